From an optimization exercise on the open Yosys and OpenROAD flow, aimed at small area, a short achievable clock period and few clock cycles per item; shortcuts taken in it are not production practice. At most, simulation tests tie the RTL to the original design; equivalence was not proved. Runs are listed by start time; runs that overlapped did not see each other's results, and the first one shown may already differ from the original design. Some runs may be left out. An edit can pass the tests and still lose a function that they never use. For runs 2, 3, 19 and 20, only the layout was checked, not whether the RTL still works. Power is estimated from default activity; no workload was simulated.

## flow/constraint.sdc

```tcl
create_clock -name core_clock -period 5.0 [get_ports {ACLK}]
set_input_delay 1.0000 -clock core_clock [delete_from_list [all_inputs] [get_ports {ACLK}]]
set_output_delay 1.0000 -clock core_clock [all_outputs]
set_load 0.01 [all_outputs]
```

## flow/config.mk

```make
export PLATFORM = sky130hd
export DESIGN_NAME = axi4_lite_slave
export DESIGN_NICKNAME = axi4_lite_slave
export VERILOG_FILES = /design/flow/design.v
export SDC_FILE = /design/flow/constraint.sdc
export NUM_CORES = 4
export LEC_CHECK = 0
export CAP_MARGIN = 40
export CORE_MARGIN = 2
export CORE_UTILIZATION = 40
export SLEW_MARGIN = 40
```

## flow/run.sh

```bash
#!/bin/bash
# synth_recipe.tcl (not shown) runs the flow's synth.tcl, then flattens the netlist and writes it again
# the make line also repeats each setting of config.mk as NAME=value (left out here)
make -C /OpenROAD-flow-scripts/flow DESIGN_CONFIG=/design/flow/config.mk WORK_HOME=/design/flow/orfs CLKGATE_MAP_FILE= SYNTH_SCRIPT=/design/flow/synth_recipe.tcl finish
```

## flow/design.v

```verilog
module axi4_lite_slave #(
    parameter ADDRESS     = 32,
    parameter DATA_WIDTH  = 32,
    parameter REG_COUNT   = 32
) (
    input  wire                        ACLK,
    input  wire                        ARESETN,
    input  wire [ADDRESS-1:0]          S_ARADDR,
    input  wire                        S_ARVALID,
    output wire                        S_ARREADY,
    output reg  [DATA_WIDTH-1:0]       S_RDATA,
    output reg  [1:0]                  S_RRESP,
    output reg                         S_RVALID,
    input  wire                        S_RREADY,
    input  wire [ADDRESS-1:0]          S_AWADDR,
    input  wire                        S_AWVALID,
    output wire                        S_AWREADY,
    input  wire [DATA_WIDTH-1:0]       S_WDATA,
    input  wire [(DATA_WIDTH/8)-1:0]   S_WSTRB,
    input  wire                        S_WVALID,
    output wire                        S_WREADY,
    output reg  [1:0]                  S_BRESP,
    output reg                         S_BVALID,
    input  wire                        S_BREADY
);
    localparam [1:0] RESP_OKAY   = 2'b00;
    localparam [1:0] RESP_SLVERR = 2'b10;
    reg [31:0] regs [0:31];
    reg [31:0] written;
    reg        aw_v;             
    reg [4:0]  aw_idx;
    reg        aw_al;            
    reg        w_v;              
    reg [31:0] w_data;
    reg [3:0]  w_strb;
    reg        b1_v;             
    reg        b1_err;
    reg        awready_r, wready_r;
    assign S_AWREADY = awready_r;
    assign S_WREADY  = wready_r;
    wire w_commit = aw_v && w_v && !b1_v;
    wire w_ok     = aw_al && (w_strb != 4'b0000);
    wire aw_hs    = S_AWVALID && awready_r;
    wire w_hs     = S_WVALID && wready_r;
    wire b_pop    = S_BVALID && S_BREADY;
    wire aw_v_n = aw_hs || (aw_v && !w_commit);
    wire w_v_n  = w_hs  || (w_v  && !w_commit);
    wire b1_v_n = S_BVALID && !b_pop && (b1_v || w_commit);
    wire w_commit_n = aw_v_n && w_v_n && !b1_v_n;
    always @(posedge ACLK or negedge ARESETN) begin
        if (!ARESETN) begin
            aw_v      <= 1'b0;
            w_v       <= 1'b0;
            awready_r <= 1'b0;
            wready_r  <= 1'b0;
        end else begin
            aw_v      <= aw_v_n;
            w_v       <= w_v_n;
            awready_r <= !aw_v_n || w_commit_n;
            wready_r  <= !w_v_n  || w_commit_n;
        end
    end
    always @(posedge ACLK) begin
        if (awready_r) begin
            aw_idx <= S_AWADDR[6:2];
            aw_al  <= (S_AWADDR[1:0] == 2'b00);
        end
        if (wready_r) begin
            w_data <= S_WDATA;
            w_strb <= S_WSTRB;
        end
    end
    always @(posedge ACLK or negedge ARESETN) begin
        if (!ARESETN) begin
            S_BVALID <= 1'b0;
            S_BRESP  <= RESP_OKAY;
            b1_v     <= 1'b0;
            b1_err   <= 1'b0;
        end else begin
            if (!S_BVALID || b_pop) begin
                if (b1_v) begin
                    S_BVALID <= 1'b1;
                    S_BRESP  <= b1_err ? RESP_SLVERR : RESP_OKAY;
                end else begin
                    S_BVALID <= w_commit;
                    S_BRESP  <= w_ok ? RESP_OKAY : RESP_SLVERR;
                end
            end
            b1_v <= b1_v_n;
            if (w_commit)
                b1_err <= !w_ok;
        end
    end
    integer r, b;
    always @(posedge ACLK or negedge ARESETN) begin
        if (!ARESETN) begin
            written <= 32'd0;
        end else if (w_commit && w_ok) begin
            written[aw_idx] <= 1'b1;
        end
    end
    always @(posedge ACLK) begin
        for (r = 0; r < 32; r = r + 1)
            for (b = 0; b < 4; b = b + 1)
                if (w_commit && w_ok && aw_idx == r && (w_strb[b] || !written[r]))
                    regs[r][b*8 +: 8] <= w_strb[b] ? w_data[b*8 +: 8] : 8'd0;
    end
    reg        ar_v, ars_v;
    reg [4:0]  ar_idx, ars_idx;
    reg        ar_al, ars_al;
    assign S_ARREADY = !ars_v;
    wire ar_hs    = S_ARVALID && !ars_v;
    wire r_commit = ar_v && (!S_RVALID || S_RREADY);
    always @(posedge ACLK or negedge ARESETN) begin
        if (!ARESETN) begin
            ar_v     <= 1'b0;
            ars_v    <= 1'b0;
            S_RVALID <= 1'b0;
        end else begin
            if (r_commit) begin
                ar_v  <= ars_v || ar_hs;
                ars_v <= 1'b0;
            end else if (ar_hs) begin
                ar_v  <= 1'b1;
                ars_v <= ar_v;
            end
            S_RVALID <= r_commit || (S_RVALID && !S_RREADY);
        end
    end
    always @(posedge ACLK) begin
        if (r_commit || !ar_v) begin
            ar_idx <= ars_v ? ars_idx : S_ARADDR[6:2];
            ar_al  <= ars_v ? ars_al  : (S_ARADDR[1:0] == 2'b00);
        end
        if (!ars_v) begin
            ars_idx <= S_ARADDR[6:2];
            ars_al  <= (S_ARADDR[1:0] == 2'b00);
        end
    end
    always @(posedge ACLK) begin
        if (r_commit) begin
            S_RDATA <= (ar_al && written[ar_idx]) ? regs[ar_idx] : 32'd0;
            S_RRESP <= ar_al ? RESP_OKAY : RESP_SLVERR;
        end
    end
endmodule
```

==> impl_metrics.toml, run 1 <==
[synthesis]
syn-cell-area_mm2 = 0.04424
syn_avg_cell_area_um2 = 17.42
synth_async_sr_flop_share_pct = 3.726
yosys_register_bits = 1154
synth_flop_cell = "edfxtp_1"
synth_top_area_cell = "edfxtp_1"
yosys.area.top_type_share_pct = 75.00
synth_cell_type_count = 71
synth.yosys.seq_area_share_pct = 77.71
synth_commonest_cells = "edfxtp_1 (1,105), a21oi_1 (185), mux2i_1 (127)"
synth-edff-count = 1105
synthMostInstantiatedCell = "edfxtp_1"
yosysWarnings = 2
synth_cells = 2540
synthTopCellsByArea = "edfxtp_1 (75%), mux2i_1 (2.9%), dfrtp_1 (2.4%), a22o_1 (2.2%), a21oi_1 (2.1%)"

[drt]
drtAntennaViolNets = 0
first_iter_violations = 2879
drt-total-wl_mm = 128.9
viasPerCell = 5.826
first_pass_iters = 5
num_vias = 25670
drcViolationCount = 0
wl_per_cell_um = 29.25

[critical_path]
timing.critical_path.from = "ar_idx[2]$_DFFE_PN_"
critPathMostFrequentCell = "buf_4"
cp_max_fo = 22
crit_buf_inv = 3
setup.worst_path.class = "flop to flop"
cp-end-kind = "flop"
path_cells = "buf_4, buf_4, and2_1, and3_1, buf_4, a221oi_1, o2111a_1, a311oi_1"
crit_slowest_cell = "edfxtp_1"
arrival_ps = 4250
cp.required_ps = 5420
critPathMaxStageDelay_ps = 760
r2r-start = "ar_idx[2]$_DFFE_PN_"
critPathLaunchType = "flop"
cpLargestDelayFamily = "buffers and inverters"

[floorplan]
initial_core_util_pct = 40.14
core_area_mm2 = 0.1102
pin_count = 148
row_count = 122
die_x_um = 336.6
die_h_um = 336.6
dieArea_mm2 = 0.1133

[pwr]
p_comb_share_pct = 22.2
power.switching_mw = 8.089
finalPower_mw = 26.71
power-per-cell-area_mw_per_mm2 = 514.4
p_seq_share_pct = 45.6
switching_share_pct = 30.28
max-vdd-ir-drop_uv = 434.2
p_leak_nw = 17.23
internal-power_mw = 18.62
pwr-share-clk_pct = 32.3

[timing]
setup_violations = 0
post-route-min-period_ps = 3830
slew_viol_final = 0
period_share_pct = 76.59
setup_tns_ps = 0
rsz0062_at_grt = "false"
timing.fmax_mhz = 261.1
fin_skew_ps = 18.55
worst_pin_slew_ps = 912.8
hold_viol = 0
max_slew_margin_pct = 39.02
timing.hold.ws_ps = 292.9

[grt]
grtUsageMet2_pct = 36.12
use_met1_pct = 30.31
grt_remaining_overflow = 0
grt_pass1_vias = 25740
grt-busiest-layer = "met2"
grt_max_degree = 73
antenna_found_initial = 1
grt_pass1_wl_mm = 181.7
grt_util_all_layers_pct = 22.49
grt_use_met3_pct = 4.774

[layout]
n_fill_cell = 9371
area_growth_pct = 17.38
final_nets = 2931
instances_no_fill = 4406
drive_gt1_share_pct = 18.38

[place]
place.gp.congestion = 0.9947
placed_cells = 4189
port_buffers = 95
hpwl_mm = 84.27

[cts]
cts_root_buffer = "clkbuf_16"
cts_buffers = 113
ctsHtreeMaxLevel = 3
holdBufCountCts = 0
clockBufferDepth = 3
cts.repair.resized = 0
cts.sinks = 1154
clk_latency_ps = 700
cts_tree = "built"
cts_setup_buffers = 0
clkTransAtPathRegs_ps = 60

[flow_run]
max-cap-violations = 0

[min_path]
hp-class = "input pin to asynchronous set/reset pin"

[status]
status = "timing/DRC/antenna clean"
[layout by cell type (no fill, tap or decap), types with 30 or more instances in the layout]
master           synthesis  layout
buf_4                   16     209
mux2_2                  37      37
and3_1                  44      44
a221oi_1                77      77
a21oi_1                185     171
dfrtp_1                 43      42
mux2i_1                127     127
o21ai_0                 31      31
nor3b_1                 30      30
clkdlybuf4s50_1          0      94
edfxtp_1              1105    1105
clkbuf_16                0     115
a22o_1                 111     111
nor2_1                  94      81
o21bai_1                32      32
a22oi_1                 93      93
[path summary, 6_finish.rpt]
check	cells after the start	slack [ps]	end
max in group asynchronous	1	4300	wready_r$_DFF_PN0_
hold reg to reg	2	470	S_BVALID$_DFFE_PN0P_
setup reg to reg	8	1170	S_RDATA[31]$_SDFFCE_PN0P_
setup / recovery	8	1170	S_RDATA[31]$_SDFFCE_PN0P_
min in group core_clock	2	470	S_BVALID$_DFFE_PN0P_
hold / removal	1	290	ar_v$_DFFE_PN0P_
[metal layers]
| metal | routed length, um | part of all wire [%] | vias up |
|---|---|---|---|
| li1 | - | - | 10970 |
| met1 | 53690 | 42 | 13270 |
| met2 | 60700 | 47 | 1176 |
| met3 | 10320 | 8.0 | 245 |
| met4 | 4152 | 3.2 | 2 |
| met5 | 13 | 0.010 | - |
[per-stage QoR]
step,utilization [%],area [um^2],worst slack (ps)
2_1_floorplan,-,44240,2663
3_3_place_gp,43.55,47990,1061
3_5_place_dp,43.66,48120,1410
4_1_cts,47.07,51880,1339
5_1_grt,47.12,51930,1195
6_report,47.12,51930,1170
[logic make-up after synthesis]
family,Yosys count,share of synthesized area [%]
AOI/OAI and AO/OA,681,11.53
DFF,1154,77.71
buffers and inverters,163,1.804
and+or+nand+nor,365,4.664
muxes,170,4.121
other,1,0.008476
adders and majority gates,6,0.1697
[sequential cells by signal, summed over array words and instances (netlist names), 4 cells and up]
name	flops
ar_idx	5
ars_idx	5
w_strb	4
written	32
regs	1024
aw_idx	5
S_RDATA	32
w_data	32
[power by group through the flow]
stage / logic, mW / registers [mW] / clock network (mW)
finish: 5.92 / 12.2 / 8.62
global placement: 5.68 / 12.4 / 0
global route: 6.25 / 12.2 / 9.10
CTS: 5.88 / 12.2 / 8.72
detailed placement: 5.85 / 12.4 / 0
floorplan: 3.34 / 12.1 / 0
[area by class of cell]
class / count / area [um^2] / area share (%)
well taps: 1488 / 1862 / 3.585
flip-flops and latches: 1154 / 34380 / 66.20
diodes: 1 / 2.502 / 0.004819
inverters: 13 / 48.80 / 0.09397
multi-input cells: 1224 / 9214 / 17.74
clock inverters: 72 / 743.2 / 1.431
clock buffers: 142 / 3019 / 5.814
repair buffers: 312 / 2660 / 5.123
Testbench counts, summed over its fixed seeds: cycles 2,416, items 4,800.
==> run 2, diff against run 1 <==
--- a/flow/design.v
+++ b/flow/design.v
@@ -107,30 +107,34 @@
     end
-    reg        ar_v, ars_v;
-    reg [4:0]  ar_idx, ars_idx;
-    reg        ar_al, ars_al;
-    assign S_ARREADY = !ars_v;
-    wire ar_hs    = S_ARVALID && !ars_v;
+    reg        ar_v, ars_v, arready_r;
+    reg [31:0] ar_sel;
+    reg        ar_al;
+    reg [4:0]  ars_idx;
+    reg        ars_al;
+    assign S_ARREADY = arready_r;
+    wire ar_hs    = S_ARVALID && arready_r;
     wire r_commit = ar_v && (!S_RVALID || S_RREADY);
+    wire ars_v_n  = !r_commit && (ars_v || (ar_hs && ar_v));
     always @(posedge ACLK or negedge ARESETN) begin
         if (!ARESETN) begin
-            ar_v     <= 1'b0;
-            ars_v    <= 1'b0;
-            S_RVALID <= 1'b0;
+            ar_v      <= 1'b0;
+            ars_v     <= 1'b0;
+            arready_r <= 1'b0;
+            S_RVALID  <= 1'b0;
         end else begin
-            if (r_commit) begin
-                ar_v  <= ars_v || ar_hs;
-                ars_v <= 1'b0;
-            end else if (ar_hs) begin
-                ar_v  <= 1'b1;
-                ars_v <= ar_v;
-            end
-            S_RVALID <= r_commit || (S_RVALID && !S_RREADY);
+            ar_v      <= ars_v || ar_hs || (ar_v && !r_commit);
+            ars_v     <= ars_v_n;
+            arready_r <= !ars_v_n;
+            S_RVALID  <= r_commit || (S_RVALID && !S_RREADY);
         end
     end
+    wire [4:0] src_idx = ars_v ? ars_idx : S_ARADDR[6:2];
+    wire       src_al  = ars_v ? ars_al  : (S_ARADDR[1:0] == 2'b00);
+    integer k;
     always @(posedge ACLK) begin
         if (r_commit || !ar_v) begin
-            ar_idx <= ars_v ? ars_idx : S_ARADDR[6:2];
-            ar_al  <= ars_v ? ars_al  : (S_ARADDR[1:0] == 2'b00);
+            for (k = 0; k < 32; k = k + 1)
+                ar_sel[k] <= src_al && written[k] && (src_idx == k);
+            ar_al <= src_al;
         end
-        if (!ars_v) begin
+        if (arready_r) begin
             ars_idx <= S_ARADDR[6:2];
@@ -139,5 +143,12 @@
     end
+    reg [31:0] rd_or;
+    integer q;
+    always @* begin
+        rd_or = 32'd0;
+        for (q = 0; q < 32; q = q + 1)
+            rd_or = rd_or | (regs[q] & {32{ar_sel[q]}});
+    end
     always @(posedge ACLK) begin
         if (r_commit) begin
-            S_RDATA <= (ar_al && written[ar_idx]) ? regs[ar_idx] : 32'd0;
+            S_RDATA <= rd_or;
             S_RRESP <= ar_al ? RESP_OKAY : RESP_SLVERR;
--- a/flow/config.mk
+++ b/flow/config.mk
@@ -10,2 +10,3 @@
 export CORE_UTILIZATION = 40
+export SETUP_SLACK_MARGIN = 2.8
 export SLEW_MARGIN = 40
==> impl_metrics.toml, run 2 <==
[synthesis]
synth-edff-count = 1138
synth_commonest_cells = "edfxtp_1 (1,138), a22oi_1 (513), nand4_1 (138)"
syn-cell-area_mm2 = 0.04319
yosysWarnings = 2
synth_cells = 2365
yosys.area.top_type_share_pct = 79.13
synth_top_area_cell = "edfxtp_1"
synth_async_sr_flop_share_pct = 3.723
synth_cell_type_count = 54
yosys_register_bits = 1182
synth_flop_cell = "edfxtp_1"
synthMostInstantiatedCell = "edfxtp_1"
syn_avg_cell_area_um2 = 18.26
synth.yosys.seq_area_share_pct = 81.68
synthTopCellsByArea = "edfxtp_1 (79%), a22oi_1 (8.9%), dfrtp_1 (2.5%), nand4_1 (2.0%), clkbuf_1 (1.1%)"

[critical_path]
cp-end-kind = "flop"
rr_worst_depth = 7
arrival_ps = 2670
r2r-start = "b1_v$_DFF_PN0_"
critPathLaunchType = "flop"
cp.required_ps = 5370
timing.critical_path.from = "b1_v$_DFF_PN0_"
cp_max_fo = 24
r2r_end = "regs[3][31]$_DFFE_PP_"
setup.worst_path.class = "flop to flop"
rrSetupSlack_ps = 2710
endpoint = "regs[3][31]$_DFFE_PP_"

[grt]
grt_pass1_vias = 26110
grt_max_degree = 45
antenna_found_initial = 7
grt_remaining_overflow = 0
grt_util_all_layers_pct = 25.67
grt_pass1_wl_mm = 199.5

[drt]
first_iter_violations = 4099
drt-total-wl_mm = 146.5
drtAntennaViolNets = 0
first_pass_iters = 5
num_vias = 27220
drcViolationCount = 0
viasPerCell = 6.398
wl_per_cell_um = 34.43

[pwr]
max-vdd-ir-drop_uv = 349.0
p_leak_nw = 17.34
power-per-cell-area_mw_per_mm2 = 494.6
finalPower_mw = 26.67

[timing]
timing.hold.ws_ps = 284.8
setup_violations = 0
rsz0062_at_grt = "true"
post-route-min-period_ps = 2292
period_share_pct = 45.84
worst_pin_slew_ps = 887.1
hold_viol = 0
max_slew_margin_pct = 40.86
setup_tns_ps = 0
timing.fmax_mhz = 436.3
fin_skew_ps = 28.70
slew_viol_final = 0

[place]
port_buffers = 95
hpwl_mm = 83.62
place_area_mm2 = 0.04753
place.gp.congestion = 0.9426

[layout]
finalInstanceArea_mm2 = 0.05391
antenna_cells = 0
final_nets = 2866
largest_register_ffs = 1024
regMostFlops = "regs"
final_common_cell = "edfxtp_1"
post-route-util_pct = 50.36
n_fill_cell = 8500
drive_gt1_share_pct = 24.83
area_growth_pct = 24.83
layout_common_cells = "edfxtp_1 (1,138), a22oi_1 (508), buf_4 (173), nand4_1 (138), clkbuf_16 (121)"

[cts]
cts_buffers = 113
clkTransAtPathRegs_ps = 60
holdBufCountCts = 0
cts_tree = "built"
clockBufferDepth = 3
clk_latency_ps = 710
ctsHtreeMaxLevel = 3
cts_root_buffer = "clkbuf_16"
cts.sinks = 1182

[min_path]
hp-class = "input pin to asynchronous set/reset pin"

[flow_run]
max-cap-violations = 0

[floorplan]
initial_core_util_pct = 40.34
die_x_um = 332.6
dieArea_mm2 = 0.1106
core_area_mm2 = 0.1071
die_h_um = 332.6
row_count = 120
pin_count = 148

[status]
status = "timing/DRC/antenna clean"
[run 2: changes by cell type after synthesis, sizes merged, moves of 34 or more]
cell    change
o21ai      -34
a221oi     -77
a22oi     +420
mux2       -37
nor2       -84
buf        -72
mux2i     -127
nand4     +123
a22o      -108
clkbuf     +55
a21oi     -103
[run 2: where the power goes]
group / total (mW) / internal (mW) / switching, mW
clock: 8.61 / 4.95 / 3.66
combinational: 5.59 / 1.55 / 4.04
sequential: 12.5 / 11.9 / 0.578
total: 26.7 / 18.4 / 8.28
[run 2: area by class of cell]
class                   count  area (um^2)  area share (%)
well taps                1403         1755           3.256
inverters                  16        71.32          0.1323
multi-input cells        1039         8936           16.58
flip-flops and latches   1182        35280           65.45
clock buffers             140         3097           5.744
clock inverters            73        650.6           1.207
repair buffers            401         4118           7.638
[run 2: cells by family (layout without fill, tap and decap cells)]
kind of cell | after synthesis | after routing | share of synthesized area [%]
AOI/OAI and AO/OA | 703 | 703 | 12.03
and+or+nand+nor | 324 | 328 | 4.737
buffers and inverters | 149 | 630 | 1.373
other | 1 | 2 | 0.008683
DFF | 1182 | 1182 | 81.68
adders and majority gates | 6 | 6 | 0.1738
[run 2: worst min-delay path by stage]
stage                                   from                      to  cells past startpoint
final                                ARESETN           w_v$_DFF_PN0_                      1
after global routing                 ARESETN           w_v$_DFF_PN0_                      1
after CTS                            ARESETN  S_BRESP[1]$_DFFE_PN0P_                      1
after detailed placement  b1_err$_DFFE_PN0P_      b1_err$_DFFE_PN0P_                      2
after global placement        ar_v$_DFF_PN0_      S_RVALID$_DFF_PN0_                      1
after floorplan           b1_err$_DFFE_PN0P_      b1_err$_DFFE_PN0P_                      2
[run 2: worst max-delay path, stage by stage (launching register included)]
cell	delay, ps
dfrtp_1	380
nand4b_4	250
nor2_4	180
buf_6	260
nand4_1	240
buf_4	230
a21oi_1	160
buf_4	260
[run 2: repair_timing]
| item | CTS | global route |
|---|---|---|
| hold endpoints to repair | 0 | 0 |
| buffers inserted | 122 | 36 |
| gates cloned | 3 | 4 |
| setup endpoints to repair | 1123 | 813 |
| pin swaps | 48 | 24 |
| gates resized for setup | 257 | 93 |
[run 2: stage by stage]
step / instances / worst slack (ps)
2_1_floorplan: 2366 / 2442
3_3_place_gp: 3834 / 1659
3_5_place_dp: 3876 / 1767
4_1_cts: 4214 / 2690
5_1_grt: 4254 / 2703
6_report: 4254 / 2708
[run 2: routing by layer]
metal	global-route usage, %	share of wire [%]	vias up
met2	39.75	45	2032
met4	9.188	4.0	4
met3	5.649	13	371
met5	0	0.016	-
met1	35.81	38	14010
li1	-	-	10800
==> run 3, diff against run 2 <==
--- a/flow/config.mk
+++ b/flow/config.mk
@@ -10,3 +10,3 @@
 export CORE_UTILIZATION = 40
-export SETUP_SLACK_MARGIN = 2.8
+export SETUP_SLACK_MARGIN = 2.4
 export SLEW_MARGIN = 40
==> impl_metrics.toml, run 3 <==
[cts]
clkTransAtPathRegs_ps = 60
cts_tree = "built"
ctsHtreeMaxLevel = 3
cts_buffers = 110
clockBufferDepth = 3
cts.sinks = 1182
cts_root_buffer = "clkbuf_16"
holdBufCountCts = 0
clk_latency_ps = 710

[critical_path]
critPathMostFrequentCell = "buf_4"
path_cells = "inv_1, buf_4, or4_4, or2_4, a21oi_1, buf_4"
rrSetupSlack_ps = 2410
crit_buf_inv = 3
setup.worst_path.class = "flop to flop"
crit_slowest_cell = "or4_4"
cp.required_ps = 5380
critPathMaxStageDelay_ps = 650
critPathLaunchType = "flop"
cp-end-kind = "flop"
rr_worst_depth = 6
r2r_end = "regs[20][11]$_DFFE_PP_"
cp.depth = 6
r2r-start = "aw_idx[2]$_DFFE_PP_"
cp_max_fo = 22
cpLargestDelayFamily = "simple AND/OR/NAND/NOR gates"
arrival_ps = 2970

[layout]
area_growth_pct = 18.79
largest_register_ffs = 1024
layout_common_cells = "edfxtp_1 (1,138), a22oi_1 (513), buf_4 (169), nand4_1 (138), clkbuf_16 (114)"
final_nets = 2760
regMostFlops = "regs"
final_common_cell = "edfxtp_1"
drive_gt1_share_pct = 18.23
finalInstanceArea_mm2 = 0.05130

[drt]
drcViolationCount = 0
first_pass_iters = 6
viasPerCell = 6.418
num_vias = 26610
drtAntennaViolNets = 0
first_iter_violations = 3938
drt-total-wl_mm = 144.4
wl_per_cell_um = 34.83

[synthesis]
synthTopCellsByArea = "edfxtp_1 (79%), a22oi_1 (8.9%), dfrtp_1 (2.5%), nand4_1 (2.0%), clkbuf_1 (1.1%)"
synth_async_sr_flop_share_pct = 3.723
synthMuxAreaShare_pct = 0
yosys.area.top_type_share_pct = 79.13
syn-cell-area_mm2 = 0.04319
syn_avg_cell_area_um2 = 18.26
synth_top_area_cell = "edfxtp_1"
yosys_register_bits = 1182
synth_flop_cell = "edfxtp_1"
synth_adder_area_share_pct = 0.1738
synth_cell_type_count = 54
synthMostInstantiatedCell = "edfxtp_1"
synth_cells = 2365
synth-edff-count = 1138
synth_commonest_cells = "edfxtp_1 (1,138), a22oi_1 (513), nand4_1 (138)"
synthXorXnorAreaFrac_pct = 0
yosysWarnings = 2
synth.yosys.seq_area_share_pct = 81.68
synth_top_family_by_area = "compound AO/OA/AOI/OAI gates"
synth_compound_area_share_pct = 12.03
synth-simple-area-share_pct = 4.737

[timing]
worst_pin_slew_ps = 895.7
fin_skew_ps = 30.37
hold_viol = 0
setup_violations = 0
setup_tns_ps = 0
post-route-min-period_ps = 2594
timing.hold.ws_ps = 282.7
timing.fmax_mhz = 385.5
max_slew_margin_pct = 40.29
period_share_pct = 51.88
slew_viol_final = 0
setup_ws_ps = 2406
rsz0062_at_grt = "true"

[place]
place.gp.congestion = 0.9568
hpwl_mm = 83.86
pre_cts_slack_ps = 1518
port_buffers = 95
place_area_mm2 = 0.04723

[grt]
antenna_found_initial = 7
grt_pass1_vias = 25570
grt_max_degree = 45
grt_remaining_overflow = 0
grt_pass1_wl_mm = 198.8
grt_util_all_layers_pct = 25.62

[floorplan]
die_h_um = 332.6
die_x_um = 332.6
pin_count = 148
row_count = 120
core_area_mm2 = 0.1071
dieArea_mm2 = 0.1106
initial_core_util_pct = 40.34

[pwr]
power-per-cell-area_mw_per_mm2 = 501.2
max-vdd-ir-drop_uv = 440.2
p_leak_nw = 16.51

[status]
status = "timing/DRC/antenna clean"

[flow_run]
max-cap-violations = 0

[min_path]
hp-class = "input pin to asynchronous set/reset pin"
run 3: cell counts after synthesis:
No cell type changed its count.
run 3: cell families after synthesis:
logic type                 after synthesis
DFF                                   1182
other                                    1
adders and majority gates                6
AOI/OAI and AO/OA                      703
buffers and inverters                  149
and+or+nand+nor                        324
run 3: cell type report:
class | count | area, um^2
Clock buffer | 128 | 2905
Tap cell | 1403 | 1755
Clock inverter | 79 | 625.6
Timing Repair Buffer | 301 | 2786
Antenna cell | 1 | 2.502
Inverter | 16 | 60.06
Fill cell | 8839 | 55750
Multi-Input combinational cell | 1036 | 7888
Sequential cell | 1182 | 35280
run 3: metal layers:
| metal | vias to the layer above | track usage (%) | wire length, um |
|---|---|---|---|
| met1 | 13740 | 36.29 | 56320 |
| met3 | 295 | 5.568 | 17460 |
| met5 | - | 0 | 0 |
| met2 | 1986 | 39.33 | 65410 |
| li1 | 10590 | - | - |
| met4 | 0 | 8.723 | 5195 |
run 3: worst register-to-register path, stage by stage, from the launching register on:
cell and delay [ps]:
edfxtp_1 450, inv_1 80, buf_4 260, or4_4 670, or2_4 320, a21oi_1 190, buf_4 280
run 3: worst max path at each step:
stage	endpoint	slack [ps]	startpoint
floorplan	regs[15][0]$_DFFE_PP_	2040	aw_idx[0]$_DFFE_PP_
global placement	regs[23][0]$_DFFE_PP_	1400	aw_idx[0]$_DFFE_PP_
detailed placement	regs[27][26]$_DFFE_PP_	1520	w_strb[1]$_DFFE_PP_
CTS	regs[4][8]$_DFFE_PP_	2400	aw_idx[2]$_DFFE_PP_
global route	regs[9][20]$_DFFE_PP_	2400	aw_idx[1]$_DFFE_PP_
finish	regs[20][11]$_DFFE_PP_	2410	aw_idx[2]$_DFFE_PP_
run 3: repair_timing:
action,4_1_cts,5_1_grt
gates resized for setup,44,13
pin swaps,1,1
buffers inserted,22,4
setup endpoints to repair,1059,220
cloned,2,0
run 3: stage by stage:
| step | instances | power (mW) | util [%] |
|---|---|---|---|
| detailed placement | 3910 | 17.39 | 44.12 |
| global placement | 3890 | 17.17 | 43.78 |
| floorplan | 2366 | 14.69 | - |
| global route | 4145 | 26.36 | 47.92 |
| finish | 4146 | 25.71 | 47.92 |
| CTS | 4141 | 25.61 | 47.80 |
run 3: where the power goes:
part | switching, mW | internal (mW)
sequential | 0.612 | 11.9
combinational | 3.66 | 1.30
clock | 3.64 | 4.61
total | 7.90 | 17.8
==> run 4, diff against run 3 <==
--- a/flow/design.v
+++ b/flow/design.v
@@ -29,10 +29,6 @@
     reg [31:0] written;
-    reg        aw_v;             
-    reg [4:0]  aw_idx;
-    reg        aw_al;            
-    reg        w_v;              
-    reg [31:0] w_data;
-    reg [3:0]  w_strb;
-    reg        b1_v;             
-    reg        b1_err;
+    reg        aw_v, aws_v;
+    reg [4:0]  aw_idx, aws_idx;
+    reg        aw_al, aws_al;
+    reg        b1_v, b1_err;
     reg        awready_r, wready_r;
@@ -40,11 +36,9 @@
     assign S_WREADY  = wready_r;
-    wire w_commit = aw_v && w_v && !b1_v;
-    wire w_ok     = aw_al && (w_strb != 4'b0000);
-    wire aw_hs    = S_AWVALID && awready_r;
-    wire w_hs     = S_WVALID && wready_r;
-    wire b_pop    = S_BVALID && S_BREADY;
-    wire aw_v_n = aw_hs || (aw_v && !w_commit);
-    wire w_v_n  = w_hs  || (w_v  && !w_commit);
-    wire b1_v_n = S_BVALID && !b_pop && (b1_v || w_commit);
-    wire w_commit_n = aw_v_n && w_v_n && !b1_v_n;
+    wire aw_hs = S_AWVALID && awready_r;
+    wire w_hs  = S_WVALID && wready_r;
+    wire b_pop = S_BVALID && S_BREADY;
+    wire w_ok  = aw_al && (S_WSTRB != 4'b0000);
+    wire aw_v_n  = aws_v || aw_hs || (aw_v && !w_hs);
+    wire aws_v_n = !w_hs && (aws_v || (aw_hs && aw_v));
+    wire b1_v_n  = S_BVALID && !b_pop && (b1_v || w_hs);
     always @(posedge ACLK or negedge ARESETN) begin
@@ -52,29 +46,17 @@
             aw_v      <= 1'b0;
-            w_v       <= 1'b0;
+            aws_v     <= 1'b0;
             awready_r <= 1'b0;
             wready_r  <= 1'b0;
+            b1_v      <= 1'b0;
+            b1_err    <= 1'b0;
+            S_BVALID  <= 1'b0;
+            S_BRESP   <= RESP_OKAY;
         end else begin
             aw_v      <= aw_v_n;
-            w_v       <= w_v_n;
-            awready_r <= !aw_v_n || w_commit_n;
-            wready_r  <= !w_v_n  || w_commit_n;
-        end
-    end
-    always @(posedge ACLK) begin
-        if (awready_r) begin
-            aw_idx <= S_AWADDR[6:2];
-            aw_al  <= (S_AWADDR[1:0] == 2'b00);
-        end
-        if (wready_r) begin
-            w_data <= S_WDATA;
-            w_strb <= S_WSTRB;
-        end
-    end
-    always @(posedge ACLK or negedge ARESETN) begin
-        if (!ARESETN) begin
-            S_BVALID <= 1'b0;
-            S_BRESP  <= RESP_OKAY;
-            b1_v     <= 1'b0;
-            b1_err   <= 1'b0;
-        end else begin
+            aws_v     <= aws_v_n;
+            awready_r <= !aws_v_n;
+            wready_r  <= aw_v_n && !b1_v_n;
+            b1_v      <= b1_v_n;
+            if (w_hs)
+                b1_err <= !w_ok;
             if (!S_BVALID || b_pop) begin
@@ -84,3 +66,3 @@
                 end else begin
-                    S_BVALID <= w_commit;
+                    S_BVALID <= w_hs;
                     S_BRESP  <= w_ok ? RESP_OKAY : RESP_SLVERR;
@@ -88,5 +70,12 @@
             end
-            b1_v <= b1_v_n;
-            if (w_commit)
-                b1_err <= !w_ok;
+        end
+    end
+    always @(posedge ACLK) begin
+        if (w_hs || !aw_v) begin
+            aw_idx <= aws_v ? aws_idx : S_AWADDR[6:2];
+            aw_al  <= aws_v ? aws_al  : (S_AWADDR[1:0] == 2'b00);
+        end
+        if (awready_r) begin
+            aws_idx <= S_AWADDR[6:2];
+            aws_al  <= (S_AWADDR[1:0] == 2'b00);
         end
@@ -97,3 +86,3 @@
             written <= 32'd0;
-        end else if (w_commit && w_ok) begin
+        end else if (w_hs && aw_al) begin
             written[aw_idx] <= 1'b1;
@@ -104,4 +93,4 @@
             for (b = 0; b < 4; b = b + 1)
-                if (w_commit && w_ok && aw_idx == r && (w_strb[b] || !written[r]))
-                    regs[r][b*8 +: 8] <= w_strb[b] ? w_data[b*8 +: 8] : 8'd0;
+                if (w_hs && aw_al && aw_idx == r && (S_WSTRB[b] || !written[r]))
+                    regs[r][b*8 +: 8] <= S_WSTRB[b] ? S_WDATA[b*8 +: 8] : 8'd0;
     end
--- a/flow/config.mk
+++ b/flow/config.mk
@@ -10,3 +10,3 @@
 export CORE_UTILIZATION = 40
-export SETUP_SLACK_MARGIN = 2.4
+export SETUP_SLACK_MARGIN = 2.8
 export SLEW_MARGIN = 40
==> impl_metrics.toml, run 4 <==
[min_path]
hp-class = "input pin to asynchronous set/reset pin"

[synthesis]
synth-edff-count = 1108
synth_top_area_cell = "edfxtp_1"
synthTopCellsByArea = "edfxtp_1 (79%), a22oi_1 (9.2%), dfrtp_1 (2.6%), nand4_1 (1.9%), a21oi_1 (1.6%)"
synthMostInstantiatedCell = "edfxtp_1"
syn-cell-area_mm2 = 0.04207
yosys.area.top_type_share_pct = 79.08
yosysWarnings = 2
synth.yosys.seq_area_share_pct = 81.70
syn_avg_cell_area_um2 = 18.05
yosys_register_bits = 1152
synth_async_sr_flop_share_pct = 3.819
synth_cells = 2331
synth_commonest_cells = "edfxtp_1 (1,108), a22oi_1 (518), a21oi_1 (131)"
synth_cell_type_count = 52
synth_flop_cell = "edfxtp_1"

[critical_path]
cp.required_ps = 4000
cp_max_fo = 2
crit_buf_inv = 1
cpLargestDelayFamily = "flip-flops"
path_cells = "buf_6"
crit_slowest_cell = "dfrtp_2"
cp-end-kind = "primary output"
critPathMaxStageDelay_ps = 430
setup.worst_path.class = "flop to primary output"
critPathLaunchType = "flop"
arrival_ps = 1250

[place]
port_buffers = 95
pre_cts_slack_ps = 1099
hpwl_mm = 84.40
place.gp.congestion = 0.9639

[layout]
final_nets = 2760
largest_register_ffs = 1024
n_fill_cell = 8326
post-route-util_pct = 50.73
multi_input_area_mm2 = 0.008931
layout_common_cells = "edfxtp_1 (1,108), a22oi_1 (507), nand4_1 (129), clkbuf_16 (111), a21oi_4 (110)"
area_growth_pct = 25.32
drive_gt1_share_pct = 25.36
final_common_cell = "edfxtp_1"
regMostFlops = "regs"
ff_latch_area_mm2 = 0.03438

[grt]
grt_max_degree = 45
grt_remaining_overflow = 0
grt_util_all_layers_pct = 26.60
grt_pass1_vias = 25700
grt_pass1_wl_mm = 199.4
antenna_found_initial = 5

[timing]
hold_viol = 0
max_slew_margin_pct = 39.16
worst_pin_slew_ps = 912.6
rsz0062_at_grt = "true"
fin_skew_ps = 21.23
setup_ws_ps = 2753
post-route-min-period_ps = 2247
setup_tns_ps = 0
slew_viol_final = 0
setup_violations = 0
period_share_pct = 44.95
timing.fmax_mhz = 445.0

[cts]
clockBufferDepth = 3
cts_tree = "built"
holdBufCountCts = 0
clk_latency_ps = 700
clkTransAtPathRegs_ps = 60
ctsHtreeMaxLevel = 3
cts_buffers = 109
cts_root_buffer = "clkbuf_16"
cts.sinks = 1152

[drt]
first_pass_iters = 7
viasPerCell = 6.414
dr_wl_met2_mm = 66.82
wl_met3_mm = 17.19
drt-met1-wl_mm = 55.19
num_vias = 26440
drcViolationCount = 0
drtAntennaViolNets = 0
wl_per_cell_um = 35.11
drt-total-wl_mm = 144.7
first_iter_violations = 3961
highest_layer = "met4"

[status]
status = "timing/DRC/antenna clean"

[floorplan]
dieArea_mm2 = 0.1078
die_h_um = 328.3
die_x_um = 328.3
initial_core_util_pct = 40.48
row_count = 118
core_area_mm2 = 0.1039
pin_count = 148

[pwr]
finalPower_mw = 25.34
power-per-cell-area_mw_per_mm2 = 480.6
max-vdd-ir-drop_uv = 356.3
p_leak_nw = 16.90

[flow_run]
max-cap-violations = 0
[run 4: cell types whose count changed in the layout (fill, tap and decap cells not counted), moves of 19 or more]
cell           change
a2111oi_2         -47
buf_4             -72
a21oi_1           -48
buf_12            +91
buf_2             +34
buf_6             +19
a21oi_4           +95
edfxtp_1          -30
dlygate4sd2_1     -21
[run 4: through the flow]
stage | instance area (um^2) | hold slack [ps] | std cells
finish | 52730 | 303.1 | 4122
global route | 52730 | 337.7 | 4122
CTS | 52440 | 305.1 | 4109
detailed placement | 46070 | 497.8 | 3765
global placement | 45740 | 492.4 | 3747
floorplan | 43110 | 468.2 | 2332
[run 4: final timing paths]
kind / startpoint / end / slack, ps / cells after the start
worst max register to register: aw_idx[2]$_DFFE_PN_ / regs[8][30]$_DFFE_PP_ / 2770 / 4
worst max-delay path: arready_r$_DFF_PN0_ / S_ARREADY / 2750 / 1
min in group core_clock: b1_err$_DFFE_PN0P_ / b1_err$_DFFE_PN0P_ / 520 / 1
worst min-delay path: ARESETN / S_RVALID$_DFF_PN0_ / 300 / 1
worst min register to register: b1_err$_DFFE_PN0P_ / b1_err$_DFFE_PN0P_ / 520 / 1
max in group asynchronous: ARESETN / wready_r$_DFF_PN0_ / 4260 / 1
[run 4: report_power, final]
part	switching, mW	total [mW]	internal (mW)
logic	3.43	4.99	1.57
clock network	3.58	8.43	4.85
registers	0.813	11.9	11.1
[run 4: kinds of logic (layout without fill, tap and decap cells)]
kind of cell	Yosys count	after routing	share of synthesized area [%]
adders and majority gates	6	6	0.1784
xor gates and xnor gates	3	3	0.06246
AOI/OAI and AO/OA	691	691	11.58
and+or+nand+nor	331	332	4.895
buffers and inverters	137	545	1.309
other	1	3	0.008913
muxes	10	10	0.2617
DFF	1152	1152	81.70
[run 4: timing repair]
item                        CTS  global route
setup endpoints to repair  1462           747
gates cloned                  1             0
setup buffers               138            12
pin swaps                    33             8
resized for setup           276            43
[run 4: layer usage]
layer / track usage, % / vias up
met4: 9.619 / 0
met3: 6.350 / 326
li1: - / 10450
met2: 41.56 / 1909
met5: 0 / -
met1: 36.46 / 13750
[run 4: layout make-up]
cell class,count,area share (%)
diodes,1,0.004746
clock buffers,125,5.387
clock inverters,80,1.521
inverters,11,0.1210
multi-input cells,1044,16.94
flip-flops and latches,1152,65.20
well taps,1380,3.275
repair buffers,329,7.553
Testbench counts for the RTL of run 4, summed over its fixed seeds: cycles 2,416, items 4,800.
==> run 5, diff against run 4 <==
--- a/flow/config.mk
+++ b/flow/config.mk
@@ -7,6 +7,8 @@
 export LEC_CHECK = 0
-export CAP_MARGIN = 40
+export CAP_MARGIN = 20
 export CORE_MARGIN = 2
 export CORE_UTILIZATION = 40
+export CTS_CLUSTER_DIAMETER = 100
+export CTS_CLUSTER_SIZE = 30
 export SETUP_SLACK_MARGIN = 2.8
-export SLEW_MARGIN = 40
+export SLEW_MARGIN = 20
==> impl_metrics.toml, run 5 <==
[status]
status = "timing/DRC/antenna clean"

[timing]
timing.hold.ws_ps = 218.8
hold_viol = 0
worst_pin_slew_ps = 1053
max_slew_margin_pct = 29.80
setup_ws_ps = 2762
period_share_pct = 44.77
setup_tns_ps = 0
rsz0062_at_grt = "true"
fin_skew_ps = 21.66
setup_violations = 0
timing.fmax_mhz = 446.7
slew_viol_final = 0
post-route-min-period_ps = 2238

[grt]
grt_remaining_overflow = 0
grt_util_all_layers_pct = 26.19
grt_pass1_vias = 24970
grt_pass1_wl_mm = 196.2
grt_max_degree = 45
antenna_found_initial = 2

[pwr]
p_seq_share_pct = 55.7
power.switching_mw = 7.019
p_leak_nw = 15.67
pwr-share-clk_pct = 20.9
max-vdd-ir-drop_uv = 325.4
power-per-cell-area_mw_per_mm2 = 424.4
p_comb_share_pct = 23.4
internal-power_mw = 14.34
switching_share_pct = 32.86

[synthesis]
synth.yosys.seq_area_share_pct = 81.70
synth-edff-count = 1108
yosys.area.top_type_share_pct = 79.08
synth_top_area_cell = "edfxtp_1"
syn_avg_cell_area_um2 = 18.05
yosysWarnings = 2
syn-cell-area_mm2 = 0.04207
synth_flop_cell = "edfxtp_1"
synth_async_sr_flop_share_pct = 3.819
synth_cell_type_count = 52
synthTopCellsByArea = "edfxtp_1 (79%), a22oi_1 (9.2%), dfrtp_1 (2.6%), nand4_1 (1.9%), a21oi_1 (1.6%)"
yosys_register_bits = 1152
synthMostInstantiatedCell = "edfxtp_1"
synth_commonest_cells = "edfxtp_1 (1,108), a22oi_1 (518), a21oi_1 (131)"
synth_cells = 2331

[layout]
largest_register_ffs = 1024
final_common_cell = "edfxtp_1"
final_nets = 2691
n_fill_cell = 8564
layout_common_cells = "edfxtp_1 (1,108), a22oi_1 (506), nand4_1 (129), a21oi_4 (110), buf_12 (110)"
instances_no_fill = 3974
finalInstanceArea_mm2 = 0.05033
antenna_cells = 0
area_growth_pct = 19.64
regMostFlops = "regs"
drive_gt1_share_pct = 21.82

[cts]
cts_root_buffer = "clkbuf_16"
clockBufferDepth = 3
cts.sinks = 1152
ctsHtreeMaxLevel = 2
clk_latency_ps = 650
cts_tree = "built"
cts_buffers = 44
clkTransAtPathRegs_ps = 110

[drt]
num_vias = 25890
drcViolationCount = 0
wl_per_cell_um = 35.92
viasPerCell = 6.514
drt-total-wl_mm = 142.8
first_pass_iters = 6
first_iter_violations = 4317
drtAntennaViolNets = 0

[floorplan]
die_x_um = 328.3
row_count = 118
dieArea_mm2 = 0.1078
die_h_um = 328.3
initial_core_util_pct = 40.48
pin_count = 148
core_area_mm2 = 0.1039

[critical_path]
crit_slowest_cell = "or4_1"
r2r_end = "S_RDATA[4]$_DFFE_PP_"
critPathMaxStageDelay_ps = 630
arrival_ps = 2630
r2r-start = "ar_sel[31]$_DFFE_PN_"
rrSetupSlack_ps = 2760
rr_worst_depth = 4
cp_max_fo = 21
crit_buf_inv = 1
cp-end-kind = "flop"
setup.worst_path.class = "flop to flop"
path_cells = "buf_4, a22oi_1, nand4_1, or4_1"
cpLargestDelayFamily = "simple AND/OR/NAND/NOR gates"
cp.required_ps = 5390
critPathLaunchType = "flop"

[place]
pre_cts_slack_ps = 1104
place_area_mm2 = 0.04580
place.gp.congestion = 0.9639
port_buffers = 95
hpwl_mm = 83.61
placed_cells = 3750

[flow_run]
max-cap-violations = 0

[min_path]
hp-class = "input pin to asynchronous set/reset pin"
==> run 5: layer usage <==
layer  vias to the layer above  track usage (%)  part of all wire (%)
li1                      10200                -                     -
met1                     13540            37.03                    38
met2                      1865            40.99                    46
met3                       274            5.337                    12
met4                         0            8.060                   3.5
met5                         -                0                     0
==> run 5: worst max path at each step <==
stage / cells past startpoint / slack, ps / end / startpoint
floorplan: 1 / 2580 / ar_al$_DFFE_PN_ / S_RREADY
global placement: 4 / 1110 / regs[28][12]$_DFFE_PP_ / S_WVALID
detailed placement: 4 / 1100 / regs[28][12]$_DFFE_PP_ / S_WVALID
CTS: 4 / 2540 / b1_err$_DFFE_PN0P_ / S_WSTRB[1]
global route: 1 / 2740 / S_ARREADY / arready_r$_DFF_PN0_
finish: 4 / 2760 / S_RDATA[4]$_DFFE_PP_ / ar_sel[31]$_DFFE_PN_
==> run 5: logic make-up (layout without fill, tap and decap cells) <==
kind of cell / Yosys count / count (layout) / synth area share, %
AO/OA/AOI/OAI: 691 / 691 / 11.58
XOR/XNOR: 3 / 3 / 0.06246
other: 1 / 2 / 0.008913
multiplexers: 10 / 10 / 0.2617
AND/OR/NAND/NOR: 331 / 332 / 4.895
flip-flops: 1152 / 1152 / 81.70
buffers and inverters: 137 / 398 / 1.309
adder cells (fa/ha/maj): 6 / 6 / 0.1784
==> run 5: final cells by class <==
class	count	area, um^2	share of cell area [%]
clock inverter	2	21.27	0.04226
multi-input combinational	1044	8952	17.79
timing repair buffer	325	4009	7.964
sequential	1152	34380	68.30
clock buffer	60	1182	2.349
inverter	11	66.31	0.1317
tap	1380	1727	3.430
==> run 5: power groups by stage <==
stage	logic [mW]	registers (mW)	clock network, mW
after floorplan	2.20	11.7	0
after global placement	3.89	12.3	0
after detailed placement	4.00	12.3	0
after CTS	4.69	11.8	4.50
after global routing	5.19	11.9	4.80
final	5.00	11.9	4.47
==> run 5: stage by stage <==
stage	utilization [%]	power, mW
3_3_place_gp	44.01	16.21
4_1_cts	48.03	21.03
3_5_place_dp	44.06	16.30
2_1_floorplan	-	13.94
5_1_grt	48.43	21.88
6_report	48.43	21.36
==> run 5: timing repair <==
action / CTS / global route
hold buffers: 0 / 0
buffers inserted: 144 / 15
gates cloned: 0 / 2
endpoints found under the setup margin: 1980 / 1004
gates resized for setup: 304 / 64
pin swaps: 32 / 11
==> run 6, diff against run 5 <==
--- a/flow/config.mk
+++ b/flow/config.mk
@@ -10,5 +10,5 @@
 export CORE_UTILIZATION = 40
-export CTS_CLUSTER_DIAMETER = 100
-export CTS_CLUSTER_SIZE = 30
-export SETUP_SLACK_MARGIN = 2.8
+export CTS_CLUSTER_DIAMETER = 80
+export CTS_CLUSTER_SIZE = 25
+export SETUP_SLACK_MARGIN = 2.7
 export SLEW_MARGIN = 20
==> impl_metrics.toml, run 6 <==
[layout]
layout_common_cells = "edfxtp_1 (1,108), a22oi_1 (514), buf_4 (169), nand4_1 (129), a21oi_1 (63)"
regMostFlops = "regs"
final_common_cell = "edfxtp_1"
area_growth_pct = 17.41
largest_register_ffs = 1024
finalInstanceArea_mm2 = 0.04940
final_nets = 2714
drive_gt1_share_pct = 20.03

[pwr]
pwr-share-clk_pct = 24.0
p_seq_share_pct = 54.1
p_comb_share_pct = 21.9
power-per-cell-area_mw_per_mm2 = 439.6
p_leak_nw = 15.71
power.switching_mw = 7.013
internal-power_mw = 14.70
max-vdd-ir-drop_uv = 261.4
switching_share_pct = 32.29

[critical_path]
cp-end-kind = "flop"
arrival_ps = 2690
setup.worst_path.class = "flop to flop"
cp_max_fo = 8
crit_slowest_cell = "edfxtp_1"
path_cells = "nor2b_4, nand3_1, a21oi_1, buf_4"
crit_buf_inv = 1
critPathMaxStageDelay_ps = 640
cpLargestDelayFamily = "simple AND/OR/NAND/NOR gates"
cp.required_ps = 5360
critPathLaunchType = "flop"

[place]
place.gp.congestion = 1.025
hpwl_mm = 85.31
place_area_mm2 = 0.04543
port_buffers = 95

[timing]
fin_skew_ps = 32.16
post-route-min-period_ps = 2327
rsz0062_at_grt = "false"
slew_viol_final = 0
timing.fmax_mhz = 429.7
setup_tns_ps = 0
max_slew_margin_pct = 34.50
timing.hold.ws_ps = 427.4
setup_violations = 0
period_share_pct = 46.54
worst_pin_slew_ps = 982.5
hold_viol = 0

[synthesis]
synth_cells = 2331
synth_flop_cell = "edfxtp_1"
syn_avg_cell_area_um2 = 18.05
synth-edff-count = 1108
synth_top_family_by_area = "compound AO/OA/AOI/OAI gates"
synth_adder_area_share_pct = 0.1784
yosys.area.top_type_share_pct = 79.08
synth_async_sr_flop_share_pct = 3.819
synthMostInstantiatedCell = "edfxtp_1"
synth.yosys.seq_area_share_pct = 81.70
synth_top_area_cell = "edfxtp_1"
synth_cell_type_count = 52
synthMuxAreaShare_pct = 0.2617
synthXorXnorAreaFrac_pct = 0.06245
synth_commonest_cells = "edfxtp_1 (1,108), a22oi_1 (518), a21oi_1 (131)"
synth-simple-area-share_pct = 4.895
yosys_register_bits = 1152
synthTopCellsByArea = "edfxtp_1 (79%), a22oi_1 (9.2%), dfrtp_1 (2.6%), nand4_1 (1.9%), a21oi_1 (1.6%)"
syn-cell-area_mm2 = 0.04207
synth_compound_area_share_pct = 11.58
yosysWarnings = 2

[floorplan]
initial_core_util_pct = 40.48
dieArea_mm2 = 0.1078
row_count = 118
pin_count = 148
die_x_um = 328.3
die_h_um = 328.3
core_area_mm2 = 0.1039

[drt]
num_vias = 26020
viasPerCell = 6.485
first_pass_iters = 6
first_iter_violations = 3960
drtAntennaViolNets = 0
wl_per_cell_um = 36.20
drcViolationCount = 0
drt-total-wl_mm = 145.3

[grt]
antenna_found_initial = 1
grt_pass1_vias = 24880
grt_remaining_overflow = 0
grt_max_degree = 45
grt_util_all_layers_pct = 26.46
grt_pass1_wl_mm = 198.1

[cts]
cts_root_buffer = "clkbuf_16"
cts_tree = "built"
holdBufCountCts = 0
clockBufferDepth = 3
cts_buffers = 55
ctsHtreeMaxLevel = 2
cts.sinks = 1152
clkTransAtPathRegs_ps = 100
clk_latency_ps = 670

[flow_run]
max-cap-violations = 0

[status]
status = "timing/DRC/antenna clean"

[min_path]
hp-class = "input pin to asynchronous set/reset pin"
[run 6: changes by cell type in the layout (fill, tap and decap cells not counted), sizes merged]
cell / delta
clkinv: +2
clkbuf: +16
diode: +1
and4b: -1
clkdlybuf4s15: +3
buf: +7
clkinvlp: +3
bufinv: +1
and4: +1
inv: +5
[run 6: logic make-up (layout without fill, tap and decap cells)]
family	Yosys count	count (layout)
AND/OR/NAND/NOR	331	332
buffers and inverters	137	435
adder cells (fa/ha/maj)	6	6
flip-flops	1152	1152
AO/OA/AOI/OAI	691	691
multiplexers	10	10
XOR/XNOR	3	3
other	1	3
[run 6: cell type report]
type	count	area, um^2
Antenna cell	1	2.502
Clock buffer	75	1493
Clock inverter	12	160.2
Fill cell	8670	54540
Inverter	11	51.30
Multi-Input combinational cell	1044	8159
Sequential cell	1152	34380
Tap cell	1380	1727
Timing Repair Buffer	336	3421
Timing Repair inverter	1	7.507
[run 6: layer usage]
| layer | vias up | track usage [%] | routed length, um |
|---|---|---|---|
| met5 | - | 0 | 0 |
| met4 | 0 | 9.917 | 6481 |
| met3 | 315 | 5.258 | 16810 |
| met2 | 1845 | 41.45 | 66800 |
| met1 | 13590 | 36.73 | 55160 |
| li1 | 10270 | - | - |
[run 6: worst paths after layout]
kind / startpoint / end / slack (ps) / depth (start not counted)
max in group asynchronous: ARESETN / arready_r$_DFF_PN0_ / 4040 / 2
min in group core_clock: b1_err$_DFFE_PN0P_ / b1_err$_DFFE_PN0P_ / 520 / 1
max reg2reg: aw_idx[4]$_DFFE_PN_ / regs[20][2]$_DFFE_PP_ / 2670 / 4
min: ARESETN / S_BVALID$_DFFE_PN0P_ / 430 / 2
min reg2reg: b1_err$_DFFE_PN0P_ / b1_err$_DFFE_PN0P_ / 520 / 1
max: aw_idx[4]$_DFFE_PN_ / regs[20][2]$_DFFE_PP_ / 2670 / 4
[run 6: worst reg2reg max path, delay by kind of cell, from the launching register on]
family                 cells  cell delay (ps)
and+or+nand+nor            2              810
DFF                        1              640
buffers and inverters      1              280
AOI/OAI and AO/OA          1              300
[run 6: per-stage QoR]
| step | cells | total power, mW | utilization [%] | setup slack, ps |
|---|---|---|---|---|
| after floorplan | 2332 | 13.76 | - | 2519 |
| after global placement | 3790 | 15.99 | 43.58 | 1204 |
| after global routing | 4011 | 22.22 | 47.52 | 2701 |
| after CTS | 4008 | 21.55 | 47.47 | 2560 |
| after detailed placement | 3796 | 16.11 | 43.71 | 1155 |
| final | 4012 | 21.72 | 47.53 | 2673 |
[run 6: power groups by stage]
stage               clock network (mW)  registers [mW]  logic [mW]
CTS                               5.22            11.7        4.63
global placement                     0            12.3        3.69
floorplan                            0            11.6        2.11
global route                      5.55            11.8        4.91
finish                            5.21            11.8        4.76
detailed placement                   0            12.3        3.84
[run 6: repair_timing]
| action | in CTS | in global routing |
|---|---|---|
| resized for setup | 279 | 39 |
| setup buffers | 123 | 3 |
| pin swaps | 5 | 0 |
| setup endpoints to repair | 1943 | 564 |
| cloned | 2 | 0 |
==> run 7, diff against run 6 <==
--- a/flow/config.mk
+++ b/flow/config.mk
@@ -9,6 +9,6 @@
 export CORE_MARGIN = 2
-export CORE_UTILIZATION = 40
+export CORE_UTILIZATION = 55
 export CTS_CLUSTER_DIAMETER = 80
 export CTS_CLUSTER_SIZE = 25
-export SETUP_SLACK_MARGIN = 2.7
+export SETUP_SLACK_MARGIN = 2.8
 export SLEW_MARGIN = 20
==> impl_metrics.toml, run 7 <==
[critical_path]
cp.required_ps = 5360
cp_max_fo = 11
critPathLaunchType = "flop"
cp-end-kind = "flop"
setup.worst_path.class = "flop to flop"
arrival_ps = 2640

[layout]
final_nets = 2727
area_growth_pct = 19.59
largest_register_ffs = 1024
drive_gt1_share_pct = 22.84
instances_no_fill = 3623
layout_common_cells = "edfxtp_1 (1,108), a22oi_1 (509), buf_4 (135), nand4_1 (129), a21oi_4 (105)"
final_common_cell = "edfxtp_1"
regMostFlops = "regs"

[place]
port_buffers = 95
place.gp.congestion = 1.042
placed_cells = 3358
hpwl_mm = 84.46

[timing]
fin_skew_ps = 40.37
period_share_pct = 45.52
setup_violations = 0
timing.fmax_mhz = 439.4
setup_tns_ps = 0
slew_viol_final = 0
max_slew_margin_pct = 38.51
hold_viol = 0
rsz0062_at_grt = "true"
post-route-min-period_ps = 2276
worst_pin_slew_ps = 922.4

[synthesis]
synthMostInstantiatedCell = "edfxtp_1"
synth_top_area_cell = "edfxtp_1"
synth_cell_type_count = 52
synth_flop_cell = "edfxtp_1"
syn_avg_cell_area_um2 = 18.05
synth-edff-count = 1108
yosys.area.top_type_share_pct = 79.08
synth_commonest_cells = "edfxtp_1 (1,108), a22oi_1 (518), a21oi_1 (131)"
synth_cells = 2331
yosysWarnings = 2
synth_async_sr_flop_share_pct = 3.819
yosys_register_bits = 1152
synth.yosys.seq_area_share_pct = 81.70
synthTopCellsByArea = "edfxtp_1 (79%), a22oi_1 (9.2%), dfrtp_1 (2.6%), nand4_1 (1.9%), a21oi_1 (1.6%)"
syn-cell-area_mm2 = 0.04207

[floorplan]
pin_count = 148
dieArea_mm2 = 0.07872
initial_core_util_pct = 55.49
core_area_mm2 = 0.07582
row_count = 101
die_x_um = 280.6
die_h_um = 280.6

[drt]
drtAntennaViolNets = 0
wl_per_cell_um = 40.32
first_pass_iters = 8
drcViolationCount = 0
viasPerCell = 7.299
drt-total-wl_mm = 146.1
num_vias = 26450
first_iter_violations = 4592

[status]
status = "timing/DRC/antenna clean"

[grt]
grt_pass1_wl_mm = 196.7
grt_util_all_layers_pct = 36.96
grt_max_degree = 45
grt_remaining_overflow = 0
grt_pass1_vias = 24680
antenna_found_initial = 3

[cts]
cts_tree = "built"
cts_buffers = 53
ctsHtreeMaxLevel = 2
clk_latency_ps = 670
clockBufferDepth = 3
cts.sinks = 1152
holdBufCountCts = 0
cts_root_buffer = "clkbuf_16"
clkTransAtPathRegs_ps = 100

[pwr]
p_leak_nw = 15.95
max-vdd-ir-drop_uv = 395.8
power-per-cell-area_mw_per_mm2 = 439.4

[min_path]
hp-class = "input pin to asynchronous set/reset pin"

[flow_run]
max-cap-violations = 0
## run 7: cell counts after synthesis
No cell type changed its count.
## run 7: cell families after synthesis
group / synth area share (%)
compound gates: 11.58
xor+xnor: 0.06246
fa+ha+maj: 0.1784
buf+inv: 1.309
flops: 81.70
mux: 0.2617
other cells: 0.008913
simple gates: 4.895
## run 7: worst max-delay path, cell delays in order, from the launching register on
cell and delay (ps):
edfxtp_1 420, buf_4 200, ha_4 280, and2b_2 280
nand3_2 350, a21oi_4 250, buf_4 200
## run 7: worst paths after layout
kind                            slack [ps]                     to  cells after the start                 from
min in group core_clock                540   S_BVALID$_DFFE_PN0P_                      2       b1_v$_DFF_PN0_
worst min-delay path                   350         ar_v$_DFF_PN0_                      1              ARESETN
worst max-delay path                  2720  regs[27][8]$_DFFE_PP_                      6  aw_idx[0]$_DFFE_PN_
worst max register to register        2720  regs[27][8]$_DFFE_PP_                      6  aw_idx[0]$_DFFE_PN_
worst min register to register         540   S_BVALID$_DFFE_PN0P_                      2       b1_v$_DFF_PN0_
max in group asynchronous             4190    awready_r$_DFF_PN0_                      1              ARESETN
## run 7: what timing repair did
item | CTS | global route
pin swaps | 25 | 11
cloned | 2 | 2
setup buffers | 155 | 20
gates resized for setup | 316 | 37
setup endpoints to repair | 2091 | 783
## run 7: metal layers
metal / vias up / wire (um) / track usage, %
met5: - / 13 / 0
li1: 10310 / - / -
met2: 2073 / 65800 / 55.81
met4: 2 / 5394 / 11.64
met3: 288 / 19230 / 8.036
met1: 13770 / 55660 / 54.37
## run 7: where the power goes
part | switching [mW] | leakage (nW) | internal, mW
logic | 3.57 | 4.50 | 1.60
registers | 0.785 | 10.7 | 11.1
clock network | 2.93 | 0.757 | 2.14
## run 7: through the flow
stage | instance area, um^2 | util, % | worst slack (ps) | hold slack (ps) | total power, mW
finish | 50310 | 66.35 | 2724 | 345.7 | 22.11
global route | 50310 | 66.35 | 2713 | 382.7 | 22.53
global placement | 45300 | 59.74 | 1177 | 498.5 | 16.23
detailed placement | 45400 | 59.87 | 1105 | 511.3 | 16.33
floorplan | 43110 | - | 2582 | 468.2 | 13.94
CTS | 49850 | 65.75 | 2737 | 531.6 | 21.70
## run 7: final cells by class
cell class | count | area [um^2]
multi-input cells | 1045 | 8962
repair buffers | 351 | 4109
flip-flops and latches | 1152 | 34380
inverters | 11 | 66.31
well taps | 978 | 1224
diodes | 1 | 2.502
clock inverters | 9 | 95.09
clock buffers | 76 | 1476
fillers | 5176 | 25510
==> run 8, diff against run 7 <==
--- a/flow/config.mk
+++ b/flow/config.mk
@@ -9,3 +9,3 @@
 export CORE_MARGIN = 2
-export CORE_UTILIZATION = 55
+export CORE_UTILIZATION = 40
 export CTS_CLUSTER_DIAMETER = 80
==> impl_metrics.toml, run 8 <==
[grt]
grt_remaining_overflow = 0
grt_max_degree = 45
grt_pass1_vias = 25030
use_met1_pct = 36.30
grt_util_all_layers_pct = 26.20
antenna_found_initial = 3
grt-busiest-layer = "met2"
grtUsageMet2_pct = 41.00
grt_use_met3_pct = 6.507
grt_pass1_wl_mm = 196.4

[synthesis]
synth_async_sr_flop_share_pct = 3.819
yosys.area.top_type_share_pct = 79.08
synth_cell_type_count = 52
synth-edff-count = 1108
synth_flop_cell = "edfxtp_1"
synth.yosys.seq_area_share_pct = 81.70
syn_avg_cell_area_um2 = 18.05
yosys_register_bits = 1152
syn-cell-area_mm2 = 0.04207
synth_commonest_cells = "edfxtp_1 (1,108), a22oi_1 (518), a21oi_1 (131)"
synth_top_area_cell = "edfxtp_1"
synthMostInstantiatedCell = "edfxtp_1"
synth_cells = 2331
synthTopCellsByArea = "edfxtp_1 (79%), a22oi_1 (9.2%), dfrtp_1 (2.6%), nand4_1 (1.9%), a21oi_1 (1.6%)"
yosysWarnings = 2

[floorplan]
pin_count = 148
core_area_mm2 = 0.1039
row_count = 118
die_h_um = 328.3
initial_core_util_pct = 40.48
die_x_um = 328.3
dieArea_mm2 = 0.1078

[critical_path]
crit_slowest_cell = "clkdlybuf4s50_1"
cp-end-kind = "flop"
path_cells = "clkdlybuf4s50_1, buf_4, and2_2"
cp_max_fo = 32
critPathLaunchType = "input pin"
crit_buf_inv = 2
critPathMaxStageDelay_ps = 730
cpLargestDelayFamily = "buffers and inverters"
arrival_ps = 2670
setup.worst_path.class = "input pin to flop"
cp.required_ps = 5380

[min_path]
hp-class = "input pin to asynchronous set/reset pin"

[cts]
cts_tree = "built"
cts.sinks = 1152
clkTransAtPathRegs_ps = 100
clk_latency_ps = 670
ctsHtreeMaxLevel = 2
cts_buffers = 53
cts_root_buffer = "clkbuf_16"
clockBufferDepth = 3

[drt]
first_pass_iters = 6
drt-total-wl_mm = 143.3
drtAntennaViolNets = 0
first_iter_violations = 4042
drcViolationCount = 0
wl_per_cell_um = 35.87
num_vias = 25890
viasPerCell = 6.482

[layout]
area_growth_pct = 20.38
final_common_cell = "edfxtp_1"
largest_register_ffs = 1024
final_nets = 2699
drive_gt1_share_pct = 22.31
layout_common_cells = "edfxtp_1 (1,108), a22oi_1 (504), nand4_1 (129), a21oi_4 (110), buf_12 (109)"
regMostFlops = "regs"
instances_no_fill = 3994
n_fill_cell = 8558

[place]
placed_cells = 3750
port_buffers = 95
place.gp.congestion = 0.9639
hpwl_mm = 83.61

[timing]
worst_pin_slew_ps = 1052
max_slew_margin_pct = 29.84
timing.fmax_mhz = 436.4
hold_viol = 0
setup_tns_ps = 0
setup_violations = 0
period_share_pct = 45.83
rsz0062_at_grt = "true"
fin_skew_ps = 40.73
post-route-min-period_ps = 2292
slew_viol_final = 0

[pwr]
power-per-cell-area_mw_per_mm2 = 432.7
max-vdd-ir-drop_uv = 373.0
p_leak_nw = 15.85
finalPower_mw = 21.91

[flow_run]
max-cap-violations = 0

[status]
status = "timing/DRC/antenna clean"
[run 8: cell counts after synthesis]
Identical to the previous run, type by type.
[run 8: path summary, 6_finish.rpt]
check | from | end | slack (ps) | cells past startpoint
worst max-delay path | S_WSTRB[1] | regs[24][8]$_DFFE_PP_ | 2710 | 3
worst min-delay path | ARESETN | S_BRESP[1]$_DFFE_PN0P_ | 200 | 1
worst max register to register | ar_sel[18]$_DFFE_PN_ | S_RDATA[4]$_DFFE_PP_ | 2730 | 7
worst min register to register | ar_al$_DFFE_PN_ | S_RRESP[1]$_DFFE_PP_ | 520 | 1
max in group asynchronous | ARESETN | wready_r$_DFF_PN0_ | 4320 | 2
min in group core_clock | ar_al$_DFFE_PN_ | S_RRESP[1]$_DFFE_PP_ | 520 | 1
[run 8: worst reg2reg max path: stages (launching register included)]
cell      delay, ps
edfxtp_1        540
buf_12          220
buf_16          160
buf_12          150
buf_4           170
a22oi_1         160
nand4_1         160
or4_4           460
[run 8: metrics by stage]
step / hold WS [ps] / util [%] / cell area [um^2] / setup slack (ps)
5_1_grt: 187.2 / 48.72 / 50640 / 2700
3_5_place_dp: 495.8 / 44.06 / 45800 / 1104
3_3_place_gp: 492.4 / 44.01 / 45740 / 1107
2_1_floorplan: 468.2 / - / 43110 / 2582
6_report: 199.3 / 48.73 / 50640 / 2708
4_1_cts: 505.7 / 48.29 / 50190 / 2567
[run 8: layout make-up]
type / count / area (um^2) / share of cell area [%]
Antenna cell: 1 / 2.502 / 0.004941
Clock buffer: 75 / 1471 / 2.905
Clock inverter: 7 / 67.56 / 0.1334
Inverter: 11 / 63.81 / 0.1260
Multi-Input combinational cell: 1043 / 8927 / 17.63
Sequential cell: 1152 / 34380 / 67.88
Tap cell: 1380 / 1727 / 3.409
Timing Repair Buffer: 325 / 4009 / 7.916
[run 8: report_power, final]
part           internal, mW  leakage [nW]  switching [mW]
clock                  2.08         0.748            2.92
sequential             11.1          10.7           0.803
combinational          1.59          4.41            3.43
total                  14.8          15.8            7.16
[run 8: kinds of logic (layout without fill, tap and decap cells)]
logic type,after synthesis,after routing,share of synthesized area (%)
other,1,3,0.008913
AOI/OAI and AO/OA,691,691,11.58
xor gates and xnor gates,3,3,0.06246
DFF,1152,1152,81.70
adders and majority gates,6,6,0.1784
and+or+nand+nor,331,331,4.895
buffers and inverters,137,418,1.309
muxes,10,10,0.2617
[run 8: routing by layer]
metal	up-vias	wire length (um)
met1	13560	54870
met4	0	4876
met2	1799	66330
li1	10240	-
met3	281	17210
met5	-	0
[run 8: what timing repair did]
action | CTS | global route
pin swaps | 25 | 19
hold buffers | 0 | 0
cloned | 0 | 1
gates resized for setup | 305 | 61
setup buffers | 141 | 18
setup endpoints to repair | 1950 | 1051
==> run 9, diff against run 8 <==
--- a/flow/config.mk
+++ b/flow/config.mk
@@ -12,3 +12,3 @@
 export CTS_CLUSTER_SIZE = 25
-export SETUP_SLACK_MARGIN = 2.8
+export SETUP_SLACK_MARGIN = 3.0
 export SLEW_MARGIN = 20
==> impl_metrics.toml, run 9 <==
[status]
status = "timing/DRC/antenna clean"

[synthesis]
synth_compound_area_share_pct = 11.58
synth_async_sr_flop_share_pct = 3.819
synth_cell_type_count = 52
yosys_register_bits = 1152
synthMostInstantiatedCell = "edfxtp_1"
yosys.area.top_type_share_pct = 79.08
syn-cell-area_mm2 = 0.04207
synthMuxAreaShare_pct = 0.2617
synth_cells = 2331
syn_avg_cell_area_um2 = 18.05
synth_top_area_cell = "edfxtp_1"
synth-simple-area-share_pct = 4.895
synthXorXnorAreaFrac_pct = 0.06245
synth-edff-count = 1108
synth.yosys.seq_area_share_pct = 81.70
synth_top_family_by_area = "compound AO/OA/AOI/OAI gates"
yosysWarnings = 2
synth_adder_area_share_pct = 0.1784
synthTopCellsByArea = "edfxtp_1 (79%), a22oi_1 (9.2%), dfrtp_1 (2.6%), nand4_1 (1.9%), a21oi_1 (1.6%)"
synth_commonest_cells = "edfxtp_1 (1,108), a22oi_1 (518), a21oi_1 (131)"
synth_flop_cell = "edfxtp_1"

[min_path]
hp-class = "input pin to asynchronous set/reset pin"

[timing]
worst_pin_slew_ps = 941.9
post-route-min-period_ps = 2260
timing.fmax_mhz = 442.5
setup_tns_ps = 0
hold_viol = 0
setup_violations = 0
slew_viol_final = 0
period_share_pct = 45.20
max_slew_margin_pct = 37.21
fin_skew_ps = 28.15
rsz0062_at_grt = "true"
setup_ws_ps = 2740

[place]
pre_cts_slack_ps = 1280
place_area_mm2 = 0.04654
place.gp.congestion = 0.9291
hpwl_mm = 81.21
port_buffers = 95

[drt]
wl_per_cell_um = 37.42
viasPerCell = 6.600
num_vias = 27000
drcViolationCount = 0
first_iter_violations = 4804
drt-total-wl_mm = 153.1
drtAntennaViolNets = 0
first_pass_iters = 6

[critical_path]
cp.required_ps = 4000
crit_buf_inv = 1
critPathLaunchType = "flop"
crit_slowest_cell = "edfxtp_1"
cp-end-kind = "primary output"
cpLargestDelayFamily = "flip-flops"
timing.critical_path.from = "S_RDATA[22]$_DFFE_PP_"
path_cells = "buf_2"
r2r-start = "ar_sel[28]$_DFFE_PN_"
critPathMaxStageDelay_ps = 430
setup.worst_path.class = "flop to primary output"
arrival_ps = 1260
cp_max_fo = 1

[layout]
regMostFlops = "regs"
final_common_cell = "edfxtp_1"
final_nets = 2797
area_growth_pct = 27.75
layout_common_cells = "edfxtp_1 (1,108), a22oi_1 (419), buf_12 (180), nand4_1 (129), a21oi_4 (128)"
post-route-util_pct = 51.71
largest_register_ffs = 1024
drive_gt1_share_pct = 30.05
finalInstanceArea_mm2 = 0.05375

[cts]
holdBufCountCts = 0
clockBufferDepth = 3
clk_latency_ps = 690
clkTransAtPathRegs_ps = 100
cts.sinks = 1152
cts_buffers = 53
cts_tree = "built"
ctsHtreeMaxLevel = 2
cts_root_buffer = "clkbuf_16"

[grt]
grt_max_degree = 45
grt_util_all_layers_pct = 27.87
grt_pass1_wl_mm = 207.5
antenna_found_initial = 3
grt_pass1_vias = 25840
grt_remaining_overflow = 0

[pwr]
p_leak_nw = 16.86
max-vdd-ir-drop_uv = 286.8
power-per-cell-area_mw_per_mm2 = 435.7
finalPower_mw = 23.42

[floorplan]
row_count = 118
die_h_um = 328.3
dieArea_mm2 = 0.1078
die_x_um = 328.3
core_area_mm2 = 0.1039
pin_count = 148
initial_core_util_pct = 40.48

[flow_run]
max-cap-violations = 0
run 9: cell counts after synthesis:
No cell type changed its count.
run 9: per-layer routing:
metal	part of all wire, %	GRT usage, %	wire length, um
met1	37	38.28	56290
met5	0.027	0	41
met2	45	42.68	69280
met4	5.5	12.88	8432
met3	12	5.952	19040
run 9: path summary, 6_finish.rpt:
check,to,slack [ps],cells after the start
setup / recovery,S_RDATA[22],2740,1
min in group core_clock,S_RRESP[1]$_DFFE_PP_,530,1
hold / removal,b1_err$_DFFE_PN0P_,190,1
setup reg to reg,S_RDATA[25]$_DFFE_PP_,2800,7
hold reg to reg,S_RRESP[1]$_DFFE_PP_,530,1
max in group asynchronous,written[15]$_DFFE_PN0P_,4320,2
run 9: logic make-up (layout without fill, tap and decap cells):
logic type | Yosys count | in the layout
AO/OA/AOI/OAI | 691 | 691
XOR/XNOR | 3 | 3
adder cells (fa/ha/maj) | 6 | 6
buffers and inverters | 137 | 513
flip-flops | 1152 | 1152
multiplexers | 10 | 10
other | 1 | 4
AND/OR/NAND/NOR | 331 | 332
run 9: metrics by stage:
stage | hold slack, ps | instances
after floorplan | 468.2 | 2332
after global placement | 488.1 | 3725
after detailed placement | 499.9 | 3727
after CTS | 476.0 | 4060
after global routing | 197.1 | 4089
final | 188.3 | 4091
run 9: cell type report:
| class | instances | area [um^2] |
|---|---|---|
| Fill cell | 8096 | 50190 |
| Sequential cell | 1152 | 34380 |
| Clock inverter | 6 | 58.81 |
| Timing Repair Buffer | 422 | 6157 |
| Multi-Input combinational cell | 1044 | 9858 |
| Antenna cell | 2 | 5.005 |
| Tap cell | 1380 | 1727 |
| Inverter | 11 | 85.08 |
| Clock buffer | 74 | 1479 |
run 9: repair_timing:
item	CTS	global route
buffers inserted	238	23
pin swaps	88	97
setup endpoints to repair	2199	1237
gates resized for setup	448	95
cloned	15	5
endpoints found under the hold margin	0	0
run 9: power breakdown:
group	leakage (nW)	total (mW)	internal, mW	switching, mW
logic	5.43	6.42	2.40	4.02
registers	10.7	12.0	11.1	0.886
clock network	0.748	5.03	2.09	2.94
total	16.9	23.4	15.6	7.85
==> run 10, diff against run 9 <==
==> flow/flow/run.sh (new file) <==
#!/bin/bash
set -euo pipefail
bash standard.sh "BUFFER_PORTS_ARGS=-buffer_cell sky130_fd_sc_hd__buf_2" finish > standard.log 2>&1
==> flow/standard.sh (new file) <==
#!/bin/bash
# synth_recipe.tcl (not shown) runs the flow's synth.tcl, then flattens the netlist and writes it again
# the make line also repeats each setting of config.mk as NAME=value (left out here)
make -C /OpenROAD-flow-scripts/flow DESIGN_CONFIG=/design/flow/config.mk WORK_HOME=/design/flow/orfs CLKGATE_MAP_FILE= SYNTH_SCRIPT=/design/flow/synth_recipe.tcl "${@:-finish}"
--- a/flow/config.mk
+++ b/flow/config.mk
@@ -12,3 +12,3 @@
 export CTS_CLUSTER_SIZE = 25
-export SETUP_SLACK_MARGIN = 3.0
+export SETUP_SLACK_MARGIN = 2.8
 export SLEW_MARGIN = 20
removed: flow/run.sh
==> impl_metrics.toml, run 10 <==
[drt]
num_vias = 25820
wl_per_cell_um = 36.43
drtAntennaViolNets = 0
first_iter_violations = 4505
drt-total-wl_mm = 144.0
viasPerCell = 6.531
drcViolationCount = 0
first_pass_iters = 5

[flow_run]
max-cap-violations = 0

[layout]
final_nets = 2657
ff_latch_area_mm2 = 0.03438
n_fill_cell = 8538
largest_register_ffs = 1024
regMostFlops = "regs"
area_growth_pct = 18.42
post-route-util_pct = 47.93
drive_gt1_share_pct = 22.24
layout_common_cells = "edfxtp_1 (1,108), a22oi_1 (513), nand4_1 (129), a21oi_4 (117), buf_12 (91)"
final_common_cell = "edfxtp_1"
instances_no_fill = 3953
finalInstanceArea_mm2 = 0.04982
multi_input_area_mm2 = 0.008921

[critical_path]
crit_slowest_cell = "edfxtp_1"
timing.critical_path.from = "S_RDATA[8]$_DFFE_PP_"
setup.worst_path.class = "flop to primary output"
crit_buf_inv = 1
cp_max_fo = 1
arrival_ps = 1260
r2r-start = "aw_idx[1]$_DFFE_PN_"
cpLargestDelayFamily = "flip-flops"
rrSetupSlack_ps = 2740
cp.required_ps = 4000
rr_worst_depth = 6
critPathMaxStageDelay_ps = 430
r2r_end = "regs[27][17]$_DFFE_PP_"
cp-end-kind = "primary output"
path_cells = "buf_2"
cp.depth = 1
endpoint = "S_RDATA[8]"
critPathLaunchType = "flop"

[floorplan]
core_area_mm2 = 0.1039
dieArea_mm2 = 0.1078
die_h_um = 328.3
die_x_um = 328.3
row_count = 118
initial_core_util_pct = 40.48
pin_count = 148

[grt]
grt_max_degree = 45
grt_util_all_layers_pct = 26.09
grt_pass1_vias = 24560
grt_pass1_wl_mm = 194.8
grt_remaining_overflow = 0
antenna_found_initial = 3

[synthesis]
synthMuxAreaShare_pct = 0.2617
synth_top_area_cell = "edfxtp_1"
synth.yosys.seq_area_share_pct = 81.70
synth_async_sr_flop_share_pct = 3.819
syn_avg_cell_area_um2 = 18.05
synthMostInstantiatedCell = "edfxtp_1"
synth-simple-area-share_pct = 4.895
synth_cell_type_count = 52
synth_top_family_by_area = "compound AO/OA/AOI/OAI gates"
synth_commonest_cells = "edfxtp_1 (1,108), a22oi_1 (518), a21oi_1 (131)"
synth_compound_area_share_pct = 11.58
synth_adder_area_share_pct = 0.1784
syn-cell-area_mm2 = 0.04207
yosys_register_bits = 1152
synth_cells = 2331
synth_flop_cell = "edfxtp_1"
synthTopCellsByArea = "edfxtp_1 (79%), a22oi_1 (9.2%), dfrtp_1 (2.6%), nand4_1 (1.9%), a21oi_1 (1.6%)"
yosysWarnings = 2
yosys.area.top_type_share_pct = 79.08
synthXorXnorAreaFrac_pct = 0.06245
synth-edff-count = 1108

[timing]
rsz0062_at_grt = "true"
worst_pin_slew_ps = 1091
max_slew_margin_pct = 27.27
setup_violations = 0
period_share_pct = 45.18
setup_ws_ps = 2741
slew_viol_final = 0
hold_viol = 0
fin_skew_ps = 32.20
timing.fmax_mhz = 442.7
post-route-min-period_ps = 2259
setup_tns_ps = 0

[place]
pre_cts_slack_ps = 1622
place.gp.congestion = 0.9791
place_area_mm2 = 0.04518
placed_cells = 3733
hpwl_mm = 82.00
port_buffers = 95

[cts]
clkTransAtPathRegs_ps = 90
cts.sinks = 1152
cts_root_buffer = "clkbuf_16"
holdBufCountCts = 0
cts_tree = "built"
clk_latency_ps = 690
clockBufferDepth = 3
cts_buffers = 54
ctsHtreeMaxLevel = 2

[pwr]
p_seq_share_pct = 54.4
internal-power_mw = 14.68
power.switching_mw = 7.219
power-per-cell-area_mw_per_mm2 = 439.5
p_leak_nw = 15.55
p_comb_share_pct = 22.3
switching_share_pct = 32.97
pwr-share-clk_pct = 23.2
max-vdd-ir-drop_uv = 427.6

[status]
status = "timing/DRC/antenna clean"

[min_path]
hp-class = "input pin to asynchronous set/reset pin"
## run 10: cell counts after synthesis
No cell type changed its count.
## run 10: cells by family (layout without fill, tap and decap cells)
logic type                 after synthesis  count (layout)
AOI/OAI and AO/OA                      691             691
xor gates and xnor gates                 3               3
muxes                                   10              10
other                                    1               3
adders and majority gates                6               6
DFF                                   1152            1152
and+or+nand+nor                        331             331
buffers and inverters                  137             377
## run 10: what timing repair did
action	4_1_cts	5_1_grt
resized for setup	130	29
hold endpoints to repair	0	0
buffers inserted	113	20
setup endpoints to repair	1140	372
pin swaps	15	8
gates cloned	0	1
## run 10: worst min path at each step
stage / startpoint / to / slack [ps] / cells past startpoint
after floorplan: b1_v$_DFF_PN0_ / S_BVALID$_DFFE_PN0P_ / 470 / 2
after global placement: ar_v$_DFF_PN0_ / S_RVALID$_DFF_PN0_ / 490 / 1
after detailed placement: ar_al$_DFFE_PN_ / S_RRESP[1]$_DFFE_PP_ / 500 / 1
after CTS: S_ARADDR[6] / ars_idx[4]$_DFFE_PP_ / 480 / 1
after global routing: ARESETN / S_BRESP[1]$_DFFE_PN0P_ / 330 / 1
final: ARESETN / S_BRESP[1]$_DFFE_PN0P_ / 310 / 1
## run 10: cell type report
class / count / share of cell area (%)
Inverter: 11 / 0.1030
Clock inverter: 10 / 0.1883
Timing Repair Buffer: 282 / 6.336
Multi-Input combinational cell: 1043 / 17.91
Antenna cell: 1 / 0.005023
Sequential cell: 1152 / 69.00
Tap cell: 1380 / 3.466
Clock buffer: 74 / 2.998
## run 10: power by group through the flow
stage / clock, mW / combinational (mW) / sequential (mW)
2_1_floorplan: 0 / 2.20 / 11.7
3_3_place_gp: 0 / 3.89 / 12.2
3_5_place_dp: 0 / 3.94 / 12.3
4_1_cts: 5.11 / 4.59 / 11.9
5_1_grt: 5.44 / 5.06 / 11.9
6_report: 5.09 / 4.89 / 11.9
## run 10: metrics by stage
stage / hold WS, ps / power (mW)
floorplan: 468.2 / 13.94
global placement: 492.5 / 16.13
detailed placement: 503.3 / 16.19
CTS: 484.6 / 21.57
global route: 328.7 / 22.42
finish: 308.3 / 21.90
## run 10: routing by layer
metal,track usage [%],up-vias,wire length (um)
li1,-,10170,-
met1,36.55,13470,55170
met2,40.73,1856,66030
met3,5.313,321,16920
met4,9.113,0,5870
met5,0,-,0
==> run 11, diff against run 10 <==
==> flow/flow/run.sh (replaced) <==
#!/bin/bash
set -euo pipefail
bash standard.sh "BUFFER_PORTS_ARGS=-buffer_cell sky130_fd_sc_hd__buf_4" finish > standard.log 2>&1
==> impl_metrics.toml, run 11 <==
[timing]
max_slew_margin_pct = 20.93
worst_pin_slew_ps = 1171
post-route-min-period_ps = 2304
setup_violations = 0
setup_ws_ps = 2696
slew_viol_final = 0
period_share_pct = 46.08
setup_tns_ps = 0
fin_skew_ps = 18.60
timing.fmax_mhz = 434.0
hold_viol = 0
rsz0062_at_grt = "true"

[critical_path]
crit_slowest_cell = "edfxtp_1"
cp_max_fo = 8
critPathMaxStageDelay_ps = 510
critPathMostFrequentCell = "buf_4"
cp.required_ps = 5360
path_cells = "and4b_4, buf_4, nand3_2, a21oi_1, buf_4"
setup.worst_path.class = "flop to flop"
cp-end-kind = "flop"
arrival_ps = 2660
critPathLaunchType = "flop"

[status]
status = "timing/DRC/antenna clean"

[synthesis]
yosys.area.top_type_share_pct = 79.08
synth_cells = 2331
synth_compound_area_share_pct = 11.58
synth-edff-count = 1108
synth_top_family_by_area = "compound AO/OA/AOI/OAI gates"
synthTopCellsByArea = "edfxtp_1 (79%), a22oi_1 (9.2%), dfrtp_1 (2.6%), nand4_1 (1.9%), a21oi_1 (1.6%)"
syn-cell-area_mm2 = 0.04207
yosysWarnings = 2
syn_avg_cell_area_um2 = 18.05
synth_top_area_cell = "edfxtp_1"
yosys_register_bits = 1152
synth_cell_type_count = 52
synthMuxAreaShare_pct = 0.2617
synth.yosys.seq_area_share_pct = 81.70
synthXorXnorAreaFrac_pct = 0.06245
synth-simple-area-share_pct = 4.895
synth_adder_area_share_pct = 0.1784
synth_commonest_cells = "edfxtp_1 (1,108), a22oi_1 (518), a21oi_1 (131)"
synth_async_sr_flop_share_pct = 3.819
synthMostInstantiatedCell = "edfxtp_1"
synth_flop_cell = "edfxtp_1"

[drt]
drcViolationCount = 0
drt-total-wl_mm = 144.2
viasPerCell = 6.490
drtAntennaViolNets = 0
wl_per_cell_um = 36.32
first_iter_violations = 4165
num_vias = 25770
first_pass_iters = 8

[floorplan]
row_count = 118
core_area_mm2 = 0.1039
die_x_um = 328.3
initial_core_util_pct = 40.48
pin_count = 148
die_h_um = 328.3
dieArea_mm2 = 0.1078

[cts]
cts_tree = "built"
clockBufferDepth = 3
clkTransAtPathRegs_ps = 100
clk_latency_ps = 660
ctsHtreeMaxLevel = 2
cts_buffers = 53
cts.sinks = 1152
cts_root_buffer = "clkbuf_16"
holdBufCountCts = 0

[pwr]
pwr-share-clk_pct = 22.4
power-per-cell-area_mw_per_mm2 = 431.9
max-vdd-ir-drop_uv = 430.3
p_leak_nw = 15.82
switching_share_pct = 32.80
p_seq_share_pct = 54.8
internal-power_mw = 14.63
power.switching_mw = 7.142
p_comb_share_pct = 22.8

[layout]
final_nets = 2682
layout_common_cells = "edfxtp_1 (1,108), a22oi_1 (516), buf_4 (143), nand4_1 (129), a21oi_4 (118)"
drive_gt1_share_pct = 22.66
final_common_cell = "edfxtp_1"
instances_no_fill = 3971
largest_register_ffs = 1024
ff_latch_area_mm2 = 0.03438
antenna_cells = 0
area_growth_pct = 19.82
regMostFlops = "regs"
n_fill_cell = 8516
multi_input_area_mm2 = 0.008935

[grt]
antenna_found_initial = 2
grt_util_all_layers_pct = 26.12
grt_pass1_wl_mm = 195.2
grt_remaining_overflow = 0
grt_max_degree = 45
grt_pass1_vias = 24640

[min_path]
hp-class = "input pin to asynchronous set/reset pin"

[place]
placed_cells = 3737
port_buffers = 95
place.gp.congestion = 0.9579
hpwl_mm = 81.77
pre_cts_slack_ps = 1700

[flow_run]
max-cap-violations = 0
## run 11: cells by family (layout without fill, tap and decap cells)
group,Yosys count,after routing
AND/OR/NAND/NOR,331,331
AO/OA/AOI/OAI,691,691
XOR/XNOR,3,3
adder cells (fa/ha/maj),6,6
flip-flops,1152,1152
other,1,2
buffers and inverters,137,396
multiplexers,10,10
## run 11: layer usage
metal,routed length [um],global-route usage [%]
met3,15680,5.367
met1,55940,36.18
met4,5455,9.162
met2,67180,41.14
met5,0,0
## run 11: critical path, delay by kind of cell, from the launching register on
family | cells | cell delay (ps)
compound gates | 1 | 290
simple gates | 2 | 710
flops | 1 | 510
buf+inv | 2 | 470
## run 11: final timing paths
path | start | endpoint | slack, ps | cells after the start
hold / removal | ARESETN | awready_r$_DFF_PN0_ | 330 | 1
setup / recovery | aw_idx[2]$_DFFE_PN_ | regs[18][26]$_DFFE_PP_ | 2700 | 5
setup reg to reg | aw_idx[2]$_DFFE_PN_ | regs[18][26]$_DFFE_PP_ | 2700 | 5
hold reg to reg | ar_al$_DFFE_PN_ | S_RRESP[1]$_DFFE_PP_ | 530 | 1
max in group asynchronous | ARESETN | wready_r$_DFF_PN0_ | 4260 | 1
min in group core_clock | S_AWADDR[6] | aws_idx[4]$_DFFE_PP_ | 520 | 1
## run 11: final cells by class
class	instances	share of cell area [%]
clock buffer	71	2.765
inverter	11	0.1018
tap	1380	3.425
timing repair buffer	308	7.674
multi-input combinational	1043	17.72
sequential	1152	68.20
clock inverter	6	0.1142
## run 11: stage by stage
stage          area, um^2  power (mW)  hold WS [ps]  utilization, %
2_1_floorplan       43110       13.94         468.2               -
3_3_place_gp        45390       16.17         484.3           43.67
3_5_place_dp        45470       16.24         509.7           43.75
4_1_cts             49690       21.47         319.2           47.80
5_1_grt             50410       22.32         334.3           48.50
6_report            50410       21.77         325.3           48.50
## run 11: power groups by stage
stage / sequential [mW] / clock [mW] / combinational (mW)
finish: 11.9 / 4.87 / 4.97
floorplan: 11.7 / 0 / 2.20
global route: 11.9 / 5.23 / 5.14
global placement: 12.3 / 0 / 3.90
CTS: 11.9 / 4.89 / 4.71
detailed placement: 12.2 / 0 / 4.01
## run 11: timing repair
action | 4_1_cts | 5_1_grt
gates resized for setup | 158 | 43
cloned | 0 | 0
buffers inserted | 120 | 37
setup endpoints to repair | 1136 | 624
pin swaps | 7 | 2
==> run 12, diff against run 11 <==
--- a/flow/design.v
+++ b/flow/design.v
@@ -30,4 +30,7 @@
     reg        aw_v, aws_v;
-    reg [4:0]  aw_idx, aws_idx;
-    reg        aw_al, aws_al;
+    reg [3:0]  aw_lo;            
+    reg [7:0]  aw_hi;            
+    reg        aw_al;
+    reg [4:0]  aws_idx;
+    reg        aws_al;
     reg        b1_v, b1_err;
@@ -72,6 +75,12 @@
     end
+    wire [4:0] aw_src_idx = aws_v ? aws_idx : S_AWADDR[6:2];
+    wire       aw_src_al  = aws_v ? aws_al  : (S_AWADDR[1:0] == 2'b00);
+    integer j;
     always @(posedge ACLK) begin
         if (w_hs || !aw_v) begin
-            aw_idx <= aws_v ? aws_idx : S_AWADDR[6:2];
-            aw_al  <= aws_v ? aws_al  : (S_AWADDR[1:0] == 2'b00);
+            for (j = 0; j < 4; j = j + 1)
+                aw_lo[j] <= (aw_src_idx[1:0] == j);
+            for (j = 0; j < 8; j = j + 1)
+                aw_hi[j] <= aw_src_al && (aw_src_idx[4:2] == j);
+            aw_al <= aw_src_al;
         end
@@ -86,4 +95,6 @@
             written <= 32'd0;
-        end else if (w_hs && aw_al) begin
-            written[aw_idx] <= 1'b1;
+        end else if (w_hs) begin
+            for (r = 0; r < 32; r = r + 1)
+                if (aw_lo[r % 4] && aw_hi[r / 4])
+                    written[r] <= 1'b1;
         end
@@ -93,3 +104,3 @@
             for (b = 0; b < 4; b = b + 1)
-                if (w_hs && aw_al && aw_idx == r && (S_WSTRB[b] || !written[r]))
+                if (w_hs && aw_lo[r % 4] && aw_hi[r / 4] && (S_WSTRB[b] || !written[r]))
                     regs[r][b*8 +: 8] <= S_WSTRB[b] ? S_WDATA[b*8 +: 8] : 8'd0;
==> flow/flow/run.sh (replaced) <==
#!/bin/bash
set -euo pipefail
bash standard.sh "BUFFER_PORTS_ARGS=-buffer_cell sky130_fd_sc_hd__buf_2" finish > standard.log 2>&1
==> impl_metrics.toml, run 12 <==
[critical_path]
rrSetupSlack_ps = 2600
setup.worst_path.class = "input pin to flop"
arrival_ps = 2750
cp-end-kind = "flop"
r2r_end = "regs[7][16]$_DFFE_PP_"
rr_worst_depth = 3
r2r-start = "wready_r$_DFF_PN0_"
cp_max_fo = 8
critPathLaunchType = "input pin"
cp.required_ps = 5310

[floorplan]
row_count = 118
core_area_mm2 = 0.1038
dieArea_mm2 = 0.1076
initial_core_util_pct = 40.47
pin_count = 148
die_x_um = 328.1
die_h_um = 328.1

[pwr]
max-vdd-ir-drop_uv = 293.0
finalPower_mw = 22.45
power-per-cell-area_mw_per_mm2 = 461.9
p_leak_nw = 14.76

[layout]
post-route-util_pct = 46.83
final_nets = 2590
final_common_cell = "edfxtp_1"
layout_common_cells = "edfxtp_1 (1,115), a22oi_1 (511), nand4_1 (128), a21oi_4 (123), buf_2 (91)"
drive_gt1_share_pct = 19.25
regMostFlops = "regs"
area_growth_pct = 15.71
largest_register_ffs = 1024

[drt]
drt-total-wl_mm = 125.4
drtAntennaViolNets = 0
viasPerCell = 6.234
num_vias = 24220
drcViolationCount = 0
first_iter_violations = 3486
first_pass_iters = 5
wl_per_cell_um = 32.27

[synthesis]
synth.yosys.seq_area_share_pct = 82.33
synth_flop_cell = "edfxtp_1"
synth-edff-count = 1115
yosys_register_bits = 1159
synth_cell_type_count = 40
synth_commonest_cells = "edfxtp_1 (1,115), a22oi_1 (512), a21oi_1 (131)"
syn_avg_cell_area_um2 = 18.20
yosys.area.top_type_share_pct = 79.71
synth_top_area_cell = "edfxtp_1"
synth_cells = 2308
yosysWarnings = 2
synthMostInstantiatedCell = "edfxtp_1"
syn-cell-area_mm2 = 0.04200
synth_async_sr_flop_share_pct = 3.796
synthTopCellsByArea = "edfxtp_1 (80%), a22oi_1 (9.2%), dfrtp_1 (2.6%), nand4_1 (1.9%), a21oi_1 (1.6%)"

[place]
place.gp.congestion = 0.9747
hpwl_mm = 78.03
port_buffers = 95

[timing]
worst_pin_slew_ps = 1114
post-route-min-period_ps = 2445
timing.fmax_mhz = 409.1
setup_violations = 0
fin_skew_ps = 19.46
max_slew_margin_pct = 25.71
rsz0062_at_grt = "true"
slew_viol_final = 0
timing.hold.ws_ps = 413.7
setup_tns_ps = 0
hold_viol = 0
period_share_pct = 48.89

[cts]
cts_root_buffer = "clkbuf_16"
cts_buffers = 54
ctsHtreeMaxLevel = 2
cts_tree = "built"
holdBufCountCts = 0
clockBufferDepth = 3
clk_latency_ps = 670
clkTransAtPathRegs_ps = 100
cts.sinks = 1159

[status]
status = "timing/DRC/antenna clean"

[flow_run]
max-cap-violations = 0

[grt]
grt_util_all_layers_pct = 22.66
grt_pass1_wl_mm = 173.7
grt_pass1_vias = 23530
grt_remaining_overflow = 0
grt_max_degree = 45
antenna_found_initial = 0

[min_path]
hp-class = "input pin to asynchronous set/reset pin"
## run 12: layout make-up
cell class | instances | area [um^2]
fillers | 8494 | 55190
flip-flops and latches | 1159 | 34590
multi-input cells | 1018 | 8334
repair buffers | 236 | 2318
well taps | 1380 | 1727
clock buffers | 70 | 1475
clock inverters | 7 | 102.6
inverters | 14 | 56.30
diodes | 1 | 2.502
## run 12: how the worst max path moves through the flow
stage / from / endpoint / slack, ps / depth (start not counted)
2_1_floorplan: S_RREADY / ar_al$_DFFE_PN_ / 2580 / 1
3_3_place_gp: S_WSTRB[1] / regs[9][12]$_DFFE_PP_ / 1730 / 4
3_5_place_dp: S_WSTRB[1] / regs[9][12]$_DFFE_PP_ / 1720 / 4
4_1_cts: wready_r$_DFF_PN0_ / S_WREADY / 2710 / 1
5_1_grt: S_WVALID / regs[7][20]$_DFFE_PP_ / 2610 / 4
6_report: S_WVALID / regs[7][16]$_DFFE_PP_ / 2560 / 4
## run 12: metal layers
layer	GRT usage, %	wire length, um
met1	31.04	48620
met3	4.378	12890
met5	0	0
met2	36.75	59560
met4	6.931	4290
## run 12: repair_timing
action,in CTS,in global routing
gates cloned,0,0
setup endpoints to repair,872,934
pin swaps,7,3
gates resized for setup,111,42
buffers inserted,47,54
## run 12: power by group
group	internal (mW)	total [mW]	switching [mW]
clock network	2.16	5.11	2.96
logic	1.42	4.82	3.40
registers	11.6	12.5	0.881
total	15.2	22.5	7.24
## run 12: logic make-up (layout without fill, tap and decap cells)
| group | Yosys count | after routing | synth area share, % |
|---|---|---|---|
| other cells | 1 | 3 | 0.008928 |
| flops | 1159 | 1159 | 82.33 |
| mux | 2 | 2 | 0.05361 |
| simple gates | 343 | 343 | 4.936 |
| compound gates | 671 | 671 | 11.30 |
| buf+inv | 132 | 327 | 1.364 |
## run 12: worst max-delay path: stages
cell     delay [ps]
buf_2           140
and3_1          460
nand2_1         490
a21oi_2         640
## run 12: stage by stage
stage	std cells	setup WS [ps]	instance area, um^2
after floorplan	2309	2582	42490
after global placement	3705	1734	44460
after detailed placement	3706	1723	44490
after CTS	3830	2709	47310
after global routing	3884	2608	48600
final	3885	2555	48600
Testbench counts for the RTL of run 12, summed over its fixed seeds: cycles 2,416, items 4,800.
==> run 13, diff against run 12 <==
==> flow/run.sh (new file) <==
#!/bin/bash
# synth_recipe.tcl (not shown) runs the flow's synth.tcl, then flattens the netlist and writes it again
# the make line also repeats each setting of config.mk as NAME=value (left out here)
make -C /OpenROAD-flow-scripts/flow DESIGN_CONFIG=/design/flow/config.mk WORK_HOME=/design/flow/orfs CLKGATE_MAP_FILE= SYNTH_SCRIPT=/design/flow/synth_recipe.tcl finish
removed: flow/flow/run.sh
removed: flow/standard.sh
==> impl_metrics.toml, run 13 <==
[status]
status = "timing/DRC/antenna clean"

[layout]
drive_gt1_share_pct = 21.69
area_growth_pct = 20.74
largest_register_ffs = 1024
regMostFlops = "regs"
final_common_cell = "edfxtp_1"
n_fill_cell = 8257
final_nets = 2682
layout_common_cells = "edfxtp_1 (1,115), a22oi_1 (510), nand4_1 (128), a21oi_4 (128), buf_12 (128)"

[floorplan]
die_x_um = 328.1
row_count = 118
core_area_mm2 = 0.1038
initial_core_util_pct = 40.47
dieArea_mm2 = 0.1076
die_h_um = 328.1
pin_count = 148

[critical_path]
r2r-start = "ar_sel[31]$_DFFE_PN_"
crit_slowest_cell = "edfxtp_1"
setup.worst_path.class = "flop to primary output"
critPathMaxStageDelay_ps = 400
cp.depth = 1
cp_max_fo = 1
cpLargestDelayFamily = "flip-flops"
r2r_end = "S_RDATA[26]$_DFFE_PP_"
cp-end-kind = "primary output"
timing.critical_path.from = "S_RDATA[4]$_DFFE_PP_"
crit_buf_inv = 1
cp.required_ps = 4000
path_cells = "buf_2"
rrSetupSlack_ps = 2790
critPathLaunchType = "flop"
rr_worst_depth = 4
endpoint = "S_RDATA[4]"
arrival_ps = 1240

[grt]
grt_pass1_vias = 24810
grt_util_all_layers_pct = 23.84
antenna_found_initial = 3
grt_max_degree = 45
grt_pass1_wl_mm = 181.9
grt_remaining_overflow = 0

[cts]
ctsHtreeMaxLevel = 2
clk_latency_ps = 690
cts_buffers = 55
cts_tree = "built"
cts_root_buffer = "clkbuf_16"
cts.sinks = 1159
clkTransAtPathRegs_ps = 100
clockBufferDepth = 3

[timing]
rsz0062_at_grt = "true"
setup_violations = 0
slew_viol_final = 0
max_slew_margin_pct = 38.21
timing.fmax_mhz = 447.4
fin_skew_ps = 37.84
post-route-min-period_ps = 2235
worst_pin_slew_ps = 926.8
setup_tns_ps = 0
period_share_pct = 44.70
hold_viol = 0

[flow_run]
max-cap-violations = 0

[synthesis]
synth_flop_cell = "edfxtp_1"
synthTopCellsByArea = "edfxtp_1 (80%), a22oi_1 (9.2%), dfrtp_1 (2.6%), nand4_1 (1.9%), a21oi_1 (1.6%)"
synth_top_area_cell = "edfxtp_1"
synth_cell_type_count = 40
yosysWarnings = 2
syn_avg_cell_area_um2 = 18.20
synth_commonest_cells = "edfxtp_1 (1,115), a22oi_1 (512), a21oi_1 (131)"
yosys.area.top_type_share_pct = 79.71
synth_async_sr_flop_share_pct = 3.796
syn-cell-area_mm2 = 0.04200
synth-edff-count = 1115
synth_cells = 2308
synth.yosys.seq_area_share_pct = 82.33
synthMostInstantiatedCell = "edfxtp_1"
yosys_register_bits = 1159

[pwr]
power-per-cell-area_mw_per_mm2 = 454.2
power.switching_mw = 7.569
switching_share_pct = 32.86
finalPower_mw = 23.03
pwr-share-clk_pct = 22.3
p_comb_share_pct = 23.1
max-vdd-ir-drop_uv = 280.7
p_seq_share_pct = 54.6
p_leak_nw = 15.64
internal-power_mw = 15.46

[drt]
drt-total-wl_mm = 131.3
drcViolationCount = 0
first_iter_violations = 3988
viasPerCell = 6.276
wl_per_cell_um = 32.85
drtAntennaViolNets = 0
num_vias = 25080
first_pass_iters = 5

[place]
hpwl_mm = 78.30
port_buffers = 95
place.gp.congestion = 0.9976

[min_path]
hp-class = "input pin to asynchronous set/reset pin"
==> run 13: cell counts after synthesis <==
No cell type changed its count.
==> run 13: final cells by class <==
type	instances	area, um^2	area share [%]
sequential	1159	34590	68.19
multi-input combinational	1018	8566	16.89
timing repair buffer	327	4153	8.188
tap	1380	1727	3.404
clock buffer	79	1466	2.891
clock inverter	17	155.1	0.3059
inverter	14	60.06	0.1184
antenna	2	5.005	0.009868
==> run 13: repair_timing <==
action,CTS,global route
gates resized for setup,369,30
pin swaps,9,11
hold buffers,0,0
endpoints found under the hold margin,0,0
endpoints found under the setup margin,2106,762
setup buffers,180,9
==> run 13: how the worst min path moves through the flow <==
stage / startpoint / end / slack, ps / depth (start not counted)
finish: ARESETN / S_RVALID$_DFF_PN0_ / 430 / 2
global route: ARESETN / ars_v$_DFF_PN0_ / 460 / 2
CTS: ARESETN / S_RVALID$_DFF_PN0_ / 420 / 2
detailed placement: b1_err$_DFFE_PN0P_ / b1_err$_DFFE_PN0P_ / 490 / 1
global placement: b1_err$_DFFE_PN0P_ / b1_err$_DFFE_PN0P_ / 500 / 1
floorplan: b1_v$_DFF_PN0_ / S_BVALID$_DFFE_PN0P_ / 470 / 2
==> run 13: power by group through the flow <==
stage	combinational [mW]	clock (mW)	sequential, mW
after floorplan	2.27	0	12.3
after global placement	3.83	0	12.9
final	5.33	5.13	12.6
after CTS	5.10	5.16	12.4
after global routing	5.53	5.49	12.6
after detailed placement	3.90	0	13.0
==> run 13: metal layers <==
layer / vias up / routed length [um] / GRT usage (%)
li1: 10140 / - / -
met5: - / 13 / 0
met2: 1715 / 61070 / 38.09
met3: 296 / 14350 / 5.157
met1: 12930 / 50920 / 32.57
met4: 2 / 4912 / 7.838
==> run 13: metrics by stage <==
step / hold WS (ps) / std cells / worst slack, ps / instance area, um^2 / utilization (%)
final: 433.8 / 3996 / 2765 / 50720 / 48.86
after global placement: 495.3 / 3709 / 1457 / 44960 / 43.32
after CTS: 419.9 / 3985 / 2718 / 50450 / 48.61
after global routing: 460.2 / 3994 / 2698 / 50710 / 48.86
after floorplan: 468.2 / 2309 / 2582 / 42490 / -
after detailed placement: 494.4 / 3709 / 1401 / 44980 / 43.34
==> run 13: cell families (layout without fill, tap and decap cells) <==
family / after synthesis / count (layout) / synth area share, %
and+or+nand+nor: 343 / 343 / 4.936
DFF: 1159 / 1159 / 82.33
muxes: 2 / 2 / 0.05361
AOI/OAI and AO/OA: 671 / 671 / 11.30
other: 1 / 4 / 0.008928
buffers and inverters: 132 / 437 / 1.364
==> run 14, diff against run 13 <==
--- a/flow/design.v
+++ b/flow/design.v
@@ -109,2 +109,3 @@
     reg [31:0] ar_sel;
+    reg [4:0]  ar_idx;
     reg        ar_al;
@@ -131,9 +132,11 @@
     wire       src_al  = ars_v ? ars_al  : (S_ARADDR[1:0] == 2'b00);
+    wire       ar_ld    = r_commit || !ar_v;
+    wire [4:0] ar_idx_n = ar_ld ? src_idx : ar_idx;
+    wire       ar_al_n  = ar_ld ? src_al  : ar_al;
     integer k;
     always @(posedge ACLK) begin
-        if (r_commit || !ar_v) begin
-            for (k = 0; k < 32; k = k + 1)
-                ar_sel[k] <= src_al && written[k] && (src_idx == k);
-            ar_al <= src_al;
-        end
+        ar_idx <= ar_idx_n;
+        ar_al  <= ar_al_n;
+        for (k = 0; k < 32; k = k + 1)
+            ar_sel[k] <= ar_al_n && written[k] && (ar_idx_n == k);
         if (arready_r) begin
==> impl_metrics.toml, run 14 <==
[critical_path]
critPathLaunchType = "flop"
path_cells = "buf_2"
cp.required_ps = 4000
crit_buf_inv = 1
cpLargestDelayFamily = "flip-flops"
cp-end-kind = "primary output"
arrival_ps = 1250
rr_worst_depth = 4
r2r-start = "ar_sel[2]$_DFF_P_"
cp_max_fo = 1
crit_slowest_cell = "edfxtp_1"
r2r_end = "S_RDATA[23]$_DFFE_PP_"
setup.worst_path.class = "flop to primary output"
rrSetupSlack_ps = 2770
critPathMaxStageDelay_ps = 410

[drt]
viasPerCell = 6.376
num_vias = 25600
first_iter_violations = 4017
drcViolationCount = 0
drtAntennaViolNets = 0
first_pass_iters = 5
drt-total-wl_mm = 143.5
wl_per_cell_um = 35.75

[floorplan]
initial_core_util_pct = 40.25
die_x_um = 329.0
pin_count = 148
die_h_um = 329.0
core_area_mm2 = 0.1050
row_count = 119
dieArea_mm2 = 0.1082

[synthesis]
yosys_register_bits = 1164
yosys.area.top_type_share_pct = 76.91
synth-edff-count = 1082
syn-cell-area_mm2 = 0.04225
synth_flop_cell = "edfxtp_1"
synth_commonest_cells = "edfxtp_1 (1,082), a22oi_1 (512), a21oi_1 (136)"
synthTopCellsByArea = "edfxtp_1 (77%), a22oi_1 (9.1%), dfrtp_1 (2.6%), nand4_1 (1.9%), dfxtp_1 (1.8%)"
synth_cell_type_count = 51
yosysWarnings = 2
synth.yosys.seq_area_share_pct = 81.31
syn_avg_cell_area_um2 = 17.84
synthMostInstantiatedCell = "edfxtp_1"
synth_async_sr_flop_share_pct = 3.780
synth_top_area_cell = "edfxtp_1"
synth_cells = 2368

[grt]
grt_pass1_vias = 24530
grt_max_degree = 45
grt_pass1_wl_mm = 194.9
grt_remaining_overflow = 0
antenna_found_initial = 2
grt_util_all_layers_pct = 26.03

[pwr]
p_comb_share_pct = 14.2
power-per-cell-area_mw_per_mm2 = 416.5
power.switching_mw = 5.403
p_leak_nw = 15.22
p_seq_share_pct = 59.9
finalPower_mw = 19.96
switching_share_pct = 27.06
internal-power_mw = 14.56
pwr-share-clk_pct = 25.9
max-vdd-ir-drop_uv = 388.9

[layout]
area_growth_pct = 13.46
final_nets = 2698
regMostFlops = "regs"
largest_register_ffs = 1024
final_common_cell = "edfxtp_1"
drive_gt1_share_pct = 17.44
layout_common_cells = "edfxtp_1 (1,082), a22oi_1 (510), buf_4 (152), a21oi_1 (129), nand4_1 (128)"

[status]
status = "timing/DRC/antenna clean"

[timing]
hold_viol = 0
slew_viol_final = 0
fin_skew_ps = 40.00
setup_tns_ps = 0
rsz0062_at_grt = "true"
timing.fmax_mhz = 444.5
max_slew_margin_pct = 26.20
period_share_pct = 44.99
post-route-min-period_ps = 2250
worst_pin_slew_ps = 1107
setup_ws_ps = 2750
setup_violations = 0

[place]
pre_cts_slack_ps = 1167
hpwl_mm = 83.83
place.gp.congestion = 1.011
port_buffers = 95

[cts]
holdBufCountCts = 0
clk_latency_ps = 680
ctsHtreeMaxLevel = 2
cts_tree = "built"
cts_root_buffer = "clkbuf_16"
cts.sinks = 1164
clockBufferDepth = 3
cts_buffers = 54
clkTransAtPathRegs_ps = 100

[min_path]
hp-class = "input pin to asynchronous set/reset pin"

[flow_run]
max-cap-violations = 0
[run 14: timing repair]
| action | in CTS | in global routing |
|---|---|---|
| gates cloned | 4 | 0 |
| resized for setup | 286 | 28 |
| buffers inserted | 30 | 6 |
| pin swaps | 7 | 1 |
| setup endpoints to repair | 2127 | 225 |
[run 14: per-layer routing]
layer,vias up,global-route usage [%],wire [um]
met4,2,7.385,4869
met5,-,0,13
met3,238,5.227,15560
met1,13430,36.46,56260
li1,10250,-,-
met2,1681,41.46,66840
[run 14: power by group through the flow]
stage                     Combinational (mW)  Clock [mW]  Sequential, mW
final                                   2.84        5.17            11.9
after global routing                    2.96        5.50            12.0
after CTS                               2.81        5.18            11.9
after detailed placement                2.73           0            12.2
after global placement                  2.69           0            12.1
after floorplan                         1.30           0            12.0
[run 14: how the worst max path moves through the flow]
stage                                from                     end  slack [ps]  depth (start not counted)
global route        S_RDATA[31]$_DFFE_PP_             S_RDATA[31]        2730                          1
CTS                 S_RDATA[31]$_DFFE_PP_             S_RDATA[31]        2750                          1
floorplan                        S_WVALID    regs[0][0]$_DFFE_PP_        2670                          4
global placement               S_WSTRB[2]  regs[21][23]$_DFFE_PP_        1180                          4
detailed placement             S_WSTRB[2]  regs[26][23]$_DFFE_PP_        1170                          4
finish              S_RDATA[31]$_DFFE_PP_             S_RDATA[31]        2750                          1
[run 14: kinds of logic after synthesis]
family,after synthesis,share of synthesized area [%]
DFF,1164,81.31
AOI/OAI and AO/OA,704,12.34
and+or+nand+nor,318,4.371
buffers and inverters,171,1.682
muxes,10,0.2813
other,1,0.008876
[run 14: stage by stage]
| step | hold WS [ps] | std cells | util [%] | instance area, um^2 |
|---|---|---|---|---|
| 2_1_floorplan | 433.8 | 2369 | - | 42320 |
| 3_3_place_gp | 447.1 | 3886 | 43.53 | 45700 |
| 3_5_place_dp | 457.1 | 3886 | 43.53 | 45700 |
| 4_1_cts | 440.4 | 4005 | 45.55 | 47810 |
| 5_1_grt | 484.8 | 4011 | 45.66 | 47920 |
| 6_report | 433.3 | 4015 | 45.67 | 47930 |
[run 14: final cells by class]
class | count | area [um^2]
antenna | 4 | 10.01
clock buffer | 76 | 1498
clock inverter | 9 | 105.1
fill | 8980 | 57030
inverter | 43 | 176.4
multi-input combinational | 1035 | 7465
sequential | 1164 | 34450
tap | 1391 | 1740
timing repair buffer | 290 | 2471
timing repair inverter | 3 | 22.52
Testbench counts for the RTL of run 14, summed over its fixed seeds: cycles 2,416, items 4,800.
==> run 15, diff against run 14 <==
==> flow/flow/run.sh (new file) <==
#!/bin/bash
set -euo pipefail
bash standard.sh "BUFFER_PORTS_ARGS=-buffer_cell sky130_fd_sc_hd__buf_2" finish > standard.log 2>&1
==> flow/standard.sh (new file) <==
#!/bin/bash
# synth_recipe.tcl (not shown) runs the flow's synth.tcl, then flattens the netlist and writes it again
# the make line also repeats each setting of config.mk as NAME=value (left out here)
make -C /OpenROAD-flow-scripts/flow DESIGN_CONFIG=/design/flow/config.mk WORK_HOME=/design/flow/orfs CLKGATE_MAP_FILE= SYNTH_SCRIPT=/design/flow/synth_recipe.tcl "${@:-finish}"
removed: flow/run.sh
==> impl_metrics.toml, run 15 <==
[critical_path]
cp-end-kind = "flop"
critPathLaunchType = "input pin"
crit_slowest_cell = "a21oi_2"
timing.critical_path.from = "S_WVALID"
critPathMaxStageDelay_ps = 630
path_cells = "buf_2, and3_1, nand2_1, a21oi_2"
arrival_ps = 2610
cp_max_fo = 8
rr_worst_depth = 3
cp.required_ps = 5310
r2r-start = "wready_r$_DFF_PN0_"
setup.worst_path.class = "input pin to flop"

[timing]
period_share_pct = 46.05
rsz0062_at_grt = "true"
setup_tns_ps = 0
hold_viol = 0
setup_violations = 0
fin_skew_ps = 30.60
setup_ws_ps = 2697
worst_pin_slew_ps = 1033
timing.fmax_mhz = 434.3
post-route-min-period_ps = 2303
max_slew_margin_pct = 31.13
slew_viol_final = 0

[grt]
grt_util_all_layers_pct = 25.17
grt_max_degree = 45
grt_remaining_overflow = 0
antenna_found_initial = 7
grt_pass1_wl_mm = 190.0
grt_pass1_vias = 24250

[drt]
num_vias = 25400
viasPerCell = 6.418
wl_per_cell_um = 34.98
drcViolationCount = 0
drt-total-wl_mm = 138.4
first_pass_iters = 8
first_iter_violations = 4004
drtAntennaViolNets = 0

[min_path]
hp-class = "input pin to asynchronous set/reset pin"

[synthesis]
yosysWarnings = 2
yosys_register_bits = 1164
synth_flop_cell = "edfxtp_1"
synthMostInstantiatedCell = "edfxtp_1"
synth_commonest_cells = "edfxtp_1 (1,082), a22oi_1 (512), a21oi_1 (136)"
syn_avg_cell_area_um2 = 17.84
synth_cells = 2368
synth.yosys.seq_area_share_pct = 81.31
synth_top_area_cell = "edfxtp_1"
synth_cell_type_count = 51
syn-cell-area_mm2 = 0.04225
synthTopCellsByArea = "edfxtp_1 (77%), a22oi_1 (9.1%), dfrtp_1 (2.6%), nand4_1 (1.9%), dfxtp_1 (1.8%)"
synth_async_sr_flop_share_pct = 3.780
yosys.area.top_type_share_pct = 76.91
synth-edff-count = 1082

[layout]
largest_register_ffs = 1024
drive_gt1_share_pct = 17.77
area_growth_pct = 12.15
layout_common_cells = "edfxtp_1 (1,082), a22oi_1 (510), nand4_1 (128), buf_4 (121), a21oi_1 (94)"
final_common_cell = "edfxtp_1"
regMostFlops = "regs"
antenna_cells = 0
final_nets = 2642

[cts]
clk_latency_ps = 680
cts_root_buffer = "clkbuf_16"
cts_tree = "built"
cts.sinks = 1164
clkTransAtPathRegs_ps = 100
cts_buffers = 54
ctsHtreeMaxLevel = 2
clockBufferDepth = 3

[place]
hpwl_mm = 82.82
pre_cts_slack_ps = 1428
place.gp.congestion = 1.064
port_buffers = 95

[floorplan]
initial_core_util_pct = 40.25
row_count = 119
core_area_mm2 = 0.1050
dieArea_mm2 = 0.1082
pin_count = 148
die_h_um = 329.0
die_x_um = 329.0

[pwr]
power-per-cell-area_mw_per_mm2 = 418.7
max-vdd-ir-drop_uv = 430.1
p_leak_nw = 14.90

[status]
status = "timing/DRC/antenna clean"

[flow_run]
max-cap-violations = 0
## run 15: cell types whose count changed in the layout (fill, tap and decap cells not counted), sizes merged
| cell | before | now |
|---|---|---|
| dlygate4sd2 | 2 | 0 |
| clkinvlp | 7 | 4 |
| clkbuf | 77 | 79 |
| bufinv | 1 | 0 |
| diode | 4 | 0 |
| clkinv | 5 | 4 |
| and2 | 35 | 34 |
| clkdlybuf4s15 | 1 | 0 |
| clkdlybuf4s18 | 1 | 0 |
| inv | 42 | 45 |
| clkdlybuf4s50 | 49 | 0 |
## run 15: stage by stage
step / hold slack (ps) / instance area (um^2) / cells / power [mW] / utilization (%)
global route: 473.3 / 47380 / 3957 / 20.34 / 45.14
global placement: 453.9 / 45020 / 3853 / 14.69 / 42.89
CTS: 449.1 / 47140 / 3953 / 19.78 / 44.91
detailed placement: 458.4 / 45060 / 3854 / 14.77 / 42.93
floorplan: 433.8 / 42320 / 2369 / 13.32 / -
finish: 441.1 / 47380 / 3957 / 19.84 / 45.14
## run 15: cells by family (layout without fill, tap and decap cells)
| kind of cell | Yosys count | count (layout) | synth area share, % |
|---|---|---|---|
| flip-flops | 1164 | 1164 | 81.31 |
| AO/OA/AOI/OAI | 704 | 704 | 12.34 |
| AND/OR/NAND/NOR | 318 | 318 | 4.371 |
| buffers and inverters | 171 | 368 | 1.682 |
| multiplexers | 10 | 10 | 0.2813 |
| other | 1 | 2 | 0.008876 |
## run 15: critical path, delay by kind of cell
kind / cells / cell delay (ps)
AND/OR/NAND/NOR: 2 / 820
AO/OA/AOI/OAI: 1 / 630
buffers and inverters: 1 / 140
## run 15: worst paths after layout
path | slack [ps] | endpoint
max reg2reg | 2750 | regs[28][10]$_DFFE_PP_
min reg2reg | 470 | ar_idx[4]$_DFF_P_
min in group core_clock | 470 | ar_idx[4]$_DFF_P_
max | 2700 | regs[28][10]$_DFFE_PP_
min | 440 | ar_v$_DFF_PN0_
max in group asynchronous | 4040 | wready_r$_DFF_PN0_
## run 15: repair_timing
| item | CTS | global route |
|---|---|---|
| gates resized for setup | 88 | 27 |
| hold buffers | 0 | 0 |
| pin swaps | 5 | 2 |
| setup buffers | 11 | 0 |
| gates cloned | 1 | 0 |
| setup endpoints to repair | 456 | 232 |
## run 15: cell type report
cell class | count | area [um^2]
Inverter | 43 | 165.2
Tap cell | 1391 | 1740
Fill cell | 8938 | 57590
Timing Repair inverter | 1 | 7.507
Clock inverter | 9 | 80.08
Timing Repair Buffer | 237 | 1690
Sequential cell | 1164 | 34450
Multi-Input combinational cell | 1034 | 7736
Clock buffer | 78 | 1515
## run 15: power breakdown
| group | switching (mW) | leakage [nW] | internal [mW] |
|---|---|---|---|
| logic | 1.96 | 3.42 | 0.797 |
| clock network | 2.97 | 0.767 | 2.14 |
| registers | 0.453 | 10.7 | 11.5 |
## run 15: per-layer routing
layer,vias up,GRT usage [%],wire (um),part of all wire (%)
li1,10140,-,-,-
met1,13180,35.23,53750,39
met2,1777,39.18,63190,46
met3,292,5.372,15730,11
met4,4,8.517,5650,4.1
met5,-,0.5652,98,0.071
==> run 16, diff against run 15 <==
==> flow/run.sh (new file) <==
#!/bin/bash
# synth_recipe.tcl (not shown) runs the flow's synth.tcl, then flattens the netlist and writes it again
# the make line also repeats each setting of config.mk as NAME=value (left out here)
make -C /OpenROAD-flow-scripts/flow DESIGN_CONFIG=/design/flow/config.mk WORK_HOME=/design/flow/orfs CLKGATE_MAP_FILE= SYNTH_SCRIPT=/design/flow/synth_recipe.tcl finish
--- a/flow/config.mk
+++ b/flow/config.mk
@@ -7,3 +7,3 @@
 export LEC_CHECK = 0
-export CAP_MARGIN = 20
+export CAP_MARGIN = 10
 export CORE_MARGIN = 2
@@ -13,2 +13,2 @@
 export SETUP_SLACK_MARGIN = 2.8
-export SLEW_MARGIN = 20
+export SLEW_MARGIN = 10
removed: flow/flow/run.sh
removed: flow/standard.sh
==> impl_metrics.toml, run 16 <==
[synthesis]
syn_avg_cell_area_um2 = 17.84
synth.yosys.seq_area_share_pct = 81.31
synthMostInstantiatedCell = "edfxtp_1"
synth_cell_type_count = 51
yosys.area.top_type_share_pct = 76.91
synth_flop_cell = "edfxtp_1"
syn-cell-area_mm2 = 0.04225
yosys_register_bits = 1164
synth-edff-count = 1082
synth_top_area_cell = "edfxtp_1"
synth_async_sr_flop_share_pct = 3.780
synth_cells = 2368
synth_commonest_cells = "edfxtp_1 (1,082), a22oi_1 (512), a21oi_1 (136)"
yosysWarnings = 2
synthTopCellsByArea = "edfxtp_1 (77%), a22oi_1 (9.1%), dfrtp_1 (2.6%), nand4_1 (1.9%), dfxtp_1 (1.8%)"

[timing]
slew_viol_final = 0
hold_viol = 0
timing.fmax_mhz = 444.9
setup_violations = 0
rsz0062_at_grt = "true"
fin_skew_ps = 42.03
period_share_pct = 44.95
setup_tns_ps = 0
worst_pin_slew_ps = 1085
post-route-min-period_ps = 2248
max_slew_margin_pct = 27.65
setup_ws_ps = 2752

[layout]
area_growth_pct = 13.45
final_common_cell = "edfxtp_1"
layout_common_cells = "edfxtp_1 (1,082), a22oi_1 (510), buf_4 (151), a21oi_1 (129), nand4_1 (128)"
final_nets = 2697
ff_latch_area_mm2 = 0.03445
regMostFlops = "regs"
largest_register_ffs = 1024
multi_input_area_mm2 = 0.007462
n_fill_cell = 8978
drive_gt1_share_pct = 17.33

[critical_path]
arrival_ps = 1250
cp-end-kind = "primary output"
crit_slowest_cell = "edfxtp_1"
rrSetupSlack_ps = 2780
critPathMaxStageDelay_ps = 410
cp.required_ps = 4000
critPathLaunchType = "flop"
path_cells = "buf_2"
setup.worst_path.class = "flop to primary output"
cpLargestDelayFamily = "flip-flops"
cp_max_fo = 1
crit_buf_inv = 1

[grt]
grt_remaining_overflow = 0
grt_max_degree = 45
grt_util_all_layers_pct = 26.03
grt_pass1_wl_mm = 194.9
antenna_found_initial = 2
grt_pass1_vias = 24530

[drt]
first_pass_iters = 9
drtAntennaViolNets = 0
drcViolationCount = 0
viasPerCell = 6.421
first_iter_violations = 4143
wl_per_cell_um = 35.77
num_vias = 25780
drt-total-wl_mm = 143.6

[pwr]
max-vdd-ir-drop_uv = 388.8
power-per-cell-area_mw_per_mm2 = 416.8
p_leak_nw = 15.22

[cts]
holdBufCountCts = 0
ctsHtreeMaxLevel = 2
clk_latency_ps = 680
cts_tree = "built"
cts.sinks = 1164
cts_root_buffer = "clkbuf_16"
cts_buffers = 54
clockBufferDepth = 3
clkTransAtPathRegs_ps = 100

[floorplan]
initial_core_util_pct = 40.25
row_count = 119
pin_count = 148
die_x_um = 329.0
die_h_um = 329.0
core_area_mm2 = 0.1050
dieArea_mm2 = 0.1082

[place]
port_buffers = 95
place.gp.congestion = 1.011
pre_cts_slack_ps = 1167
hpwl_mm = 83.83

[status]
status = "timing/DRC/antenna clean"

[flow_run]
max-cap-violations = 0

[min_path]
hp-class = "input pin to asynchronous set/reset pin"
-- run 16: worst paths after layout --
path,start,to,cells past startpoint
worst min register to register,ar_idx[4]$_DFF_P_,ar_idx[4]$_DFF_P_,2
worst max register to register,ar_sel[18]$_DFF_P_,S_RDATA[15]$_DFFE_PP_,4
max in group asynchronous,ARESETN,written[4]$_DFFE_PN0P_,2
worst min-delay path,ARESETN,arready_r$_DFF_PN0_,2
worst max-delay path,S_RDATA[31]$_DFFE_PP_,S_RDATA[31],1
min in group core_clock,ar_idx[4]$_DFF_P_,ar_idx[4]$_DFF_P_,2
-- run 16: cell type report --
| type | count | share of cell area (%) |
|---|---|---|
| Antenna cell | 5 | 0.02611 |
| Multi-Input combinational cell | 1035 | 15.57 |
| Clock inverter | 9 | 0.2193 |
| Sequential cell | 1164 | 71.87 |
| Timing Repair inverter | 3 | 0.04699 |
| Inverter | 43 | 0.3681 |
| Clock buffer | 76 | 3.125 |
| Tap cell | 1391 | 3.631 |
| Timing Repair Buffer | 289 | 5.140 |
-- run 16: cells by family after synthesis --
| kind of cell | after synthesis | share of synthesized area [%] |
|---|---|---|
| DFF | 1164 | 81.31 |
| and+or+nand+nor | 318 | 4.371 |
| other | 1 | 0.008876 |
| buffers and inverters | 171 | 1.682 |
| AOI/OAI and AO/OA | 704 | 12.34 |
| muxes | 10 | 0.2813 |
-- run 16: routing by layer --
metal  track usage [%]  share of wire, %  up-vias
li1                  -                 -    10260
met1             36.46                39    13560
met2             41.46                47     1722
met3             5.227                11      245
met4             7.385               3.4        2
met5                 0            0.0091        -
-- run 16: repair_timing --
item	4_1_cts	5_1_grt
pin swaps	7	1
buffers inserted	30	5
resized for setup	286	35
gates cloned	4	0
endpoints found under the setup margin	2127	510
-- run 16: where the power goes --
part | leakage (nW) | switching, mW | internal, mW
sequential | 10.7 | 0.442 | 11.5
combinational | 3.73 | 1.97 | 0.880
clock | 0.779 | 3.01 | 2.17
total | 15.2 | 5.42 | 14.6
-- run 16: metrics by stage --
stage | power [mW] | utilization (%) | area (um^2) | hold WS [ps] | instances
after floorplan | 13.32 | - | 42320 | 433.8 | 2369
after global placement | 14.84 | 43.53 | 45700 | 447.1 | 3886
after detailed placement | 14.91 | 43.53 | 45700 | 457.1 | 3886
after CTS | 19.94 | 45.55 | 47810 | 440.4 | 4005
after global routing | 20.47 | 45.65 | 47910 | 484.8 | 4010
final | 19.98 | 45.66 | 47930 | 432.1 | 4015
==> run 17, diff against run 16 <==
--- a/flow/config.mk
+++ b/flow/config.mk
@@ -7,3 +7,3 @@
 export LEC_CHECK = 0
-export CAP_MARGIN = 10
+export CAP_MARGIN = 20
 export CORE_MARGIN = 2
@@ -13,2 +13,3 @@
 export SETUP_SLACK_MARGIN = 2.8
-export SLEW_MARGIN = 10
+export SLEW_MARGIN = 20
+export TNS_END_PERCENT = 30
==> impl_metrics.toml, run 17 <==
[status]
status = "timing/DRC/antenna clean"

[cts]
cts_buffers = 53
clockBufferDepth = 3
clk_latency_ps = 680
cts.sinks = 1164
cts_root_buffer = "clkbuf_16"
cts_tree = "built"
ctsHtreeMaxLevel = 2
holdBufCountCts = 0
clkTransAtPathRegs_ps = 100

[timing]
worst_pin_slew_ps = 1040
rsz0062_at_grt = "true"
setup_tns_ps = 0
post-route-min-period_ps = 2355
setup_violations = 0
period_share_pct = 47.09
setup_ws_ps = 2645
hold_viol = 0
slew_viol_final = 0
timing.hold.ws_ps = 437.5
fin_skew_ps = 21.91
timing.fmax_mhz = 424.7
max_slew_margin_pct = 30.65

[synthesis]
yosys.area.top_type_share_pct = 76.91
synthTopCellsByArea = "edfxtp_1 (77%), a22oi_1 (9.1%), dfrtp_1 (2.6%), nand4_1 (1.9%), dfxtp_1 (1.8%)"
synth_cells = 2368
synth_async_sr_flop_share_pct = 3.780
synthMostInstantiatedCell = "edfxtp_1"
syn-cell-area_mm2 = 0.04225
synth.yosys.seq_area_share_pct = 81.31
synth_cell_type_count = 51
yosysWarnings = 2
syn_avg_cell_area_um2 = 17.84
yosys_register_bits = 1164
synth_top_area_cell = "edfxtp_1"
synth-edff-count = 1082
synth_flop_cell = "edfxtp_1"
synth_commonest_cells = "edfxtp_1 (1,082), a22oi_1 (512), a21oi_1 (136)"

[place]
hpwl_mm = 81.29
port_buffers = 95
place_area_mm2 = 0.04570
pre_cts_slack_ps = 1188
place.gp.congestion = 1.101

[grt]
grt_max_degree = 45
grt_pass1_wl_mm = 189.7
grt_remaining_overflow = 0
antenna_found_initial = 1
grt_util_all_layers_pct = 25.23
grt_pass1_vias = 24470

[critical_path]
critPathLaunchType = "flop"
arrival_ps = 2740
cp-end-kind = "flop"
cp.required_ps = 5380
cp_max_fo = 17
setup.worst_path.class = "flop to flop"

[layout]
largest_register_ffs = 1024
final_common_cell = "edfxtp_1"
finalInstanceArea_mm2 = 0.04757
final_nets = 2680
area_growth_pct = 12.59
layout_common_cells = "edfxtp_1 (1,082), a22oi_1 (511), buf_4 (160), a21oi_1 (134), nand4_1 (128)"
drive_gt1_share_pct = 15.85
n_fill_cell = 8988
regMostFlops = "regs"

[drt]
wl_per_cell_um = 34.67
drt-total-wl_mm = 139.0
drcViolationCount = 0
first_pass_iters = 11
drtAntennaViolNets = 0
num_vias = 25750
first_iter_violations = 4367
viasPerCell = 6.420

[floorplan]
die_x_um = 329.0
initial_core_util_pct = 40.25
pin_count = 148
die_h_um = 329.0
core_area_mm2 = 0.1050
dieArea_mm2 = 0.1082
row_count = 119

[pwr]
p_leak_nw = 15.08
pwr-share-clk_pct = 25.6
power.switching_mw = 5.367
p_comb_share_pct = 14.3
switching_share_pct = 27.04
power-per-cell-area_mw_per_mm2 = 417.3
p_seq_share_pct = 60.2
internal-power_mw = 14.48
max-vdd-ir-drop_uv = 314.5

[flow_run]
max-cap-violations = 0

[min_path]
hp-class = "input pin to asynchronous set/reset pin"
run 17: cell counts after synthesis:
No cell type changed its count.
run 17: final timing paths:
| path | start | to | slack (ps) | depth (start not counted) |
|---|---|---|---|---|
| worst max register to register | ar_sel[13]$_DFF_P_ | S_RDATA[2]$_DFFE_PP_ | 2650 | 4 |
| min in group core_clock | ar_idx[4]$_DFF_P_ | ar_idx[4]$_DFF_P_ | 490 | 2 |
| worst max-delay path | ar_sel[13]$_DFF_P_ | S_RDATA[2]$_DFFE_PP_ | 2650 | 4 |
| worst min-delay path | ARESETN | ar_v$_DFF_PN0_ | 440 | 2 |
| max in group asynchronous | ARESETN | written[15]$_DFFE_PN0P_ | 4080 | 2 |
| worst min register to register | ar_idx[4]$_DFF_P_ | ar_idx[4]$_DFF_P_ | 490 | 2 |
run 17: final cells by class:
type | instances | area [um^2] | share of cell area, %
Antenna cell | 1 | 2.502 | 0.005261
Clock buffer | 93 | 1540 | 3.238
Clock inverter | 7 | 50.05 | 0.1052
Inverter | 43 | 176.4 | 0.3709
Multi-Input combinational cell | 1034 | 7401 | 15.56
Sequential cell | 1164 | 34420 | 72.37
Tap cell | 1391 | 1740 | 3.659
Timing Repair Buffer | 273 | 2201 | 4.627
Timing Repair inverter | 4 | 30.03 | 0.06313
run 17: repair_timing:
action                                 in CTS  in global routing
setup buffers                               7                  6
pin swaps                                   1                  3
resized for setup                         115                127
cloned                                      3                  1
setup endpoints to repair                2077               1570
endpoints found under the hold margin       0                  0
run 17: power by group through the flow:
stage	clock network [mW]	logic, mW	registers (mW)
floorplan	0	1.28	12.0
global placement	0	2.71	12.1
detailed placement	0	2.75	12.2
CTS	5.11	2.78	11.9
global route	5.42	2.93	12.0
finish	5.07	2.83	11.9
run 17: routing by layer:
metal / GRT usage (%) / wire length [um]
met5: 0.3913 / 73
met4: 8.447 / 5372
met3: 6.594 / 17410
met2: 39.20 / 63200
met1: 34.61 / 52990
run 17: through the flow:
| stage | std cells | utilization [%] | power, mW |
|---|---|---|---|
| after floorplan | 2369 | - | 13.29 |
| after global placement | 3892 | 43.53 | 14.84 |
| after detailed placement | 3892 | 43.54 | 14.92 |
| after CTS | 4002 | 45.24 | 19.83 |
| after global routing | 4009 | 45.31 | 20.35 |
| final | 4010 | 45.31 | 19.85 |
run 17: cells by family (layout without fill, tap and decap cells):
| group | count (synthesis) | after routing | share of synthesized area (%) |
|---|---|---|---|
| multiplexers | 10 | 10 | 0.2813 |
| AO/OA/AOI/OAI | 704 | 704 | 12.34 |
| AND/OR/NAND/NOR | 318 | 318 | 4.371 |
| other | 1 | 3 | 0.008876 |
| buffers and inverters | 171 | 420 | 1.682 |
| flip-flops | 1164 | 1164 | 81.31 |
run 17: worst max-delay path, stage by stage, from the launching register on:
cell and delay (ps):
dfxtp_2 540, buf_4 360, a22oi_1 250, nand4_1 220, or4_1 660
==> run 18, diff against run 17 <==
--- a/flow/config.mk
+++ b/flow/config.mk
@@ -10,6 +10,5 @@
 export CORE_UTILIZATION = 40
-export CTS_CLUSTER_DIAMETER = 80
-export CTS_CLUSTER_SIZE = 25
+export CTS_CLUSTER_DIAMETER = 60
+export CTS_CLUSTER_SIZE = 30
 export SETUP_SLACK_MARGIN = 2.8
 export SLEW_MARGIN = 20
-export TNS_END_PERCENT = 30
==> impl_metrics.toml, run 18 <==
[synthesis]
synth.yosys.seq_area_share_pct = 81.31
synthMostInstantiatedCell = "edfxtp_1"
synth_cell_type_count = 51
syn_avg_cell_area_um2 = 17.84
syn-cell-area_mm2 = 0.04225
synth-edff-count = 1082
synth_async_sr_flop_share_pct = 3.780
yosys_register_bits = 1164
synthTopCellsByArea = "edfxtp_1 (77%), a22oi_1 (9.1%), dfrtp_1 (2.6%), nand4_1 (1.9%), dfxtp_1 (1.8%)"
synth_cells = 2368
synth_commonest_cells = "edfxtp_1 (1,082), a22oi_1 (512), a21oi_1 (136)"
synth_top_area_cell = "edfxtp_1"
yosys.area.top_type_share_pct = 76.91
yosysWarnings = 2
synth_flop_cell = "edfxtp_1"

[pwr]
finalPower_mw = 21.83
max-vdd-ir-drop_uv = 275.4
power-per-cell-area_mw_per_mm2 = 444.8
p_leak_nw = 15.75

[timing]
period_share_pct = 44.84
fin_skew_ps = 48.71
slew_viol_final = 0
hold_viol = 0
max_slew_margin_pct = 28.41
worst_pin_slew_ps = 1074
setup_violations = 0
timing.fmax_mhz = 446.0
setup_tns_ps = 0
rsz0062_at_grt = "true"
post-route-min-period_ps = 2242

[critical_path]
cp_max_fo = 2
crit_slowest_cell = "dfrtp_2"
critPathLaunchType = "flop"
arrival_ps = 1240
cp-end-kind = "primary output"
path_cells = "buf_6"
cpLargestDelayFamily = "flip-flops"
setup.worst_path.class = "flop to primary output"
cp.required_ps = 4000
crit_buf_inv = 1
critPathMaxStageDelay_ps = 440

[layout]
instances_no_fill = 4056
layout_common_cells = "edfxtp_1 (1,082), a22oi_1 (510), buf_4 (141), nand4_1 (128), a21oi_1 (126)"
largest_register_ffs = 1024
regMostFlops = "regs"
area_growth_pct = 16.15
final_common_cell = "edfxtp_1"
final_nets = 2710
n_fill_cell = 8870
drive_gt1_share_pct = 19.39

[flow_run]
max-cap-violations = 0

[drt]
wl_per_cell_um = 35.46
drt-total-wl_mm = 143.8
first_pass_iters = 8
drt-met1-wl_mm = 56.27
drtAntennaViolNets = 0
drcViolationCount = 0
wl_met3_mm = 16.18
num_vias = 25930
dr_wl_met2_mm = 66.60
viasPerCell = 6.393
first_iter_violations = 4355
highest_layer = "met5"

[place]
port_buffers = 95
placed_cells = 3886
place.gp.congestion = 1.011
hpwl_mm = 83.83

[floorplan]
initial_core_util_pct = 40.25
dieArea_mm2 = 0.1082
row_count = 119
core_area_mm2 = 0.1050
pin_count = 148
die_h_um = 329.0
die_x_um = 329.0

[grt]
grt_util_all_layers_pct = 26.20
grt_pass1_vias = 24670
grt_max_degree = 45
antenna_found_initial = 3
grt_remaining_overflow = 0
grt_pass1_wl_mm = 195.6

[cts]
cts_tree = "built"
ctsHtreeMaxLevel = 3
clockBufferDepth = 3
clk_latency_ps = 690
cts.sinks = 1164
clkTransAtPathRegs_ps = 100
cts_root_buffer = "clkbuf_16"
cts_buffers = 72

[min_path]
hp-class = "input pin to asynchronous set/reset pin"

[status]
status = "timing/DRC/antenna clean"
==> run 18: per-layer routing <==
layer  vias up  track usage [%]
met2      1754            41.12
met1     13580            36.88
met3       249            5.426
li1      10340                -
met5         -                0
met4         4            8.070
==> run 18: power breakdown <==
group | switching [mW] | internal (mW)
clock network | 3.69 | 3.34
logic | 1.97 | 0.875
registers | 0.449 | 11.5
total | 6.11 | 15.7
==> run 18: timing repair <==
item | 4_1_cts | 5_1_grt
resized for setup | 299 | 19
setup buffers | 27 | 2
setup endpoints to repair | 2162 | 249
hold buffers | 0 | 0
cloned | 4 | 0
pin swaps | 8 | 1
==> run 18: path summary, 6_finish.rpt <==
path / startpoint / endpoint / slack (ps) / cells after the start
max: wready_r$_DFF_PN0_ / S_WREADY / 2760 / 1
min: ARESETN / S_BVALID$_DFFE_PN0P_ / 430 / 2
max reg2reg: ar_sel[13]$_DFF_P_ / S_RDATA[11]$_DFFE_PP_ / 2760 / 4
min reg2reg: ar_idx[4]$_DFF_P_ / ar_idx[4]$_DFF_P_ / 490 / 2
max in group asynchronous: ARESETN / written[4]$_DFFE_PN0P_ / 4040 / 2
min in group core_clock: ar_idx[4]$_DFF_P_ / ar_idx[4]$_DFF_P_ / 490 / 2
==> run 18: through the flow <==
| stage | setup slack (ps) | instance area [um^2] | util (%) | hold WS [ps] |
|---|---|---|---|---|
| floorplan | 2670 | 42320 | - | 433.8 |
| global placement | 1177 | 45700 | 43.53 | 447.1 |
| detailed placement | 1167 | 45700 | 43.53 | 457.1 |
| CTS | 2737 | 48980 | 46.66 | 437.1 |
| global route | 2730 | 49060 | 46.74 | 474.7 |
| finish | 2758 | 49070 | 46.75 | 429.3 |
==> run 18: layout make-up <==
cell class | instances | area (um^2) | share of cell area [%]
Multi-Input combinational cell | 1035 | 7501 | 15.29
Tap cell | 1391 | 1740 | 3.547
Clock buffer | 77 | 1894 | 3.860
Sequential cell | 1164 | 34440 | 70.18
Antenna cell | 4 | 10.01 | 0.02040
Clock inverter | 55 | 862.1 | 1.757
Inverter | 43 | 176.4 | 0.3595
Timing Repair inverter | 3 | 22.52 | 0.04590
Timing Repair Buffer | 284 | 2427 | 4.947
==> run 18: kinds of logic (layout without fill, tap and decap cells) <==
logic type	count (synthesis)	count (layout)	synth area share (%)
flops	1164	1164	81.31
compound gates	704	704	12.34
simple gates	318	319	4.371
buf+inv	171	462	1.682
mux	10	10	0.2813
other cells	1	6	0.008876
==> run 19, diff against run 18 <==
--- a/flow/design.v
+++ b/flow/design.v
@@ -35,2 +35,3 @@
     reg        aws_al;
+    reg [31:0] aw_arm;           
     reg        b1_v, b1_err;
@@ -77,11 +78,19 @@
     wire       aw_src_al  = aws_v ? aws_al  : (S_AWADDR[1:0] == 2'b00);
+    wire       aw_ld = w_hs || !aw_v;
+    reg  [3:0] aw_lo_n;
+    reg  [7:0] aw_hi_n;
     integer j;
+    always @* begin
+        for (j = 0; j < 4; j = j + 1)
+            aw_lo_n[j] = aw_ld ? (aw_src_idx[1:0] == j) : aw_lo[j];
+        for (j = 0; j < 8; j = j + 1)
+            aw_hi_n[j] = aw_ld ? (aw_src_al && (aw_src_idx[4:2] == j)) : aw_hi[j];
+    end
     always @(posedge ACLK) begin
-        if (w_hs || !aw_v) begin
-            for (j = 0; j < 4; j = j + 1)
-                aw_lo[j] <= (aw_src_idx[1:0] == j);
-            for (j = 0; j < 8; j = j + 1)
-                aw_hi[j] <= aw_src_al && (aw_src_idx[4:2] == j);
+        aw_lo <= aw_lo_n;
+        aw_hi <= aw_hi_n;
+        if (aw_ld)
             aw_al <= aw_src_al;
-        end
+        for (j = 0; j < 32; j = j + 1)
+            aw_arm[j] <= aw_v_n && !b1_v_n && aw_lo_n[j % 4] && aw_hi_n[j / 4];
         if (awready_r) begin
@@ -95,5 +104,5 @@
             written <= 32'd0;
-        end else if (w_hs) begin
+        end else begin
             for (r = 0; r < 32; r = r + 1)
-                if (aw_lo[r % 4] && aw_hi[r / 4])
+                if (S_WVALID && aw_arm[r])
                     written[r] <= 1'b1;
@@ -104,3 +113,3 @@
             for (b = 0; b < 4; b = b + 1)
-                if (w_hs && aw_lo[r % 4] && aw_hi[r / 4] && (S_WSTRB[b] || !written[r]))
+                if (S_WVALID && aw_arm[r] && (S_WSTRB[b] || !written[r]))
                     regs[r][b*8 +: 8] <= S_WSTRB[b] ? S_WDATA[b*8 +: 8] : 8'd0;
--- a/flow/config.mk
+++ b/flow/config.mk
@@ -10,4 +10,4 @@
 export CORE_UTILIZATION = 40
-export CTS_CLUSTER_DIAMETER = 60
-export CTS_CLUSTER_SIZE = 30
+export CTS_CLUSTER_DIAMETER = 80
+export CTS_CLUSTER_SIZE = 25
 export SETUP_SLACK_MARGIN = 2.8
==> impl_metrics.toml, run 19 <==
[layout]
layout_common_cells = "edfxtp_1 (1,070), a22oi_1 (512), buf_4 (159), a21oi_1 (134), nand4_1 (128)"
instances_no_fill = 4114
regMostFlops = "regs"
post-route-util_pct = 45.30
area_growth_pct = 12.78
drive_gt1_share_pct = 15.50
largest_register_ffs = 1024
n_fill_cell = 9103
final_common_cell = "edfxtp_1"
final_nets = 2771

[synthesis]
yosysWarnings = 2
synth.yosys.seq_area_share_pct = 81.33
syn_avg_cell_area_um2 = 17.52
synth_async_sr_flop_share_pct = 3.679
synth_top_area_cell = "edfxtp_1"
synth_cells = 2448
synth-edff-count = 1070
synthTopCellsByArea = "edfxtp_1 (75%), a22oi_1 (9.0%), dfxtp_1 (3.8%), dfrtp_1 (2.6%), nand4_1 (1.9%)"
yosys_register_bits = 1196
synth_cell_type_count = 50
synth_flop_cell = "edfxtp_1"
syn-cell-area_mm2 = 0.04288
synth_commonest_cells = "edfxtp_1 (1,070), a22oi_1 (512), a21oi_1 (134)"
yosys.area.top_type_share_pct = 74.93
synthMostInstantiatedCell = "edfxtp_1"

[timing]
setup_tns_ps = 0
hold_viol = 0
period_share_pct = 46.20
setup_ws_ps = 2690
rsz0062_at_grt = "true"
worst_pin_slew_ps = 1036
timing.fmax_mhz = 432.9
max_slew_margin_pct = 30.94
slew_viol_final = 0
fin_skew_ps = 31.58
post-route-min-period_ps = 2310
setup_violations = 0

[critical_path]
setup.worst_path.class = "flop to primary output"
rrSetupSlack_ps = 2780
path_cells = "buf_2"
cp.required_ps = 4000
crit_buf_inv = 1
critPathMaxStageDelay_ps = 470
rr_worst_depth = 4
crit_slowest_cell = "edfxtp_1"
arrival_ps = 1310
cp-end-kind = "primary output"
cp_max_fo = 1
r2r_end = "S_RDATA[22]$_DFFE_PP_"
r2r-start = "ar_sel[8]$_DFF_P_"
cpLargestDelayFamily = "flip-flops"
critPathLaunchType = "flop"

[cts]
holdBufCountCts = 0
clockBufferDepth = 3
cts_buffers = 56
ctsHtreeMaxLevel = 2
cts.sinks = 1196
cts_tree = "built"
clkTransAtPathRegs_ps = 100
cts_root_buffer = "clkbuf_16"
clk_latency_ps = 680

[drt]
viasPerCell = 6.320
drt-total-wl_mm = 140.9
drcViolationCount = 0
wl_per_cell_um = 34.24
first_pass_iters = 5
drtAntennaViolNets = 0
num_vias = 26000
first_iter_violations = 4478

[place]
place.gp.congestion = 1.023
pre_cts_slack_ps = 1370
placed_cells = 3985
port_buffers = 95
hpwl_mm = 83.59

[grt]
grt_remaining_overflow = 0
grt_pass1_vias = 24900
grt_max_degree = 45
grt_util_all_layers_pct = 24.99
antenna_found_initial = 5
grt_pass1_wl_mm = 193.1

[floorplan]
initial_core_util_pct = 40.17
die_h_um = 331.4
dieArea_mm2 = 0.1098
die_x_um = 331.4
pin_count = 148
row_count = 120
core_area_mm2 = 0.1068

[flow_run]
max-cap-violations = 0

[status]
status = "timing/DRC/antenna clean"

[pwr]
p_leak_nw = 15.88
power-per-cell-area_mw_per_mm2 = 390.9
max-vdd-ir-drop_uv = 292.5

[min_path]
hp-class = "input pin to asynchronous set/reset pin"
-- run 19: cell count changes after synthesis, moves of 25 or more --
cell      delta
clkbuf_1    -35
inv_1       -25
nand2b_1    +34
dfxtp_1     +44
and3_1      +25
buf_2       +38
-- run 19: routing by layer --
layer	vias to the layer above	track usage (%)	routed length, um	share of wire (%)
li1	10470	-	-	-
met1	13490	34.99	55950	40
met2	1736	39.15	63920	45
met3	297	5.045	15400	11
met4	10	8.423	5540	3.9
met5	-	0	68	0.048
-- run 19: report_power, final --
part | leakage (nW) | internal [mW] | total, mW | switching, mW
Clock | 0.828 | 2.28 | 5.38 | 3.10
Sequential | 11.1 | 11.4 | 11.9 | 0.560
Combinational | 4.00 | 0.524 | 1.58 | 1.05
-- run 19: area by class of cell --
class	count	area [um^2]	share of cell area [%]
tap	1403	1755	3.630
multi-input combinational	1109	7552	15.62
inverter	19	86.33	0.1785
timing repair buffer	278	2255	4.662
clock buffer	97	1642	3.394
antenna	1	2.502	0.005175
clock inverter	7	81.33	0.1682
timing repair inverter	4	30.03	0.06209
sequential	1196	34960	72.28
-- run 19: how the worst max path moves through the flow --
| stage | from | end | slack [ps] | cells after the start |
|---|---|---|---|---|
| global route | S_RDATA[24]$_DFFE_PP_ | S_RDATA[24] | 2670 | 1 |
| finish | S_RDATA[24]$_DFFE_PP_ | S_RDATA[24] | 2690 | 1 |
| detailed placement | S_WSTRB[0] | regs[7][4]$_DFFE_PP_ | 1370 | 4 |
| floorplan | S_WVALID | regs[10][0]$_DFFE_PP_ | 2630 | 4 |
| CTS | S_RDATA[24]$_DFFE_PP_ | S_RDATA[24] | 2660 | 1 |
| global placement | S_WSTRB[0] | regs[23][0]$_DFFE_PP_ | 1390 | 4 |
-- run 19: through the flow --
stage	power, mW	area [um^2]	hold slack (ps)
4_1_cts	18.85	48190	427.2
2_1_floorplan	12.71	42880	410.8
3_5_place_dp	13.70	46300	441.4
5_1_grt	19.38	48360	454.8
6_report	18.90	48360	429.0
3_3_place_gp	13.63	46300	419.2
-- run 19: kinds of logic (layout without fill, tap and decap cells) --
| kind of cell | after synthesis | count (layout) | synth area share (%) |
|---|---|---|---|
| AO/OA/AOI/OAI | 704 | 705 | 11.60 |
| multiplexers | 9 | 9 | 0.2159 |
| flip-flops | 1196 | 1196 | 81.33 |
| buffers and inverters | 145 | 405 | 1.468 |
| other | 1 | 3 | 0.008745 |
| AND/OR/NAND/NOR | 393 | 393 | 5.384 |
-- run 19: repair_timing --
item	CTS	global route
resized for setup	249	37
hold endpoints to repair	0	0
pin swaps	2	0
setup endpoints to repair	1982	1104
gates cloned	5	0
setup buffers	12	5
==> run 20, diff against run 19 <==
==> flow/flow/run.sh (new file) <==
#!/bin/bash
set -euo pipefail
bash standard.sh "BUFFER_PORTS_ARGS=-buffer_cell sky130_fd_sc_hd__buf_2" finish > standard.log 2>&1
==> flow/standard.sh (new file) <==
#!/bin/bash
# synth_recipe.tcl (not shown) runs the flow's synth.tcl, then flattens the netlist and writes it again
# the make line also repeats each setting of config.mk as NAME=value (left out here)
make -C /OpenROAD-flow-scripts/flow DESIGN_CONFIG=/design/flow/config.mk WORK_HOME=/design/flow/orfs CLKGATE_MAP_FILE= SYNTH_SCRIPT=/design/flow/synth_recipe.tcl "${@:-finish}"
removed: flow/run.sh
==> impl_metrics.toml, run 20 <==
[synthesis]
synth_compound_area_share_pct = 11.60
synthMostInstantiatedCell = "edfxtp_1"
synthTopCellsByArea = "edfxtp_1 (75%), a22oi_1 (9.0%), dfxtp_1 (3.8%), dfrtp_1 (2.6%), nand4_1 (1.9%)"
yosysWarnings = 2
synth_cells = 2448
synth-edff-count = 1070
synth_flop_cell = "edfxtp_1"
synth_cell_type_count = 50
syn_avg_cell_area_um2 = 17.52
synth_top_area_cell = "edfxtp_1"
synth.yosys.seq_area_share_pct = 81.33
synth-simple-area-share_pct = 5.384
synthXorXnorAreaFrac_pct = 0
syn-cell-area_mm2 = 0.04288
yosys_register_bits = 1196
synth_commonest_cells = "edfxtp_1 (1,070), a22oi_1 (512), a21oi_1 (134)"
synth_adder_area_share_pct = 0
synth_async_sr_flop_share_pct = 3.679
synth_top_family_by_area = "compound AO/OA/AOI/OAI gates"
yosys.area.top_type_share_pct = 74.93
synthMuxAreaShare_pct = 0.2159

[place]
placed_cells = 3937
hpwl_mm = 83.06
place_area_mm2 = 0.04558
pre_cts_slack_ps = 1576
place.gp.congestion = 1.016
port_buffers = 95

[critical_path]
critPathLaunchType = "flop"
crit_slowest_cell = "edfxtp_1"
rr_worst_depth = 4
r2r_end = "S_RDATA[21]$_DFFE_PP_"
path_cells = "buf_2"
cp_max_fo = 1
crit_buf_inv = 1
critPathMaxStageDelay_ps = 460
cpLargestDelayFamily = "flip-flops"
cp.required_ps = 4000
setup.worst_path.class = "flop to primary output"
rrSetupSlack_ps = 2780
cp-end-kind = "primary output"
r2r-start = "ar_sel[12]$_DFF_P_"
arrival_ps = 1310

[drt]
drtAntennaViolNets = 0
viasPerCell = 6.359
drt-total-wl_mm = 139.0
wl_per_cell_um = 34.16
num_vias = 25880
first_pass_iters = 6
first_iter_violations = 4207
drcViolationCount = 0

[timing]
setup_violations = 0
max_slew_margin_pct = 27.04
fin_skew_ps = 33.90
period_share_pct = 46.16
setup_tns_ps = 0
timing.fmax_mhz = 433.3
timing.hold.ws_ps = 346.2
slew_viol_final = 0
worst_pin_slew_ps = 1094
setup_ws_ps = 2692
hold_viol = 0
post-route-min-period_ps = 2308
rsz0062_at_grt = "true"

[cts]
clkTransAtPathRegs_ps = 100
holdBufCountCts = 0
cts_buffers = 56
cts_root_buffer = "clkbuf_16"
cts.sinks = 1196
clk_latency_ps = 680
cts_tree = "built"
ctsHtreeMaxLevel = 2
clockBufferDepth = 3

[floorplan]
dieArea_mm2 = 0.1098
initial_core_util_pct = 40.17
row_count = 120
core_area_mm2 = 0.1068
pin_count = 148
die_x_um = 331.4
die_h_um = 331.4

[grt]
grt_max_degree = 45
grt_pass1_wl_mm = 191.1
grt_pass1_vias = 24780
grt_remaining_overflow = 0
grt_util_all_layers_pct = 24.60
antenna_found_initial = 6

[pwr]
internal-power_mw = 14.14
finalPower_mw = 18.91
max-vdd-ir-drop_uv = 344.7
p_leak_nw = 15.67
power-per-cell-area_mw_per_mm2 = 392.7
pwr-share-clk_pct = 28.3
switching_share_pct = 25.24
power.switching_mw = 4.774
p_comb_share_pct = 8.2
p_seq_share_pct = 63.4

[layout]
area_growth_pct = 12.31
antenna_cells = 0
final_nets = 2728
drive_gt1_share_pct = 16.42
layout_common_cells = "edfxtp_1 (1,070), a22oi_1 (510), nand4_1 (128), buf_4 (111), a21oi_1 (92)"
largest_register_ffs = 1024
finalInstanceArea_mm2 = 0.04816
final_common_cell = "edfxtp_1"
instances_no_fill = 4070
regMostFlops = "regs"
post-route-util_pct = 45.11

[flow_run]
max-cap-violations = 0

[status]
status = "timing/DRC/antenna clean"

[min_path]
hp-class = "input pin to asynchronous set/reset pin"
==> run 20: cell counts after synthesis <==
No cell type changed its count.
==> run 20: repair_timing <==
action                                  in CTS  in global routing
setup buffers                               20                  5
endpoints found under the hold margin        0                  0
resized for setup                          105                 12
pin swaps                                    8                  3
cloned                                       3                  1
endpoints found under the setup margin     439                345
==> run 20: cells by family (layout without fill, tap and decap cells) <==
kind of cell    after synthesis  in the layout
compound gates              704            705
other cells                   1              2
flops                      1196           1196
simple gates                393            393
mux                           9              9
buf+inv                     145            362
==> run 20: layout make-up <==
type | count | area [um^2]
clock buffer | 94 | 1628
clock inverter | 10 | 82.58
fill | 9079 | 58590
inverter | 19 | 82.58
multi-input combinational | 1109 | 7861
sequential | 1196 | 34970
tap | 1403 | 1755
timing repair buffer | 236 | 1754
timing repair inverter | 3 | 22.52
==> run 20: worst max-delay path by stage <==
stage | start | endpoint | slack, ps | cells past startpoint
floorplan | S_WVALID | regs[10][0]$_DFFE_PP_ | 2630 | 4
global placement | S_WSTRB[0] | regs[29][7]$_DFFE_PP_ | 1480 | 3
detailed placement | S_WSTRB[0] | regs[20][5]$_DFFE_PP_ | 1580 | 3
CTS | S_WSTRB[1] | regs[26][10]$_DFFE_PP_ | 2630 | 3
global route | S_RDATA[31]$_DFFE_PP_ | S_RDATA[31] | 2670 | 1
finish | S_RDATA[31]$_DFFE_PP_ | S_RDATA[31] | 2690 | 1
==> run 20: power groups by stage <==
| stage | Sequential, mW | Combinational (mW) | Clock (mW) |
|---|---|---|---|
| finish | 12.0 | 1.56 | 5.36 |
| global route | 12.0 | 1.66 | 5.70 |
| CTS | 11.9 | 1.52 | 5.39 |
| detailed placement | 12.2 | 1.42 | 0 |
| global placement | 12.1 | 1.37 | 0 |
| floorplan | 11.9 | 0.788 | 0 |
==> run 20: per-layer routing <==
layer | up-vias | track usage, % | wire length, um
met5 | - | 0 | 13
met4 | 2 | 7.520 | 5201
met3 | 289 | 4.999 | 16920
met2 | 1887 | 38.82 | 63500
met1 | 13340 | 34.50 | 53390
li1 | 10370 | - | -
==> run 21, diff against run 20 <==
--- a/flow/design.v
+++ b/flow/design.v
@@ -35,3 +35,2 @@
     reg        aws_al;
-    reg [31:0] aw_arm;           
     reg        b1_v, b1_err;
@@ -78,19 +77,11 @@
     wire       aw_src_al  = aws_v ? aws_al  : (S_AWADDR[1:0] == 2'b00);
-    wire       aw_ld = w_hs || !aw_v;
-    reg  [3:0] aw_lo_n;
-    reg  [7:0] aw_hi_n;
     integer j;
-    always @* begin
-        for (j = 0; j < 4; j = j + 1)
-            aw_lo_n[j] = aw_ld ? (aw_src_idx[1:0] == j) : aw_lo[j];
-        for (j = 0; j < 8; j = j + 1)
-            aw_hi_n[j] = aw_ld ? (aw_src_al && (aw_src_idx[4:2] == j)) : aw_hi[j];
-    end
     always @(posedge ACLK) begin
-        aw_lo <= aw_lo_n;
-        aw_hi <= aw_hi_n;
-        if (aw_ld)
+        if (w_hs || !aw_v) begin
+            for (j = 0; j < 4; j = j + 1)
+                aw_lo[j] <= (aw_src_idx[1:0] == j);
+            for (j = 0; j < 8; j = j + 1)
+                aw_hi[j] <= aw_src_al && (aw_src_idx[4:2] == j);
             aw_al <= aw_src_al;
-        for (j = 0; j < 32; j = j + 1)
-            aw_arm[j] <= aw_v_n && !b1_v_n && aw_lo_n[j % 4] && aw_hi_n[j / 4];
+        end
         if (awready_r) begin
@@ -104,5 +95,5 @@
             written <= 32'd0;
-        end else begin
+        end else if (w_hs) begin
             for (r = 0; r < 32; r = r + 1)
-                if (S_WVALID && aw_arm[r])
+                if (aw_lo[r % 4] && aw_hi[r / 4])
                     written[r] <= 1'b1;
@@ -113,3 +104,3 @@
             for (b = 0; b < 4; b = b + 1)
-                if (S_WVALID && aw_arm[r] && (S_WSTRB[b] || !written[r]))
+                if (w_hs && aw_lo[r % 4] && aw_hi[r / 4] && (S_WSTRB[b] || !written[r]))
                     regs[r][b*8 +: 8] <= S_WSTRB[b] ? S_WDATA[b*8 +: 8] : 8'd0;
==> flow/run.sh (new file) <==
#!/bin/bash
# synth_recipe.tcl (not shown) runs the flow's synth.tcl, then flattens the netlist and writes it again
# the make line also repeats each setting of config.mk as NAME=value (left out here)
make -C /OpenROAD-flow-scripts/flow DESIGN_CONFIG=/design/flow/config.mk WORK_HOME=/design/flow/orfs CLKGATE_MAP_FILE= SYNTH_SCRIPT=/design/flow/synth_recipe.tcl finish
--- a/flow/config.mk
+++ b/flow/config.mk
@@ -12,2 +12,3 @@
 export CTS_CLUSTER_SIZE = 25
+export GPL_TIMING_DRIVEN = 1
 export SETUP_SLACK_MARGIN = 2.8
removed: flow/flow/run.sh
removed: flow/standard.sh
==> impl_metrics.toml, run 21 <==
[status]
status = "timing/DRC/antenna clean"

[critical_path]
crit_slowest_cell = "edfxtp_1"
cpLargestDelayFamily = "flip-flops"
critPathMaxStageDelay_ps = 410
critPathLaunchType = "flop"
timing.critical_path.from = "S_RDATA[31]$_DFFE_PP_"
cp_max_fo = 1
arrival_ps = 1250
rrSetupSlack_ps = 2770
cp.required_ps = 4000
r2r-start = "ar_sel[2]$_DFF_P_"
crit_buf_inv = 1
path_cells = "buf_2"
cp-end-kind = "primary output"
setup.worst_path.class = "flop to primary output"

[place]
place.gp.congestion = 1.011
port_buffers = 95
hpwl_mm = 83.83
place_area_mm2 = 0.04570
placed_cells = 3886

[synthesis]
synth_compound_area_share_pct = 12.34
yosys_register_bits = 1164
yosysWarnings = 2
syn-cell-area_mm2 = 0.04225
synth_async_sr_flop_share_pct = 3.780
synth_adder_area_share_pct = 0
synthXorXnorAreaFrac_pct = 0
synth_top_family_by_area = "compound AO/OA/AOI/OAI gates"
synth_commonest_cells = "edfxtp_1 (1,082), a22oi_1 (512), a21oi_1 (136)"
synthMostInstantiatedCell = "edfxtp_1"
synthTopCellsByArea = "edfxtp_1 (77%), a22oi_1 (9.1%), dfrtp_1 (2.6%), nand4_1 (1.9%), dfxtp_1 (1.8%)"
synth.yosys.seq_area_share_pct = 81.31
synth-simple-area-share_pct = 4.371
synthMuxAreaShare_pct = 0.2814
synth_top_area_cell = "edfxtp_1"
synth_cells = 2368
synth-edff-count = 1082
yosys.area.top_type_share_pct = 76.91
synth_flop_cell = "edfxtp_1"
synth_cell_type_count = 51
syn_avg_cell_area_um2 = 17.84

[grt]
antenna_found_initial = 2
grt_pass1_vias = 24530
grt_util_all_layers_pct = 26.03
grt_max_degree = 45
grt_remaining_overflow = 0
grt_pass1_wl_mm = 194.9

[floorplan]
die_x_um = 329.0
initial_core_util_pct = 40.25
die_h_um = 329.0
row_count = 119
core_area_mm2 = 0.1050
pin_count = 148
dieArea_mm2 = 0.1082

[cts]
cts_buffers = 54
cts.sinks = 1164
cts_root_buffer = "clkbuf_16"
clk_latency_ps = 680
cts_tree = "built"
ctsHtreeMaxLevel = 2
clockBufferDepth = 3
clkTransAtPathRegs_ps = 100

[min_path]
hp-class = "input pin to asynchronous set/reset pin"

[timing]
max_slew_margin_pct = 26.20
slew_viol_final = 0
post-route-min-period_ps = 2250
setup_violations = 0
rsz0062_at_grt = "true"
setup_tns_ps = 0
fin_skew_ps = 40.00
hold_viol = 0
timing.fmax_mhz = 444.5
worst_pin_slew_ps = 1107
period_share_pct = 44.99

[layout]
finalInstanceArea_mm2 = 0.04793
post-route-util_pct = 45.67
area_growth_pct = 13.46
layout_common_cells = "edfxtp_1 (1,082), a22oi_1 (510), buf_4 (152), a21oi_1 (129), nand4_1 (128)"
drive_gt1_share_pct = 17.44
largest_register_ffs = 1024
final_common_cell = "edfxtp_1"
final_nets = 2698
n_fill_cell = 8980
regMostFlops = "regs"
instances_no_fill = 4015

[drt]
drt-met1-wl_mm = 56.26
drtAntennaViolNets = 0
wl_met3_mm = 15.56
dr_wl_met2_mm = 66.84
wl_per_cell_um = 35.75
num_vias = 25600
highest_layer = "met5"
drt-total-wl_mm = 143.5
drcViolationCount = 0
viasPerCell = 6.376
first_pass_iters = 5
first_iter_violations = 4017

[flow_run]
max-cap-violations = 0

[pwr]
power-per-cell-area_mw_per_mm2 = 416.5
p_leak_nw = 15.22
max-vdd-ir-drop_uv = 388.9
[run 21: changes by cell type after synthesis, sizes merged, moves of 25 or more]
cell | before | now
clkbuf | 79 | 115
dfxtp | 82 | 38
and3 | 30 | 5
a2111oi | 0 | 32
buf | 47 | 13
nand2b | 39 | 5
[run 21: repair_timing]
item / in CTS / in global routing
setup buffers: 30 / 6
gates cloned: 4 / 0
hold buffers: 0 / 0
setup endpoints to repair: 2127 / 225
gates resized for setup: 286 / 28
pin swaps: 7 / 1
[run 21: area by class of cell]
class	count	area [um^2]	area share [%]
Clock inverter	9	105.1	0.2193
Inverter	43	176.4	0.3680
Multi-Input combinational cell	1035	7465	15.57
Tap cell	1391	1740	3.631
Antenna cell	4	10.01	0.02088
Sequential cell	1164	34450	71.86
Timing Repair inverter	3	22.52	0.04698
Clock buffer	76	1498	3.124
Timing Repair Buffer	290	2471	5.155
[run 21: power by group]
part / switching, mW / total, mW / internal (mW)
combinational: 1.96 / 2.84 / 0.881
clock: 3.00 / 5.17 / 2.17
sequential: 0.442 / 11.9 / 11.5
[run 21: routing by layer]
metal / up-vias / track usage, %
met5: - / 0
met4: 2 / 7.385
met3: 238 / 5.227
met2: 1681 / 41.46
met1: 13430 / 36.46
li1: 10250 / -
[run 21: worst paths after layout]
check                                         endpoint  cells after the start
worst max-delay path                       S_RDATA[31]                      1
worst min-delay path               arready_r$_DFF_PN0_                      2
max in group asynchronous       written[4]$_DFFE_PN0P_                      2
worst min register to register       ar_idx[4]$_DFF_P_                      2
min in group core_clock              ar_idx[4]$_DFF_P_                      2
worst max register to register   S_RDATA[23]$_DFFE_PP_                      4
[run 21: cells by family (layout without fill, tap and decap cells)]
kind of cell / count (synthesis) / count (layout)
other: 1 / 6
muxes: 10 / 10
DFF: 1164 / 1164
and+or+nand+nor: 318 / 319
buffers and inverters: 171 / 421
AOI/OAI and AO/OA: 704 / 704
[run 21: stage by stage]
| step | total power, mW | setup WS (ps) | hold slack [ps] |
|---|---|---|---|
| floorplan | 13.32 | 2670 | 433.8 |
| global placement | 14.84 | 1177 | 447.1 |
| detailed placement | 14.91 | 1167 | 457.1 |
| CTS | 19.94 | 2745 | 440.4 |
| global route | 20.47 | 2734 | 484.8 |
| finish | 19.96 | 2750 | 433.3 |
Testbench counts for the RTL of run 21, summed over its fixed seeds: cycles 2,416, items 4,800.
==> run 22, diff against run 21 <==
--- a/flow/config.mk
+++ b/flow/config.mk
@@ -12,3 +12,3 @@
 export CTS_CLUSTER_SIZE = 25
-export GPL_TIMING_DRIVEN = 1
+export PLACE_DENSITY = 0.8
 export SETUP_SLACK_MARGIN = 2.8
==> impl_metrics.toml, run 22 <==
[status]
status = "timing/DRC/antenna clean"

[synthesis]
synth-edff-count = 1082
synth_commonest_cells = "edfxtp_1 (1,082), a22oi_1 (512), a21oi_1 (136)"
synthMostInstantiatedCell = "edfxtp_1"
syn_avg_cell_area_um2 = 17.84
synth_async_sr_flop_share_pct = 3.780
synth_cell_type_count = 51
synth_flop_cell = "edfxtp_1"
yosys.area.top_type_share_pct = 76.91
syn-cell-area_mm2 = 0.04225
synth_cells = 2368
yosys_register_bits = 1164
synth.yosys.seq_area_share_pct = 81.31
yosysWarnings = 2
synthTopCellsByArea = "edfxtp_1 (77%), a22oi_1 (9.1%), dfrtp_1 (2.6%), nand4_1 (1.9%), dfxtp_1 (1.8%)"
synth_top_area_cell = "edfxtp_1"

[drt]
first_pass_iters = 5
wl_per_cell_um = 32.39
first_iter_violations = 4579
drt-total-wl_mm = 129.6
num_vias = 25840
drcViolationCount = 0
viasPerCell = 6.456
drtAntennaViolNets = 0

[layout]
largest_register_ffs = 1024
drive_gt1_share_pct = 16.08
antenna_cells = 0
layout_common_cells = "edfxtp_1 (1,082), a22oi_1 (511), buf_4 (161), a21oi_1 (130), nand4_1 (128)"
ff_latch_area_mm2 = 0.03444
final_common_cell = "edfxtp_1"
final_nets = 2687
multi_input_area_mm2 = 0.007456
n_fill_cell = 8751
area_growth_pct = 12.84
regMostFlops = "regs"

[critical_path]
arrival_ps = 1270
critPathLaunchType = "flop"
setup.worst_path.class = "flop to primary output"
r2r-start = "ar_sel[4]$_DFF_P_"
cp_max_fo = 1
cp-end-kind = "primary output"
r2r_end = "S_RDATA[6]$_DFFE_PP_"
crit_buf_inv = 1
critPathMaxStageDelay_ps = 440
crit_slowest_cell = "edfxtp_1"
rr_worst_depth = 4
cpLargestDelayFamily = "flip-flops"
cp.required_ps = 4000
path_cells = "buf_2"
rrSetupSlack_ps = 2800

[cts]
cts.sinks = 1164
clk_latency_ps = 660
clockBufferDepth = 3
cts_root_buffer = "clkbuf_16"
clkTransAtPathRegs_ps = 100
ctsHtreeMaxLevel = 2
cts_buffers = 52
cts_tree = "built"

[timing]
worst_pin_slew_ps = 1293
setup_tns_ps = 0
hold_viol = 0
setup_violations = 0
fin_skew_ps = 34.05
slew_viol_final = 0
period_share_pct = 45.30
timing.fmax_mhz = 441.5
post-route-min-period_ps = 2265
rsz0062_at_grt = "true"
max_slew_margin_pct = 13.83

[min_path]
hp-class = "input pin to asynchronous set/reset pin"

[place]
port_buffers = 95
place.gp.congestion = 1.071
hpwl_mm = 77.17

[grt]
grt_pass1_wl_mm = 179.6
grt_remaining_overflow = 0
grt_pass1_vias = 24870
grt_util_all_layers_pct = 23.41
grt_max_degree = 45
antenna_found_initial = 0

[floorplan]
core_area_mm2 = 0.1050
row_count = 119
die_x_um = 329.0
die_h_um = 329.0
dieArea_mm2 = 0.1082
initial_core_util_pct = 40.25
pin_count = 148

[pwr]
finalPower_mw = 19.61
max-vdd-ir-drop_uv = 376.2
power-per-cell-area_mw_per_mm2 = 411.3
p_leak_nw = 15.09

[flow_run]
max-cap-violations = 0
run 22: cell counts after synthesis:
Identical to the previous run, type by type.
run 22: metrics by stage:
step	setup slack, ps	util [%]	instance area (um^2)	hold WS (ps)	instances
3_5_place_dp	1350	43.52	45690	473.3	3883
5_1_grt	2682	45.41	47670	471.7	4003
3_3_place_gp	1314	43.51	45670	445.7	3882
4_1_cts	2702	45.24	47490	444.8	3995
2_1_floorplan	2670	-	42320	433.8	2369
6_report	2735	45.41	47670	442.5	4003
run 22: worst max-delay path by stage:
stage	endpoint	startpoint	depth (start not counted)
floorplan	regs[0][0]$_DFFE_PP_	S_WVALID	4
global placement	regs[21][16]$_DFFE_PP_	S_WSTRB[2]	4
detailed placement	regs[7][16]$_DFFE_PP_	S_WSTRB[2]	4
CTS	S_RDATA[13]	S_RDATA[13]$_DFFE_PP_	1
global route	S_RDATA[13]	S_RDATA[13]$_DFFE_PP_	1
finish	S_RDATA[21]	S_RDATA[21]$_DFFE_PP_	1
run 22: cells by family after synthesis:
family | Yosys count | share of synthesized area [%]
multiplexers | 10 | 0.2813
buffers and inverters | 171 | 1.682
AND/OR/NAND/NOR | 318 | 4.371
AO/OA/AOI/OAI | 704 | 12.34
other | 1 | 0.008876
flip-flops | 1164 | 81.31
run 22: where the power goes:
group	internal, mW	switching, mW
combinational	0.913	1.84
clock	2.01	2.82
sequential	11.5	0.509
total	14.4	5.17
run 22: timing repair:
item	in CTS	in global routing
setup buffers	23	8
cloned	3	0
pin swaps	11	4
endpoints found under the setup margin	2000	1123
hold buffers	0	0
resized for setup	238	43
run 22: cell type report:
| type | instances | area share (%) |
|---|---|---|
| Timing Repair inverter | 3 | 0.04200 |
| Clock buffer | 85 | 3.055 |
| Tap cell | 1391 | 3.651 |
| Clock inverter | 1 | 0.01837 |
| Sequential cell | 1164 | 72.24 |
| Timing Repair Buffer | 282 | 4.987 |
| Multi-Input combinational cell | 1034 | 15.64 |
| Inverter | 43 | 0.3622 |
run 22: metal layers:
layer,GRT usage (%),wire length (um)
met1,30.85,44530
met2,36.07,58330
met3,7.028,20110
met4,10.11,6623
met5,0.3913,56
==> run 23, diff against run 22 <==
--- a/flow/config.mk
+++ b/flow/config.mk
@@ -12,3 +12,3 @@
 export CTS_CLUSTER_SIZE = 25
-export PLACE_DENSITY = 0.8
+export PLACE_DENSITY = 0.92
 export SETUP_SLACK_MARGIN = 2.8
==> impl_metrics.toml, run 23 <==
[synthesis]
synth-edff-count = 1082
syn_avg_cell_area_um2 = 17.84
synth_cells = 2368
yosysWarnings = 2
synth_commonest_cells = "edfxtp_1 (1,082), a22oi_1 (512), a21oi_1 (136)"
synth.yosys.seq_area_share_pct = 81.31
yosys_register_bits = 1164
synth_flop_cell = "edfxtp_1"
syn-cell-area_mm2 = 0.04225
synth_top_area_cell = "edfxtp_1"
synthMostInstantiatedCell = "edfxtp_1"
yosys.area.top_type_share_pct = 76.91
synth_cell_type_count = 51
synth_async_sr_flop_share_pct = 3.780
synthTopCellsByArea = "edfxtp_1 (77%), a22oi_1 (9.1%), dfrtp_1 (2.6%), nand4_1 (1.9%), dfxtp_1 (1.8%)"

[timing]
slew_viol_final = 0
worst_pin_slew_ps = 1315
setup_violations = 0
hold_viol = 0
rsz0062_at_grt = "true"
max_slew_margin_pct = 12.30
fin_skew_ps = 35.73
timing.fmax_mhz = 435.3
post-route-min-period_ps = 2297
setup_tns_ps = 0
period_share_pct = 45.94

[layout]
area_growth_pct = 13.56
layout_common_cells = "edfxtp_1 (1,082), a22oi_1 (508), buf_4 (140), nand4_1 (128), a21oi_1 (109)"
regMostFlops = "regs"
ff_latch_area_mm2 = 0.03444
final_nets = 2680
drive_gt1_share_pct = 16.79
multi_input_area_mm2 = 0.007646
finalInstanceArea_mm2 = 0.04797
largest_register_ffs = 1024
final_common_cell = "edfxtp_1"
post-route-util_pct = 45.70
instances_no_fill = 4010
n_fill_cell = 8420

[grt]
antenna_found_initial = 7
grt_remaining_overflow = 0
grt_pass1_wl_mm = 184.4
grt_util_all_layers_pct = 23.76
grt_pass1_vias = 26020
grt_max_degree = 45

[drt]
highest_layer = "met5"
drt-met1-wl_mm = 42.41
wl_met3_mm = 22.20
drtAntennaViolNets = 0
drcViolationCount = 0
first_iter_violations = 4851
viasPerCell = 6.641
dr_wl_met2_mm = 59.39
drt-total-wl_mm = 132.5
num_vias = 26630
wl_per_cell_um = 33.03
first_pass_iters = 7

[cts]
cts_buffers = 52
holdBufCountCts = 0
clkTransAtPathRegs_ps = 100
clockBufferDepth = 3
cts_tree = "built"
cts_root_buffer = "clkbuf_16"
cts.sinks = 1164
ctsHtreeMaxLevel = 2
clk_latency_ps = 660

[place]
port_buffers = 95
place.gp.congestion = 0.9383
place_area_mm2 = 0.04551
hpwl_mm = 77.39
placed_cells = 3863

[min_path]
hp-class = "input pin to asynchronous set/reset pin"

[pwr]
p_leak_nw = 15.10
max-vdd-ir-drop_uv = 388.5
power-per-cell-area_mw_per_mm2 = 412.4

[floorplan]
die_x_um = 329.0
dieArea_mm2 = 0.1082
core_area_mm2 = 0.1050
initial_core_util_pct = 40.25
pin_count = 148
die_h_um = 329.0
row_count = 119

[critical_path]
cp-end-kind = "flop"
critPathLaunchType = "flop"
arrival_ps = 2660
cp.required_ps = 5360
setup.worst_path.class = "flop to flop"
cp_max_fo = 20

[flow_run]
max-cap-violations = 0

[status]
status = "timing/DRC/antenna clean"
==> run 23: cell counts after synthesis <==
No cell type changed its count.
==> run 23: layout make-up <==
type | count | area share (%)
sequential | 1164 | 71.78
multi-input combinational | 1034 | 15.94
timing repair buffer | 275 | 5.086
tap | 1391 | 3.628
clock buffer | 95 | 3.114
inverter | 43 | 0.3599
timing repair inverter | 3 | 0.04694
clock inverter | 1 | 0.02347
antenna | 4 | 0.02086
==> run 23: metal layers <==
layer,vias to the layer above,track usage [%]
met2,2912,36.63
met3,628,8.931
li1,10200,-
met5,-,0.3913
met4,6,12.95
met1,12890,28.94
==> run 23: worst max-delay path, cell delays in order, from the launching register on <==
cell	delay, ps
dfxtp_2	520
buf_6	290
a22oi_1	260
nand4_1	330
or4_1	550
==> run 23: path summary, 6_finish.rpt <==
path	to	slack (ps)	startpoint	cells after the start
min in group core_clock	ar_idx[4]$_DFF_P_	490	ar_idx[4]$_DFF_P_	2
hold / removal	aws_v$_DFF_PN0_	440	ARESETN	2
hold reg to reg	ar_idx[4]$_DFF_P_	490	ar_idx[4]$_DFF_P_	2
max in group asynchronous	S_RVALID$_DFF_PN0_	4060	ARESETN	2
setup / recovery	S_RDATA[2]$_DFFE_PP_	2700	ar_sel[1]$_DFF_P_	4
setup reg to reg	S_RDATA[2]$_DFFE_PP_	2700	ar_sel[1]$_DFF_P_	4
==> run 23: metrics by stage <==
step / setup slack [ps] / power (mW) / hold slack (ps)
after detailed placement: 1135 / 14.86 / 458.1
after CTS: 2716 / 19.55 / 449.9
after global placement: 1193 / 14.73 / 448.8
after floorplan: 2670 / 13.32 / 433.8
after global routing: 2708 / 20.16 / 480.7
final: 2703 / 19.78 / 442.4
==> run 23: what timing repair did <==
item                                    in CTS  in global routing
buffers inserted                            40                  4
cloned                                       3                  0
pin swaps                                    5                  1
resized for setup                          281                 51
endpoints found under the setup margin    1987                655
hold endpoints to repair                     0                  0
==> run 23: logic make-up (layout without fill, tap and decap cells) <==
kind of cell	Yosys count	count (layout)	synth area share, %
DFF	1164	1164	81.31
other	1	6	0.008876
AOI/OAI and AO/OA	704	704	12.34
buffers and inverters	171	417	1.682
and+or+nand+nor	318	318	4.371
muxes	10	10	0.2813
==> run 23: report_power, final <==
part | leakage (nW) | switching [mW] | internal (mW)
clock network | 0.715 | 2.85 | 2.04
logic | 3.68 | 1.91 | 0.917
registers | 10.7 | 0.549 | 11.5
total | 15.1 | 5.31 | 14.5

separate check: timing with driven ports:
The flow's constraints put no driver on any port. The routed layouts listed below were extracted and timed again, unchanged, in two steps. Step 1 assumes that a clkbuf_16 drives the clock port and a buf_2 every other input. Step 2 adds t to the input delays and takes it off the output delays; t is the mean of the earliest and latest rising clock arrival at the registers after step 1. Input paths then give back, and output paths get back, about the clock's delay inside the block. Three values: no drivers, after step 1, after step 2; two values: the first two.
run	shift t [ns]	setup WS [ns]	worst setup path after step 2	latest minus earliest clock arrival (ns)
run 1	0.761	1.170 / 1.170 / 1.170	register to register	0.024 / 0.024
run 2	0.760	2.708 / 2.664 / 2.147	input to register	0.031 / 0.031
run 3	0.756	2.406 / 2.368 / 2.037	input to register	0.031 / 0.031
run 4	0.756	2.753 / 2.681 / 2.059	input to register	0.024 / 0.024
run 5	0.710	2.762 / 2.706 / 2.093	input to register	0.029 / 0.029
run 6	0.726	2.673 / 2.664 / 2.019	input to register	0.037 / 0.036
run 7	0.725	2.724 / 2.699 / 2.059	input to register	0.042 / 0.042
run 8	0.720	2.708 / 2.696 / 2.019	input to register	0.045 / 0.045
run 9	0.744	2.740 / 2.670 / 2.282	input to register	0.031 / 0.032
run 10	0.740	2.741 / 2.672 / 2.170	input to register	0.033 / 0.033
run 11	0.720	2.696 / 2.696 / 2.164	input to register	0.020 / 0.020
run 12	0.733	2.555 / 2.600 / 1.871	input to register	0.023 / 0.024
run 13	0.746	2.765 / 2.692 / 2.059	input to register	0.040 / 0.039
run 14	0.734	2.750 / 2.680 / 2.142	input to register	0.041 / 0.041
run 15	0.731	2.697 / 2.684 / 2.015	input to register	0.032 / 0.032
run 16	0.733	2.752 / 2.681 / 2.138	input to register	0.045 / 0.044
run 17	0.740	2.645 / 2.645 / 2.019	input to register	0.023 / 0.023
run 18	0.728	2.758 / 2.691 / 2.164	input to register	0.049 / 0.048
run 19	0.730	2.690 / 2.625 / 2.089	input to register	0.034 / 0.034
run 20	0.732	2.692 / 2.623 / 2.125	input to register	0.034 / 0.035
run 21	0.734	2.750 / 2.680 / 2.142	input to register	0.041 / 0.041
run 22	0.709	2.735 / 2.669 / 2.188	input to register	0.035 / 0.034
run 23	0.701	2.703 / 2.685 / 2.102	input to register	0.036 / 0.036
After both steps setup and hold are still met in every run listed. For run 13, which loses most, drivers alone change the setup slack by -0.073 ns; drivers and shift together by -0.706 ns.
